Source: an optimization exercise on an open RTL-to-GDS flow (aim: small area). Production flows keep margins and buffers that such runs may drop. RTL that was checked went through simulation tests only; none was proved equivalent to the original. Runs are listed by start time; runs that overlapped did not see each other's results, and the first one shown may already differ from the original design. The series may have gaps, and a smaller design here may also do less where the tests do not look. For runs 5 to 7, only the layout was checked, not whether the RTL still works. In runs 17 to 29 the design's own scripts or RTL, not TritonCTS, make the clock network. The clock port is modelled as an ideal driver, which makes a skipped or thinned clock tree look cheaper than it is; a real chip needs a root buffer or a tree.

[flow/run.sh]
#!/bin/bash
# synth_recipe.tcl (not shown) runs the flow's synth.tcl, then flattens the netlist and writes it again
# the make line also repeats each setting of config.mk as NAME=value (left out here)
make -C /OpenROAD-flow-scripts/flow DESIGN_CONFIG=/design/flow/config.mk WORK_HOME=/design/flow/orfs CLKGATE_MAP_FILE= SYNTH_SCRIPT=/design/flow/synth_recipe.tcl finish
[flow/config.mk]
export PLATFORM = sky130hd
export DESIGN_NAME = axis_jtag_v1_0
export DESIGN_NICKNAME = axis_jtag_v1_0
export VERILOG_FILES = /design/flow/design.v
export SDC_FILE = /design/flow/constraint.sdc
export NUM_CORES = 4
export LEC_CHECK = 0
export CAP_MARGIN = 20
export CORE_MARGIN = 2
export CORE_UTILIZATION = 35
export SLEW_MARGIN = 20
[flow/constraint.sdc]
create_clock -name core_clock -period 10.0 [get_ports {s_axis_aclk}]
set_input_delay 2.0000 -clock core_clock [delete_from_list [all_inputs] [get_ports {s_axis_aclk}]]
set_output_delay 2.0000 -clock core_clock [all_outputs]
set_load 0.01 [all_outputs]
[flow/design.v]
`timescale 1ns / 1ps
module jtag_fifo # (
   parameter integer C_S_AXIS_DATA_WIDTH = 64
)
(
   input  wire           CLK        ,
   input  wire           ARESETN    ,
   output reg            RESET      ,
   output reg            ENABLE     ,
   input  wire           DONE       ,
   output wire [31 : 0 ] TMS_VECTOR ,
   output wire [31 : 0 ] TDI_VECTOR ,
   input  wire [31 : 0 ] TDO_VECTOR ,
   input  wire           S_AXIS_TVALID ,
   output reg            S_AXIS_TREADY ,
   input  wire [C_S_AXIS_DATA_WIDTH-1 : 0 ] S_AXIS_TDATA 
);
   localparam  IDLE = 2'b01 ,
               PULL = 2'b10 ;          
   reg [ 1:0]  state;
   reg [31:0]  tms_output;
   reg [31:0]  tdi_output;
   reg         first;
   always @(posedge CLK) begin 
      if (ARESETN == 1'b0) begin
         state         <= IDLE;
         first         <= 1'b1;
         RESET         <= 1'b1;
         ENABLE        <= 1'b0;
         S_AXIS_TREADY <= 1'b0;
      end else
      case (state)
         IDLE : begin
            if (DONE == 1'b1 || first == 1'b1) begin
               state      <= PULL;
               first      <= 1'b0;
               RESET      <= 1'b1;
               ENABLE     <= 1'b0;
               S_AXIS_TREADY <= 1'b0;
            end else begin
               S_AXIS_TREADY <= 1'b0;
            end
         end
         PULL : begin
            if (S_AXIS_TVALID == 1'b1) begin
               state <= IDLE;
               RESET      <= 1'b0;
               ENABLE     <= 1'b1;
               S_AXIS_TREADY <= 1'b1;
               tms_output    <= S_AXIS_TDATA[31:0];
	           tdi_output	 <= S_AXIS_TDATA[63:32];
            end else begin
               state <= PULL;
            end 
         end
         default : begin
            state <= IDLE;
         end
      endcase
   end
   assign TMS_VECTOR = tms_output;
   assign TDI_VECTOR = tdi_output;
endmodule
`timescale 1 ns / 1 ps
module jtag_fifo_proc # (
   parameter integer C_TCK_CLOCK_RATIO    = 4,
   parameter integer C_S_AXIS_DATA_LENGTH = 32
)
(
   input  wire           CLK        ,
   input  wire           RESET      ,
   input  wire           ENABLE     ,
   output reg            DONE       ,
   input  wire [31 : 0 ] TMS_VECTOR ,
   input  wire [31 : 0 ] TDI_VECTOR ,
   output wire [31 : 0 ] TDO_VECTOR ,
   output wire           TCK        ,
   output wire           TMS        ,
   output wire           TDI        ,
   input  wire           TDO       
);
   localparam  IDLE = 3'b001 ,
               TCKL = 3'b010 ,
               TCKH = 3'b100 ;           
   reg [ 2:0]   state, next_state;
   reg          enable_d;
   wire         enable_red;
   reg          tck_en;
   reg          tck_i;
   reg          done_i;
   reg [ 7:0]   tck_count;
   reg [31:0]   bit_count;
   reg [31:0]   tms_output;
   reg [31:0]   tdi_output;
   reg [31:0]   tdo_capture;
   reg [0:0]    tdo_buffer [31:0];
   reg [4:0]    index;
   wire         tck_pulse;
   wire [31:0]  tdo_capture2;
   always @(posedge CLK) begin
      if (RESET == 1'b1) begin
         state    <= IDLE;
         enable_d <= 1'b0;
      end else begin
         state    <= next_state;
         enable_d <= ENABLE;
      end
   end
   assign enable_red = ENABLE && !enable_d;
   always @(state or enable_red or bit_count or tck_pulse) begin 
      next_state = state;
      tck_en     = 1'b0;
      done_i     = 1'b0;
      case (state)
         IDLE : begin
            if (enable_red == 1'b1) begin
               next_state = TCKL;
               tck_en      = 1'b1;
            end
         end
         TCKL : begin
            tck_en     = 1'b1;
            if (tck_pulse == 1'b1) begin
               next_state = TCKH;
            end else begin
               next_state = TCKL;
            end 
         end
         TCKH : begin
            tck_en     = 1'b1;
            if (tck_pulse == 1'b1) begin
               if (bit_count == 0) begin
                  next_state = IDLE;
                  done_i     = 1'b1;
               end else begin
                  next_state = TCKL;
               end
            end else begin
               next_state = TCKH;
            end 
         end
         default : begin
            next_state = IDLE;
         end
      endcase
   end
   always @(posedge CLK) begin
      if (RESET == 1'b1) begin
         tck_count <= 0;
         bit_count <= 0;
         index     <= 0;
      end else begin
         if (enable_red == 1'b1) begin
            tck_count <= 0;
            bit_count <= C_S_AXIS_DATA_LENGTH-1;
            index     <= 0;
         end else if (tck_en == 1'b1) begin
            if (tck_count == (C_TCK_CLOCK_RATIO/2)-1) begin
               tck_count <= 0;
            end else begin
               tck_count <= tck_count + 1;
            end
            if (state == TCKH && tck_pulse) begin
               bit_count <= bit_count - 1;
               index     <= index + 1;
            end
         end
      end
   end
   assign tck_pulse = (tck_count == (C_TCK_CLOCK_RATIO/2)-1) ? 1'b1 : 1'b0;
   always @(posedge CLK) begin
      if (RESET == 1'b1) begin
         tck_i       <= 1'b0;
         tms_output  <= 0;
         tdi_output  <= 0;
         tdo_capture <= 0;
         DONE        <= 1'b0;
      end else begin
         DONE <= done_i;
         if (enable_red == 1'b1) begin
            tck_i       <= 1'b0;
            tms_output  <= TMS_VECTOR;
            tdi_output  <= TDI_VECTOR;
            tdo_capture <= 0;
         end else if (tck_en == 1'b1) begin
            if (tck_pulse == 1'b1) begin
               tck_i <= ~tck_i;
               if (state == TCKH) begin
                  tms_output  <= {1'b0, tms_output[31:1]};
                  tdi_output  <= {1'b0, tdi_output[31:1]};
                  tdo_capture <= {tdo_capture[30:0], TDO};
               end else begin
                  tdo_buffer[index] <= TDO;
               end
            end
         end else begin
            tms_output <= 0;
            tdi_output <= 0;
         end
      end
   end
genvar i;
generate 
    for (i=0; i < 32; i = i + 1) begin : array
        assign tdo_capture2[i] = tdo_buffer[i];
    end
endgenerate
assign TMS = tms_output[0];
assign TDI = tdi_output[0];
assign TCK = tck_i;
assign TDO_VECTOR = tdo_capture2;   
endmodule
`timescale 1 ns / 1 ps
   module axis_jtag_v1_0 #
   (
      parameter integer C_S_AXIS_DATA_WIDTH   = 64,
      parameter integer C_S_AXIS_DATA_LENGTH  = 32,
      parameter integer C_TCK_CLOCK_RATIO     = 4
   )
   (
      input  wire                                  channel,
      input  wire                                  s_axis_aclk,
      input  wire                                  s_axis_aresetn,
      input  wire [C_S_AXIS_DATA_WIDTH-1 : 0]      s_axis_tdata,
      input  wire                                  s_axis_tvalid,
      output wire                                  s_axis_tready,
      input  wire [7 : 0]                          s_axis_tkeep,
      input  wire                                  s_axis_tlast,
      (* X_INTERFACE_INFO = "xilinx.com:interface:jtag:2.0 jtag_0 TCK" *)
      output wire                                  TCK_0,
      (* X_INTERFACE_INFO = "xilinx.com:interface:jtag:2.0 jtag_0 TMS" *)
      output wire                                  TMS_0,
      (* X_INTERFACE_INFO = "xilinx.com:interface:jtag:2.0 jtag_0 TDI" *)
      output wire                                  TDI_0,
      (* X_INTERFACE_INFO = "xilinx.com:interface:jtag:2.0 jtag_0 TDO" *)
      input  wire                                  TDO_0,
      (* X_INTERFACE_INFO = "xilinx.com:interface:jtag:2.0 jtag_1 TCK" *)
      output wire                                  TCK_1,
      (* X_INTERFACE_INFO = "xilinx.com:interface:jtag:2.0 jtag_1 TMS" *)
      output wire                                  TMS_1,
      (* X_INTERFACE_INFO = "xilinx.com:interface:jtag:2.0 jtag_1 TDI" *)
      output wire                                  TDI_1,
      (* X_INTERFACE_INFO = "xilinx.com:interface:jtag:2.0 jtag_1 TDO" *)
      input  wire                                  TDO_1
   );
   wire [31:0] tdo_vector;
   wire [31:0] tdi_vector;
   wire [31:0] tms_vector;
   wire        enable;
   wire        reset;
   wire        done;
   wire        TCK;
   wire        TMS;
   wire        TDI;
   wire        TDO;
   reg         x1;
   reg         x2;
   reg         x3;
   reg         x4;
   reg         x5;
   reg         x6;
   wire        proc_reset;
   assign proc_reset = reset | ~s_axis_aresetn;
   always @(*) begin
      if (channel == 1'b0) begin
         x1 <= TCK;
         x2 <= TMS;
         x3 <= TDI;
         x4 <= 1'b0;
         x5 <= 1'b0;
         x6 <= 1'b0;
      end else begin
         x1 <= 1'b0;
         x2 <= 1'b0;
         x3 <= 1'b0;
         x4 <= TCK;
         x5 <= TMS;
         x6 <= TDI;
      end
   end
   assign TCK_0 = x1;
   assign TMS_0 = x2;
   assign TDI_0 = x3;
   assign TCK_1 = x4;
   assign TMS_1 = x5;
   assign TDI_1 = x6;
   jtag_fifo # (
      .C_S_AXIS_DATA_WIDTH (C_S_AXIS_DATA_WIDTH)
   ) u_jtag_fifo (
      .CLK        (s_axis_aclk),
      .ARESETN    (s_axis_aresetn),
      .RESET      (reset),
      .ENABLE     (enable),
      .DONE       (done),
      .TMS_VECTOR (tms_vector),
      .TDI_VECTOR (tdi_vector),
      .TDO_VECTOR (tdo_vector),
      .S_AXIS_TDATA (s_axis_tdata),
      .S_AXIS_TVALID (s_axis_tvalid),
      .S_AXIS_TREADY (s_axis_tready)
   );
   jtag_fifo_proc # (
      .C_TCK_CLOCK_RATIO (C_TCK_CLOCK_RATIO),
      .C_S_AXIS_DATA_LENGTH (C_S_AXIS_DATA_LENGTH)
   ) u_jtag_fifo_proc (
      .CLK        (s_axis_aclk),
      .RESET      (proc_reset),
      .ENABLE     (enable),
      .DONE       (done),
      .TMS_VECTOR (tms_vector),
      .TDI_VECTOR (tdi_vector),
      .TDO_VECTOR (tdo_vector),
      .TCK        (TCK),
      .TMS        (TMS),
      .TDI        (TDI),
      .TDO        (TDO)
   );
   endmodule
==> results of run 1 <==
## metal layers
layer  vias up  global-route usage [%]  wire length (µm)
li1       2538                       -                 -
met3        12                    3.72               567
met1      2449                    18.5              6990
met5         -                       0                 0
met2       116                    22.7              6970
met4         0                    4.17               131
## cells by family (layout without fill, tap and decap cells)
logic type / Yosys count / in the layout / synth area share, %
and+or+nand+nor: 219 / 219 / 18.6
DFF: 180 / 180 / 59.6
AOI/OAI and AO/OA: 143 / 143 / 15.6
buffers and inverters: 51 / 124 / 2.85
muxes: 12 / 12 / 1.69
adders and majority gates: 6 / 6 / 1.05
xor gates and xnor gates: 5 / 5 / 0.615
## worst register-to-register path, cell delays in order (launching register included)
cell	delay, ns
dfxtp_1	0.40
ha_1	0.18
nor4b_4	0.46
nand3_1	0.86
nor2_4	0.28
buf_4	0.53
a221o_1	0.27
## worst paths after layout
path	endpoint	cells after the start
max	TMS_1	3
min	u_jtag_fifo_proc.bit_count[29]$_SDFFE_PP0P_	2
max reg2reg	u_jtag_fifo_proc.tms_output[13]$_SDFFE_PP0P_	6
min reg2reg	u_jtag_fifo_proc.bit_count[29]$_SDFFE_PP0P_	2
## through the flow
stage / hold WS, ns / instances / setup slack [ns] / util, %
after floorplan: 0.439 / 616 / 5.82 / -
after global placement: 0.454 / 927 / 4.67 / 40.4
after detailed placement: 0.458 / 927 / 4.63 / 40.4
after CTS: 0.474 / 959 / 4.63 / 43.4
after global routing: 0.486 / 959 / 4.59 / 43.4
final: 0.471 / 959 / 4.70 / 43.4
## flip-flops by register name, indices dropped and copies added (netlist names), 2 cells and up
| register | cells |
|---|---|
| u_jtag_fifo.state | 2 |
| u_jtag_fifo.tdi_output | 32 |
| u_jtag_fifo.tms_output | 32 |
| u_jtag_fifo_proc.bit_count | 32 |
| u_jtag_fifo_proc.state | 3 |
| u_jtag_fifo_proc.tck_count | 8 |
| u_jtag_fifo_proc.tdi_output | 32 |
| u_jtag_fifo_proc.tms_output | 32 |
## area by class of cell
cell class / count / area [µm²] / area share (%)
inverters: 11 / 41.3 / 0.473
multi-input cells: 385 / 2700 / 30.9
well taps: 270 / 338 / 3.87
repair buffers: 81 / 793 / 9.08
clock inverters: 11 / 110 / 1.26
flip-flops and latches: 180 / 4240 / 48.6
clock buffers: 21 / 504 / 5.77
## cell usage in the layout (no fill, tap or decap), drive strengths merged, types with 6 or more instances in the layout
cell type | synthesis | routed
or4 | 14 | 14
nand4 | 9 | 9
inv | 11 | 16
nor2b | 6 | 6
nor3 | 10 | 10
o21ai | 17 | 17
nor4 | 18 | 18
nor2 | 13 | 13
and3 | 61 | 61
mux2i | 12 | 12
a221o | 58 | 58
nand2b | 8 | 8
and2 | 8 | 8
a21oi | 30 | 30
buf | 5 | 7
o31ai | 14 | 14
ha | 6 | 6
clkbuf | 35 | 21
dfxtp | 116 | 116
clkdlybuf4s50 | 0 | 74
or3 | 27 | 27
edfxtp | 64 | 64
nand2 | 27 | 27
==> summary.md, run 1 <==
| Metric | Value |
|---|---|
| 1st-pass router iterations | `5` |
| CTS Buf Count | `17` |
| Ys Warns | `3` |
| Worst flop-to-flop path startpoint | `u_jtag_fifo_proc.tck_count[0]$_SDFFE_PP0P_` |
| Fmax | `189 MHz` |
| Crit path cell chain | `clkdlybuf4s50_1, and2_1, clkdlybuf4s50_1` |
| Post-synth top flop | `dfxtp_1` |
| # setup viols final | `0` |
| # diodes | `0` |
| Largest net degree at the start of global routing | `81` |
| Setup CP Type | `in -> out` |
| Initial core utilization | `35.4%` |
| Area growth, synth to finish | `22.6%` |
| Routability congestion estimate | `0.753` |
| Asr flop ratio synth | `0%` |
| Die Y | `~150 µm` |
| Worst setup EP type | `output port` |
| Clk sinks | `180` |
| CTS max path bufs | `2` |
| Share of cells above drive strength 1 | `about 7.5%` |
| Yosys cell types | `49` |
| Unrepaired setup endpoints after global routing | `false` |
| Via count | `5115` |
| Slowest CP cell | `clkdlybuf4s50_1` |
| Fillcell total | `approximately 1900` |
| Hold_buf cts | `0` |
| Wirelength, routed | `approximately 15000 µm` |
| Vias per cell | `between 5 and 6` |
| Initial antenna violation count | `0` |
| CP delay by family, top | `buffers and inverters` |
| Setup TNS | `0 ns` |
| Num ports | `86` |
| Reg-to-reg slack, setup | `6.97 ns` |
| Hold Startpoint | `u_jtag_fifo_proc.bit_count[29]$_SDFFE_PP0P_` |
| CP Launch Type | `input pin` |
| CTS tree | `yes` |
| Total GRT Usage | `~14%` |
| Slew @ Worst Pin | `just over 1 ns` |
| Design area | `about 8700 µm²` |
| Leading area contributor after synthesis | `dfxtp_1` |
| # port buffers | `74` |
| Arrival @ worst endpoint | `3.30 ns` |
| Synth top area cells | `dfxtp_1 (33%), edfxtp_1 (27%), a221o_1 (8.2%)` |
| Largest stage delay on the critical path | `around 0.6 ns` |
| Final Hold Fails | `0` |
| Syn_nets | `about 700` |
| Final Critical Period | `5.30 ns` |
| H-tree Lvls | `4` |
| Setup Skew | `0.00832 ns` |
| Die extent in x | `147 µm` |
| Post-cts repair resize count | `0` |
| Die area | `21500 µm²` |
| Clock transition at the registers of the reported paths | `0.07 ns` |
| Cells after synthesis | `616` |
| Seq cells post-synth | `180` |
| First-pass GRT wire length | `24700 µm` |
| Vias in the first global route | `4991` |
| Critical path required time | `8.00 ns` |
| CP Launch Point | `channel` |
| Cell with the most instances after synthesis | `dfxtp_1` |
| Avg Cell Area, Syn | `11.6 µm²` |
| Max Slew Vio Count | `0` |
| Most used cell, CP | `clkdlybuf4s50_1` |
| Max-Cap Viols | `0` |
| WL/cell | `15.3 µm` |
| Rows | `52` |
| Placed Area | `8120 µm²` |
| Status | `no timing/DRC/antenna violations` |
| Post-synth top cells | `dfxtp_1 (116), edfxtp_1 (64), and3_1 (61)` |
| Post-synthesis sequential area ratio | `59.6%` |
| Share of the cycle needed by the critical path after routing | `53.0%` |
| Max FO, Critical Path | `6` |
| Worst hold path class | `reg -> reg` |
| Number of flops mapped to enable cells by yosys | `64` |
| Clock latency at the later pin of the worst-skew pair | `0.43 ns` |
| Core area | `approximately 20000 µm²` |
| ANT nets after route | `0` |
| Overflow after GRT | `0` |
| Final nets | `761` |
| Crit path buf inv count | `2` |
| Synth Cell Area | `7120 µm²` |
| Post-synth top area share | `approximately 33%` |
| Remaining DRCs | `0` |
| Slew headroom | `between 30% and 40%` |
| Setup bufs post-CTS | `0` |
| Detailed-placement wirelength estimate | `a little over 9000 µm` |
| Root buffer cell | `clkbuf_16` |
| Starting DRT DRC Count | `362` |
Power of run 1 is not shown: the default activity estimate is doubtful for this run.
==> run 2, diff against run 1 <==
==> flow/design.v (replaced) <==
`timescale 1 ns / 1 ps
module axis_jtag_v1_0 #
(
   parameter integer C_S_AXIS_DATA_WIDTH   = 64,
   parameter integer C_S_AXIS_DATA_LENGTH  = 32,
   parameter integer C_TCK_CLOCK_RATIO     = 4
)
(
   input  wire                                  channel,
   input  wire                                  s_axis_aclk,
   input  wire                                  s_axis_aresetn,
   input  wire [C_S_AXIS_DATA_WIDTH-1 : 0]      s_axis_tdata,
   input  wire                                  s_axis_tvalid,
   output wire                                  s_axis_tready,
   input  wire [7 : 0]                          s_axis_tkeep,
   input  wire                                  s_axis_tlast,
   output wire                                  TCK_0,
   output wire                                  TMS_0,
   output wire                                  TDI_0,
   input  wire                                  TDO_0,
   output wire                                  TCK_1,
   output wire                                  TMS_1,
   output wire                                  TDI_1,
   input  wire                                  TDO_1
);
   reg         pull;      
   reg         ready;     
   reg         active;    
   reg  [6:0]  k;         
   reg  [31:0] tms_q;
   reg  [31:0] tdi_q;
   wire        last = &k;
   always @(posedge s_axis_aclk) begin
      if (!s_axis_aresetn) begin
         pull   <= 1'b0;
         ready  <= 1'b0;
         active <= 1'b0;
         k      <= 7'd0;
      end else begin
         pull   <= (pull & ~s_axis_tvalid) | (~pull & ~ready & ~active);
         ready  <= pull & s_axis_tvalid;
         active <= ready | (active & ~last);
         k      <= active ? k + 7'd1 : 7'd0;
      end
   end
   always @(posedge s_axis_aclk) begin
      if (pull) begin
         tms_q <= s_axis_tdata[31:0];
         tdi_q <= s_axis_tdata[63:32];
      end
   end
   wire tck = k[1];
   wire tms = active & tms_q[k[6:2]];
   wire tdi = active & tdi_q[k[6:2]];
   assign s_axis_tready = ready;
   assign TCK_0 = ~channel & tck;
   assign TMS_0 = ~channel & tms;
   assign TDI_0 = ~channel & tdi;
   assign TCK_1 =  channel & tck;
   assign TMS_1 =  channel & tms;
   assign TDI_1 =  channel & tdi;
endmodule
==> summary.md, run 2 <==
| Metric | Value |
|---|---|
| Via count | `1704 (-67%)` |
| Ys Warns | `1 (-2)` |
| Max FO, Critical Path | `4 (-2)` |
| Cell with the most instances after synthesis | `edfxtp_1` |
| Unrepaired setup endpoints after global routing | `false` |
| Commonest non-fill, non-tap cells in the layout | `clkdlybuf4s50_1 (74), edfxtp_1 (64), mux2i_1 (16), nor2_1 (9), clkbuf_8 (9)` |
| Share of the cycle needed by the critical path after routing | `54.9% (+1.8 points)` |
| Detailed-placement wirelength estimate | `3850 µm (-58%)` |
| CTS max path bufs | `2 (unchanged)` |
| Final Hold Fails | `0 (unchanged)` |
| Seq cells post-synth | `74 (-59%)` |
| Avg Cell Area, Syn | `17.5 µm² (+51%)` |
| Post-synth top flop | `edfxtp_1` |
| Remaining DRCs | `0 (unchanged)` |
| Max Slew Vio Count | `0 (unchanged)` |
| Slowest CP cell | `clkdlybuf4s50_1` |
| Total GRT Usage | `13.0% (-0.99 points)` |
| Critical path required time | `8.00 ns (about the same)` |
| Die Y | `95.3 µm (-35%)` |
| Setup Skew | `0.00546 ns (-0.00286 ns)` |
| Share of cells above drive strength 1 | `10.4% (+2.8 points)` |
| Worst hold path class | `reg -> reg` |
| Setup CP Type | `in -> out` |
| Hold_buf cts | `0 (unchanged)` |
| Cells after synthesis | `167 (-73%)` |
| Post-synth top area share | `65.8% (+33 points)` |
| Area growth, synth to finish | `34.8%` |
| Yosys cell types | `29 (-41%)` |
| Max-Cap Viols | `0 (unchanged)` |
| Post-cts repair resize count | `0 (unchanged)` |
| Hold Startpoint | `k[0]$_SDFF_PN0_` |
| Fillcell total | `703 (-62%)` |
| Die area | `9090 µm² (-58%)` |
| Clock transition at the registers of the reported paths | `0.07 ns (about the same)` |
| Starting DRT DRC Count | `72 (-80%)` |
| Util after Layout | `48.4% (+5.0 points)` |
| Die extent in x | `95.3 µm (-35%)` |
| First-pass GRT wire length | `8530 µm (-65%)` |
| Final Critical Period | `5.49 ns (+0.185 ns)` |
| H-tree Lvls | `3 (-1)` |
| Synth top area cells | `edfxtp_1 (66%), dfxtp_1 (6.9%), mux2i_1 (5.5%)` |
| Vias in the first global route | `1720 (-66%)` |
| Clock latency at the later pin of the worst-skew pair | `0.34 ns (-0.09 ns)` |
| # diodes | `0 (unchanged)` |
| Commonest non-fill, non-tap cell in the layout | `clkdlybuf4s50_1` |
| ANT nets after route | `0 (unchanged)` |
| Worst flop-to-flop path startpoint | `pull$_SDFF_PN0_` |
| Largest net degree at the start of global routing | `36 (-56%)` |
| 1st-pass router iterations | `4 (-1)` |
| # port buffers | `74 (unchanged)` |
| Status | `no timing/DRC/antenna violations` |
| Clk sinks | `74 (-59%)` |
| Slew @ Worst Pin | `0.925 ns (-0.115 ns)` |
| CTS tree | `yes` |
| Post-synth top cells | `edfxtp_1 (64), mux2i_1 (16), dfxtp_1 (10)` |
| Core area | `8130 µm² (-60%)` |
| CTS Buf Count | `9 (-8)` |
| # setup viols final | `0 (unchanged)` |
| Post-synthesis sequential area ratio | `72.7% (+13 points)` |
| Worst setup EP type | `output port` |
| Rows | `33 (-37%)` |
| CP Launch Type | `input pin` |
| Setup bufs post-CTS | `0 (unchanged)` |
| Top Registers | `tdi_q x32, tms_q x32, k x7` |
| Initial antenna violation count | `0 (unchanged)` |
| Leading area contributor after synthesis | `edfxtp_1` |
| Initial core utilization | `35.9% (+0.47 points)` |
| Num ports | `86 (unchanged)` |
| Slew headroom | `38.4% (+7.9 points)` |
| Arrival @ worst endpoint | `3.49 ns (+0.19 ns)` |
| WL/cell | `15.5 µm (+1.3%)` |
| Syn_nets | `247 (-65%)` |
| Routability congestion estimate | `0.758 (+0.77%)` |
| Final nets | `326 (-57%)` |
| Overflow after GRT | `0 (unchanged)` |
| Hold WS | `0.452 ns (-0.0189 ns)` |
| Number of flops mapped to enable cells by yosys | `64 (unchanged)` |
| Wirelength, routed | `5510 µm (-62%)` |
| Setup TNS | `0 ns (unchanged)` |
| Area of the multi-input gates | `746 µm² (-72%)` |
| Asr flop ratio synth | `0% (unchanged)` |
| Root buffer cell | `clkbuf_8` |
| Most used cell, CP | `clkdlybuf4s50_1` |
| Vias per cell | `4.79 (-10%)` |
| Synth Cell Area | `2920 µm² (-59%)` |
| Fmax | `182 MHz (-3.4%)` |
| Largest stage delay on the critical path | `0.60 ns (about the same)` |
| Crit path cell chain | `clkdlybuf4s50_1, nand2b_1, nor3_1, clkdlybuf4s50_1` |
| Reg area | `2120 µm² (-50%)` |
| CP Launch Point | `channel` |
[run 2: cell count changes in the layout (fill, tap and decap cells not counted), sizes merged, moves of 17 or more]
cell,delta
a21oi,-30
a221o,-58
and3,-58
dfxtp,-106
nand2,-23
nor4,-18
o21ai,-17
or3,-27
[run 2: worst paths after layout]
| kind | end | slack [ns] | depth (start not counted) |
|---|---|---|---|
| setup reg to reg | pull$_SDFF_PN0_ | 8.26 | 3 |
| hold reg to reg | k[0]$_SDFF_PN0_ | 0.45 | 1 |
| hold / removal | k[0]$_SDFF_PN0_ | 0.45 | 1 |
| setup / recovery | TDI_0 | 4.51 | 4 |
[run 2: cell type report]
type	instances	area share (%)
tap	105	3.34
timing repair buffer	75	19.0
sequential	74	54.0
clock buffer	9	3.15
multi-input combinational	85	18.9
inverter	1	0.0953
clock inverter	7	1.53
[run 2: per-layer routing]
layer  wire (µm)  vias up  track usage [%]
met1        2420      817             17.0
met3         451       11             4.82
met4         115        0             5.80
met5           0        -                0
met2        2530       62             19.5
li1            -      814                -
[run 2: kinds of logic after synthesis]
| kind of cell | after synthesis | synth area share, % |
|---|---|---|
| flip-flops | 74 | 72.7 |
| adder cells (fa/ha/maj) | 1 | 0.428 |
| multiplexers | 24 | 11.8 |
| buffers and inverters | 8 | 1.80 |
| AO/OA/AOI/OAI | 15 | 4.54 |
| AND/OR/NAND/NOR | 40 | 7.28 |
| XOR/XNOR | 5 | 1.50 |
[run 2: worst max-delay path: cells and delay by family]
family,cells,cell delay [ns]
buffers and inverters,2,1.07
AND/OR/NAND/NOR,2,0.42
[run 2: metrics by stage]
step / setup WS [ns] / instance area [µm²] / instances
2_1_floorplan: 5.55 / 2920 / 167
3_3_place_gp: 4.57 / 3750 / 340
3_5_place_dp: 4.54 / 3750 / 340
4_1_cts: 4.53 / 3940 / 356
5_1_grt: 4.41 / 3940 / 356
6_report: 4.51 / 3940 / 356
Power of run 2 is not shown: the default activity estimate is doubtful for this run.
==> run 3, diff against run 2 <==
==> flow/flow/run.sh (new file) <==
#!/bin/bash
# Standard layout, with the smallest buffer on the ports and a lighter clock tree.
export BUFFER_PORTS_ARGS="-buffer_cell sky130_fd_sc_hd__buf_1"
export CTS_ARGS="-sink_clustering_enable -repair_clock_nets -dont_use_dummy_load -buf_list {sky130_fd_sc_hd__clkbuf_2 sky130_fd_sc_hd__clkbuf_4}"
bash standard.sh > standard.log 2>&1
==> flow/standard.sh (new file) <==
#!/bin/bash
# synth_recipe.tcl (not shown) runs the flow's synth.tcl, then flattens the netlist and writes it again
# the make line also repeats each setting of config.mk as NAME=value (left out here)
make -C /OpenROAD-flow-scripts/flow DESIGN_CONFIG=/design/flow/config.mk WORK_HOME=/design/flow/orfs CLKGATE_MAP_FILE= SYNTH_SCRIPT=/design/flow/synth_recipe.tcl "${@:-finish}"
--- a/flow/config.mk
+++ b/flow/config.mk
@@ -5,6 +5,7 @@
 export SDC_FILE = /design/flow/constraint.sdc
 export NUM_CORES = 4
 export LEC_CHECK = 0
+export ABC_AREA = 1
 export CAP_MARGIN = 20
 export CORE_MARGIN = 2
 export CORE_UTILIZATION = 35
removed: flow/run.sh
==> summary.md, run 3 <==
| Metric | Value |
|---|---|
| CTS tree | `yes` |
| Routed metal-1 wirelength | `2890 µm (+20%)` |
| Top Metal Used | `met4` |
| Avg Cell Area, Syn | `10.3 µm² (-41%)` |
| Post-synth top cells | `nand2_1 (95), edfxtp_1 (64), inv_1 (38), nand3_1 (38), nor2_1 (27)` |
| Crit path buf inv count | `3 (+1)` |
| H-tree Lvls | `3 (unchanged)` |
| Largest stage delay on the critical path | `0.17 ns (-0.43 ns)` |
| Share of the cycle needed by the critical path after routing | `45.0% (-9.8 points)` |
| Vias in the first global route | `2026 (+18%)` |
| # diodes | `0 (unchanged)` |
| Num ports | `86 (unchanged)` |
| Hold_buf cts | `0 (unchanged)` |
| Setup CP Type | `in -> out` |
| Starting DRT DRC Count | `146 (+100%)` |
| Slew @ Worst Pin | `0.987 ns (+0.0619 ns)` |
| Commonest non-fill, non-tap cells in the layout | `nand2_1 (95), buf_1 (74), edfxtp_1 (64), inv_1 (38), nand3_1 (38)` |
| Worst hold path class | `reg -> reg` |
| Fmax | `222 MHz (+22%)` |
| Top Registers | `tdi_q x32, tms_q x32, k x7` |
| Detailed-placement wirelength estimate | `4370 µm (+14%)` |
| Commonest non-fill, non-tap cell in the layout | `nand2_1` |
| Seq cells post-synth | `74 (unchanged)` |
| Die area | `9690 µm² (+6.6%)` |
| Worst setup EP type | `output port` |
| CTS max path bufs | `2 (unchanged)` |
| Most used cell, CP | `buf_1` |
| Remaining DRCs | `0 (unchanged)` |
| Crit path cell chain | `buf_1, inv_1, nor2_1, buf_1` |
| Share of cells above drive strength 1 | `3.73% (-6.6 points)` |
| Routed length on met2 | `2900 µm (+15%)` |
| Initial core utilization | `36.0% (+0.070 points)` |
| Synth top area cells | `edfxtp_1 (62%), nand2_1 (11%), dfxtp_1 (6.4%)` |
| Via count | `2198 (+29%)` |
| Initial antenna violation count | `0 (unchanged)` |
| Status | `no timing/DRC/antenna violations` |
| Post-synthesis sequential area ratio | `68.0% (-4.7 points)` |
| Setup bufs post-CTS | `0 (unchanged)` |
| WL/cell | `12.9 µm (-16%)` |
| Unrepaired setup endpoints after global routing | `false` |
| ANT nets after route | `0 (unchanged)` |
| Critical path required time | `8.00 ns (about the same)` |
| Number of flops mapped to enable cells by yosys | `64 (unchanged)` |
| # port buffers | `74 (unchanged)` |
| Max FO, Critical Path | `5 (+1)` |
| Cells after synthesis | `302 (+81%)` |
| Leading area contributor after synthesis | `edfxtp_1` |
| Routability congestion estimate | `0.749 (-1.3%)` |
| CTS Buf Count | `9 (unchanged)` |
| Wirelength, routed | `6250 µm (+13%)` |
| Slew headroom | `34.2% (-4.2 points)` |
| Core area | `8680 µm² (+6.7%)` |
| Root buffer cell | `clkbuf_4` |
| Setup TNS | `0 ns (unchanged)` |
| Die extent in x | `98.4 µm (+3.2%)` |
| Max Slew Vio Count | `0 (unchanged)` |
| Final Critical Period | `4.50 ns (-0.985 ns)` |
| Ys Warns | `1 (unchanged)` |
| Overflow after GRT | `0 (unchanged)` |
| Syn_nets | `382 (+55%)` |
| Max-Cap Viols | `0 (unchanged)` |
| First-pass GRT wire length | `9920 µm (+16%)` |
| Final nets | `457 (+40%)` |
| Clock transition at the registers of the reported paths | `0.09 ns (+0.02 ns)` |
| Clock latency at the later pin of the worst-skew pair | `0.41 ns (+0.07 ns)` |
| Asr flop ratio synth | `0% (unchanged)` |
| Synth Cell Area | `3120 µm² (+6.9%)` |
| Cell with the most instances after synthesis | `nand2_1` |
| Arrival @ worst endpoint | `2.50 ns (-0.99 ns)` |
| Vias per cell | `4.55 (-4.9%)` |
| Area growth, synth to finish | `12.5%` |
| Die Y | `98.4 µm (+3.2%)` |
| Post-cts repair resize count | `0 (unchanged)` |
| Yosys cell types | `17 (-41%)` |
| # setup viols final | `0 (unchanged)` |
| Clk sinks | `74 (unchanged)` |
| CP delay by family, top | `buffers and inverters` |
| Routed wire length on met3 | `401 µm (-11%)` |
| Post-synth top area share | `61.6% (-4.2 points)` |
| Post-synth top flop | `edfxtp_1` |
| CP Launch Type | `input pin` |
| Largest net degree at the start of global routing | `38 (+5.6%)` |
| 1st-pass router iterations | `4 (unchanged)` |
| Final Hold Fails | `0 (unchanged)` |
| Total GRT Usage | `13.4% (+0.35 points)` |
| Rows | `34 (+3.0%)` |
| Setup Skew | `0.0240 ns (+0.0185 ns)` |
| Slowest CP cell | `buf_1` |
-- run 3: layer usage --
metal,global-route usage [%],vias up
met1,18.2,992
met2,20.4,74
met3,4.82,5
met4,3.90,0
li1,-,1127
met5,0,-
-- run 3: path summary, 6_finish.rpt --
path / from / end / slack, ns / depth (start not counted)
setup / recovery: channel / TDI_1 / 5.50 / 4
hold / removal: k[0]$_SDFF_PN0_ / k[0]$_SDFF_PN0_ / 0.47 / 1
setup reg to reg: k[3]$_SDFF_PN0_ / active$_SDFF_PN0_ / 8.15 / 7
hold reg to reg: k[0]$_SDFF_PN0_ / k[0]$_SDFF_PN0_ / 0.47 / 1
-- run 3: area by class of cell --
cell class	instances	area, µm²
Tap cell	108	135
Timing Repair Buffer	76	293
Clock buffer	9	67.6
Inverter	39	146
Sequential cell	74	2120
Multi-Input combinational cell	177	748
Fill cell	888	5160
-- run 3: cell families (layout without fill, tap and decap cells) --
kind of cell	count (synthesis)	after routing	synth area share, %
buffers and inverters	51	124	8.06
AO/OA/AOI/OAI	15	15	2.48
flip-flops	74	74	68.0
AND/OR/NAND/NOR	161	161	21.1
adder cells (fa/ha/maj)	1	1	0.401
-- run 3: metrics by stage --
step	area (µm²)	hold slack, ns	setup WS [ns]	std cells	utilization [%]
2_1_floorplan	3120	0.429	5.80	302	-
3_3_place_gp	3450	0.437	5.52	474	39.7
3_5_place_dp	3450	0.448	5.50	474	39.7
4_1_cts	3510	0.471	5.49	483	40.5
5_1_grt	3510	0.474	5.33	483	40.5
6_report	3510	0.470	5.50	483	40.5
Power of run 3 is not shown: the default activity estimate is doubtful for this run.
==> run 4, diff against run 3 <==
==> flow/flow/run.sh (replaced) <==
#!/bin/bash
# Standard layout, with the smallest buffer on the ports and a lighter clock tree.
export BUFFER_PORTS_ARGS="-buffer_cell sky130_fd_sc_hd__buf_1"
export CTS_ARGS="-sink_clustering_enable -repair_clock_nets -dont_use_dummy_load"
bash standard.sh > standard.log 2>&1
--- a/flow/config.mk
+++ b/flow/config.mk
@@ -5,7 +5,6 @@
 export SDC_FILE = /design/flow/constraint.sdc
 export NUM_CORES = 4
 export LEC_CHECK = 0
-export ABC_AREA = 1
 export CAP_MARGIN = 20
 export CORE_MARGIN = 2
 export CORE_UTILIZATION = 35
==> summary.md, run 4 <==
| Metric | Value |
|---|---|
| Routed metal-1 wirelength | `2280 µm (-21%)` |
| Clock transition at the registers of the reported paths | `0.07 ns (-0.02 ns)` |
| Num ports | `86 (unchanged)` |
| Post-synth top area share | `65.8% (+4.2 points)` |
| Area growth, synth to finish | `16.9%` |
| WL/cell | `15.2 µm (+18%)` |
| Via count | `1648 (-25%)` |
| Worst flop-to-flop path startpoint | `pull$_SDFF_PN0_` |
| Setup bufs post-CTS | `0 (unchanged)` |
| Overflow after GRT | `0 (unchanged)` |
| Initial core utilization | `35.9% (-0.070 points)` |
| Fmax | `212 MHz (-4.6%)` |
| Share of the cycle needed by the critical path after routing | `47.2% (+2.2 points)` |
| Root buffer cell | `clkbuf_8` |
| ANT nets after route | `0 (unchanged)` |
| Synth Cell Area | `2920 µm² (-6.5%)` |
| Post-synth top cells | `edfxtp_1 (64), mux2i_1 (16), dfxtp_1 (10)` |
| # setup viols final | `0 (unchanged)` |
| 1st-pass router iterations | `4 (unchanged)` |
| Post-cts repair resize count | `0 (unchanged)` |
| Seq cells post-synth | `74 (unchanged)` |
| Total GRT Usage | `12.5% (-0.91 points)` |
| Max-Cap Viols | `0 (unchanged)` |
| Post-synthesis sequential area ratio | `72.7% (+4.7 points)` |
| Rows | `33 (-2.9%)` |
| Slew @ Worst Pin | `0.908 ns (-0.0789 ns)` |
| Asr flop ratio synth | `0% (unchanged)` |
| Setup TNS | `0 ns (unchanged)` |
| Final Hold Fails | `0 (unchanged)` |
| Most used cell, CP | `buf_1` |
| Reg area | `2120 µm² (about the same)` |
| Syn_nets | `247 (-35%)` |
| Fillcell total | `769 (-13%)` |
| Worst hold path class | `reg -> reg` |
| Critical path required time | `8.00 ns (about the same)` |
| Initial antenna violation count | `0 (unchanged)` |
| Avg Cell Area, Syn | `17.5 µm² (+69%)` |
| Largest net degree at the start of global routing | `36 (-5.3%)` |
| Post-synth top flop | `edfxtp_1` |
| CP Launch Point | `channel` |
| Non-filler cells, final | `349 (-28%)` |
| Top Registers | `tdi_q x32, tms_q x32, k x7` |
| Setup Skew | `0.00917 ns (-0.0148 ns)` |
| CTS tree | `yes` |
| Arrival @ worst endpoint | `2.72 ns (+0.22 ns)` |
| CTS Buf Count | `9 (unchanged)` |
| Commonest non-fill, non-tap cells in the layout | `buf_1 (74), edfxtp_1 (64), mux2i_1 (16), nor2_1 (9), clkbuf_8 (9)` |
| Leading area contributor after synthesis | `edfxtp_1` |
| Starting DRT DRC Count | `69 (-53%)` |
| CP delay by family, top | `simple AND/OR/NAND/NOR gates` |
| Final nets | `326 (-29%)` |
| Worst setup EP type | `output port` |
| Ys Warns | `1 (unchanged)` |
| Number of flops mapped to enable cells by yosys | `64 (unchanged)` |
| Die extent in x | `95.3 µm (-3.1%)` |
| Status | `no timing/DRC/antenna violations` |
| Final Critical Period | `4.72 ns (+0.219 ns)` |
| Synth top area cells | `edfxtp_1 (66%), dfxtp_1 (6.9%), mux2i_1 (5.5%)` |
| Max FO, Critical Path | `4 (-1)` |
| Routability congestion estimate | `0.730 (-2.5%)` |
| Wirelength, routed | `5320 µm (-15%)` |
| Vias in the first global route | `1646 (-19%)` |
| Crit path buf inv count | `2 (-1)` |
| Area of the multi-input gates | `746 µm² (-0.33%)` |
| Commonest non-fill, non-tap cell in the layout | `buf_1` |
| Cells after synthesis | `167 (-45%)` |
| Max Slew Vio Count | `0 (unchanged)` |
| CTS max path bufs | `2 (unchanged)` |
| Die Y | `95.3 µm (-3.1%)` |
| Share of cells above drive strength 1 | `8.61% (+4.9 points)` |
| Die area | `9090 µm² (-6.2%)` |
| Clk sinks | `74 (unchanged)` |
| First-pass GRT wire length | `8150 µm (-18%)` |
| Crit path cell chain | `buf_1, nand2b_1, nor3_1, buf_1` |
| Vias per cell | `4.72 (+3.8%)` |
| Largest stage delay on the critical path | `0.22 ns (+0.05 ns)` |
| Routed wire length on met3 | `425 µm (+6.0%)` |
| Hold Startpoint | `k[0]$_SDFF_PN0_` |
| Remaining DRCs | `0 (unchanged)` |
| CP Launch Type | `input pin` |
| Hold_buf cts | `0 (unchanged)` |
| Core area | `8130 µm² (-6.3%)` |
| Top Metal Used | `met4` |
| Clock latency at the later pin of the worst-skew pair | `0.33 ns (-0.08 ns)` |
| Slowest CP cell | `buf_1` |
| H-tree Lvls | `3 (unchanged)` |
| Yosys cell types | `29 (+12)` |
| Setup CP Type | `in -> out` |
| Routed length on met2 | `2560 µm (-12%)` |
| Post-placement cell count | `340 (-28%)` |
| Unrepaired setup endpoints after global routing | `false` |
| Cell with the most instances after synthesis | `edfxtp_1` |
| Slew headroom | `39.5% (+5.3 points)` |
| # diodes | `0 (unchanged)` |
| Detailed-placement wirelength estimate | `3790 µm (-13%)` |
| # port buffers | `74 (unchanged)` |
run 4: changes by cell type after synthesis, moves of 7 or more:
cell     change
a21oi_1      -8
inv_1       -37
mux2i_1     +16
mux4_2       +7
nand2_1     -91
nand3_1     -35
nor2_1      -18
run 4: metal layers:
metal	global-route usage [%]	vias to the layer above
met1	15.7	777
li1	-	805
met5	0	-
met2	19.7	59
met3	3.87	7
met4	5.80	0
run 4: path summary, 6_finish.rpt:
| kind | endpoint | slack, ns | depth (start not counted) |
|---|---|---|---|
| setup / recovery | TDI_0 | 5.28 | 4 |
| hold / removal | k[0]$_SDFF_PN0_ | 0.46 | 1 |
| setup reg to reg | pull$_SDFF_PN0_ | 8.27 | 3 |
| hold reg to reg | k[0]$_SDFF_PN0_ | 0.46 | 1 |
run 4: final cells by class:
type	count	share of cell area [%]
sequential	74	62.2
inverter	1	0.110
tap	105	3.85
multi-input combinational	85	21.8
clock buffer	9	3.63
timing repair buffer	75	8.35
run 4: logic make-up after synthesis:
| family | count (synthesis) | synth area share (%) |
|---|---|---|
| XOR/XNOR | 5 | 1.50 |
| buffers and inverters | 8 | 1.80 |
| multiplexers | 24 | 11.8 |
| AND/OR/NAND/NOR | 40 | 7.28 |
| adder cells (fa/ha/maj) | 1 | 0.428 |
| AO/OA/AOI/OAI | 15 | 4.54 |
| flip-flops | 74 | 72.7 |
run 4: worst register-to-register path, cell delays in order, from the launching register on:
cell and delay, ns:
dfxtp_2 0.84, buf_4 0.50, nor3_1 0.11, o21a_1 0.18
run 4: stage by stage:
step / hold slack [ns] / area, µm² / util (%) / setup slack, ns
2_1_floorplan: 0.418 / 2920 / - / 5.55
3_3_place_gp: 0.430 / 3290 / 40.5 / 5.32
3_5_place_dp: 0.455 / 3290 / 40.5 / 5.29
4_1_cts: 0.466 / 3410 / 42.0 / 5.29
5_1_grt: 0.476 / 3410 / 42.0 / 5.18
6_report: 0.460 / 3410 / 42.0 / 5.28
Power of run 4 is not shown: the default activity estimate is doubtful for this run.
==> run 5, diff against run 4 <==
--- a/flow/design.v
+++ b/flow/design.v
@@ -49,9 +49,19 @@
          tdi_q <= s_axis_tdata[63:32];
       end
    end
+   wire [3:0]  s1n = ~(4'b0001 << k[3:2]);
+   wire [7:0]  s2n = ~(8'b00000001 << k[6:4]);
+   wire [7:0]  gms, gdi;
+   genvar g, j;
+   generate
+      for (g = 0; g < 8; g = g + 1) begin : grp
+         assign gms[g] = &(tms_q[4*g+3:4*g] | s1n);
+         assign gdi[g] = &(tdi_q[4*g+3:4*g] | s1n);
+      end
+   endgenerate
    wire tck = k[1];
-   wire tms = active & tms_q[k[6:2]];
-   wire tdi = active & tdi_q[k[6:2]];
+   wire tms = active & (&(gms | s2n));
+   wire tdi = active & (&(gdi | s2n));
    assign s_axis_tready = ready;
    assign TCK_0 = ~channel & tck;
    assign TMS_0 = ~channel & tms;
==> flow/flow/run.sh (replaced) <==
#!/bin/bash
# Layout flow: the standard ORFS flow (standard.sh) with three changes:
#  - synthesis maps the logic with an area-oriented ABC script (abc.script);
#    the registers are the standard synthesis's (ABC does not touch them);
#  - port buffers are the smallest buffer, sky130_fd_sc_hd__buf_1;
#  - clock tree synthesis without dummy loads.
# Each tool's output goes to the ORFS logs; make's output to standard.log.
set -euo pipefail
here=$(pwd)
cp flow/abc.script "$here/abc_area_opt.script"
cat > "$here/synth_opt.tcl" <<TCL
proc abc {args} {
  set i [lsearch -exact \$args -script]
  if { \$i >= 0 } { lset args [expr { \$i + 1 }] $here/abc_area_opt.script }
  yosys abc {*}\$args
}
source $here/synth_recipe.tcl
TCL
sed "s#SYNTH_SCRIPT=[^ ]*#SYNTH_SCRIPT=$here/synth_opt.tcl#" standard.sh > standard_opt.sh
export BUFFER_PORTS_ARGS="-buffer_cell sky130_fd_sc_hd__buf_1"
export CTS_ARGS="${CTS_ARGS_OPT:--sink_clustering_enable -repair_clock_nets -dont_use_dummy_load}"
bash standard_opt.sh > standard.log 2>&1
==> flow/flow/abc.script (new file) <==
&get -n
&st
&dch
&nf -R 1000 -p -F 8 -A 8 -a
&put
==> summary.md, run 5 <==
| Metric | Value |
|---|---|
| Status | `no timing/DRC/antenna violations` |
| Setup bufs post-CTS | `0 (unchanged)` |
| Area growth, synth to finish | `20.1%` |
| Worst setup EP type | `output port` |
| Top Registers | `tdi_q x32, tms_q x32, k x7` |
| Post-synth top area share | `71.3% (+5.5 points)` |
| Max-Cap Viols | `0 (unchanged)` |
| Leading area contributor after synthesis | `edfxtp_1` |
| Final nets | `343 (+5.2%)` |
| Cells after synthesis | `176 (+5.4%)` |
| WL/cell | `15.5 µm (+2.0%)` |
| Critical path required time | `8.00 ns (about the same)` |
| Crit path cell chain | `or2_0, buf_4, o22ai_1, o21ai_0, nand3_1, nor3_1, nand3_1, nor2b_1, buf_1` |
| Post-synthesis sequential area ratio | `78.7% (+6.1 points)` |
| H-tree Lvls | `3 (unchanged)` |
| Commonest non-fill, non-tap cell in the layout | `buf_1` |
| Slew headroom | `48.1% (+8.7 points)` |
| Cell with the most instances after synthesis | `edfxtp_1` |
| Remaining DRCs | `0 (unchanged)` |
| Max FO, Critical Path | `10 (+6)` |
| # setup viols final | `0 (unchanged)` |
| CP Launch Type | `flop` |
| CTS Buf Count | `9 (unchanged)` |
| Yosys cell types | `23 (-21%)` |
| Vias in the first global route | `1742 (+5.8%)` |
| Total GRT Usage | `13.8% (+1.3 points)` |
| Area of the multi-input gates | `573 µm² (-23%)` |
| Largest net degree at the start of global routing | `35 (-2.8%)` |
| Setup CP Type | `reg -> out` |
| Reg area | `2120 µm² (about the same)` |
| Fmax | `215 MHz (+1.4%)` |
| Share of the cycle needed by the critical path after routing | `46.6% (-0.67 points)` |
| Most used cell, CP | `nand3_1` |
| Final Hold Fails | `0 (unchanged)` |
| Via count | `1763 (+7.0%)` |
| Final Critical Period | `4.66 ns (-0.0675 ns)` |
| Arrival @ worst endpoint | `2.66 ns (-0.06 ns)` |
| Overflow after GRT | `0 (unchanged)` |
| # port buffers | `74 (unchanged)` |
| Unrepaired setup endpoints after global routing | `false` |
| Initial core utilization | `36.6% (+0.67 points)` |
| Core area | `7370 µm² (-9.4%)` |
| Setup TNS | `0 ns (unchanged)` |
| Post-synth top cells | `edfxtp_1 (64), o22ai_1 (32), nor2_1 (16), o21ai_0 (16), dfxtp_1 (10)` |
| Max Slew Vio Count | `0 (unchanged)` |
| Die Y | `91.8 µm (-3.8%)` |
| CTS max path bufs | `2 (unchanged)` |
| # diodes | `0 (unchanged)` |
| Number of flops mapped to enable cells by yosys | `64 (unchanged)` |
| Vias per cell | `4.90 (+3.7%)` |
| Synth Cell Area | `2700 µm² (-7.7%)` |
| Largest stage delay on the critical path | `0.48 ns (+0.26 ns)` |
| Routability congestion estimate | `0.737 (+1.0%)` |
| First-pass GRT wire length | `8650 µm (+6.2%)` |
| Initial antenna violation count | `0 (unchanged)` |
| Avg Cell Area, Syn | `15.3 µm² (-12%)` |
| CTS tree | `yes` |
| Detailed-placement wirelength estimate | `3800 µm (+0.11%)` |
| Post-cts repair resize count | `0 (unchanged)` |
| ANT nets after route | `0 (unchanged)` |
| Ys Warns | `1 (unchanged)` |
| Starting DRT DRC Count | `72 (+4.3%)` |
| Clk sinks | `74 (unchanged)` |
| Slowest CP cell | `or2_0` |
| Post-synth top flop | `edfxtp_1` |
| Synth top area cells | `edfxtp_1 (71%), dfxtp_1 (7.4%), o22ai_1 (7.4%)` |
| Wirelength, routed | `5590 µm (+5.2%)` |
| Setup Skew | `0.00915 ns (-0.0000185 ns)` |
| Num ports | `86 (unchanged)` |
| Root buffer cell | `clkbuf_8` |
| Rows | `31 (-6.1%)` |
| Fillcell total | `707 (-8.1%)` |
| Die area | `8420 µm² (-7.4%)` |
| Asr flop ratio synth | `0% (unchanged)` |
| Clock latency at the later pin of the worst-skew pair | `0.33 ns (about the same)` |
| Syn_nets | `256 (+3.6%)` |
| Seq cells post-synth | `74 (unchanged)` |
| Slew @ Worst Pin | `0.778 ns (-0.130 ns)` |
| Reg-to-reg slack, setup | `8.31 ns (+0.04 ns)` |
| Hold_buf cts | `0 (unchanged)` |
| 1st-pass router iterations | `4 (unchanged)` |
| Commonest non-fill, non-tap cells in the layout | `buf_1 (74), edfxtp_1 (64), o22ai_1 (32), o21ai_0 (16), nor2_1 (16)` |
| Share of cells above drive strength 1 | `4.60% (-4.0 points)` |
| Die extent in x | `91.8 µm (-3.8%)` |
| Worst hold path class | `reg -> reg` |
| Clock transition at the registers of the reported paths | `0.07 ns (about the same)` |
[run 5: cell count changes in the layout (fill, tap and decap cells not counted), moves of 3 or more]
cell	delta
a221oi_1	-4
and2_1	-4
mux2i_1	-15
mux4_2	-7
nand2b_1	-3
nand3_1	+3
nor2_1	+7
o21ai_0	+16
o221ai_1	-4
o22ai_1	+32
[run 5: through the flow]
stage | setup WS, ns | utilization (%) | area [µm²] | cells | hold WS (ns)
3_3_place_gp | 5.53 | 42.2 | 3110 | 351 | 0.445
4_1_cts | 5.31 | 43.9 | 3240 | 360 | 0.462
3_5_place_dp | 5.51 | 42.2 | 3110 | 351 | 0.446
6_report | 5.34 | 43.9 | 3240 | 360 | 0.459
5_1_grt | 5.04 | 43.9 | 3240 | 360 | 0.478
2_1_floorplan | 5.80 | - | 2700 | 176 | 0.430
[run 5: path summary, 6_finish.rpt]
check | start | end | depth (start not counted)
max | k[2]$_SDFF_PN0_ | TDI_1 | 9
min | k[0]$_SDFF_PN0_ | k[0]$_SDFF_PN0_ | 1
max reg2reg | pull$_SDFF_PN0_ | tms_q[0]$_DFFE_PP_ | 1
min reg2reg | k[0]$_SDFF_PN0_ | k[0]$_SDFF_PN0_ | 1
[run 5: final cells by class]
class                      instances  area share [%]
multi-input combinational        102            17.7
tap                               99            3.83
sequential                        74            65.6
clock buffer                       9            3.83
timing repair buffer              76            9.05
[run 5: critical path: cells and delay by family, from the launching register on]
family | cells | cell delay, ns
and+or+nand+nor | 5 | 1.12
AOI/OAI and AO/OA | 2 | 0.32
buffers and inverters | 2 | 0.45
DFF | 1 | 0.43
[run 5: routing by layer]
metal  global-route usage (%)  up-vias  wire length (µm)  part of all wire [%]
li1                         -      875                 -                     -
met1                     17.5      830              2520                    45
met2                     22.5       53              2690                    48
met3                     4.35        5               315                   5.6
met4                     4.48        0                63                   1.1
met5                        0        -                 0                     0
[run 5: cell families after synthesis]
logic type               share of synthesized area, %
AO/OA/AOI/OAI                                    11.4
flip-flops                                       78.7
multiplexers                                    0.371
AND/OR/NAND/NOR                                  8.40
XOR/XNOR                                        0.650
adder cells (fa/ha/maj)                         0.464
Power of run 5 is not shown: the default activity estimate is doubtful for this run.
==> run 6, diff against run 5 <==
--- a/flow/design.v
+++ b/flow/design.v
@@ -23,25 +23,21 @@
    output wire                                  TDI_1,
    input  wire                                  TDO_1
 );
-   reg         pull;      
-   reg         ready;     
-   reg         active;    
-   reg  [6:0]  k;         
+   reg  [7:0]  c;
    reg  [31:0] tms_q;
    reg  [31:0] tdi_q;
-   wire        last = &k;
+   wire [6:0]  k      = c[6:0];
+   wire        active = ~c[7];
+   wire        pull   = c[7] & c[0];
+   wire        ready  = c[7] & c[1];
+   wire        inc    = ~(pull & ~s_axis_tvalid);
    always @(posedge s_axis_aclk) begin
-      if (!s_axis_aresetn) begin
-         pull   <= 1'b0;
-         ready  <= 1'b0;
-         active <= 1'b0;
-         k      <= 7'd0;
-      end else begin
-         pull   <= (pull & ~s_axis_tvalid) | (~pull & ~ready & ~active);
-         ready  <= pull & s_axis_tvalid;
-         active <= ready | (active & ~last);
-         k      <= active ? k + 7'd1 : 7'd0;
-      end
+      if (!s_axis_aresetn)
+         c <= 8'd128;
+      else if (ready)
+         c <= 8'd0;
+      else
+         c <= c + {7'd0, inc};
    end
    always @(posedge s_axis_aclk) begin
       if (pull) begin
@@ -49,19 +45,19 @@
          tdi_q <= s_axis_tdata[63:32];
       end
    end
-   wire [3:0]  s1n = ~(4'b0001 << k[3:2]);
-   wire [7:0]  s2n = ~(8'b00000001 << k[6:4]);
-   wire [7:0]  gms, gdi;
-   genvar g, j;
+   wire [7:0]  s1n = ~(8'b00000001 << k[4:2]);
+   wire [3:0]  s2  = {4{active}} & (4'b0001 << k[6:5]);
+   wire [3:0]  gms, gdi;
+   genvar g;
    generate
-      for (g = 0; g < 8; g = g + 1) begin : grp
-         assign gms[g] = &(tms_q[4*g+3:4*g] | s1n);
-         assign gdi[g] = &(tdi_q[4*g+3:4*g] | s1n);
+      for (g = 0; g < 4; g = g + 1) begin : grp
+         assign gms[g] = &(tms_q[8*g+7:8*g] | s1n);
+         assign gdi[g] = &(tdi_q[8*g+7:8*g] | s1n);
       end
    endgenerate
-   wire tck = k[1];
-   wire tms = active & (&(gms | s2n));
-   wire tdi = active & (&(gdi | s2n));
+   wire tck = active & k[1];
+   wire tms = |(gms & s2);
+   wire tdi = |(gdi & s2);
    assign s_axis_tready = ready;
    assign TCK_0 = ~channel & tck;
    assign TMS_0 = ~channel & tms;
--- a/flow/flow/run.sh
+++ b/flow/flow/run.sh
@@ -18,5 +18,5 @@
 TCL
 sed "s#SYNTH_SCRIPT=[^ ]*#SYNTH_SCRIPT=$here/synth_opt.tcl#" standard.sh > standard_opt.sh
 export BUFFER_PORTS_ARGS="-buffer_cell sky130_fd_sc_hd__buf_1"
-export CTS_ARGS="${CTS_ARGS_OPT:--sink_clustering_enable -repair_clock_nets -dont_use_dummy_load}"
+export CTS_ARGS="-sink_clustering_enable -repair_clock_nets -dont_use_dummy_load -buf_list sky130_fd_sc_hd__clkbuf_4"
 bash standard_opt.sh > standard.log 2>&1
==> summary.md, run 6 <==
| Metric | Value |
|---|---|
| Commonest non-fill, non-tap cells in the layout | `buf_1 (74), edfxtp_1 (64), o22ai_1 (24), nor2_1 (14), clkbuf_4 (9)` |
| Post-synthesis compound-gate area fraction | `9.18% (-2.2 points)` |
| Crit path cell chain | `or2_0, o22ai_1, nor4_1, a21oi_1, o211ai_1, and2_0, buf_1` |
| Cell with the most instances after synthesis | `edfxtp_1` |
| Rows | `31 (unchanged)` |
| Asr flop ratio synth | `0% (unchanged)` |
| Overflow after GRT | `0 (unchanged)` |
| # diodes | `0 (unchanged)` |
| Commonest non-fill, non-tap cell in the layout | `buf_1` |
| Clock latency at the later pin of the worst-skew pair | `0.41 ns (+0.08 ns)` |
| Area growth, synth to finish | `17.8%` |
| Largest family of logic cells by synthesized area | `simple AND/OR/NAND/NOR gates` |
| Clk sinks | `72 (-2.7%)` |
| Critical path required time | `8.00 ns (about the same)` |
| Die Y | `91.6 µm (-0.20%)` |
| CP Launch Point | `c[2]$_SDFF_PP0_` |
| CTS tree | `yes` |
| Unrepaired setup endpoints after global routing | `false` |
| Routability congestion estimate | `0.753 (+2.1%)` |
| Seq cells post-synth | `72 (-2.7%)` |
| Post-synth top area share | `71.6% (+0.30 points)` |
| Avg Cell Area, Syn | `15.6 µm² (+1.9%)` |
| Slew @ Worst Pin | `0.826 ns (+0.0484 ns)` |
| Hold Path Cell Cnt | `2 (+1)` |
| Largest net degree at the start of global routing | `66 (+89%)` |
| Via count | `1776 (+0.74%)` |
| Mux cell area share after synthesis | `0% (-0.37 points)` |
| Final Hold Fails | `0 (unchanged)` |
| Syn_nets | `253 (-1.2%)` |
| Hold Startpoint | `c[6]$_SDFF_PP0_` |
| Root buffer cell | `clkbuf_4` |
| Gr busiest metal | `met2` |
| Largest stage delay on the critical path | `0.55 ns (+0.07 ns)` |
| Number of flops mapped to enable cells by yosys | `64 (unchanged)` |
| Post-Synth XOR/XNOR Area | `0.979% (+0.33 points)` |
| Yosys cell types | `30 (+30%)` |
| CP Launch Type | `flop` |
| Wirelength, routed | `5820 µm (+4.1%)` |
| ANT nets after route | `0 (unchanged)` |
| Fin worst setup slack | `5.36 ns (+0.0164 ns)` |
| Max FO, Critical Path | `12 (+2)` |
| Share of the cycle needed by the critical path after routing | `46.4% (-0.16 points)` |
| GRT met1 Usage | `20.1% (+2.6 points)` |
| Setup CP Type | `reg -> out` |
| Synth Cell Area | `2680 µm² (-0.42%)` |
| Worst flop-to-flop path startpoint | `c[7]$_SDFF_PN1_` |
| H-tree Lvls | `3 (unchanged)` |
| Detailed-placement wirelength estimate | `3940 µm (+3.9%)` |
| Post-cts repair resize count | `0 (unchanged)` |
| Initial core utilization | `36.6% (+0.040 points)` |
| CP delay by family, top | `simple AND/OR/NAND/NOR gates` |
| M2 GR Usage | `21.6% (-0.92 points)` |
| Share of cells above drive strength 1 | `4.30% (-0.30 points)` |
| Status | `no timing/DRC/antenna violations` |
| Final Critical Period | `4.64 ns (-0.0164 ns)` |
| Ys Warns | `1 (unchanged)` |
| M3 GR Usage | `4.56% (+0.21 points)` |
| Setup Skew | `0.0188 ns (+0.00969 ns)` |
| WL/cell | `16.4 µm (+5.5%)` |
| Top Registers | `tdi_q x32, tms_q x32, c x8` |
| Cells after synthesis | `172 (-2.3%)` |
| 1st-pass router iterations | `4 (unchanged)` |
| Initial antenna violation count | `0 (unchanged)` |
| Hold_buf cts | `0 (unchanged)` |
| Max Slew Vio Count | `0 (unchanged)` |
| Post-synthesis sequential area ratio | `77.6% (-1.2 points)` |
| Slew headroom | `44.9% (-3.2 points)` |
| Die area | `8380 µm² (-0.40%)` |
| Num ports | `86 (unchanged)` |
| Leading area contributor after synthesis | `edfxtp_1` |
| Starting DRT DRC Count | `196 (+170%)` |
| # setup viols final | `0 (unchanged)` |
| Post-synth top flop | `edfxtp_1` |
| Worst slack, placed | `5.41 ns (-0.0975 ns)` |
| Hold worst-path end | `c[6]$_SDFF_PP0_` |
| Clock transition at the registers of the reported paths | `0.08 ns (about the same)` |
| Core area | `7330 µm² (-0.53%)` |
| Synth top area cells | `edfxtp_1 (72%), dfxtp_1 (6.0%), o22ai_1 (5.6%)` |
| Vias per cell | `5.00 (+2.2%)` |
| Setup TNS | `0 ns (unchanged)` |
| Reg-to-reg slack, setup | `7.68 ns (-0.63 ns)` |
| CTS max path bufs | `2 (unchanged)` |
| Worst setup EP type | `output port` |
| Final nets | `339 (-1.2%)` |
| Crit path buf inv count | `1 (-1)` |
| Post-Synth Adder-Cell Area | `0.932% (+0.47 points)` |
| Vias in the first global route | `1737 (-0.29%)` |
| Max-Cap Viols | `0 (unchanged)` |
| Arrival @ worst endpoint | `2.64 ns (-0.02 ns)` |
| Fillcell total | `698 (-1.3%)` |
| Worst reg-to-reg path cell count | `8 (+7)` |
| Post-Synth Simple-Gate Area | `11.2% (+2.8 points)` |
| Slowest CP cell | `or2_0` |
| First-pass GRT wire length | `9100 µm (+5.2%)` |
| # port buffers | `74 (unchanged)` |
| Setup bufs post-CTS | `0 (unchanged)` |
| Die extent in x | `91.6 µm (-0.20%)` |
| CTS Buf Count | `9 (unchanged)` |
| Remaining DRCs | `0 (unchanged)` |
| Post-synth top cells | `edfxtp_1 (64), o22ai_1 (24), nor2_1 (14)` |
| Total GRT Usage | `15.0% (+1.2 points)` |
| RR Endpoint | `c[4]$_SDFF_PP0_` |
| Fmax | `216 MHz (+0.35%)` |
| Worst hold path class | `reg -> reg` |
==> run 6: changes by cell type after synthesis, moves of 2 or more <==
| cell | before | now |
|---|---|---|
| or3b_1 | 0 | 2 |
| and2_0 | 1 | 3 |
| nor3_1 | 6 | 2 |
| o22ai_1 | 32 | 24 |
| nor4_1 | 0 | 5 |
| dfxtp_1 | 10 | 8 |
| nand4_1 | 0 | 2 |
| or3_1 | 0 | 3 |
| o21ai_0 | 16 | 6 |
| nor2_1 | 16 | 14 |
| a21oi_1 | 1 | 3 |
| o221ai_1 | 0 | 3 |
==> run 6: worst reg2reg max path, delay by kind of cell, from the launching register on <==
kind | cells | cell delay (ns)
and+or+nand+nor | 4 | 0.49
xor gates and xnor gates | 1 | 0.14
adders and majority gates | 2 | 0.47
buffers and inverters | 1 | 0.60
DFF | 1 | 0.51
==> run 6: worst max path at each step <==
stage / endpoint / cells after the start
after detailed placement: TCK_1 / 3
after floorplan: TCK_0 / 1
after CTS: TDI_1 / 7
after global routing: TDI_1 / 8
final: TDI_1 / 7
after global placement: TCK_1 / 3
==> run 6: logic make-up after synthesis <==
family / count (synthesis)
flops: 72
fa+ha+maj: 2
buf+inv: 1
simple gates: 55
xor+xnor: 3
compound gates: 39
==> run 6: through the flow <==
step	instance area [µm²]	hold WS, ns	utilization, %	std cells
after global placement	3090	0.550	42.2	346
after global routing	3160	0.611	43.1	355
after detailed placement	3090	0.548	42.2	346
final	3160	0.567	43.1	355
after floorplan	2680	0.509	-	172
after CTS	3160	0.561	43.1	355
==> run 6: final cells by class <==
| cell class | instances | area [µm²] | share of cell area [%] |
|---|---|---|---|
| sequential | 72 | 2080 | 65.8 |
| multi-input combinational | 99 | 599 | 19.0 |
| timing repair buffer | 75 | 285 | 9.02 |
| tap | 99 | 124 | 3.92 |
| clock buffer | 9 | 67.6 | 2.14 |
| inverter | 1 | 3.75 | 0.119 |
==> run 6: metal layers <==
metal / share of wire, % / wire length, µm
met4: 2.2 / 129
met5: 0 / 0
met3: 5.9 / 344
met1: 47 / 2720
met2: 45 / 2620
Power of run 6 is not shown: the default activity estimate is doubtful for this run.
==> run 7, diff against run 6 <==
--- a/flow/flow/run.sh
+++ b/flow/flow/run.sh
@@ -18,5 +18,5 @@
 TCL
 sed "s#SYNTH_SCRIPT=[^ ]*#SYNTH_SCRIPT=$here/synth_opt.tcl#" standard.sh > standard_opt.sh
 export BUFFER_PORTS_ARGS="-buffer_cell sky130_fd_sc_hd__buf_1"
-export CTS_ARGS="-sink_clustering_enable -repair_clock_nets -dont_use_dummy_load -buf_list sky130_fd_sc_hd__clkbuf_4"
+export CTS_ARGS="-sink_clustering_enable -repair_clock_nets -dont_use_dummy_load -buf_list sky130_fd_sc_hd__clkbuf_16 -sink_clustering_size 80 -sink_clustering_max_diameter 500"
 bash standard_opt.sh > standard.log 2>&1
==> summary.md, run 7 <==
| Metric | Value |
|---|---|
| Status | `no timing/DRC/antenna violations` |
| Post-synth top cells | `edfxtp_1 (64), o22ai_1 (24), nor2_1 (14)` |
| Core area | `7330 µm² (unchanged)` |
| # port buffers | `74 (unchanged)` |
| Max-Cap Viols | `0 (unchanged)` |
| Max FO, Critical Path | `12 (unchanged)` |
| Setup Skew | `0.00788 ns (-0.0110 ns)` |
| Clk sinks | `72 (unchanged)` |
| Vias in the first global route | `1776 (+2.2%)` |
| Total GRT Usage | `14.8% (-0.14 points)` |
| CTS Buf Count | `9 (unchanged)` |
| Vias per cell | `4.98 (-0.51%)` |
| Slowest CP cell | `or2_0` |
| CP Launch Type | `flop` |
| Post-synth top flop | `edfxtp_1` |
| First-pass GRT wire length | `9220 µm (+1.3%)` |
| Max Slew Vio Count | `0 (unchanged)` |
| Area growth, synth to finish | `23.7%` |
| Detailed-placement wirelength estimate | `3940 µm (unchanged)` |
| 1st-pass router iterations | `4 (unchanged)` |
| Die Y | `91.6 µm (unchanged)` |
| Seq cells post-synth | `72 (unchanged)` |
| Post-cts repair resize count | `0 (unchanged)` |
| Routability congestion estimate | `0.753 (unchanged)` |
| Leading area contributor after synthesis | `edfxtp_1` |
| Hold_buf cts | `0 (unchanged)` |
| # setup viols final | `0 (unchanged)` |
| Final nets | `339 (unchanged)` |
| Worst hold path class | `reg -> reg` |
| Avg Cell Area, Syn | `15.6 µm² (unchanged)` |
| Root buffer cell | `clkbuf_16` |
| Unrepaired setup endpoints after global routing | `false` |
| Initial core utilization | `36.6% (unchanged)` |
| Cells after synthesis | `172 (unchanged)` |
| Share of the cycle needed by the critical path after routing | `45.9% (-0.51 points)` |
| Cell with the most instances after synthesis | `edfxtp_1` |
| Slew headroom | `45.2% (+0.23 points)` |
| Placed Area | `3090 µm² (unchanged)` |
| Initial antenna violation count | `0 (unchanged)` |
| Final Hold Fails | `0 (unchanged)` |
| Post-placement cell count | `346 (unchanged)` |
| Ys Warns | `1 (unchanged)` |
| Syn_nets | `253 (unchanged)` |
| Final Critical Period | `4.59 ns (-0.0505 ns)` |
| Setup CP Type | `reg -> out` |
| Post-synthesis sequential area ratio | `77.6% (unchanged)` |
| Via count | `1767 (-0.51%)` |
| H-tree Lvls | `3 (unchanged)` |
| Synth Cell Area | `2680 µm² (unchanged)` |
| Rows | `31 (unchanged)` |
| Die area | `8380 µm² (unchanged)` |
| Design area | `3320 µm² (+5.0%)` |
| Wirelength, routed | `5830 µm (+0.17%)` |
| Remaining DRCs | `0 (unchanged)` |
| Post-Synth Simple-Gate Area | `11.2% (unchanged)` |
| CTS max path bufs | `2 (unchanged)` |
| Synth top area cells | `edfxtp_1 (72%), dfxtp_1 (6.0%), o22ai_1 (5.6%)` |
| CTS tree | `yes` |
| Setup bufs post-CTS | `0 (unchanged)` |
| Post-synthesis compound-gate area fraction | `9.18% (unchanged)` |
| Worst setup EP type | `output port` |
| Crit path cell chain | `or2_0, o22ai_1, nor4_1, a21oi_1, o211ai_1, and2_0, buf_1` |
| Clock latency at the later pin of the worst-skew pair | `0.32 ns (-0.09 ns)` |
| Starting DRT DRC Count | `200 (+2.0%)` |
| Post-Synth XOR/XNOR Area | `0.979% (unchanged)` |
| Asr flop ratio synth | `0% (unchanged)` |
| Overflow after GRT | `0 (unchanged)` |
| Commonest non-fill, non-tap cells in the layout | `buf_1 (74), edfxtp_1 (64), o22ai_1 (24), nor2_1 (14), clkbuf_16 (9)` |
| Top Registers | `tdi_q x32, tms_q x32, c x8` |
| Share of cells above drive strength 1 | `4.30% (unchanged)` |
| Mux cell area share after synthesis | `0% (unchanged)` |
| WL/cell | `16.4 µm (+0.17%)` |
| Post-synth top area share | `71.6% (unchanged)` |
| Largest family of logic cells by synthesized area | `simple AND/OR/NAND/NOR gates` |
| Arrival @ worst endpoint | `2.59 ns (-0.05 ns)` |
| Setup TNS | `0 ns (unchanged)` |
| Largest net degree at the start of global routing | `66 (unchanged)` |
| Clock transition at the registers of the reported paths | `0.04 ns (-0.04 ns)` |
| Num ports | `86 (unchanged)` |
| ANT nets after route | `0 (unchanged)` |
| Commonest non-fill, non-tap cell in the layout | `buf_1` |
| Non-filler cells, final | `355 (unchanged)` |
| Critical path required time | `8.00 ns (about the same)` |
| Post-Synth Adder-Cell Area | `0.932% (unchanged)` |
| Yosys cell types | `30 (unchanged)` |
| Slew @ Worst Pin | `0.823 ns (-0.00348 ns)` |
| Number of flops mapped to enable cells by yosys | `64 (unchanged)` |
| # diodes | `0 (unchanged)` |
| Largest stage delay on the critical path | `0.56 ns (about the same)` |
| Util after Layout | `45.3% (+2.2 points)` |
| Die extent in x | `91.6 µm (unchanged)` |
| Fmax | `218 MHz (+1.1%)` |
==> run 7: changes by cell type in the layout (fill, tap and decap cells not counted) <==
cell | previous run | this run
clkbuf_16 | 0 | 9
clkbuf_4 | 9 | 0
==> run 7: worst paths after layout <==
kind,start,to,slack [ns],cells after the start
max,c[2]$_SDFF_PP0_,TDI_1,5.41,7
min,c[6]$_SDFF_PP0_,c[6]$_SDFF_PP0_,0.57,2
max reg2reg,c[7]$_SDFF_PN1_,c[4]$_SDFF_PP0_,7.67,8
min reg2reg,c[6]$_SDFF_PP0_,c[6]$_SDFF_PP0_,0.57,2
==> run 7: worst max-delay path: cells and delay by family, from the launching register on <==
family | cells | cell delay [ns]
AO/OA/AOI/OAI | 3 | 0.44
buffers and inverters | 1 | 0.15
flip-flops | 1 | 0.53
AND/OR/NAND/NOR | 3 | 1.16
==> run 7: final cells by class <==
class,count,area (µm²)
Tap cell,99,124
Clock buffer,9,225
Sequential cell,72,2080
Inverter,1,3.75
Multi-Input combinational cell,99,599
Timing Repair Buffer,75,285
Fill cell,679,4010
==> run 7: logic make-up after synthesis <==
| group | Yosys count |
|---|---|
| buffers and inverters | 1 |
| adders and majority gates | 2 |
| and+or+nand+nor | 55 |
| DFF | 72 |
| xor gates and xnor gates | 3 |
| AOI/OAI and AO/OA | 39 |
==> run 7: metal layers <==
metal / global-route usage, % / share of wire [%] / vias up
met5: 0 / 0 / -
met4: 6.19 / 1.0 / 0
met3: 4.32 / 5.2 / 9
met2: 22.2 / 47 / 54
met1: 20.1 / 47 / 838
li1: - / - / 866
==> run 7: stage by stage <==
step	hold slack [ns]	setup WS (ns)
floorplan	0.509	5.69
global placement	0.550	5.42
detailed placement	0.548	5.41
CTS	0.561	5.41
global route	0.611	5.19
finish	0.569	5.41
Power of run 7 is not shown: the default activity estimate is doubtful for this run.
==> run 8, diff against run 7 <==
--- a/flow/design.v
+++ b/flow/design.v
@@ -40,10 +40,8 @@
          c <= c + {7'd0, inc};
    end
    always @(posedge s_axis_aclk) begin
-      if (pull) begin
-         tms_q <= s_axis_tdata[31:0];
-         tdi_q <= s_axis_tdata[63:32];
-      end
+      tms_q <= ~((s_axis_tdata[31:0]  | {32{~pull}}) & (tms_q | {32{pull}}));
+      tdi_q <= ~((s_axis_tdata[63:32] | {32{~pull}}) & (tdi_q | {32{pull}}));
    end
    wire [7:0]  s1n = ~(8'b00000001 << k[4:2]);
    wire [3:0]  s2  = {4{active}} & (4'b0001 << k[6:5]);
@@ -56,8 +54,8 @@
       end
    endgenerate
    wire tck = active & k[1];
-   wire tms = |(gms & s2);
-   wire tdi = |(gdi & s2);
+   wire tms = |(gms & s2) ^ (active & c[0]);
+   wire tdi = |(gdi & s2) ^ (active & c[0]);
    assign s_axis_tready = ready;
    assign TCK_0 = ~channel & tck;
    assign TMS_0 = ~channel & tms;
--- a/flow/flow/run.sh
+++ b/flow/flow/run.sh
@@ -18,5 +18,5 @@
 TCL
 sed "s#SYNTH_SCRIPT=[^ ]*#SYNTH_SCRIPT=$here/synth_opt.tcl#" standard.sh > standard_opt.sh
 export BUFFER_PORTS_ARGS="-buffer_cell sky130_fd_sc_hd__buf_1"
-export CTS_ARGS="-sink_clustering_enable -repair_clock_nets -dont_use_dummy_load -buf_list sky130_fd_sc_hd__clkbuf_16 -sink_clustering_size 80 -sink_clustering_max_diameter 500"
+export CTS_ARGS="-sink_clustering_enable -repair_clock_nets -dont_use_dummy_load -buf_list sky130_fd_sc_hd__clkbuf_4"
 bash standard_opt.sh > standard.log 2>&1
==> flow/flow/abc.script (replaced) <==
strash
dch
amap
topo
==> summary.md, run 8 <==
| Metric | Value |
|---|---|
| Arrival @ worst endpoint | `2.77 ns (+0.18 ns)` |
| Critical path required time | `8.00 ns (about the same)` |
| Util after Layout | `43.1% (-2.2 points)` |
| Clock transition at the registers of the reported paths | `0.10 ns (+0.06 ns)` |
| Detailed-placement wirelength estimate | `4470 µm (+13%)` |
| Clock latency at the later pin of the worst-skew pair | `0.41 ns (+0.09 ns)` |
| Synth Cell Area | `2440 µm² (-9.0%)` |
| Setup bufs post-CTS | `0 (unchanged)` |
| Status | `no timing/DRC/antenna violations` |
| Commonest non-fill, non-tap cell in the layout | `o22ai_1` |
| Final nets | `415 (+22%)` |
| CTS tree | `yes` |
| Vias per cell | `5.56 (+12%)` |
| Reg-to-reg slack, setup | `7.94 ns (+0.27 ns)` |
| Setup TNS | `0 ns (unchanged)` |
| Starting DRT DRC Count | `104 (-48%)` |
| Worst hold path class | `reg -> reg` |
| Num ports | `86 (unchanged)` |
| Overflow after GRT | `0 (unchanged)` |
| Cell with the most instances after synthesis | `o22ai_1` |
| Wirelength, routed | `6580 µm (+13%)` |
| Placed Area | `2840 µm² (-8.1%)` |
| Hold Startpoint | `tdi_q[30]$_DFF_P_` |
| Unrepaired setup endpoints after global routing | `false` |
| Rows | `30 (-3.2%)` |
| Die Y | `87.6 µm (-4.4%)` |
| # port buffers | `74 (unchanged)` |
| Setup CP Type | `reg -> out` |
| # setup viols final | `0 (unchanged)` |
| Synth top area cells | `dfxtp_1 (59%), o22ai_1 (22%), nor2_1 (3.7%)` |
| Seq cells post-synth | `72 (unchanged)` |
| Area growth, synth to finish | `19.1%` |
| Via count | `2291 (+30%)` |
| CTS max path bufs | `2 (unchanged)` |
| Die extent in x | `87.6 µm (-4.4%)` |
| Commonest non-fill, non-tap cells in the layout | `o22ai_1 (87), buf_1 (74), dfxtp_1 (72), nor2_1 (23)` |
| Max Slew Vio Count | `0 (unchanged)` |
| H-tree Lvls | `3 (unchanged)` |
| Share of cells above drive strength 1 | `3.61% (-0.68 points)` |
| Root buffer cell | `clkbuf_4` |
| Hold_buf cts | `0 (unchanged)` |
| Hold Path Cell Cnt | `1 (-1)` |
| Number of flops mapped to enable cells by yosys | `0 (-100%)` |
| Post-synth top cells | `o22ai_1 (87), dfxtp_1 (72), nor2_1 (24)` |
| Initial antenna violation count | `0 (unchanged)` |
| Syn_nets | `328 (+30%)` |
| Post-cts repair resize count | `0 (unchanged)` |
| Clk sinks | `72 (unchanged)` |
| Largest net degree at the start of global routing | `65 (-1.5%)` |
| Setup Skew | `0.0264 ns (+0.0185 ns)` |
| Asr flop ratio synth | `0% (unchanged)` |
| Routability congestion estimate | `0.753 (unchanged)` |
| Final Critical Period | `4.77 ns (+0.182 ns)` |
| Slew headroom | `50.5% (+5.3 points)` |
| Share of the cycle needed by the critical path after routing | `47.7% (+1.8 points)` |
| Remaining DRCs | `0 (unchanged)` |
| Hold worst-path end | `tdi_q[30]$_DFF_P_` |
| Post-synthesis sequential area ratio | `59.0% (-19 points)` |
| # diodes | `0 (unchanged)` |
| CTS Buf Count | `9 (unchanged)` |
| Cells after synthesis | `247 (+44%)` |
| Post-synth top flop | `dfxtp_1` |
| Slew @ Worst Pin | `0.735 ns (-0.0876 ns)` |
| Total GRT Usage | `17.8% (+3.0 points)` |
| Worst setup EP type | `output port` |
| Max FO, Critical Path | `8 (-4)` |
| Ys Warns | `1 (unchanged)` |
| Worst flop-to-flop path startpoint | `c[7]$_SDFF_PN1_` |
| Fmax | `210 MHz (-3.8%)` |
| RR Endpoint | `c[6]$_SDFF_PP0_` |
| Post-synth top area share | `59.0% (-13 points)` |
| WL/cell | `16.0 µm (-2.7%)` |
| Top Registers | `tdi_q x32, tms_q x32, c x8` |
| Max-Cap Viols | `0 (unchanged)` |
| Fillcell total | `711 (+4.7%)` |
| Final Hold Fails | `0 (unchanged)` |
| Yosys cell types | `20 (-33%)` |
| Vias in the first global route | `2138 (+20%)` |
| ANT nets after route | `0 (unchanged)` |
| Leading area contributor after synthesis | `dfxtp_1` |
| CP Launch Type | `flop` |
| Initial core utilization | `36.2% (-0.44 points)` |
| Core area | `6760 µm² (-7.8%)` |
| Design area | `2910 µm² (-12%)` |
| Die area | `7670 µm² (-8.6%)` |
| Worst reg-to-reg path cell count | `11 (+3)` |
| Avg Cell Area, Syn | `9.89 µm² (-37%)` |
| 1st-pass router iterations | `4 (unchanged)` |
| First-pass GRT wire length | `10300 µm (+12%)` |
## run 8: changes by cell type after synthesis, moves of 3 or more
cell,change
nor3_1,+4
edfxtp_1,-64
dfxtp_1,+64
or3_1,-3
and2_0,-3
clkinv_1,+11
nor2_1,+10
nand3_1,+6
o22ai_1,+63
## run 8: metal layers
metal  track usage, %  vias up  wire length, µm
li1                 -     1161                -
met1             24.5     1054             3030
met2             26.6       65             3020
met3             5.47       11              414
met4             6.43        0              118
met5                0        -                0
## run 8: area by class of cell
type / count / area (µm²) / share of cell area [%]
clock buffer: 9 / 67.6 / 2.32
inverter: 12 / 45.0 / 1.55
multi-input combinational: 163 / 965 / 33.1
sequential: 72 / 1440 / 49.5
tap: 80 / 100 / 3.44
timing repair buffer: 76 / 293 / 10.1
## run 8: worst max-delay path by stage
stage | start | end | cells after the start
global placement | channel | TCK_1 | 4
global route | c[2]$_SDFF_PP0_ | TDI_0 | 9
finish | c[2]$_SDFF_PP0_ | TDI_1 | 10
CTS | c[2]$_SDFF_PP0_ | TDI_0 | 9
detailed placement | channel | TCK_1 | 4
floorplan | c[7]$_SDFF_PN1_ | c[6]$_SDFF_PP0_ | 11
## run 8: worst max-delay path, cell delays in order, from the launching register on
cell	delay, ns
dfxtp_1	0.46
clkinv_1	0.18
nand3_1	0.37
o22ai_1	0.17
nor4_1	0.47
a22o_1	0.24
a221oi_1	0.06
nor2_1	0.11
a21oi_1	0.07
nor2_1	0.10
buf_1	0.16
## run 8: cells by family after synthesis
family / after synthesis / synth area share (%)
compound gates: 106 / 27.8
simple gates: 55 / 10.4
flops: 72 / 59.0
fa+ha+maj: 2 / 1.02
buf+inv: 12 / 1.84
## run 8: stage by stage
step | hold WS [ns] | instances | setup WS (ns)
2_1_floorplan | 0.434 | 247 | 4.12
3_3_place_gp | 0.442 | 403 | 5.29
3_5_place_dp | 0.449 | 403 | 5.30
4_1_cts | 0.463 | 412 | 5.25
5_1_grt | 0.477 | 412 | 4.92
6_report | 0.461 | 412 | 5.23
Power of run 8 is not shown: the default activity estimate is doubtful for this run.
==> run 9, diff against run 8 <==
--- a/flow/config.mk
+++ b/flow/config.mk
@@ -7,5 +7,5 @@
 export LEC_CHECK = 0
 export CAP_MARGIN = 20
 export CORE_MARGIN = 2
-export CORE_UTILIZATION = 35
+export CORE_UTILIZATION = 60
 export SLEW_MARGIN = 20
==> summary.md, run 9 <==
| Metric | Value |
|---|---|
| Num ports | `86 (unchanged)` |
| Area growth, synth to finish | `17.6%` |
| Root buffer cell | `clkbuf_4` |
| H-tree Lvls | `3 (unchanged)` |
| Syn_nets | `328 (unchanged)` |
| Wirelength, routed | `5940 µm (-9.7%)` |
| Yosys cell types | `20 (unchanged)` |
| Worst slack, placed | `5.33 ns (+0.0354 ns)` |
| First-pass GRT wire length | `8850 µm (-14%)` |
| Initial antenna violation count | `0 (unchanged)` |
| Ys Warns | `1 (unchanged)` |
| Die extent in x | `67.8 µm (-23%)` |
| Post-synth top cells | `o22ai_1 (87), dfxtp_1 (72), nor2_1 (24)` |
| Post-synth top flop | `dfxtp_1` |
| Share of cells above drive strength 1 | `3.61% (unchanged)` |
| Setup bufs post-CTS | `0 (unchanged)` |
| Worst reg-to-reg path cell count | `11 (unchanged)` |
| Final nets | `415 (unchanged)` |
| Worst setup EP type | `output port` |
| Seq cells post-synth | `72 (unchanged)` |
| Post-synth top area share | `59.0% (unchanged)` |
| Hold Startpoint | `tdi_q[21]$_DFF_P_` |
| # port buffers | `74 (unchanged)` |
| Unrepaired setup endpoints after global routing | `false` |
| CTS Buf Count | `9 (unchanged)` |
| RR Endpoint | `c[6]$_SDFF_PP0_` |
| Setup CP Type | `in -> out` |
| CTS max path bufs | `2 (unchanged)` |
| Hold Path Cell Cnt | `1 (unchanged)` |
| Worst flop-to-flop path startpoint | `c[7]$_SDFF_PN1_` |
| CP Launch Type | `input pin` |
| Routability congestion estimate | `0.836 (+11%)` |
| Status | `no timing/DRC/antenna violations` |
| Rows | `23 (-23%)` |
| Top Registers | `tdi_q x32, tms_q x32, c x8` |
| Leading area contributor after synthesis | `dfxtp_1` |
| Fmax | `215 MHz (+2.4%)` |
| Hold_buf cts | `0 (unchanged)` |
| Total GRT Usage | `26.8% (+8.9 points)` |
| Clock latency at the later pin of the worst-skew pair | `0.40 ns (about the same)` |
| Vias per cell | `5.99 (+7.7%)` |
| Reg-to-reg slack, setup | `8.03 ns (+0.09 ns)` |
| Worst hold path class | `reg -> reg` |
| Final Critical Period | `4.66 ns (-0.110 ns)` |
| Cell with the most instances after synthesis | `o22ai_1` |
| Critical path required time | `8.00 ns (about the same)` |
| Clock transition at the registers of the reported paths | `0.08 ns (-0.02 ns)` |
| Die area | `4600 µm² (-40%)` |
| Max FO, Critical Path | `4 (-4)` |
| Die Y | `67.8 µm (-23%)` |
| Via count | `2287 (-0.17%)` |
| Slew headroom | `50.8% (+0.36 points)` |
| Max-Cap Viols | `0 (unchanged)` |
| Asr flop ratio synth | `0% (unchanged)` |
| Setup TNS | `0 ns (unchanged)` |
| Core area | `3970 µm² (-41%)` |
| Slew @ Worst Pin | `0.730 ns (-0.00541 ns)` |
| Arrival @ worst endpoint | `2.66 ns (-0.11 ns)` |
| Number of flops mapped to enable cells by yosys | `0 (unchanged)` |
| Synth top area cells | `dfxtp_1 (59%), o22ai_1 (22%), nor2_1 (3.7%)` |
| Initial core utilization | `61.5% (+25 points)` |
| Overflow after GRT | `0 (unchanged)` |
| # diodes | `0 (unchanged)` |
| Remaining DRCs | `0 (unchanged)` |
| Commonest non-fill, non-tap cells in the layout | `o22ai_1 (87), buf_1 (74), dfxtp_1 (72), nor2_1 (23)` |
| Setup Skew | `0.0273 ns (+0.000887 ns)` |
| # setup viols final | `0 (unchanged)` |
| ANT nets after route | `0 (unchanged)` |
| Avg Cell Area, Syn | `9.89 µm² (unchanged)` |
| Cells after synthesis | `247 (unchanged)` |
| Fin worst setup slack | `5.34 ns (+0.110 ns)` |
| Hold worst-path end | `tdi_q[21]$_DFF_P_` |
| Final Hold Fails | `0 (unchanged)` |
| Starting DRT DRC Count | `141 (+36%)` |
| Synth Cell Area | `2440 µm² (unchanged)` |
| Post-synthesis sequential area ratio | `59.0% (unchanged)` |
| 1st-pass router iterations | `4 (unchanged)` |
| Vias in the first global route | `1904 (-11%)` |
| Post-cts repair resize count | `0 (unchanged)` |
| WL/cell | `15.5 µm (-2.6%)` |
| Largest net degree at the start of global routing | `65 (unchanged)` |
| Max Slew Vio Count | `0 (unchanged)` |
| Share of the cycle needed by the critical path after routing | `46.6% (-1.1 points)` |
| CTS tree | `yes` |
| Clk sinks | `72 (unchanged)` |
| Commonest non-fill, non-tap cell in the layout | `o22ai_1` |
| Detailed-placement wirelength estimate | `4110 µm (-8.1%)` |
[run 9: cell counts after synthesis]
No cell type changed its count.
[run 9: worst max-delay path by stage]
stage | start | to | slack (ns) | depth (start not counted)
2_1_floorplan | c[7]$_SDFF_PN1_ | c[6]$_SDFF_PP0_ | 4.12 | 11
3_3_place_gp | channel | TCK_1 | 5.31 | 4
3_5_place_dp | channel | TCK_1 | 5.33 | 4
4_1_cts | c[3]$_SDFF_PP0_ | TMS_1 | 5.33 | 9
5_1_grt | c[2]$_SDFF_PP0_ | TMS_0 | 5.07 | 9
6_report | channel | TCK_1 | 5.34 | 4
[run 9: layout make-up]
class	instances	area, µm²
Sequential cell	72	1440
Fill cell	325	1100
Multi-Input combinational cell	163	965
Timing Repair Buffer	76	293
Clock buffer	9	67.6
Tap cell	50	62.6
Inverter	12	45.0
[run 9: stage by stage]
stage	utilization [%]	cells	cell area, µm²	hold WS [ns]
final	72.4	382	2870	0.461
after global routing	72.4	382	2870	0.476
after CTS	72.4	382	2870	0.461
after detailed placement	70.7	373	2810	0.449
after global placement	70.7	373	2810	0.442
after floorplan	-	247	2440	0.434
[run 9: worst max-delay path, stage by stage]
cell	delay (ns)
buf_1	0.16
clkinv_1	0.14
nor3_1	0.17
buf_1	0.19
[run 9: metal layers]
metal / GRT usage [%] / up-vias / share of wire, %
li1: - / 1167 / -
met1: 36.8 / 1047 / 46
met2: 40.4 / 64 / 47
met3: 5.26 / 9 / 4.7
met4: 13.3 / 0 / 1.6
met5: 0 / - / 0
[run 9: cells by family (layout without fill, tap and decap cells)]
logic type / after synthesis / in the layout / synth area share [%]
adders and majority gates: 2 / 2 / 1.02
DFF: 72 / 72 / 59.0
AOI/OAI and AO/OA: 106 / 106 / 27.8
and+or+nand+nor: 55 / 55 / 10.4
buffers and inverters: 12 / 97 / 1.84
Power of run 9 is not shown: the default activity estimate is doubtful for this run.
==> run 10, diff against run 9 <==
--- a/flow/flow/run.sh
+++ b/flow/flow/run.sh
@@ -18,5 +18,5 @@
 TCL
 sed "s#SYNTH_SCRIPT=[^ ]*#SYNTH_SCRIPT=$here/synth_opt.tcl#" standard.sh > standard_opt.sh
 export BUFFER_PORTS_ARGS="-buffer_cell sky130_fd_sc_hd__buf_1"
-export CTS_ARGS="-sink_clustering_enable -repair_clock_nets -dont_use_dummy_load -buf_list sky130_fd_sc_hd__clkbuf_4"
+export CTS_ARGS="-sink_clustering_enable -repair_clock_nets -dont_use_dummy_load -buf_list {sky130_fd_sc_hd__clkbuf_2 sky130_fd_sc_hd__clkbuf_4}"
 bash standard_opt.sh > standard.log 2>&1
==> summary.md, run 10 <==
| Metric | Value |
|---|---|
| Commonest non-fill, non-tap cell in the layout | `o22ai_1` |
| Yosys cell types | `20 (unchanged)` |
| Post-synth top cells | `o22ai_1 (87), dfxtp_1 (72), nor2_1 (24)` |
| Num ports | `86 (unchanged)` |
| Die Y | `67.8 µm (unchanged)` |
| Synth Cell Area | `2440 µm² (unchanged)` |
| Crit path buf inv count | `3 (unchanged)` |
| Area growth, synth to finish | `17.6% (unchanged)` |
| Vias in the first global route | `1904 (unchanged)` |
| Die extent in x | `67.8 µm (unchanged)` |
| CTS max path bufs | `2 (unchanged)` |
| Worst flop-to-flop path startpoint | `c[7]$_SDFF_PN1_` |
| Vias per cell | `5.99 (unchanged)` |
| Max Slew Vio Count | `0 (unchanged)` |
| Worst hold path class | `reg -> reg` |
| Cell with the most instances after synthesis | `o22ai_1` |
| WL/cell | `15.5 µm (unchanged)` |
| Total GRT Usage | `26.8% (unchanged)` |
| Arrival @ worst endpoint | `2.66 ns (about the same)` |
| Slew headroom | `50.8% (unchanged)` |
| Wirelength, routed | `5940 µm (unchanged)` |
| Core area | `3970 µm² (unchanged)` |
| Max FO, Critical Path | `4 (unchanged)` |
| Syn_nets | `328 (unchanged)` |
| Root buffer cell | `clkbuf_4` |
| Avg Cell Area, Syn | `9.89 µm² (unchanged)` |
| Via count | `2287 (unchanged)` |
| Critical path required time | `8.00 ns (about the same)` |
| Worst setup EP type | `output port` |
| Asr flop ratio synth | `0% (unchanged)` |
| Status | `no timing/DRC/antenna violations` |
| Reg-to-reg slack, setup | `8.03 ns (about the same)` |
| Initial core utilization | `61.5% (unchanged)` |
| Most used cell, CP | `buf_1` |
| Post-synthesis sequential area ratio | `59.0% (unchanged)` |
| Slowest CP cell | `buf_1` |
| Share of cells above drive strength 1 | `3.61% (unchanged)` |
| Hold Path Cell Cnt | `1 (unchanged)` |
| Rows | `23 (unchanged)` |
| Overflow after GRT | `0 (unchanged)` |
| RR Endpoint | `c[6]$_SDFF_PP0_` |
| H-tree Lvls | `3 (unchanged)` |
| Final Hold Fails | `0 (unchanged)` |
| # port buffers | `74 (unchanged)` |
| Detailed-placement wirelength estimate | `4110 µm (unchanged)` |
| Util after Layout | `72.4% (unchanged)` |
| CP delay by family, top | `buffers and inverters` |
| ANT nets after route | `0 (unchanged)` |
| Top Registers | `tdi_q x32, tms_q x32, c x8` |
| Synth top area cells | `dfxtp_1 (59%), o22ai_1 (22%), nor2_1 (3.7%)` |
| Clock latency at the later pin of the worst-skew pair | `0.40 ns (about the same)` |
| CTS tree | `yes` |
| Cells after synthesis | `247 (unchanged)` |
| Routability congestion estimate | `0.836 (unchanged)` |
| First-pass GRT wire length | `8850 µm (unchanged)` |
| Hold_buf cts | `0 (unchanged)` |
| Post-cts repair resize count | `0 (unchanged)` |
| Initial antenna violation count | `0 (unchanged)` |
| Post-synth top flop | `dfxtp_1` |
| CP Launch Type | `input pin` |
| CTS Buf Count | `9 (unchanged)` |
| Clock transition at the registers of the reported paths | `0.08 ns (about the same)` |
| Setup TNS | `0 ns (unchanged)` |
| # setup viols final | `0 (unchanged)` |
| Clk sinks | `72 (unchanged)` |
| Setup bufs post-CTS | `0 (unchanged)` |
| Setup Skew | `0.0273 ns (unchanged)` |
| 1st-pass router iterations | `4 (unchanged)` |
| Remaining DRCs | `0 (unchanged)` |
| Seq cells post-synth | `72 (unchanged)` |
| Hold worst-path end | `tdi_q[21]$_DFF_P_` |
| Die area | `4600 µm² (unchanged)` |
| Commonest non-fill, non-tap cells in the layout | `o22ai_1 (87), buf_1 (74), dfxtp_1 (72), nor2_1 (23)` |
| Final nets | `415 (unchanged)` |
| Max-Cap Viols | `0 (unchanged)` |
| Fmax | `215 MHz (unchanged)` |
| Hold Startpoint | `tdi_q[21]$_DFF_P_` |
| Crit path cell chain | `buf_1, clkinv_1, nor3_1, buf_1` |
| Starting DRT DRC Count | `141 (unchanged)` |
| Leading area contributor after synthesis | `dfxtp_1` |
| Final Critical Period | `4.66 ns (unchanged)` |
| Worst reg-to-reg path cell count | `11 (unchanged)` |
| Largest stage delay on the critical path | `0.19 ns (about the same)` |
| Ys Warns | `1 (unchanged)` |
| Number of flops mapped to enable cells by yosys | `0 (unchanged)` |
| Post-synth top area share | `59.0% (unchanged)` |
| Share of the cycle needed by the critical path after routing | `46.6% (unchanged)` |
| # diodes | `0 (unchanged)` |
| Slew @ Worst Pin | `0.730 ns (unchanged)` |
| Unrepaired setup endpoints after global routing | `false` |
| Setup CP Type | `in -> out` |
| Largest net degree at the start of global routing | `65 (unchanged)` |
## run 10: worst max-delay path by stage
stage                          from              end  slack (ns)  cells past startpoint
finish                      channel            TCK_1        5.34                      4
global placement            channel            TCK_1        5.31                      4
floorplan           c[7]$_SDFF_PN1_  c[6]$_SDFF_PP0_        4.12                     11
CTS                 c[3]$_SDFF_PP0_            TMS_1        5.33                      9
global route        c[2]$_SDFF_PP0_            TMS_0        5.07                      9
detailed placement          channel            TCK_1        5.33                      4
## run 10: cell families after synthesis
logic type	Yosys count	share of synthesized area, %
AND/OR/NAND/NOR	55	10.4
adder cells (fa/ha/maj)	2	1.02
AO/OA/AOI/OAI	106	27.8
flip-flops	72	59.0
buffers and inverters	12	1.84
## run 10: area by class of cell
cell class                      instances  area (µm²)
Multi-Input combinational cell        163         965
Tap cell                               50        62.6
Inverter                               12        45.0
Fill cell                             325        1100
Clock buffer                            9        67.6
Timing Repair Buffer                   76         293
Sequential cell                        72        1440
## run 10: through the flow
step	cells	setup slack, ns	hold slack [ns]	cell area, µm²
floorplan	247	4.12	0.434	2440
global placement	373	5.31	0.442	2810
detailed placement	373	5.33	0.449	2810
CTS	382	5.33	0.461	2870
global route	382	5.07	0.476	2870
finish	382	5.34	0.461	2870
## run 10: worst reg2reg max path, cell delays in order, from the launching register on
cell and delay, ns:
dfxtp_1 0.43, clkinv_1 0.23, nor2_4 0.14, clkinv_1 0.08
or2_0 0.20, ha_1 0.20, ha_1 0.20, nand2_1 0.08
nor2_1 0.07, nand3_1 0.10, o21ai_0 0.08, a21oi_1 0.12
## run 10: layer usage
layer,wire (µm),vias to the layer above,track usage [%]
met4,95,0,13.3
met5,0,-,0
met2,2820,64,40.4
li1,-,1167,-
met3,282,9,5.26
met1,2750,1047,36.8
Power of run 10 is not shown: the default activity estimate is doubtful for this run.
==> run 11, diff against run 10 <==
--- a/flow/design.v
+++ b/flow/design.v
@@ -24,12 +24,13 @@
    input  wire                                  TDO_1
 );
    reg  [7:0]  c;
-   reg  [31:0] tms_q;
-   reg  [31:0] tdi_q;
+   reg  [31:0] a;
+   reg  [31:0] b;
    wire [6:0]  k      = c[6:0];
    wire        active = ~c[7];
    wire        pull   = c[7] & c[0];
    wire        ready  = c[7] & c[1];
+   wire        turn   = ~(pull | ready);
    wire        inc    = ~(pull & ~s_axis_tvalid);
    always @(posedge s_axis_aclk) begin
       if (!s_axis_aresetn)
@@ -40,22 +41,26 @@
          c <= c + {7'd0, inc};
    end
    always @(posedge s_axis_aclk) begin
-      tms_q <= ~((s_axis_tdata[31:0]  | {32{~pull}}) & (tms_q | {32{pull}}));
-      tdi_q <= ~((s_axis_tdata[63:32] | {32{~pull}}) & (tdi_q | {32{pull}}));
+      a <= ~((s_axis_tdata[31:0]  & {32{pull}})  |
+             (s_axis_tdata[63:32] & {32{ready}}) |
+             (b                   & {32{turn}}));
+      b <= a;
    end
    wire [7:0]  s1n = ~(8'b00000001 << k[4:2]);
-   wire [3:0]  s2  = {4{active}} & (4'b0001 << k[6:5]);
-   wire [3:0]  gms, gdi;
+   wire [3:0]  s2  = 4'b0001 << k[6:5];
+   wire [3:0]  ga, gb;
    genvar g;
    generate
       for (g = 0; g < 4; g = g + 1) begin : grp
-         assign gms[g] = &(tms_q[8*g+7:8*g] | s1n);
-         assign gdi[g] = &(tdi_q[8*g+7:8*g] | s1n);
+         assign ga[g] = &(a[8*g+7:8*g] | s1n);
+         assign gb[g] = &(b[8*g+7:8*g] | s1n);
       end
    endgenerate
+   wire ma = |(ga & s2);
+   wire mb = |(gb & s2);
    wire tck = active & k[1];
-   wire tms = |(gms & s2) ^ (active & c[0]);
-   wire tdi = |(gdi & s2) ^ (active & c[0]);
+   wire tms = active & ((k[0] ? ma : mb) ^ ~(k[0] ^ k[1]));
+   wire tdi = active & ((k[0] ? mb : ma) ^ ~k[1]);
    assign s_axis_tready = ready;
    assign TCK_0 = ~channel & tck;
    assign TMS_0 = ~channel & tms;
--- a/flow/flow/run.sh
+++ b/flow/flow/run.sh
@@ -18,5 +18,5 @@
 TCL
 sed "s#SYNTH_SCRIPT=[^ ]*#SYNTH_SCRIPT=$here/synth_opt.tcl#" standard.sh > standard_opt.sh
 export BUFFER_PORTS_ARGS="-buffer_cell sky130_fd_sc_hd__buf_1"
-export CTS_ARGS="-sink_clustering_enable -repair_clock_nets -dont_use_dummy_load -buf_list {sky130_fd_sc_hd__clkbuf_2 sky130_fd_sc_hd__clkbuf_4}"
+export CTS_ARGS="-sink_clustering_enable -repair_clock_nets -dont_use_dummy_load -buf_list sky130_fd_sc_hd__clkbuf_4"
 bash standard_opt.sh > standard.log 2>&1
--- a/flow/config.mk
+++ b/flow/config.mk
@@ -7,5 +7,5 @@
 export LEC_CHECK = 0
 export CAP_MARGIN = 20
 export CORE_MARGIN = 2
-export CORE_UTILIZATION = 60
+export CORE_UTILIZATION = 35
 export SLEW_MARGIN = 20
==> summary.md, run 11 <==
| Metric | Value |
|---|---|
| Status | `no timing/DRC/antenna violations` |
| Overflow after GRT | `0 (unchanged)` |
| Clock latency at the later pin of the worst-skew pair | `0.40 ns (about the same)` |
| Number of flops mapped to enable cells by yosys | `0 (unchanged)` |
| Slowest CP cell | `or4_1` |
| Rows | `30 (+30%)` |
| Syn_nets | `297 (-9.5%)` |
| # diodes | `0 (unchanged)` |
| Via count | `2128 (-7.0%)` |
| Vias in the first global route | `1967 (+3.3%)` |
| Post-synth top cells | `dfxtp_1 (72), a222oi_1 (32), o22ai_1 (26)` |
| CTS Buf Count | `9 (unchanged)` |
| Hold_buf cts | `0 (unchanged)` |
| Share of the cycle needed by the critical path after routing | `50.4% (+3.8 points)` |
| Detailed-placement wirelength estimate | `4390 µm (+7.0%)` |
| Num ports | `86 (unchanged)` |
| Seq cells post-synth | `72 (unchanged)` |
| Setup CP Type | `reg -> out` |
| Leading area contributor after synthesis | `dfxtp_1` |
| Post-cts repair resize count | `0 (unchanged)` |
| Core area | `6680 µm² (+68%)` |
| Top Registers | `a x32, b x32, c x8` |
| Routability congestion estimate | `0.807 (-3.5%)` |
| Max Slew Vio Count | `0 (unchanged)` |
| CP Launch Type | `flop` |
| Cell with the most instances after synthesis | `dfxtp_1` |
| Synth top area cells | `dfxtp_1 (61%), a222oi_1 (13%), o22ai_1 (6.8%)` |
| Largest net degree at the start of global routing | `36 (-45%)` |
| Area growth, synth to finish | `20.0%` |
| # port buffers | `74 (unchanged)` |
| Util after Layout | `42.7% (-30 points)` |
| Post-synth top area share | `60.6% (+1.6 points)` |
| Die Y | `86.4 µm (+27%)` |
| Max FO, Critical Path | `8 (+4)` |
| WL/cell | `16.0 µm (+3.0%)` |
| Design area | `2850 µm² (-0.70%)` |
| Commonest non-fill, non-tap cells in the layout | `buf_1 (74), dfxtp_1 (72), a222oi_1 (32), o22ai_1 (26), nor2_1 (19)` |
| Commonest non-fill, non-tap cell in the layout | `buf_1` |
| Remaining DRCs | `0 (unchanged)` |
| Vias per cell | `5.57 (-7.0%)` |
| Arrival @ worst endpoint | `3.04 ns (+0.38 ns)` |
| Setup Skew | `0.0328 ns (+0.00548 ns)` |
| CP delay by family, top | `simple AND/OR/NAND/NOR gates` |
| Synth Cell Area | `2380 µm² (-2.7%)` |
| Clock transition at the registers of the reported paths | `0.09 ns (about the same)` |
| Max-Cap Viols | `0 (unchanged)` |
| Worst setup EP type | `output port` |
| Fillcell total | `706 (+120%)` |
| Largest stage delay on the critical path | `0.56 ns (+0.37 ns)` |
| Slew @ Worst Pin | `0.877 ns (+0.147 ns)` |
| Ys Warns | `1 (unchanged)` |
| H-tree Lvls | `3 (unchanged)` |
| Fmax | `198 MHz (-7.5%)` |
| # setup viols final | `0 (unchanged)` |
| Avg Cell Area, Syn | `11.0 µm² (+11%)` |
| Critical path required time | `8.00 ns (about the same)` |
| First-pass GRT wire length | `9680 µm (+9.4%)` |
| Final Critical Period | `5.04 ns (+0.380 ns)` |
| Final Hold Fails | `0 (unchanged)` |
| Initial core utilization | `35.6% (-26 points)` |
| Unrepaired setup endpoints after global routing | `false` |
| Wirelength, routed | `6120 µm (+3.0%)` |
| Die area | `7470 µm² (+62%)` |
| CTS max path bufs | `2 (unchanged)` |
| Total GRT Usage | `17.1% (-9.7 points)` |
| Hold WS | `0.339 ns (-0.122 ns)` |
| Clk sinks | `72 (unchanged)` |
| Share of cells above drive strength 1 | `4.97% (+1.4 points)` |
| Setup TNS | `0 ns (unchanged)` |
| Most used cell, CP | `a21oi_1` |
| Starting DRT DRC Count | `196 (+39%)` |
| Placed Area | `2790 µm² (-0.71%)` |
| Final nets | `385 (-7.2%)` |
| Die extent in x | `86.4 µm (+27%)` |
| Post-synthesis sequential area ratio | `60.6% (+1.6 points)` |
| Crit path buf inv count | `2 (-1)` |
| 1st-pass router iterations | `6 (+2)` |
| Initial antenna violation count | `0 (unchanged)` |
| Worst hold path class | `reg -> reg` |
| Yosys cell types | `22 (+10%)` |
| CTS tree | `yes` |
| ANT nets after route | `0 (unchanged)` |
| Asr flop ratio synth | `0% (unchanged)` |
| Slew headroom | `40.9% (-9.9 points)` |
| Root buffer cell | `clkbuf_4` |
| Setup bufs post-CTS | `0 (unchanged)` |
| Cells after synthesis | `216 (-13%)` |
| Crit path cell chain | `clkinv_1, nand3_1, o22ai_1, or4_1, o221ai_1, a21oi_1, a21oi_1, o21ai_0, nor2_1, buf_1` |
| Post-synth top flop | `dfxtp_1` |
-- run 11: area by class of cell --
| cell class | instances | area [µm²] | area share [%] |
|---|---|---|---|
| Sequential cell | 72 | 1440 | 50.5 |
| Multi-Input combinational cell | 133 | 903 | 31.7 |
| Timing Repair Buffer | 77 | 300 | 10.5 |
| Tap cell | 80 | 100 | 3.51 |
| Clock buffer | 9 | 67.6 | 2.37 |
| Inverter | 11 | 41.3 | 1.45 |
-- run 11: per-stage QoR --
stage                     worst slack [ns]  instances
final                                 4.96        382
after detailed placement              5.36        373
after floorplan                       5.67        216
after CTS                             4.93        382
after global placement                5.42        373
after global routing                  4.73        382
-- run 11: logic make-up (layout without fill, tap and decap cells) --
logic type,count (synthesis),after routing,share of synthesized area [%]
DFF,72,72,60.6
buffers and inverters,11,97,1.74
adders and majority gates,2,2,1.05
and+or+nand+nor,53,53,10.4
AOI/OAI and AO/OA,78,78,26.2
-- run 11: path summary, 6_finish.rpt --
check,endpoint,startpoint,cells past startpoint,slack (ns)
max,TMS_1,c[2]$_SDFF_PP0_,10,4.96
min,b[14]$_DFF_P_,a[14]$_DFF_P_,0,0.34
max reg2reg,c[7]$_SDFF_PN1_,c[7]$_SDFF_PN1_,12,7.58
min reg2reg,b[14]$_DFF_P_,a[14]$_DFF_P_,0,0.34
-- run 11: routing by layer --
layer,track usage [%],wire length (µm),vias to the layer above
li1,-,-,1074
met1,23.8,3010,978
met2,25.0,2710,67
met3,4.00,319,9
met4,7.95,77,0
met5,0,0,-
Power of run 11 is not shown: the default activity estimate is doubtful for this run.
==> run 12, diff against run 11 <==
==> flow/flow/abc.script (replaced) <==
strash
dch
amap -F 20 -A 40 -C 5000 -E 0.5
topo
--- a/flow/config.mk
+++ b/flow/config.mk
@@ -5,7 +5,7 @@
 export SDC_FILE = /design/flow/constraint.sdc
 export NUM_CORES = 4
 export LEC_CHECK = 0
-export CAP_MARGIN = 20
+export CAP_MARGIN = 0
 export CORE_MARGIN = 2
 export CORE_UTILIZATION = 35
-export SLEW_MARGIN = 20
+export SLEW_MARGIN = 0
==> summary.md, run 12 <==
| Metric | Value |
|---|---|
| Die area | `7400 µm² (-1.0%)` |
| Hold Path Cell Cnt | `0 (unchanged)` |
| Root buffer cell | `clkbuf_4` |
| Post-synth top area share | `61.2% (+0.64 points)` |
| Rows | `29 (-3.3%)` |
| Setup bufs post-CTS | `0 (unchanged)` |
| Fillcell total | `636 (-9.9%)` |
| RR Endpoint | `c[7]$_SDFF_PN1_` |
| Critical path required time | `8.00 ns (about the same)` |
| CTS Buf Count | `9 (unchanged)` |
| Slew @ Worst Pin | `0.799 ns (-0.0776 ns)` |
| CTS tree | `yes` |
| Wirelength, routed | `5870 µm (-4.1%)` |
| Post-synth top flop | `dfxtp_1` |
| Initial antenna violation count | `0 (unchanged)` |
| Vias in the first global route | `2012 (+2.3%)` |
| Area of the multi-input gates | `878 µm² (-2.8%)` |
| Post-synth top cells | `dfxtp_1 (72), o22ai_1 (35), a222oi_1 (32)` |
| Reg-to-reg slack, setup | `7.34 ns (-0.24 ns)` |
| WL/cell | `15.9 µm (-1.0%)` |
| Detailed-placement wirelength estimate | `4360 µm (-0.84%)` |
| Clock transition at the registers of the reported paths | `0.10 ns (about the same)` |
| Total GRT Usage | `16.5% (-0.55 points)` |
| Setup TNS | `0 ns (unchanged)` |
| Area growth, synth to finish | `20.0% (about the same)` |
| Max Slew Vio Count | `0 (unchanged)` |
| # setup viols final | `0 (unchanged)` |
| Syn_nets | `288 (-3.0%)` |
| Die Y | `86 µm (-0.50%)` |
| Worst setup EP type | `output port` |
| Commonest non-fill, non-tap cell in the layout | `buf_1` |
| Cell with the most instances after synthesis | `dfxtp_1` |
| Final Critical Period | `5.09 ns (+0.0450 ns)` |
| Num ports | `86 (unchanged)` |
| Synth Cell Area | `2350 µm² (-1.1%)` |
| Fmax | `197 MHz (-0.88%)` |
| GRT met1 Usage | `21.0% (-2.8 points)` |
| Worst reg-to-reg path cell count | `12 (unchanged)` |
| Top Registers | `a x32, b x32, c x8` |
| Setup Skew | `0.0243 ns (-0.00848 ns)` |
| Slew headroom | `46.2% (+5.2 points)` |
| Synth top area cells | `dfxtp_1 (61%), a222oi_1 (14%), o22ai_1 (9.3%)` |
| Crit path cell chain | `clkinv_1, nand3_1, o22ai_1, or4_1, o22ai_1, a221o_1, o22ai_1, a21oi_1, o21ai_0, nor2_1, buf_1` |
| Clock latency at the later pin of the worst-skew pair | `0.40 ns (about the same)` |
| Asr flop ratio synth | `0% (unchanged)` |
| CTS max path bufs | `2 (unchanged)` |
| Leading area contributor after synthesis | `dfxtp_1` |
| Hold WS | `0.351 ns (+0.0122 ns)` |
| Max-Cap Viols | `0 (unchanged)` |
| Initial core utilization | `36.6% (+1.0 points)` |
| Worst flop-to-flop path startpoint | `c[7]$_SDFF_PN1_` |
| Final nets | `376 (-2.3%)` |
| M3 GR Usage | `4.23% (+0.23 points)` |
| # diodes | `0 (unchanged)` |
| Slowest CP cell | `or4_1` |
| Vias per cell | `5.70 (+2.3%)` |
| Number of flops mapped to enable cells by yosys | `0 (unchanged)` |
| # port buffers | `74 (unchanged)` |
| Arrival @ worst endpoint | `3.09 ns (+0.05 ns)` |
| Post-synthesis sequential area ratio | `61.2% (+0.64 points)` |
| Worst hold path class | `reg -> reg` |
| Avg Cell Area, Syn | `11.4 µm² (+3.3%)` |
| Final Hold Fails | `0 (unchanged)` |
| First-pass GRT wire length | `9370 µm (-3.2%)` |
| Yosys cell types | `19 (-14%)` |
| Routability congestion estimate | `0.855 (+5.9%)` |
| Via count | `2109 (-0.89%)` |
| 1st-pass router iterations | `7 (+1)` |
| Hold Startpoint | `a[22]$_DFF_P_` |
| H-tree Lvls | `3 (unchanged)` |
| Reg area | `1440 µm² (unchanged)` |
| Clk sinks | `72 (unchanged)` |
| Largest net degree at the start of global routing | `36 (unchanged)` |
| Share of the cycle needed by the critical path after routing | `50.9% (+0.45 points)` |
| Die extent in x | `86 µm (-0.50%)` |
| Starting DRT DRC Count | `193 (-1.5%)` |
| Setup CP Type | `reg -> out` |
| Unrepaired setup endpoints after global routing | `false` |
| Most used cell, CP | `o22ai_1` |
| Share of cells above drive strength 1 | `5.12% (+0.15 points)` |
| Status | `no timing/DRC/antenna violations` |
| CP Launch Type | `flop` |
| Overflow after GRT | `0 (unchanged)` |
| Hold_buf cts | `0 (unchanged)` |
| Hold worst-path end | `b[22]$_DFF_P_` |
| Seq cells post-synth | `72 (unchanged)` |
| Core area | `6420 µm² (-3.9%)` |
| Largest stage delay on the critical path | `0.55 ns (about the same)` |
| Gr busiest metal | `met2` |
| Remaining DRCs | `0 (unchanged)` |
| Max FO, Critical Path | `8 (unchanged)` |
| ANT nets after route | `0 (unchanged)` |
| M2 GR Usage | `27.1% (+2.0 points)` |
| Post-cts repair resize count | `0 (unchanged)` |
| Cells after synthesis | `207 (-4.2%)` |
| Commonest non-fill, non-tap cells in the layout | `buf_1 (74), dfxtp_1 (72), o22ai_1 (35), a222oi_1 (32), clkinv_1 (11)` |
| Ys Warns | `1 (unchanged)` |
-- run 12: cell count changes after synthesis, moves of 2 or more --
cell / previous run / this run
a221o_1: 0 / 2
a2bb2oi_1: 0 / 2
nand2_1: 6 / 4
nor2_1: 22 / 12
nor3_1: 5 / 3
o221ai_1: 5 / 0
o22a_1: 2 / 0
o22ai_1: 26 / 35
-- run 12: worst max path at each step --
stage | startpoint | endpoint | slack (ns) | depth (start not counted)
global route | c[2]$_SDFF_PP0_ | TMS_0 | 4.60 | 11
global placement | channel | TCK_1 | 5.43 | 4
finish | c[2]$_SDFF_PP0_ | TDI_1 | 4.91 | 11
CTS | c[2]$_SDFF_PP0_ | TDI_1 | 4.89 | 11
detailed placement | c[2]$_SDFF_PP0_ | TDI_1 | 5.38 | 11
floorplan | channel | TCK_1 | 5.67 | 2
-- run 12: layout make-up --
class	count	share of cell area, %
Clock buffer	9	2.39
Inverter	11	1.46
Multi-Input combinational cell	124	31.1
Sequential cell	72	51.0
Tap cell	77	3.41
Timing Repair Buffer	77	10.6
-- run 12: routing by layer --
metal / up-vias / part of all wire (%)
met5: - / 0
met4: 0 / 1.3
met3: 10 / 6.9
met2: 79 / 47
met1: 964 / 45
li1: 1056 / -
-- run 12: metrics by stage --
stage	cells	util (%)	setup WS, ns	area (µm²)
6_report	370	44.0	4.91	2830
3_3_place_gp	361	42.9	5.43	2760
3_5_place_dp	361	42.9	5.38	2760
4_1_cts	370	44.0	4.89	2830
2_1_floorplan	207	-	5.67	2350
5_1_grt	370	44.0	4.60	2830
-- run 12: cells by family after synthesis --
| kind of cell | Yosys count | synth area share (%) |
|---|---|---|
| buf+inv | 11 | 1.75 |
| flops | 72 | 61.2 |
| simple gates | 40 | 8.45 |
| fa+ha+maj | 2 | 1.06 |
| compound gates | 82 | 27.5 |
-- run 12: critical path, delay by kind of cell, from the launching register on --
kind,cells,cell delay (ns)
and+or+nand+nor,3,1.00
AOI/OAI and AO/OA,6,0.86
DFF,1,0.47
buffers and inverters,2,0.37
Power of run 12 is not shown: the default activity estimate is doubtful for this run.
==> run 13, diff against run 12 <==
--- a/flow/config.mk
+++ b/flow/config.mk
@@ -5,7 +5,7 @@
 export SDC_FILE = /design/flow/constraint.sdc
 export NUM_CORES = 4
 export LEC_CHECK = 0
-export CAP_MARGIN = 0
+export CAP_MARGIN = 20
 export CORE_MARGIN = 2
 export CORE_UTILIZATION = 35
-export SLEW_MARGIN = 0
+export SLEW_MARGIN = 20
==> summary.md, run 13 <==
| Metric | Value |
|---|---|
| Setup bufs post-CTS | `0 (unchanged)` |
| Clk sinks | `72 (unchanged)` |
| # port buffers | `74 (unchanged)` |
| Via count | `2109 (unchanged)` |
| Share of cells above drive strength 1 | `5.12% (unchanged)` |
| Synth top area cells | `dfxtp_1 (61%), a222oi_1 (14%), o22ai_1 (9.3%)` |
| Worst hold path class | `reg -> reg` |
| Setup Skew | `0.0243 ns (unchanged)` |
| Top Registers | `a x32, b x32, c x8` |
| Syn_nets | `288 (unchanged)` |
| Ys Warns | `1 (unchanged)` |
| Die area | `7400 µm² (unchanged)` |
| Leading area contributor after synthesis | `dfxtp_1` |
| Worst setup EP type | `output port` |
| Area growth, synth to finish | `20.0% (unchanged)` |
| Starting DRT DRC Count | `193 (unchanged)` |
| Overflow after GRT | `0 (unchanged)` |
| # setup viols final | `0 (unchanged)` |
| Status | `no timing/DRC/antenna violations` |
| Slew headroom | `46.2% (unchanged)` |
| Final Hold Fails | `0 (unchanged)` |
| Fmax | `197 MHz (unchanged)` |
| Post-synth top area share | `61.2% (unchanged)` |
| CTS tree | `yes` |
| Share of the cycle needed by the critical path after routing | `50.9% (unchanged)` |
| Initial antenna violation count | `0 (unchanged)` |
| # diodes | `0 (unchanged)` |
| Fillcell total | `636 (unchanged)` |
| Cell with the most instances after synthesis | `dfxtp_1` |
| Hold WS | `0.351 ns (unchanged)` |
| Critical path required time | `8.00 ns (about the same)` |
| Reg-to-reg slack, setup | `7.34 ns (about the same)` |
| Final nets | `376 (unchanged)` |
| Avg Cell Area, Syn | `11.4 µm² (unchanged)` |
| WL/cell | `15.9 µm (unchanged)` |
| Die Y | `86 µm (unchanged)` |
| Routability congestion estimate | `0.855 (unchanged)` |
| Wirelength, routed | `5870 µm (unchanged)` |
| Total GRT Usage | `16.5% (unchanged)` |
| Setup CP Type | `reg -> out` |
| Largest net degree at the start of global routing | `36 (unchanged)` |
| Cells after synthesis | `207 (unchanged)` |
| Root buffer cell | `clkbuf_4` |
| Commonest non-fill, non-tap cell in the layout | `buf_1` |
| Rows | `29 (unchanged)` |
| CTS Buf Count | `9 (unchanged)` |
| CP Launch Type | `flop` |
| Setup TNS | `0 ns (unchanged)` |
| Design area | `2830 µm² (unchanged)` |
| Max Slew Vio Count | `0 (unchanged)` |
| CTS max path bufs | `2 (unchanged)` |
| Post-cts repair resize count | `0 (unchanged)` |
| Detailed-placement wirelength estimate | `4360 µm (unchanged)` |
| Num ports | `86 (unchanged)` |
| Core area | `6420 µm² (unchanged)` |
| Vias per cell | `5.70 (unchanged)` |
| H-tree Lvls | `3 (unchanged)` |
| Final Critical Period | `5.09 ns (unchanged)` |
| 1st-pass router iterations | `7 (unchanged)` |
| Post-synth top cells | `dfxtp_1 (72), o22ai_1 (35), a222oi_1 (32)` |
| Yosys cell types | `19 (unchanged)` |
| Synth Cell Area | `2350 µm² (unchanged)` |
| Hold_buf cts | `0 (unchanged)` |
| Post-synth top flop | `dfxtp_1` |
| Max FO, Critical Path | `8 (unchanged)` |
| Commonest non-fill, non-tap cells in the layout | `buf_1 (74), dfxtp_1 (72), o22ai_1 (35), a222oi_1 (32), clkinv_1 (11)` |
| Max-Cap Viols | `0 (unchanged)` |
| Reg area | `1440 µm² (unchanged)` |
| Hold Startpoint | `a[22]$_DFF_P_` |
| First-pass GRT wire length | `9370 µm (unchanged)` |
| ANT nets after route | `0 (unchanged)` |
| Post-synthesis sequential area ratio | `61.2% (unchanged)` |
| Remaining DRCs | `0 (unchanged)` |
| Clock transition at the registers of the reported paths | `0.10 ns (about the same)` |
| Clock latency at the later pin of the worst-skew pair | `0.40 ns (about the same)` |
| Asr flop ratio synth | `0% (unchanged)` |
| Seq cells post-synth | `72 (unchanged)` |
| Worst flop-to-flop path startpoint | `c[7]$_SDFF_PN1_` |
| Vias in the first global route | `2012 (unchanged)` |
| Arrival @ worst endpoint | `3.09 ns (about the same)` |
| CP Launch Point | `c[2]$_SDFF_PP0_` |
| Die extent in x | `86 µm (unchanged)` |
| Placed Area | `2760 µm² (unchanged)` |
| Area of the multi-input gates | `878 µm² (unchanged)` |
| Unrepaired setup endpoints after global routing | `false` |
| Slew @ Worst Pin | `0.799 ns (unchanged)` |
| Initial core utilization | `36.6% (unchanged)` |
| Number of flops mapped to enable cells by yosys | `0 (unchanged)` |
run 13: area by class of cell:
class	instances	area share, %
inverters	11	1.46
repair buffers	77	10.6
multi-input cells	124	31.1
well taps	77	3.41
flip-flops and latches	72	51.0
clock buffers	9	2.39
run 13: layer usage:
metal,global-route usage (%),wire (µm),vias to the layer above
met5,0,0,-
met4,6.06,77,0
met1,21.0,2620,964
met2,27.1,2770,79
li1,-,-,1056
met3,4.23,405,10
run 13: through the flow:
stage               util [%]  setup WS [ns]  std cells
finish                  44.0           4.91        370
global route            44.0           4.60        370
CTS                     44.0           4.89        370
detailed placement      42.9           5.38        361
global placement        42.9           5.43        361
floorplan                  -           5.67        207
run 13: logic make-up after synthesis:
group,Yosys count,synth area share (%)
adders and majority gates,2,1.06
DFF,72,61.2
and+or+nand+nor,40,8.45
AOI/OAI and AO/OA,82,27.5
buffers and inverters,11,1.75
run 13: worst max-delay path: stages (launching register included):
cell	delay, ns
dfxtp_1	0.47
clkinv_1	0.21
nand3_1	0.35
o22ai_1	0.16
or4_1	0.55
o22ai_1	0.17
a221o_1	0.18
o22ai_1	0.09
a21oi_1	0.14
o21ai_0	0.12
nor2_1	0.10
buf_1	0.16
run 13: final timing paths:
check	end	cells past startpoint
setup reg to reg	c[7]$_SDFF_PN1_	12
hold / removal	b[22]$_DFF_P_	0
hold reg to reg	b[22]$_DFF_P_	0
setup / recovery	TDI_1	11
Power of run 13 is not shown: the default activity estimate is doubtful for this run.
==> run 14, diff against run 13 <==
--- a/flow/design.v
+++ b/flow/design.v
@@ -26,17 +26,18 @@
    reg  [7:0]  c;
    reg  [31:0] a;
    reg  [31:0] b;
-   wire [6:0]  k      = c[6:0];
-   wire        active = ~c[7];
-   wire        pull   = c[7] & c[0];
-   wire        ready  = c[7] & c[1];
+   reg         tms_r;
+   reg         tdi_r;
+   wire        active = ~c[7] | (~c[1] & ~c[0]);
+   wire        pull   = c[7] & c[1] & ~c[0];
+   wire        ready  = c[7] & c[1] & c[0];
    wire        turn   = ~(pull | ready);
    wire        inc    = ~(pull & ~s_axis_tvalid);
    always @(posedge s_axis_aclk) begin
       if (!s_axis_aresetn)
-         c <= 8'd128;
+         c <= 8'd129;
       else if (ready)
-         c <= 8'd0;
+         c <= 8'd1;
       else
          c <= c + {7'd0, inc};
    end
@@ -46,21 +47,27 @@
              (b                   & {32{turn}}));
       b <= a;
    end
-   wire [7:0]  s1n = ~(8'b00000001 << k[4:2]);
-   wire [3:0]  s2  = 4'b0001 << k[6:5];
-   wire [3:0]  ga, gb;
+   wire [4:0]  sel = c[6:2];
+   wire [7:0]  s1n = ~(8'b00000001 << sel[2:0]);
+   wire [3:0]  s2  = 4'b0001 << sel[4:3];
+   wire [3:0]  ga;
    genvar g;
    generate
       for (g = 0; g < 4; g = g + 1) begin : grp
          assign ga[g] = &(a[8*g+7:8*g] | s1n);
-         assign gb[g] = &(b[8*g+7:8*g] | s1n);
       end
    endgenerate
-   wire ma = |(ga & s2);
-   wire mb = |(gb & s2);
-   wire tck = active & k[1];
-   wire tms = active & ((k[0] ? ma : mb) ^ ~(k[0] ^ k[1]));
-   wire tdi = active & ((k[0] ? mb : ma) ^ ~k[1]);
+   wire m = |(ga & s2);
+   wire phase0 = ~c[1] & c[0];
+   always @(posedge s_axis_aclk) begin
+      if ((~c[1] & ~c[0]) | ready)
+         tms_r <= ~m;
+      if (phase0)
+         tdi_r <= ~m;
+   end
+   wire tck = active & ~(c[1] ^ c[0]);
+   wire tms = active & tms_r;
+   wire tdi = active & (phase0 ? ~m : tdi_r);
    assign s_axis_tready = ready;
    assign TCK_0 = ~channel & tck;
    assign TMS_0 = ~channel & tms;
==> summary.md, run 14 <==
| Metric | Value |
|---|---|
| Crit path cell chain | `clkinv_1, nand3_1, o22ai_1, or4_1, o311ai_0, a21oi_1, o21ai_0, nor2_1, buf_1` |
| Post-placement cell count | `344 (-4.7%)` |
| Via count | `1925 (-8.7%)` |
| Final Critical Period | `5.17 ns (+0.0810 ns)` |
| Slew headroom | `47.0% (+0.83 points)` |
| Cells after synthesis | `190 (-8.2%)` |
| # setup viols final | `0 (unchanged)` |
| Number of flops mapped to enable cells by yosys | `1 (+1)` |
| Largest family of logic cells by synthesized area | `compound AO/OA/AOI/OAI gates` |
| Non-filler cells, final | `353 (-4.6%)` |
| Fillcell total | `647 (+1.7%)` |
| # port buffers | `74 (unchanged)` |
| Yosys cell types | `23 (+4)` |
| Synth top area cells | `dfxtp_1 (64%), a222oi_1 (14%), o22ai_1 (4.4%)` |
| Crit path buf inv count | `2 (unchanged)` |
| Hold WS | `0.345 ns (-0.00612 ns)` |
| Die extent in x | `84.8 µm (-1.4%)` |
| WL/cell | `15.3 µm (-3.3%)` |
| 1st-pass router iterations | `7 (unchanged)` |
| Mux cell area share after synthesis | `0% (unchanged)` |
| # diodes | `0 (unchanged)` |
| Setup TNS | `0 ns (unchanged)` |
| Total GRT Usage | `16.0% (-0.53 points)` |
| Initial core utilization | `36.2% (-0.46 points)` |
| Die area | `7190 µm² (-2.8%)` |
| Largest net degree at the start of global routing | `35 (-2.8%)` |
| Top Registers | `a x32, b x32, c x8` |
| Core area | `6310 µm² (-1.7%)` |
| Max Slew Vio Count | `0 (unchanged)` |
| Seq cells post-synth | `74 (+2.8%)` |
| Worst hold path class | `reg -> reg` |
| Root buffer cell | `clkbuf_4` |
| Setup CP Type | `reg -> out` |
| CTS max path bufs | `2 (unchanged)` |
| Cell with the most instances after synthesis | `dfxtp_1` |
| Share of the cycle needed by the critical path after routing | `51.7% (+0.81 points)` |
| Vias in the first global route | `1841 (-8.5%)` |
| Leading area contributor after synthesis | `dfxtp_1` |
| Worst setup EP type | `output port` |
| CP Launch Type | `flop` |
| Slew @ Worst Pin | `0.787 ns (-0.0123 ns)` |
| Overflow after GRT | `0 (unchanged)` |
| ANT nets after route | `0 (unchanged)` |
| Post-synthesis compound-gate area fraction | `22.1% (-5.4 points)` |
| Post-cts repair resize count | `0 (unchanged)` |
| Initial antenna violation count | `0 (unchanged)` |
| Wirelength, routed | `5410 µm (-7.8%)` |
| Commonest non-fill, non-tap cells in the layout | `buf_1 (74), dfxtp_1 (73), a222oi_1 (32), o22ai_1 (16), nor2_1 (13)` |
| Detailed-placement wirelength estimate | `3690 µm (-15%)` |
| Post-synthesis sequential area ratio | `65.3% (+4.0 points)` |
| Remaining DRCs | `0 (unchanged)` |
| Starting DRT DRC Count | `190 (-1.6%)` |
| Slowest CP cell | `o311ai_0` |
| Asr flop ratio synth | `0% (unchanged)` |
| Avg Cell Area, Syn | `12.0 µm² (+5.8%)` |
| H-tree Lvls | `3 (unchanged)` |
| Vias per cell | `5.45 (-4.3%)` |
| Commonest non-fill, non-tap cell in the layout | `buf_1` |
| Clk sinks | `74 (+2.8%)` |
| Post-synth top flop | `dfxtp_1` |
| Clock latency at the later pin of the worst-skew pair | `0.41 ns (about the same)` |
| Fmax | `194 MHz (-1.6%)` |
| Num ports | `86 (unchanged)` |
| CP delay by family, top | `compound AO/OA/AOI/OAI gates` |
| Hold_buf cts | `0 (unchanged)` |
| Post-Synth Adder-Cell Area | `2.19% (+1.1 points)` |
| CTS tree | `yes` |
| Setup Skew | `0.0298 ns (+0.00549 ns)` |
| Ys Warns | `1 (unchanged)` |
| Max FO, Critical Path | `7 (-1)` |
| Setup bufs post-CTS | `0 (unchanged)` |
| Routability congestion estimate | `0.828 (-3.2%)` |
| Post-Synth XOR/XNOR Area | `0.383% (+0.38 points)` |
| Critical path required time | `8.00 ns (about the same)` |
| Syn_nets | `273 (-5.2%)` |
| Area of the multi-input gates | `753 µm² (-14%)` |
| Final Hold Fails | `0 (unchanged)` |
| Die Y | `84.8 µm (-1.4%)` |
| Area growth, synth to finish | `20.5%` |
| Rows | `29 (unchanged)` |
| Final nets | `361 (-4.0%)` |
| Largest stage delay on the critical path | `0.63 ns (+0.08 ns)` |
| Max-Cap Viols | `0 (unchanged)` |
| CTS Buf Count | `9 (unchanged)` |
| Post-Synth Simple-Gate Area | `8.05% (-0.40 points)` |
| Post-synth top area share | `64.0% (+2.7 points)` |
| Synth Cell Area | `2280 µm² (-2.9%)` |
| Post-synth top cells | `dfxtp_1 (73), a222oi_1 (32), o22ai_1 (16)` |
| Reg area | `1490 µm² (+3.5%)` |
| Status | `no timing/DRC/antenna violations` |
| Unrepaired setup endpoints after global routing | `false` |
| First-pass GRT wire length | `8800 µm (-6.1%)` |
| Clock transition at the registers of the reported paths | `0.12 ns (+0.02 ns)` |
| Arrival @ worst endpoint | `3.17 ns (+0.08 ns)` |
| Share of cells above drive strength 1 | `5.07% (-0.047 points)` |
==> run 14: cells by family after synthesis <==
family,Yosys count
AOI/OAI and AO/OA,61
xor gates and xnor gates,1
adders and majority gates,4
buffers and inverters,12
DFF,74
and+or+nand+nor,38
==> run 14: cell type report <==
cell class	instances	area share [%]
repair buffers	77	10.9
clock buffers	9	2.45
well taps	77	3.50
flip-flops and latches	74	54.2
multi-input cells	104	27.4
inverters	12	1.64
==> run 14: final timing paths <==
path | from | end | slack [ns] | depth (start not counted)
worst min register to register | a[23]$_DFF_P_ | b[23]$_DFF_P_ | 0.34 | 0
worst max register to register | c[2]$_SDFF_PP0_ | tms_r$_DFFE_PP_ | 7.30 | 6
worst max-delay path | c[2]$_SDFF_PP0_ | TDI_1 | 4.83 | 9
worst min-delay path | a[23]$_DFF_P_ | b[23]$_DFF_P_ | 0.34 | 0
==> run 14: routing by layer <==
layer  wire length (µm)  up-vias  global-route usage [%]
met2               2420       84                    22.6
met1               2520      887                    21.8
met5                  0        -                       0
met3                377        7                    6.78
li1                   -      947                       -
met4                 89        0                    5.92
==> run 14: metrics by stage <==
step,util [%],setup WS [ns],cell area [µm²]
6_report,43.6,4.83,2750
5_1_grt,43.6,4.58,2750
4_1_cts,43.6,4.83,2750
3_5_place_dp,42.5,5.29,2690
3_3_place_gp,42.5,5.32,2690
2_1_floorplan,-,5.75,2280
Power of run 14 is not shown: the default activity estimate is doubtful for this run.
==> run 15, diff against run 14 <==
--- a/flow/design.v
+++ b/flow/design.v
@@ -24,50 +24,39 @@
    input  wire                                  TDO_1
 );
    reg  [7:0]  c;
-   reg  [31:0] a;
-   reg  [31:0] b;
+   reg  [30:0] a;
+   reg  [30:0] b;
    reg         tms_r;
    reg         tdi_r;
-   wire        active = ~c[7] | (~c[1] & ~c[0]);
-   wire        pull   = c[7] & c[1] & ~c[0];
-   wire        ready  = c[7] & c[1] & c[0];
+   wire        active = ~c[7];
+   wire        pull   = c[7] & c[0];
+   wire        ready  = c[7] & c[1];
    wire        turn   = ~(pull | ready);
    wire        inc    = ~(pull & ~s_axis_tvalid);
    always @(posedge s_axis_aclk) begin
       if (!s_axis_aresetn)
-         c <= 8'd129;
+         c <= 8'd128;
       else if (ready)
-         c <= 8'd1;
+         c <= 8'd0;
       else
          c <= c + {7'd0, inc};
    end
+   wire [30:0] du = {s_axis_tdata[16], s_axis_tdata[1], s_axis_tdata[17], s_axis_tdata[2], s_axis_tdata[18], s_axis_tdata[3], s_axis_tdata[19], s_axis_tdata[4], s_axis_tdata[20], s_axis_tdata[5], s_axis_tdata[21], s_axis_tdata[6], s_axis_tdata[22], s_axis_tdata[7], s_axis_tdata[23], s_axis_tdata[8], s_axis_tdata[24], s_axis_tdata[9], s_axis_tdata[25], s_axis_tdata[10], s_axis_tdata[26], s_axis_tdata[11], s_axis_tdata[27], s_axis_tdata[12], s_axis_tdata[28], s_axis_tdata[13], s_axis_tdata[29], s_axis_tdata[14], s_axis_tdata[30], s_axis_tdata[15], s_axis_tdata[31]};
+   wire [30:0] dv = {s_axis_tdata[33], s_axis_tdata[49], s_axis_tdata[34], s_axis_tdata[50], s_axis_tdata[35], s_axis_tdata[51], s_axis_tdata[36], s_axis_tdata[52], s_axis_tdata[37], s_axis_tdata[53], s_axis_tdata[38], s_axis_tdata[54], s_axis_tdata[39], s_axis_tdata[55], s_axis_tdata[40], s_axis_tdata[56], s_axis_tdata[41], s_axis_tdata[57], s_axis_tdata[42], s_axis_tdata[58], s_axis_tdata[43], s_axis_tdata[59], s_axis_tdata[44], s_axis_tdata[60], s_axis_tdata[45], s_axis_tdata[61], s_axis_tdata[46], s_axis_tdata[62], s_axis_tdata[47], s_axis_tdata[63], s_axis_tdata[48]};
    always @(posedge s_axis_aclk) begin
-      a <= ~((s_axis_tdata[31:0]  & {32{pull}})  |
-             (s_axis_tdata[63:32] & {32{ready}}) |
-             (b                   & {32{turn}}));
+      a <= ~((du & {31{pull}}) | (dv & {31{ready}}) |
+             ({b[29:0], b[30]} & {31{turn}}));
       b <= a;
    end
-   wire [4:0]  sel = c[6:2];
-   wire [7:0]  s1n = ~(8'b00000001 << sel[2:0]);
-   wire [3:0]  s2  = 4'b0001 << sel[4:3];
-   wire [3:0]  ga;
-   genvar g;
-   generate
-      for (g = 0; g < 4; g = g + 1) begin : grp
-         assign ga[g] = &(a[8*g+7:8*g] | s1n);
+   always @(posedge s_axis_aclk) begin
+      if (c[1] & (c[0] | c[7])) begin
+         tms_r <= ready ? s_axis_tdata[0]  : ~a[0];
+         tdi_r <= ready ? s_axis_tdata[32] : b[0];
       end
-   endgenerate
-   wire m = |(ga & s2);
-   wire phase0 = ~c[1] & c[0];
-   always @(posedge s_axis_aclk) begin
-      if ((~c[1] & ~c[0]) | ready)
-         tms_r <= ~m;
-      if (phase0)
-         tdi_r <= ~m;
    end
-   wire tck = active & ~(c[1] ^ c[0]);
+   wire tck = active & c[1];
    wire tms = active & tms_r;
-   wire tdi = active & (phase0 ? ~m : tdi_r);
+   wire tdi = active & tdi_r;
    assign s_axis_tready = ready;
    assign TCK_0 = ~channel & tck;
    assign TMS_0 = ~channel & tms;
==> flow/flow/abc.script (replaced) <==
strash
dc2
dch -f
amap
==> summary.md, run 15 <==
| Metric | Value |
|---|---|
| CP delay by family, top | `buffers and inverters` |
| Setup TNS | `0 ns (unchanged)` |
| Max FO, Critical Path | `4 (-3)` |
| Arrival @ worst endpoint | `2.63 ns (-0.54 ns)` |
| Slew headroom | `36.5% (-10 points)` |
| Worst setup EP type | `output port` |
| Fillcell total | `569 (-12%)` |
| CTS Buf Count | `9 (unchanged)` |
| Share of cells above drive strength 1 | `5.51% (+0.44 points)` |
| Crit path cell chain | `buf_1, clkinv_1, nor3_1, buf_1` |
| Num ports | `86 (unchanged)` |
| Synth top area cells | `dfxtp_1 (70%), a222oi_1 (15%), edfxtp_1 (3.0%)` |
| Final nets | `319 (-12%)` |
| Syn_nets | `232 (-15%)` |
| Commonest non-fill, non-tap cell in the layout | `buf_1` |
| Cells after synthesis | `151 (-21%)` |
| ANT nets after route | `0 (unchanged)` |
| Die area | `6370 µm² (-11%)` |
| WL/cell | `13.0 µm (-15%)` |
| Area of the multi-input gates | `517 µm² (-31%)` |
| Die extent in x | `79.8 µm (-5.9%)` |
| Unrepaired setup endpoints after global routing | `false` |
| Setup Skew | `0.0197 ns (-0.0101 ns)` |
| Asr flop ratio synth | `0% (unchanged)` |
| Slowest CP cell | `nor3_1` |
| Root buffer cell | `clkbuf_4` |
| Max-Cap Viols | `0 (unchanged)` |
| CP Launch Type | `input pin` |
| Detailed-placement wirelength estimate | `2610 µm (-29%)` |
| Core area | `5540 µm² (-12%)` |
| 1st-pass router iterations | `5 (-2)` |
| Routability congestion estimate | `0.697 (-16%)` |
| # diodes | `0 (unchanged)` |
| Hold_buf cts | `0 (unchanged)` |
| Fmax | `216 MHz (+11%)` |
| Final Critical Period | `4.63 ns (-0.532 ns)` |
| Commonest non-fill, non-tap cells in the layout | `buf_1 (74), dfxtp_1 (70), a222oi_1 (31), clkinv_1 (10), clkbuf_4 (9)` |
| Area growth, synth to finish | `22.7%` |
| Synth Cell Area | `2010 µm² (-12%)` |
| Seq cells post-synth | `72 (-2.7%)` |
| Status | `no timing/DRC/antenna violations` |
| Largest stage delay on the critical path | `0.18 ns (-0.45 ns)` |
| Design area | `2470 µm² (-10%)` |
| Clk sinks | `72 (-2.7%)` |
| Via count | `1540 (-20%)` |
| Clock transition at the registers of the reported paths | `0.09 ns (-0.03 ns)` |
| Total GRT Usage | `13.4% (-2.6 points)` |
| Largest net degree at the start of global routing | `39 (+11%)` |
| Vias in the first global route | `1361 (-26%)` |
| Wirelength, routed | `4010 µm (-26%)` |
| Critical path required time | `8.00 ns (about the same)` |
| Overflow after GRT | `0 (unchanged)` |
| Yosys cell types | `16 (-30%)` |
| # port buffers | `74 (unchanged)` |
| Crit path buf inv count | `3 (+1)` |
| Post-cts repair resize count | `0 (unchanged)` |
| H-tree Lvls | `3 (unchanged)` |
| Post-synth top cells | `dfxtp_1 (70), a222oi_1 (31), clkinv_1 (10)` |
| CTS max path bufs | `2 (unchanged)` |
| Remaining DRCs | `0 (unchanged)` |
| Slew @ Worst Pin | `0.946 ns (+0.159 ns)` |
| First-pass GRT wire length | `6330 µm (-28%)` |
| Fin worst setup slack | `5.37 ns (+0.532 ns)` |
| Top Registers | `a x31, b x31, c x8` |
| Most used cell, CP | `buf_1` |
| Avg Cell Area, Syn | `13.3 µm² (+11%)` |
| Reg area | `1460 µm² (-2.0%)` |
| Reg-to-reg slack, setup | `7.65 ns (+0.35 ns)` |
| # setup viols final | `0 (unchanged)` |
| Clock latency at the later pin of the worst-skew pair | `0.39 ns (-0.02 ns)` |
| Share of the cycle needed by the critical path after routing | `46.3% (-5.3 points)` |
| Cell with the most instances after synthesis | `dfxtp_1` |
| Ys Warns | `1 (unchanged)` |
| Die Y | `79.8 µm (-5.9%)` |
| Worst slack, placed | `5.37 ns (+0.0715 ns)` |
| Vias per cell | `5.00 (-8.3%)` |
| CTS tree | `yes` |
| Number of flops mapped to enable cells by yosys | `2 (+1)` |
| Initial core utilization | `36.3% (+0.10 points)` |
| Setup CP Type | `in -> out` |
| Initial antenna violation count | `0 (unchanged)` |
| Post-synth top area share | `69.7% (+5.7 points)` |
| Final Hold Fails | `0 (unchanged)` |
| Rows | `27 (-6.9%)` |
| Starting DRT DRC Count | `128 (-33%)` |
| Post-synthesis sequential area ratio | `72.7% (+7.4 points)` |
| Leading area contributor after synthesis | `dfxtp_1` |
| Placed Area | `2400 µm² (-11%)` |
| Worst hold path class | `reg -> reg` |
| Setup bufs post-CTS | `0 (unchanged)` |
| Post-synth top flop | `dfxtp_1` |
| Max Slew Vio Count | `0 (unchanged)` |
[run 15: path summary, 6_finish.rpt]
path / from / to / cells after the start
max: channel / TCK_1 / 4
min: a[10]$_DFF_P_ / b[10]$_DFF_P_ / 0
max reg2reg: c[7]$_SDFF_PN1_ / a[17]$_DFF_P_ / 5
min reg2reg: a[10]$_DFF_P_ / b[10]$_DFF_P_ / 0
[run 15: routing by layer]
layer	part of all wire, %	GRT usage (%)
met4	2.8	8.64
met3	9.6	5.09
met1	48	17.5
met5	0	0
met2	40	18.5
[run 15: metrics by stage]
| stage | hold WS (ns) | utilization, % | instances |
|---|---|---|---|
| 2_1_floorplan | 0.310 | - | 151 |
| 3_3_place_gp | 0.310 | 43.3 | 299 |
| 3_5_place_dp | 0.313 | 43.3 | 299 |
| 4_1_cts | 0.332 | 44.5 | 308 |
| 5_1_grt | 0.335 | 44.5 | 308 |
| 6_report | 0.332 | 44.5 | 308 |
[run 15: area by class of cell]
class                   instances  share of cell area (%)
inverters                      10                    1.52
multi-input cells              69                    21.0
repair buffers                 76                    11.9
clock buffers                   9                    2.74
flip-flops and latches         72                    59.3
well taps                      72                    3.65
[run 15: cells by family (layout without fill, tap and decap cells)]
logic type	count (synthesis)	after routing	share of synthesized area, %
compound gates	41	41	18.3
flops	72	72	72.7
buf+inv	10	95	1.87
simple gates	26	26	5.91
fa+ha+maj	2	2	1.24
Power of run 15 is not shown: the default activity estimate is doubtful for this run.
==> run 16, diff against run 15 <==
--- a/flow/design.v
+++ b/flow/design.v
@@ -50,13 +50,13 @@
    end
    always @(posedge s_axis_aclk) begin
       if (c[1] & (c[0] | c[7])) begin
-         tms_r <= ready ? s_axis_tdata[0]  : ~a[0];
-         tdi_r <= ready ? s_axis_tdata[32] : b[0];
+         tms_r <= ready ? ~s_axis_tdata[0]  : a[0];
+         tdi_r <= ready ? ~s_axis_tdata[32] : ~b[0];
       end
    end
    wire tck = active & c[1];
-   wire tms = active & tms_r;
-   wire tdi = active & tdi_r;
+   wire tms = active & ~tms_r;
+   wire tdi = active & ~tdi_r;
    assign s_axis_tready = ready;
    assign TCK_0 = ~channel & tck;
    assign TMS_0 = ~channel & tms;
==> summary.md, run 16 <==
| Metric | Value |
|---|---|
| Root buffer cell | `clkbuf_4` |
| Max Slew Vio Count | `0 (unchanged)` |
| Largest net degree at the start of global routing | `36 (-7.7%)` |
| Unrepaired setup endpoints after global routing | `false` |
| # port buffers | `74 (unchanged)` |
| Setup CP Type | `in -> out` |
| Initial antenna violation count | `0 (unchanged)` |
| Fillcell total | `540 (-5.1%)` |
| # setup viols final | `0 (unchanged)` |
| Synth top area cells | `dfxtp_1 (70%), a222oi_1 (16%), edfxtp_1 (3.0%)` |
| Max FO, Critical Path | `4 (unchanged)` |
| Setup TNS | `0 ns (unchanged)` |
| Timing endpoint of the critical path | `TDI_1` |
| Slew @ Worst Pin | `0.470 ns (-0.477 ns)` |
| Number of flops mapped to enable cells by yosys | `2 (unchanged)` |
| Max-Cap Viols | `0 (unchanged)` |
| H-tree Lvls | `3 (unchanged)` |
| Area growth, synth to finish | `23.5%` |
| Cells after synthesis | `149 (-1.3%)` |
| Crit path cell chain | `buf_1, clkinv_1, nor3_1, buf_1` |
| Wirelength, routed | `3990 µm (-0.47%)` |
| Top Registers | `a x31, b x31, c x8` |
| Total GRT Usage | `13.9% (+0.48 points)` |
| Largest stage delay on the critical path | `0.17 ns (about the same)` |
| 1st-pass router iterations | `5 (unchanged)` |
| Vias per cell | `5.06 (+1.1%)` |
| Initial core utilization | `36.3% (+0.041 points)` |
| Asr flop ratio synth | `0% (unchanged)` |
| Slowest CP cell | `buf_1` |
| Clock latency at the later pin of the worst-skew pair | `0.39 ns (about the same)` |
| Synth Cell Area | `2000 µm² (-0.50%)` |
| CP Launch Point | `channel` |
| Syn_nets | `230 (-0.86%)` |
| Overflow after GRT | `0 (unchanged)` |
| Critical path required time | `8.00 ns (about the same)` |
| Die extent in x | `79.6 µm (-0.24%)` |
| CTS max path bufs | `2 (unchanged)` |
| Reg-to-reg slack, setup | `7.81 ns (+0.16 ns)` |
| Post-synth top area share | `70.0% (+0.35 points)` |
| CTS tree | `yes` |
| Cell with the most instances after synthesis | `dfxtp_1` |
| Core area | `5510 µm² (-0.61%)` |
| Leading area contributor after synthesis | `dfxtp_1` |
| Avg Cell Area, Syn | `13.4 µm² (+0.84%)` |
| Final Critical Period | `4.64 ns (+0.00124 ns)` |
| Die area | `6340 µm² (-0.48%)` |
| Share of the cycle needed by the critical path after routing | `46.4% (about the same)` |
| Worst hold path class | `reg -> reg` |
| Remaining DRCs | `0 (unchanged)` |
| Worst flop-to-flop path startpoint | `c[7]$_SDFF_PN1_` |
| Post-synth top flop | `dfxtp_1` |
| Most used cell, CP | `buf_1` |
| Final Hold Fails | `0 (unchanged)` |
| # diodes | `0 (unchanged)` |
| Rows | `27 (unchanged)` |
| Non-filler cells, final | `307 (-0.32%)` |
| Via count | `1552 (+0.78%)` |
| Post-synth top cells | `dfxtp_1 (70), a222oi_1 (31), clkinv_1 (8), nor2_1 (8), nor3_1 (7)` |
| Share of cells above drive strength 1 | `5.96% (+0.45 points)` |
| Clk sinks | `72 (unchanged)` |
| Post-placement cell count | `297 (-0.67%)` |
| Post-synthesis sequential area ratio | `73.0% (+0.36 points)` |
| Commonest non-fill, non-tap cells in the layout | `buf_1 (74), dfxtp_1 (70), a222oi_1 (31), clkbuf_4 (9), clkinv_1 (8)` |
| Vias in the first global route | `1440 (+5.8%)` |
| ANT nets after route | `0 (unchanged)` |
| Hold_buf cts | `0 (unchanged)` |
| CTS Buf Count | `9 (unchanged)` |
| Seq cells post-synth | `72 (unchanged)` |
| Worst reg-to-reg path cell count | `6 (+1)` |
| Routability congestion estimate | `0.705 (+1.2%)` |
| Yosys cell types | `16 (unchanged)` |
| Status | `no timing/DRC/antenna violations` |
| Setup Skew | `0.0304 ns (+0.0107 ns)` |
| Arrival @ worst endpoint | `2.64 ns (about the same)` |
| Num ports | `86 (unchanged)` |
| Fin worst setup slack | `5.36 ns (-0.00124 ns)` |
| Slew headroom | `68.5% (+32 points)` |
| First-pass GRT wire length | `6510 µm (+2.8%)` |
| Ys Warns | `1 (unchanged)` |
| Worst setup EP type | `output port` |
| Final nets | `318 (-0.31%)` |
| Die Y | `79.6 µm (-0.24%)` |
| Starting DRT DRC Count | `139 (+8.6%)` |
| Detailed-placement wirelength estimate | `2650 µm (+1.2%)` |
| Commonest non-fill, non-tap cell in the layout | `buf_1` |
| RR Endpoint | `a[5]$_DFF_P_` |
| Setup bufs post-CTS | `0 (unchanged)` |
| Post-cts repair resize count | `0 (unchanged)` |
| CP Launch Type | `input pin` |
| Worst slack, placed | `5.39 ns (+0.0286 ns)` |
| WL/cell | `13.0 µm (-0.15%)` |
| Fmax | `216 MHz (about the same)` |
| Clock transition at the registers of the reported paths | `0.08 ns (about the same)` |
==> run 16: critical path: cells and delay by family <==
| kind | cells | cell delay [ns] |
|---|---|---|
| buffers and inverters | 3 | 0.47 |
| and+or+nand+nor | 1 | 0.16 |
==> run 16: final cells by class <==
class | count | area, µm² | area share [%]
Sequential cell | 72 | 1460 | 59.1
Tap cell | 72 | 90.1 | 3.65
Timing Repair Buffer | 77 | 308 | 12.5
Multi-Input combinational cell | 69 | 514 | 20.8
Inverter | 8 | 30.0 | 1.22
Clock buffer | 9 | 67.6 | 2.73
==> run 16: worst min-delay path by stage <==
stage	start	to	slack [ns]	cells after the start
2_1_floorplan	a[10]$_DFF_P_	b[10]$_DFF_P_	0.31	0
3_3_place_gp	a[27]$_DFF_P_	b[27]$_DFF_P_	0.31	0
3_5_place_dp	a[29]$_DFF_P_	b[29]$_DFF_P_	0.31	0
4_1_cts	a[2]$_DFF_P_	b[2]$_DFF_P_	0.33	0
5_1_grt	a[2]$_DFF_P_	b[2]$_DFF_P_	0.33	0
6_report	a[2]$_DFF_P_	b[2]$_DFF_P_	0.32	0
==> run 16: logic make-up (layout without fill, tap and decap cells) <==
| logic type | count (synthesis) | after routing | share of synthesized area, % |
|---|---|---|---|
| fa+ha+maj | 2 | 2 | 1.25 |
| compound gates | 41 | 41 | 18.3 |
| flops | 72 | 72 | 73.0 |
| buf+inv | 8 | 94 | 1.50 |
| simple gates | 26 | 26 | 5.94 |
==> run 16: metrics by stage <==
step	hold WS (ns)	utilization, %	cell area, µm²
5_1_grt	0.334	44.9	2470
2_1_floorplan	0.310	-	2000
3_3_place_gp	0.310	43.4	2390
3_5_place_dp	0.312	43.4	2390
6_report	0.325	44.9	2470
4_1_cts	0.331	44.6	2460
==> run 16: per-layer routing <==
metal / global-route usage [%] / wire (µm)
met1: 18.1 / 1890
met2: 19.1 / 1630
met3: 5.43 / 387
met4: 8.79 / 89
met5: 0 / 0
Power of run 16 is not shown: the default activity estimate is doubtful for this run.
==> run 17, diff against run 16 <==
--- a/flow/flow/run.sh
+++ b/flow/flow/run.sh
@@ -3,7 +3,8 @@
 #  - synthesis maps the logic with an area-oriented ABC script (abc.script);
 #    the registers are the standard synthesis's (ABC does not touch them);
 #  - port buffers are the smallest buffer, sky130_fd_sc_hd__buf_1;
-#  - clock tree synthesis without dummy loads.
+#  - a one-level clock tree of 4 buffers (flow/manual_cts.tcl) in place of
+#    clock_tree_synthesis.
 # Each tool's output goes to the ORFS logs; make's output to standard.log.
 set -euo pipefail
 here=$(pwd)
@@ -18,5 +19,6 @@
 TCL
 sed "s#SYNTH_SCRIPT=[^ ]*#SYNTH_SCRIPT=$here/synth_opt.tcl#" standard.sh > standard_opt.sh
 export BUFFER_PORTS_ARGS="-buffer_cell sky130_fd_sc_hd__buf_1"
+export PRE_CTS_TCL="$here/flow/manual_cts.tcl"
 export CTS_ARGS="-sink_clustering_enable -repair_clock_nets -dont_use_dummy_load -buf_list sky130_fd_sc_hd__clkbuf_4"
 bash standard_opt.sh > standard.log 2>&1
==> flow/flow/manual_cts.tcl (new file) <==
# Sourced by ORFS's cts.tcl before clock tree synthesis (PRE_CTS_TCL).
# Replaces clock_tree_synthesis with a one-level tree: the flip-flops are
# split into 4 clusters by their placement (k-means) and each cluster gets one
# clock buffer, placed at its centre and driven by the clock port. The rest of
# cts.tcl (legalisation, timing repair) runs as usual.
proc clock_tree_synthesis { args } {
  set K 4
  set buf sky130_fd_sc_hd__clkbuf_8
  set block [ord::get_db_block]
  set net [$block findNet s_axis_aclk]
  set pts {}
  foreach it [$net getITerms] {
    set i [$it getInst]
    set bb [$i getBBox]
    lappend pts [list [expr { ([$bb xMin] + [$bb xMax]) / 2000.0 }] \
      [expr { ([$bb yMin] + [$bb yMax]) / 2000.0 }] \
      [$i getName] [[$it getMTerm] getName]]
  }
  set n [llength $pts]
  puts "manual_cts: $n clock sinks, $K clusters of $buf"
  set srt [lsort -real -index 0 $pts]
  set cs {}
  for { set k 0 } { $k < $K } { incr k } {
    set p [lindex $srt [expr { int(($k + 0.5) * $n / $K) }]]
    lappend cs [list [lindex $p 0] [lindex $p 1]]
  }
  for { set it 0 } { $it < 50 } { incr it } {
    set asg {}
    foreach p $pts {
      set best 0
      set bd 1e18
      for { set k 0 } { $k < $K } { incr k } {
        set c [lindex $cs $k]
        set d [expr { pow([lindex $p 0] - [lindex $c 0], 2) + pow([lindex $p 1] - [lindex $c 1], 2) }]
        if { $d < $bd } {
          set bd $d
          set best $k
        }
      }
      lappend asg $best
    }
    set ncs {}
    for { set k 0 } { $k < $K } { incr k } {
      set sx 0
      set sy 0
      set m 0
      foreach p $pts a $asg {
        if { $a == $k } {
          set sx [expr { $sx + [lindex $p 0] }]
          set sy [expr { $sy + [lindex $p 1] }]
          incr m
        }
      }
      if { $m > 0 } {
        lappend ncs [list [expr { $sx / $m }] [expr { $sy / $m }]]
      } else {
        lappend ncs [lindex $cs $k]
      }
    }
    set cs $ncs
  }
  for { set k 0 } { $k < $K } { incr k } {
    set pins {}
    foreach p $pts a $asg {
      if { $a == $k } {
        lappend pins [get_pins "[lindex $p 2]/[lindex $p 3]"]
      }
    }
    if { [llength $pins] == 0 } {
      continue
    }
    puts "manual_cts: cluster $k, [llength $pins] sinks at [lindex $cs $k]"
    insert_buffer -buffer_cell $buf -net s_axis_aclk -load_pins $pins \
      -location [lindex $cs $k] -buffer_name clkbuf_leaf_$k \
      -net_name clknet_leaf_$k
  }
  set_propagated_clock [all_clocks]
}
==> summary.md, run 17 <==
| Metric | Value |
|---|---|
| # port buffers | `74 (unchanged)` |
| Final Hold Fails | `0 (unchanged)` |
| Post-synth top flop | `dfxtp_1` |
| Vias in the first global route | `1384 (-3.9%)` |
| Final Critical Period | `4.64 ns (+0.00205 ns)` |
| Asr flop ratio synth | `0% (unchanged)` |
| Slew headroom | `68.6% (+0.094 points)` |
| Final nets | `313 (-1.6%)` |
| Share of cells above drive strength 1 | `3.91% (-2.0 points)` |
| Fmax | `216 MHz (about the same)` |
| CP Launch Point | `channel` |
| Worst reg-to-reg path cell count | `6 (unchanged)` |
| Cell with the most instances after synthesis | `dfxtp_1` |
| Avg Cell Area, Syn | `13.4 µm² (unchanged)` |
| Initial core utilization | `36.3% (unchanged)` |
| Clock latency at the later pin of the worst-skew pair | `0.17 ns (-0.22 ns)` |
| WL/cell | `13.0 µm (+0.23%)` |
| Clock transition at the registers of the reported paths | `0.08 ns (about the same)` |
| Commonest non-fill, non-tap cell in the layout | `buf_1` |
| Number of flops mapped to enable cells by yosys | `2 (unchanged)` |
| 1st-pass router iterations | `5 (unchanged)` |
| First-pass GRT wire length | `6350 µm (-2.3%)` |
| Rows | `27 (unchanged)` |
| Post-synth top cells | `dfxtp_1 (70), a222oi_1 (31), clkinv_1 (8), nor2_1 (8), nor3_1 (7)` |
| Hold_buf cts | `0 (unchanged)` |
| Crit path buf inv count | `3 (unchanged)` |
| Fin worst setup slack | `5.36 ns (-0.00205 ns)` |
| Timing endpoint of the critical path | `TDI_1` |
| CP delay by family, top | `buffers and inverters` |
| Initial antenna violation count | `0 (unchanged)` |
| Max Slew Vio Count | `0 (unchanged)` |
| Yosys cell types | `16 (unchanged)` |
| Unrepaired setup endpoints after global routing | `false` |
| Ys Warns | `1 (unchanged)` |
| Largest net degree at the start of global routing | `36 (unchanged)` |
| Die extent in x | `79.6 µm (unchanged)` |
| Largest stage delay on the critical path | `0.17 ns (about the same)` |
| Reg-to-reg slack, setup | `7.81 ns (about the same)` |
| Seq cells post-synth | `72 (unchanged)` |
| Total GRT Usage | `12.2% (-1.7 points)` |
| Top Registers | `a x31, b x31, c x8` |
| Core area | `5510 µm² (unchanged)` |
| Worst flop-to-flop path startpoint | `c[7]$_SDFF_PN1_` |
| Worst setup EP type | `output port` |
| CP Launch Type | `input pin` |
| Max FO, Critical Path | `4 (unchanged)` |
| Synth top area cells | `dfxtp_1 (70%), a222oi_1 (16%), edfxtp_1 (3.0%)` |
| Worst slack, placed | `5.39 ns (unchanged)` |
| Cells after synthesis | `149 (unchanged)` |
| Arrival @ worst endpoint | `2.64 ns (about the same)` |
| Slew @ Worst Pin | `0.468 ns (-0.00141 ns)` |
| # setup viols final | `0 (unchanged)` |
| Leading area contributor after synthesis | `dfxtp_1` |
| Die area | `6340 µm² (unchanged)` |
| Via count | `1507 (-2.9%)` |
| Post-cts repair resize count | `0 (unchanged)` |
| Starting DRT DRC Count | `130 (-6.5%)` |
| Max-Cap Viols | `0 (unchanged)` |
| Vias per cell | `4.99 (-1.3%)` |
| Setup bufs post-CTS | `0 (unchanged)` |
| Slowest CP cell | `buf_1` |
| CP Depth | `4 (unchanged)` |
| Post-synth top area share | `70.0% (unchanged)` |
| Wirelength, routed | `3930 µm (-1.4%)` |
| Setup CP Type | `in -> out` |
| Fillcell total | `536 (-0.74%)` |
| Share of the cycle needed by the critical path after routing | `46.4% (about the same)` |
| Detailed-placement wirelength estimate | `2650 µm (unchanged)` |
| Critical path required time | `8.00 ns (about the same)` |
| Setup TNS | `0 ns (unchanged)` |
| # diodes | `0 (unchanged)` |
| Synth Cell Area | `2000 µm² (unchanged)` |
| Area growth, synth to finish | `22.9%` |
| Num ports | `86 (unchanged)` |
| Setup Skew | `0.0353 ns (+0.00483 ns)` |
| Die Y | `79.6 µm (unchanged)` |
| Commonest non-fill, non-tap cells in the layout | `buf_1 (74), dfxtp_1 (70), a222oi_1 (31), clkinv_1 (8), nor3_1 (7)` |
| Syn_nets | `230 (unchanged)` |
| Remaining DRCs | `0 (unchanged)` |
| ANT nets after route | `0 (unchanged)` |
| Status | `no timing/DRC/antenna violations` |
| Routability congestion estimate | `0.705 (unchanged)` |
| Post-synthesis sequential area ratio | `73.0% (unchanged)` |
| Worst hold path class | `reg -> reg` |
| RR Endpoint | `a[5]$_DFF_P_` |
| Most used cell, CP | `buf_1` |
| Crit path cell chain | `buf_1, clkinv_1, nor3_1, buf_1` |
| Overflow after GRT | `0 (unchanged)` |
==> run 17: cell counts after synthesis <==
No cell type changed its count.
==> run 17: kinds of logic after synthesis <==
logic type	after synthesis	synth area share, %
buf+inv	8	1.50
flops	72	73.0
compound gates	41	18.3
fa+ha+maj	2	1.25
simple gates	26	5.94
==> run 17: worst min-delay path by stage <==
stage                              from            end  cells past startpoint
after floorplan           a[10]$_DFF_P_  b[10]$_DFF_P_                      0
after global placement    a[27]$_DFF_P_  b[27]$_DFF_P_                      0
after detailed placement  a[29]$_DFF_P_  b[29]$_DFF_P_                      0
after CTS                 a[29]$_DFF_P_  b[29]$_DFF_P_                      0
after global routing      a[30]$_DFF_P_  b[30]$_DFF_P_                      0
final                     a[29]$_DFF_P_  b[29]$_DFF_P_                      0
==> run 17: per-stage QoR <==
step	cells	hold slack [ns]	utilization, %	instance area (µm²)
floorplan	149	0.310	-	2000
global placement	297	0.310	43.4	2390
detailed placement	297	0.312	43.4	2390
CTS	301	0.332	44.4	2440
global route	302	0.342	44.6	2460
finish	302	0.331	44.6	2460
==> run 17: layer usage <==
metal / part of all wire (%) / vias up / GRT usage, % / wire length (µm)
li1: - / 759 / - / -
met1: 48 / 687 / 17.8 / 1890
met2: 41 / 59 / 19.0 / 1610
met3: 10 / 2 / 2.94 / 394
met4: 0.79 / 0 / 1.03 / 31
met5: 0 / - / 0 / 0
==> run 17: layout make-up, without the clock buffers <==
| class | instances | area [µm²] | area share [%] |
|---|---|---|---|
| flip-flops and latches | 72 | 1460 | 59.4 |
| inverters | 8 | 30.0 | 1.22 |
| multi-input cells | 69 | 514 | 20.9 |
| repair buffers | 77 | 308 | 12.5 |
| well taps | 72 | 90.1 | 3.66 |
Power of run 17 is not shown: the default activity estimate is doubtful for this run.
==> run 18, diff against run 17 <==
--- a/flow/config.mk
+++ b/flow/config.mk
@@ -7,5 +7,5 @@
 export LEC_CHECK = 0
 export CAP_MARGIN = 20
 export CORE_MARGIN = 2
-export CORE_UTILIZATION = 35
+export CORE_UTILIZATION = 60
 export SLEW_MARGIN = 20
==> summary.md, run 18 <==
| Metric | Value |
|---|---|
| Setup Skew | `0.0249 ns (-0.0104 ns)` |
| Max Slew Vio Count | `0 (unchanged)` |
| Die extent in x | `61.7 µm (-22%)` |
| # port buffers | `74 (unchanged)` |
| Max-Cap Viols | `0 (unchanged)` |
| Post-synth top area share | `70.0% (unchanged)` |
| Post-synth top cells | `dfxtp_1 (70), a222oi_1 (31), clkinv_1 (8), nor2_1 (8), nor3_1 (7)` |
| Largest net degree at the start of global routing | `37 (+2.8%)` |
| Crit path cell chain | `buf_1, clkinv_1, nor3_1, buf_1` |
| Number of flops mapped to enable cells by yosys | `2 (unchanged)` |
| Detailed-placement wirelength estimate | `2740 µm (+3.5%)` |
| Leading area contributor after synthesis | `dfxtp_1` |
| Num ports | `86 (unchanged)` |
| First-pass GRT wire length | `5910 µm (-7.1%)` |
| Non-filler cells, final | `272 (-9.9%)` |
| Initial core utilization | `64.5% (+28 points)` |
| Share of cells above drive strength 1 | `3.07% (-0.84 points)` |
| Rows | `20 (-26%)` |
| Asr flop ratio synth | `0% (unchanged)` |
| Hold_buf cts | `0 (unchanged)` |
| CP Depth | `4 (unchanged)` |
| Max FO, Critical Path | `4 (unchanged)` |
| Clock transition at the registers of the reported paths | `0.09 ns (about the same)` |
| Post-placement cell count | `268 (-9.8%)` |
| Ys Warns | `1 (unchanged)` |
| Status | `no timing/DRC/antenna violations` |
| Overflow after GRT | `0 (unchanged)` |
| Worst setup EP type | `output port` |
| Remaining DRCs | `0 (unchanged)` |
| # setup viols final | `0 (unchanged)` |
| WL/cell | `14.7 µm (+13%)` |
| Vias in the first global route | `1406 (+1.6%)` |
| Cell with the most instances after synthesis | `dfxtp_1` |
| Post-synthesis compound-gate area fraction | `18.3% (unchanged)` |
| Initial antenna violation count | `0 (unchanged)` |
| CP delay by family, top | `buffers and inverters` |
| Die area | `3810 µm² (-40%)` |
| Crit path buf inv count | `3 (unchanged)` |
| Yosys cell types | `16 (unchanged)` |
| Fmax | `217 MHz (+0.47%)` |
| Unrepaired setup endpoints after global routing | `false` |
| Commonest non-fill, non-tap cell in the layout | `buf_1` |
| Mux cell area share after synthesis | `0% (unchanged)` |
| Seq cells post-synth | `72 (unchanged)` |
| Worst reg-to-reg path cell count | `4 (-2)` |
| Worst hold path class | `reg -> reg` |
| Largest stage delay on the critical path | `0.17 ns (about the same)` |
| Post-Synth Adder-Cell Area | `1.25% (unchanged)` |
| Setup TNS | `0 ns (unchanged)` |
| Slew headroom | `39.8% (-29 points)` |
| Fillcell total | `206 (-62%)` |
| # diodes | `0 (unchanged)` |
| Fin worst setup slack | `5.38 ns (+0.0218 ns)` |
| Setup bufs post-CTS | `0 (unchanged)` |
| Routability congestion estimate | `0.747 (+6.0%)` |
| CP Launch Type | `input pin` |
| Wirelength, routed | `4000 µm (+1.7%)` |
| Setup CP Type | `in -> out` |
| ANT nets after route | `0 (unchanged)` |
| Critical path required time | `8.00 ns (about the same)` |
| Total GRT Usage | `20.0% (+7.8 points)` |
| Slew @ Worst Pin | `0.898 ns (+0.430 ns)` |
| Post-synthesis sequential area ratio | `73.0% (unchanged)` |
| Syn_nets | `230 (unchanged)` |
| Post-synth top flop | `dfxtp_1` |
| 1st-pass router iterations | `5 (unchanged)` |
| Cells after synthesis | `149 (unchanged)` |
| Clock latency at the later pin of the worst-skew pair | `0.17 ns (about the same)` |
| Post-Synth Simple-Gate Area | `5.94% (unchanged)` |
| Synth top area cells | `dfxtp_1 (70%), a222oi_1 (16%), edfxtp_1 (3.0%)` |
| Starting DRT DRC Count | `278 (+110%)` |
| Largest family of logic cells by synthesized area | `compound AO/OA/AOI/OAI gates` |
| Via count | `1585 (+5.2%)` |
| Final Critical Period | `4.62 ns (-0.0218 ns)` |
| Final Hold Fails | `0 (unchanged)` |
| Share of the cycle needed by the critical path after routing | `46.2% (-0.22 points)` |
| Worst slack, placed | `5.38 ns (-0.0115 ns)` |
| Arrival @ worst endpoint | `2.62 ns (-0.02 ns)` |
| Avg Cell Area, Syn | `13.4 µm² (unchanged)` |
| Post-cts repair resize count | `0 (unchanged)` |
| Commonest non-fill, non-tap cells in the layout | `buf_1 (74), dfxtp_1 (70), a222oi_1 (31), clkinv_1 (8), nor3_1 (7)` |
| Slowest CP cell | `buf_1` |
| Post-Synth XOR/XNOR Area | `0% (unchanged)` |
| Vias per cell | `5.83 (+17%)` |
| Area growth, synth to finish | `20.3%` |
| Core area | `3100 µm² (-44%)` |
| Hold Path Cell Cnt | `0 (unchanged)` |
| Die Y | `61.7 µm (-22%)` |
| Final nets | `311 (-0.64%)` |
| Most used cell, CP | `buf_1` |
| Synth Cell Area | `2000 µm² (unchanged)` |
| Top Registers | `a x31, b x31, c x8` |
[run 18: changes by cell type in the layout (fill, tap and decap cells not counted), sizes merged]
cell / previous run / this run
buf: 77 / 75
[run 18: logic make-up after synthesis]
group	Yosys count
simple gates	26
compound gates	41
fa+ha+maj	2
flops	72
buf+inv	8
[run 18: layout make-up, without the clock buffers]
type	count	area, µm²	area share [%]
sequential	72	1460	60.7
inverter	8	30.0	1.25
timing repair buffer	75	285	11.9
tap	44	55.1	2.29
multi-input combinational	69	519	21.6
[run 18: metal layers]
layer	routed length, µm	global-route usage (%)	vias to the layer above	share of wire [%]
li1	-	-	756	-
met1	1650	26.6	737	41
met2	2000	35.6	90	50
met3	324	2.48	2	8.1
met4	17	3.34	0	0.43
met5	0	0	-	0
[run 18: path summary, 6_finish.rpt]
path                                 startpoint            end  slack (ns)
worst min register to register     a[2]$_DFF_P_   b[2]$_DFF_P_        0.33
worst min-delay path               a[2]$_DFF_P_   b[2]$_DFF_P_        0.33
worst max register to register  c[7]$_SDFF_PN1_  a[26]$_DFF_P_        7.49
worst max-delay path                    channel          TDI_1        5.38
[run 18: through the flow]
step	utilization (%)	area, µm²	hold WS [ns]
detailed placement	75.6	2350	0.313
floorplan	-	2000	0.310
global placement	75.6	2350	0.311
finish	77.5	2410	0.328
global route	77.5	2410	0.333
CTS	77.4	2400	0.331
Power of run 18 is not shown: the default activity estimate is doubtful for this run.
==> run 19, diff against run 18 <==
--- a/flow/config.mk
+++ b/flow/config.mk
@@ -5,7 +5,7 @@
 export SDC_FILE = /design/flow/constraint.sdc
 export NUM_CORES = 4
 export LEC_CHECK = 0
-export CAP_MARGIN = 20
+export CAP_MARGIN = 0
 export CORE_MARGIN = 2
-export CORE_UTILIZATION = 60
-export SLEW_MARGIN = 20
+export CORE_UTILIZATION = 35
+export SLEW_MARGIN = 0
==> summary.md, run 19 <==
| Metric | Value |
|---|---|
| Post-synth top flop | `dfxtp_1` |
| Final nets | `312 (+0.32%)` |
| ANT nets after route | `0 (unchanged)` |
| Largest net degree at the start of global routing | `36 (-2.7%)` |
| Total GRT Usage | `12.2% (-7.8 points)` |
| CP Launch Type | `input pin` |
| Setup bufs post-CTS | `0 (unchanged)` |
| Cells after synthesis | `149 (unchanged)` |
| Critical path required time | `8.00 ns (about the same)` |
| Final Critical Period | `4.62 ns (-0.000940 ns)` |
| Post-cts repair resize count | `0 (unchanged)` |
| 1st-pass router iterations | `6 (+1)` |
| Vias in the first global route | `1384 (-1.6%)` |
| Yosys cell types | `16 (unchanged)` |
| Post-Synth Simple-Gate Area | `5.94% (unchanged)` |
| WL/cell | `13.0 µm (-12%)` |
| Rows | `27 (+35%)` |
| Fmax | `217 MHz (about the same)` |
| Routed metal-1 wirelength | `1870 µm (+13%)` |
| Most used cell, CP | `buf_1` |
| Routed length on met2 | `1600 µm (-20%)` |
| Area growth, synth to finish | `22.1%` |
| Avg Cell Area, Syn | `13.4 µm² (unchanged)` |
| Top Metal Used | `met4` |
| Post-synthesis compound-gate area fraction | `18.3% (unchanged)` |
| Cell with the most instances after synthesis | `dfxtp_1` |
| Vias per cell | `4.98 (-15%)` |
| Starting DRT DRC Count | `141 (-49%)` |
| Status | `no timing/DRC/antenna violations` |
| # port buffers | `74 (unchanged)` |
| Synth Cell Area | `2000 µm² (unchanged)` |
| Top Registers | `a x31, b x31, c x8` |
| Post-synth top area share | `70.0% (unchanged)` |
| Syn_nets | `230 (unchanged)` |
| Initial antenna violation count | `0 (unchanged)` |
| Clock latency at the later pin of the worst-skew pair | `0.18 ns (about the same)` |
| Slew headroom | `35.3% (-4.5 points)` |
| Share of the cycle needed by the critical path after routing | `46.2% (about the same)` |
| Hold Path Cell Cnt | `0 (unchanged)` |
| Largest family of logic cells by synthesized area | `compound AO/OA/AOI/OAI gates` |
| Die Y | `79.6 µm (+29%)` |
| Seq cells post-synth | `72 (unchanged)` |
| Routed wire length on met3 | `399 µm (+23%)` |
| Number of flops mapped to enable cells by yosys | `2 (unchanged)` |
| Post-synth top cells | `dfxtp_1 (70), a222oi_1 (31), clkinv_1 (8), nor2_1 (8), nor3_1 (7)` |
| Max-Cap Viols | `0 (unchanged)` |
| Hold_buf cts | `0 (unchanged)` |
| # setup viols final | `0 (unchanged)` |
| Initial core utilization | `36.3% (-28 points)` |
| Mux cell area share after synthesis | `0% (unchanged)` |
| Share of cells above drive strength 1 | `3.49% (+0.42 points)` |
| Remaining DRCs | `0 (unchanged)` |
| Max FO, Critical Path | `4 (unchanged)` |
| Setup Skew | `0.0371 ns (+0.0123 ns)` |
| Commonest non-fill, non-tap cells in the layout | `buf_1 (74), dfxtp_1 (70), a222oi_1 (31), clkinv_1 (8), nor3_1 (7)` |
| Num ports | `86 (unchanged)` |
| Crit path cell chain | `buf_1, clkinv_1, nor3_1, buf_1` |
| Commonest non-fill, non-tap cell in the layout | `buf_1` |
| Slew @ Worst Pin | `0.964 ns (+0.0666 ns)` |
| Unrepaired setup endpoints after global routing | `false` |
| Leading area contributor after synthesis | `dfxtp_1` |
| Worst hold path class | `reg -> reg` |
| First-pass GRT wire length | `6350 µm (+7.6%)` |
| Overflow after GRT | `0 (unchanged)` |
| Setup TNS | `0 ns (unchanged)` |
| # diodes | `0 (unchanged)` |
| Arrival @ worst endpoint | `2.62 ns (about the same)` |
| Max Slew Vio Count | `0 (unchanged)` |
| Worst reg-to-reg path cell count | `5 (+1)` |
| Asr flop ratio synth | `0% (unchanged)` |
| Worst slack, placed | `5.39 ns (+0.0115 ns)` |
| Routability congestion estimate | `0.705 (-5.6%)` |
| Worst setup EP type | `output port` |
| Wirelength, routed | `3910 µm (-2.3%)` |
| Die area | `6340 µm² (+66%)` |
| Final Hold Fails | `0 (unchanged)` |
| Fin worst setup slack | `5.38 ns (+0.000940 ns)` |
| Core area | `5510 µm² (+77%)` |
| Detailed-placement wirelength estimate | `2650 µm (-3.4%)` |
| Post-Synth Adder-Cell Area | `1.25% (unchanged)` |
| Synth top area cells | `dfxtp_1 (70%), a222oi_1 (16%), edfxtp_1 (3.0%)` |
| Post-synthesis sequential area ratio | `73.0% (unchanged)` |
| Clock transition at the registers of the reported paths | `0.12 ns (+0.03 ns)` |
| Via count | `1498 (-5.5%)` |
| Largest stage delay on the critical path | `0.17 ns (about the same)` |
| Die extent in x | `79.6 µm (+29%)` |
| Slowest CP cell | `buf_1` |
| Ys Warns | `1 (unchanged)` |
| Setup CP Type | `in -> out` |
| Post-Synth XOR/XNOR Area | `0% (unchanged)` |
[run 19: cell counts after synthesis]
Identical to the previous run, type by type.
[run 19: kinds of logic after synthesis]
| logic type | Yosys count |
|---|---|
| AND/OR/NAND/NOR | 26 |
| buffers and inverters | 8 |
| flip-flops | 72 |
| AO/OA/AOI/OAI | 41 |
| adder cells (fa/ha/maj) | 2 |
[run 19: final timing paths]
| kind | end | slack [ns] | startpoint |
|---|---|---|---|
| min reg2reg | b[23]$_DFF_P_ | 0.33 | a[23]$_DFF_P_ |
| max reg2reg | a[5]$_DFF_P_ | 7.40 | c[7]$_SDFF_PN1_ |
| max | TDI_1 | 5.38 | channel |
| min | b[23]$_DFF_P_ | 0.33 | a[23]$_DFF_P_ |
[run 19: area by class of cell, without the clock buffers]
cell class / instances / area, µm²
inverters: 8 / 30.0
well taps: 72 / 90.1
flip-flops and latches: 72 / 1460
fillers: 537 / 3060
repair buffers: 76 / 293
multi-input cells: 69 / 514
[run 19: routing by layer]
layer  vias up  GRT usage, %
met1       677          17.8
met2        62          19.0
li1        757             -
met5         -             0
met3         2          2.94
met4         0          1.03
[run 19: metrics by stage]
stage	cells	hold WS (ns)	utilization, %	instance area [µm²]
after floorplan	149	0.310	-	2000
after global placement	297	0.310	43.4	2390
after detailed placement	297	0.312	43.4	2390
after CTS	301	0.332	44.4	2440
after global routing	301	0.342	44.4	2440
final	301	0.328	44.4	2440
[run 19: worst max-delay path, delay by kind of cell]
family | cells | cell delay [ns]
and+or+nand+nor | 1 | 0.16
buffers and inverters | 3 | 0.45
Power of run 19 is not shown: the default activity estimate is doubtful for this run.
==> run 20, diff against run 19 <==
--- a/flow/config.mk
+++ b/flow/config.mk
@@ -5,7 +5,7 @@
 export SDC_FILE = /design/flow/constraint.sdc
 export NUM_CORES = 4
 export LEC_CHECK = 0
-export CAP_MARGIN = 0
+export CAP_MARGIN = 20
 export CORE_MARGIN = 2
-export CORE_UTILIZATION = 35
-export SLEW_MARGIN = 0
+export CORE_UTILIZATION = 75
+export SLEW_MARGIN = 20
==> summary.md, run 20 <==
| Metric | Value |
|---|---|
| Via count | `1807 (+21%)` |
| Post-cts repair resize count | `0 (unchanged)` |
| Seq cells post-synth | `72 (unchanged)` |
| Initial core utilization | `80.0% (+44 points)` |
| Commonest non-fill, non-tap cell in the layout | `buf_1` |
| Remaining DRCs | `0 (unchanged)` |
| Post-synthesis sequential area ratio | `73.0% (unchanged)` |
| Die Y | `55.7 µm (-30%)` |
| Leading area contributor after synthesis | `dfxtp_1` |
| Final Hold Fails | `0 (unchanged)` |
| Final Critical Period | `4.64 ns (+0.0268 ns)` |
| Worst hold path class | `reg -> reg` |
| Num ports | `86 (unchanged)` |
| Hold_buf cts | `0 (unchanged)` |
| Worst setup EP type | `output port` |
| Synth Cell Area | `2000 µm² (unchanged)` |
| Post-Synth Simple-Gate Area | `5.94% (unchanged)` |
| Unrepaired setup endpoints after global routing | `false` |
| Setup CP Type | `in -> out` |
| Vias in the first global route | `1762 (+27%)` |
| Detailed-placement wirelength estimate | `3530 µm (+33%)` |
| RR Endpoint | `a[0]$_DFF_P_` |
| Mux cell area share after synthesis | `0% (unchanged)` |
| Status | `no timing/DRC/antenna violations` |
| Routability congestion estimate | `0.737 (+4.6%)` |
| Synth top area cells | `dfxtp_1 (70%), a222oi_1 (16%), edfxtp_1 (3.0%)` |
| Slew headroom | `36.2% (+0.93 points)` |
| Util after Layout | `95.5% (+51 points)` |
| Max Slew Vio Count | `0 (unchanged)` |
| Yosys cell types | `16 (unchanged)` |
| Avg Cell Area, Syn | `13.4 µm² (unchanged)` |
| Slew @ Worst Pin | `0.950 ns (-0.0139 ns)` |
| Share of cells above drive strength 1 | `3.07% (-0.42 points)` |
| Cell with the most instances after synthesis | `dfxtp_1` |
| Worst flop-to-flop path startpoint | `c[7]$_SDFF_PN1_` |
| # setup viols final | `0 (unchanged)` |
| Largest family of logic cells by synthesized area | `compound AO/OA/AOI/OAI gates` |
| WL/cell | `24.8 µm (+91%)` |
| Hold Path Cell Cnt | `0 (unchanged)` |
| First-pass GRT wire length | `8850 µm (+39%)` |
| Final nets | `311 (-0.32%)` |
| Starting DRT DRC Count | `289 (+100%)` |
| Rows | `18 (-33%)` |
| 1st-pass router iterations | `6 (unchanged)` |
| Overflow after GRT | `0 (unchanged)` |
| Largest net degree at the start of global routing | `36 (unchanged)` |
| Reg-to-reg slack, setup | `7.24 ns (-0.16 ns)` |
| Die area | `3100 µm² (-51%)` |
| Post-Synth XOR/XNOR Area | `0% (unchanged)` |
| # diodes | `0 (unchanged)` |
| Arrival @ worst endpoint | `2.64 ns (+0.02 ns)` |
| Area growth, synth to finish | `19.4%` |
| CP Launch Type | `input pin` |
| Number of flops mapped to enable cells by yosys | `2 (unchanged)` |
| Post-synth top area share | `70.0% (unchanged)` |
| Top Registers | `a x31, b x31, c x8` |
| Max-Cap Viols | `0 (unchanged)` |
| Worst reg-to-reg path cell count | `4 (-1)` |
| Hold worst-path end | `b[26]$_DFF_P_` |
| Post-Synth Adder-Cell Area | `1.25% (unchanged)` |
| Initial antenna violation count | `0 (unchanged)` |
| Fin worst setup slack | `5.36 ns (-0.0268 ns)` |
| Hold Startpoint | `a[26]$_DFF_P_` |
| ANT nets after route | `0 (unchanged)` |
| Die extent in x | `55.7 µm (-30%)` |
| Core area | `2500 µm² (-55%)` |
| Fmax | `215 MHz (-0.58%)` |
| Cells after synthesis | `149 (unchanged)` |
| Setup TNS | `0 ns (unchanged)` |
| Syn_nets | `230 (unchanged)` |
| Wirelength, routed | `6410 µm (+64%)` |
| Setup bufs post-CTS | `0 (unchanged)` |
| # port buffers | `74 (unchanged)` |
| Clock latency at the later pin of the worst-skew pair | `0.17 ns (about the same)` |
| Post-synth top cells | `dfxtp_1 (70), a222oi_1 (31), clkinv_1 (8), nor2_1 (8), nor3_1 (7)` |
| Clock transition at the registers of the reported paths | `0.11 ns (about the same)` |
| Total GRT Usage | `37.6% (+25 points)` |
| Worst slack, placed | `5.36 ns (-0.0379 ns)` |
| Post-synthesis compound-gate area fraction | `18.3% (unchanged)` |
| Max FO, Critical Path | `4 (unchanged)` |
| Setup Skew | `0.0345 ns (-0.00269 ns)` |
| Critical path required time | `8.00 ns (about the same)` |
| Ys Warns | `1 (unchanged)` |
| Commonest non-fill, non-tap cells in the layout | `buf_1 (74), dfxtp_1 (70), a222oi_1 (31), clkinv_1 (8), nor3_1 (7)` |
| Vias per cell | `7.00 (+41%)` |
| Share of the cycle needed by the critical path after routing | `46.4% (+0.27 points)` |
| Post-synth top flop | `dfxtp_1` |
| Asr flop ratio synth | `0% (unchanged)` |
[run 20: cell counts after synthesis]
Identical to the previous run, type by type.
[run 20: metal layers]
metal  share of wire, %  routed length, µm  global-route usage (%)
met5                  0                  0                       0
met3                 10                660                    8.14
met4                6.7                431                    17.4
met1                 32               2060                    43.1
met2                 51               3260                    66.5
[run 20: critical path: stages]
cell,delay (ns)
buf_1,0.16
clkinv_1,0.13
nor3_1,0.17
buf_1,0.17
[run 20: final cells by class, without the clock buffers]
cell class / instances / area [µm²]
timing repair buffer: 75 / 285
multi-input combinational: 69 / 519
fill: 58 / 111
sequential: 72 / 1460
tap: 30 / 37.5
inverter: 8 / 30.0
[run 20: logic make-up after synthesis]
logic type                 after synthesis
AOI/OAI and AO/OA                       41
adders and majority gates                2
buffers and inverters                    8
DFF                                     72
and+or+nand+nor                         26
[run 20: worst max path at each step]
stage | start | end | slack [ns]
2_1_floorplan | channel | TCK_1 | 5.67
3_3_place_gp | channel | TDI_1 | 5.46
3_5_place_dp | channel | TDI_1 | 5.36
4_1_cts | channel | TCK_1 | 5.38
5_1_grt | channel | TCK_1 | 5.28
6_report | channel | TDI_1 | 5.36
[run 20: through the flow]
| step | cells | hold WS [ns] | area (µm²) |
|---|---|---|---|
| 3_3_place_gp | 254 | 0.311 | 2330 |
| 2_1_floorplan | 149 | 0.310 | 2000 |
| 4_1_cts | 258 | 0.334 | 2380 |
| 6_report | 258 | 0.332 | 2390 |
| 5_1_grt | 258 | 0.326 | 2390 |
| 3_5_place_dp | 254 | 0.314 | 2330 |
Power of run 20 is not shown: the default activity estimate is doubtful for this run.
==> run 21, diff against run 20 <==
--- a/flow/config.mk
+++ b/flow/config.mk
@@ -5,7 +5,7 @@
 export SDC_FILE = /design/flow/constraint.sdc
 export NUM_CORES = 4
 export LEC_CHECK = 0
-export CAP_MARGIN = 20
+export CAP_MARGIN = 0
 export CORE_MARGIN = 2
-export CORE_UTILIZATION = 75
-export SLEW_MARGIN = 20
+export CORE_UTILIZATION = 60
+export SLEW_MARGIN = 0
==> summary.md, run 21 <==
| Metric | Value |
|---|---|
| Crit path cell chain | `buf_1, clkinv_1, nor3_1, buf_1` |
| Commonest non-fill, non-tap cell in the layout | `buf_1` |
| Most used cell, CP | `buf_1` |
| CP delay by family, top | `buffers and inverters` |
| Asr flop ratio synth | `0% (unchanged)` |
| Post-synth top area share | `70.0% (unchanged)` |
| Synth top area cells | `dfxtp_1 (70%), a222oi_1 (16%), edfxtp_1 (3.0%)` |
| Total GRT Usage | `20.0% (-18 points)` |
| Seq cells post-synth | `72 (unchanged)` |
| Remaining DRCs | `0 (unchanged)` |
| Cell with the most instances after synthesis | `dfxtp_1` |
| Critical path required time | `8.00 ns (about the same)` |
| Syn_nets | `230 (unchanged)` |
| Leading area contributor after synthesis | `dfxtp_1` |
| Largest stage delay on the critical path | `0.17 ns (about the same)` |
| Starting DRT DRC Count | `275 (-4.8%)` |
| Via count | `1562 (-14%)` |
| Yosys cell types | `16 (unchanged)` |
| Post-cts repair resize count | `0 (unchanged)` |
| Setup CP Type | `in -> out` |
| Area of the multi-input gates | `514 µm² (-0.96%)` |
| 1st-pass router iterations | `6 (unchanged)` |
| Setup TNS | `0 ns (unchanged)` |
| Post-synth top flop | `dfxtp_1` |
| Wirelength, routed | `4040 µm (-37%)` |
| Vias per cell | `5.74 (-18%)` |
| Avg Cell Area, Syn | `13.4 µm² (unchanged)` |
| Ys Warns | `1 (unchanged)` |
| Worst slack, placed | `5.38 ns (+0.0264 ns)` |
| Top Registers | `a x31, b x31, c x8` |
| Clock transition at the registers of the reported paths | `0.11 ns (about the same)` |
| Fillcell total | `208 (+260%)` |
| Max FO, Critical Path | `4 (unchanged)` |
| Largest net degree at the start of global routing | `37 (+2.8%)` |
| Vias in the first global route | `1406 (-20%)` |
| ANT nets after route | `0 (unchanged)` |
| Worst setup EP type | `output port` |
| Die extent in x | `61.7 µm (+11%)` |
| Synth Cell Area | `2000 µm² (unchanged)` |
| Share of cells above drive strength 1 | `3.07% (unchanged)` |
| # port buffers | `74 (unchanged)` |
| Max Slew Vio Count | `0 (unchanged)` |
| Commonest non-fill, non-tap cells in the layout | `buf_1 (74), dfxtp_1 (70), a222oi_1 (31), clkinv_1 (8), nor3_1 (7)` |
| Detailed-placement wirelength estimate | `2740 µm (-22%)` |
| Share of the cycle needed by the critical path after routing | `46.1% (-0.27 points)` |
| Core area | `3100 µm² (+24%)` |
| Routability congestion estimate | `0.747 (+1.3%)` |
| Placed Area | `2350 µm² (+0.75%)` |
| Final nets | `311 (unchanged)` |
| Area growth, synth to finish | `20.0%` |
| Hold WS | `0.327 ns (-0.00471 ns)` |
| Post-synth top cells | `dfxtp_1 (70), a222oi_1 (31), clkinv_1 (8), nor2_1 (8), nor3_1 (7)` |
| Die area | `3810 µm² (+23%)` |
| Post-synthesis sequential area ratio | `73.0% (unchanged)` |
| Die Y | `61.7 µm (+11%)` |
| CP Launch Type | `input pin` |
| Slew @ Worst Pin | `1.23 ns (+0.282 ns)` |
| Slowest CP cell | `buf_1` |
| Unrepaired setup endpoints after global routing | `false` |
| Initial antenna violation count | `0 (unchanged)` |
| Setup bufs post-CTS | `0 (unchanged)` |
| Cells after synthesis | `149 (unchanged)` |
| Worst hold path class | `reg -> reg` |
| Num ports | `86 (unchanged)` |
| Rows | `20 (+2)` |
| Fin worst setup slack | `5.39 ns (+0.0271 ns)` |
| # diodes | `0 (unchanged)` |
| Final Critical Period | `4.61 ns (-0.0271 ns)` |
| WL/cell | `14.8 µm (-40%)` |
| First-pass GRT wire length | `5910 µm (-33%)` |
| Setup Skew | `0.0243 ns (-0.0101 ns)` |
| # setup viols final | `0 (unchanged)` |
| Crit path buf inv count | `3 (unchanged)` |
| Status | `no timing/DRC/antenna violations` |
| Final Hold Fails | `0 (unchanged)` |
| Reg area | `1460 µm² (unchanged)` |
| Hold_buf cts | `0 (unchanged)` |
| Clock latency at the later pin of the worst-skew pair | `0.17 ns (about the same)` |
| Max-Cap Viols | `0 (unchanged)` |
| Number of flops mapped to enable cells by yosys | `2 (unchanged)` |
| Design area | `2400 µm² (+0.52%)` |
| Slew headroom | `17.7% (-19 points)` |
| Overflow after GRT | `0 (unchanged)` |
| Initial core utilization | `64.5% (-16 points)` |
| Fmax | `217 MHz (+0.59%)` |
| Arrival @ worst endpoint | `2.61 ns (-0.03 ns)` |
-- run 21: cell counts after synthesis --
Identical to the previous run, type by type.
-- run 21: cell families after synthesis --
logic type / synth area share, %
buf+inv: 1.50
flops: 73.0
fa+ha+maj: 1.25
compound gates: 18.3
simple gates: 5.94
-- run 21: stage by stage --
stage | std cells | utilization, %
after floorplan | 149 | -
after global placement | 268 | 75.6
after detailed placement | 268 | 75.6
after CTS | 272 | 77.4
after global routing | 272 | 77.4
final | 272 | 77.4
-- run 21: area by class of cell, without the clock buffers --
type                            instances  area share [%]
Inverter                                8            1.25
Tap cell                               44            2.29
Multi-Input combinational cell         69            21.4
Sequential cell                        72            60.9
Timing Repair Buffer                   75            11.9
-- run 21: layer usage --
| layer | routed length, µm | global-route usage [%] | up-vias |
|---|---|---|---|
| met5 | 0 | 0 | - |
| met3 | 300 | 2.48 | 2 |
| met4 | 17 | 3.34 | 0 |
| met2 | 2000 | 35.6 | 76 |
| met1 | 1720 | 26.6 | 728 |
| li1 | - | - | 756 |
-- run 21: worst paths after layout --
check,from,endpoint,slack [ns],cells after the start
setup / recovery,channel,TDI_1,5.39,4
hold reg to reg,a[10]$_DFF_P_,b[10]$_DFF_P_,0.33,0
setup reg to reg,c[7]$_SDFF_PN1_,a[26]$_DFF_P_,7.05,4
hold / removal,a[10]$_DFF_P_,b[10]$_DFF_P_,0.33,0
Power of run 21 is not shown: the default activity estimate is doubtful for this run.
==> run 22, diff against run 21 <==
--- a/flow/design.v
+++ b/flow/design.v
@@ -31,7 +31,7 @@
    wire        active = ~c[7];
    wire        pull   = c[7] & c[0];
    wire        ready  = c[7] & c[1];
-   wire        turn   = ~(pull | ready);
+   wire        turn   = active;
    wire        inc    = ~(pull & ~s_axis_tvalid);
    always @(posedge s_axis_aclk) begin
       if (!s_axis_aresetn)
==> flow/flow/abc.script (replaced) <==
strash
dc2
dc2
dch -f
amap
topo
==> summary.md, run 22 <==
| Metric | Value |
|---|---|
| # port buffers | `74 (unchanged)` |
| Status | `no timing/DRC/antenna violations` |
| Top Registers | `a x31, b x31, c x8` |
| Routability congestion estimate | `0.792 (+6.0%)` |
| Post-synth top area share | `70.2% (+0.18 points)` |
| Max Slew Vio Count | `0 (unchanged)` |
| Worst setup EP type | `output port` |
| Overflow after GRT | `0 (unchanged)` |
| # setup viols final | `0 (unchanged)` |
| Syn_nets | `228 (-0.87%)` |
| WL/cell | `16.0 µm (+7.8%)` |
| Commonest non-fill, non-tap cells in the layout | `buf_1 (74), dfxtp_1 (70), a222oi_1 (31), clkinv_1 (7)` |
| Ys Warns | `1 (unchanged)` |
| Hold WS | `0.334 ns (+0.00725 ns)` |
| Final Critical Period | `4.60 ns (-0.0171 ns)` |
| Yosys cell types | `17 (+1)` |
| Seq cells post-synth | `72 (unchanged)` |
| Largest net degree at the start of global routing | `36 (-2.7%)` |
| Unrepaired setup endpoints after global routing | `false` |
| Non-filler cells, final | `270 (-0.74%)` |
| Critical path required time | `8.00 ns (about the same)` |
| Wirelength, routed | `4320 µm (+7.0%)` |
| Initial core utilization | `64.3% (-0.16 points)` |
| Avg Cell Area, Syn | `13.6 µm² (+1.1%)` |
| Share of the cycle needed by the critical path after routing | `46.0% (-0.17 points)` |
| Worst hold path class | `reg -> reg` |
| Die extent in x | `61.7 µm (-0.12%)` |
| Post-synthesis sequential area ratio | `73.2% (+0.18 points)` |
| Fmax | `217 MHz (+0.37%)` |
| Post-synth top flop | `dfxtp_1` |
| Vias in the first global route | `1452 (+3.3%)` |
| 1st-pass router iterations | `8 (+2)` |
| Final nets | `309 (-0.64%)` |
| Arrival @ worst endpoint | `2.60 ns (about the same)` |
| Cell with the most instances after synthesis | `dfxtp_1` |
| # diodes | `0 (unchanged)` |
| First-pass GRT wire length | `6490 µm (+9.8%)` |
| Core area | `3100 µm² (unchanged)` |
| Detailed-placement wirelength estimate | `3000 µm (+9.4%)` |
| Slew headroom | `39.3% (+22 points)` |
| Fillcell total | `217 (+4.3%)` |
| Area growth, synth to finish | `19.9% (about the same)` |
| Number of flops mapped to enable cells by yosys | `2 (unchanged)` |
| Remaining DRCs | `0 (unchanged)` |
| Setup Skew | `0.0117 ns (-0.0127 ns)` |
| Leading area contributor after synthesis | `dfxtp_1` |
| Share of cells above drive strength 1 | `2.65% (-0.42 points)` |
| Hold_buf cts | `0 (unchanged)` |
| Total GRT Usage | `22.9% (+2.9 points)` |
| Max-Cap Viols | `0 (unchanged)` |
| Via count | `1599 (+2.4%)` |
| Cells after synthesis | `147 (-1.3%)` |
| CP Launch Type | `input pin` |
| Die Y | `61.7 µm (-0.12%)` |
| Setup CP Type | `in -> out` |
| Setup TNS | `0 ns (unchanged)` |
| Rows | `20 (unchanged)` |
| ANT nets after route | `0 (unchanged)` |
| Die area | `3800 µm² (-0.24%)` |
| Post-synth top cells | `dfxtp_1 (70), a222oi_1 (31), clkinv_1 (7), nor2_1 (7), nor3_1 (6)` |
| Num ports | `86 (unchanged)` |
| Commonest non-fill, non-tap cell in the layout | `buf_1` |
| Post-cts repair resize count | `0 (unchanged)` |
| Setup bufs post-CTS | `0 (unchanged)` |
| Clock latency at the later pin of the worst-skew pair | `0.16 ns (about the same)` |
| Synth Cell Area | `2000 µm² (-0.25%)` |
| Starting DRT DRC Count | `161 (-41%)` |
| Initial antenna violation count | `0 (unchanged)` |
| Vias per cell | `5.92 (+3.1%)` |
| Synth top area cells | `dfxtp_1 (70%), a222oi_1 (16%), edfxtp_1 (3.0%)` |
| Final Hold Fails | `0 (unchanged)` |
| Asr flop ratio synth | `0% (unchanged)` |
| Max FO, Critical Path | `4 (unchanged)` |
| Post-placement cell count | `266 (-0.75%)` |
| Clock transition at the registers of the reported paths | `0.10 ns (about the same)` |
| Slew @ Worst Pin | `0.905 ns (-0.327 ns)` |
## run 22: path summary, 6_finish.rpt
| check | startpoint | end | slack [ns] | depth (start not counted) |
|---|---|---|---|---|
| setup / recovery | channel | TCK_1 | 5.40 | 4 |
| hold / removal | a[13]$_DFF_P_ | b[13]$_DFF_P_ | 0.33 | 0 |
| setup reg to reg | c[7]$_SDFF_PN1_ | c[5]$_SDFF_PP0_ | 7.14 | 8 |
| hold reg to reg | a[13]$_DFF_P_ | b[13]$_DFF_P_ | 0.33 | 0 |
## run 22: layer usage
metal  part of all wire [%]  track usage [%]
met1                     41             30.9
met3                    8.4             3.15
met2                     49             39.4
met4                    2.1             4.86
met5                      0                0
## run 22: cell families (layout without fill, tap and decap cells)
kind of cell	after synthesis	count (layout)	share of synthesized area, %
DFF	72	72	73.2
adders and majority gates	2	2	1.25
AOI/OAI and AO/OA	41	41	18.4
buffers and inverters	7	86	1.32
and+or+nand+nor	25	25	5.77
## run 22: cell type report, without the clock buffers
cell class                      instances  area (µm²)  area share, %
Timing Repair Buffer                   75         285           11.9
Tap cell                               44        55.1           2.30
Inverter                                7        26.3           1.10
Sequential cell                        72        1460           61.1
Multi-Input combinational cell         68         510           21.3
## run 22: metrics by stage
step                      util (%)  area [µm²]  setup slack, ns
after floorplan                  -        2000             5.65
after global placement        75.4        2340             5.45
after detailed placement      75.4        2340             5.41
after CTS                     77.1        2390             5.40
after global routing          77.1        2390             5.30
final                         77.1        2390             5.40
## run 22: critical path: stages
cell      delay [ns]
buf_1           0.15
clkinv_1        0.13
nor3_1          0.15
buf_1           0.18
Power of run 22 is not shown: the default activity estimate is doubtful for this run.
==> run 23, diff against run 22 <==
--- a/flow/flow/manual_cts.tcl
+++ b/flow/flow/manual_cts.tcl
@@ -5,7 +5,7 @@
 # cts.tcl (legalisation, timing repair) runs as usual.
 proc clock_tree_synthesis { args } {
   set K 4
-  set buf sky130_fd_sc_hd__clkbuf_8
+  set buf sky130_fd_sc_hd__buf_6
   set block [ord::get_db_block]
   set net [$block findNet s_axis_aclk]
   set pts {}
==> summary.md, run 23 <==
| Metric | Value |
|---|---|
| Status | `no timing/DRC/antenna violations` |
| Max-Cap Viols | `0 (unchanged)` |
| Top Registers | `a x31, b x31, c x8` |
| Setup TNS | `0 ns (unchanged)` |
| Worst flop-to-flop path startpoint | `c[7]$_SDFF_PN1_` |
| Max FO, Critical Path | `4 (unchanged)` |
| First-pass GRT wire length | `6450 µm (-0.54%)` |
| Worst setup EP type | `output port` |
| Cell with the most instances after synthesis | `dfxtp_1` |
| M2 GR Usage | `39.1% (-0.30 points)` |
| RR Endpoint | `c[5]$_SDFF_PP0_` |
| Hold Startpoint | `a[21]$_DFF_P_` |
| Clock latency at the later pin of the worst-skew pair | `0.14 ns (-0.02 ns)` |
| Core area | `3100 µm² (unchanged)` |
| Vias per cell | `5.90 (-0.44%)` |
| Worst reg-to-reg path cell count | `8 (unchanged)` |
| Share of cells above drive strength 1 | `2.65% (unchanged)` |
| Unrepaired setup endpoints after global routing | `false` |
| Most used cell, CP | `buf_1` |
| Rows | `20 (unchanged)` |
| Remaining DRCs | `0 (unchanged)` |
| Commonest non-fill, non-tap cell in the layout | `buf_1` |
| Final Hold Fails | `0 (unchanged)` |
| Seq cells post-synth | `72 (unchanged)` |
| WL/cell | `15.9 µm (-0.72%)` |
| Overflow after GRT | `0 (unchanged)` |
| Cells after synthesis | `147 (unchanged)` |
| Setup CP Type | `in -> out` |
| Syn_nets | `228 (unchanged)` |
| Reg-to-reg slack, setup | `7.14 ns (about the same)` |
| ANT nets after route | `0 (unchanged)` |
| Slew headroom | `39.4% (+0.10 points)` |
| Share of the cycle needed by the critical path after routing | `46.0% (about the same)` |
| Slowest CP cell | `buf_1` |
| Area growth, synth to finish | `19.4%` |
| Vias in the first global route | `1450 (-0.14%)` |
| Wirelength, routed | `4290 µm (-0.72%)` |
| # port buffers | `74 (unchanged)` |
| Post-synthesis sequential area ratio | `73.2% (unchanged)` |
| Yosys cell types | `17 (unchanged)` |
| Max Slew Vio Count | `0 (unchanged)` |
| Die extent in x | `61.7 µm (unchanged)` |
| Die Y | `61.7 µm (unchanged)` |
| Crit path cell chain | `buf_1, clkinv_1, nor3_1, buf_1` |
| Post-synth top flop | `dfxtp_1` |
| Number of flops mapped to enable cells by yosys | `2 (unchanged)` |
| Gr busiest metal | `met2` |
| Initial core utilization | `64.3% (unchanged)` |
| Largest stage delay on the critical path | `0.18 ns (about the same)` |
| Post-synth top cells | `dfxtp_1 (70), a222oi_1 (31), clkinv_1 (7), nor2_1 (7), nor3_1 (6)` |
| Num ports | `86 (unchanged)` |
| Die area | `3800 µm² (unchanged)` |
| Detailed-placement wirelength estimate | `3000 µm (unchanged)` |
| Starting DRT DRC Count | `159 (-1.2%)` |
| Setup bufs post-CTS | `0 (unchanged)` |
| Clock transition at the registers of the reported paths | `0.11 ns (about the same)` |
| Critical path required time | `8.00 ns (about the same)` |
| M3 GR Usage | `2.73% (-0.42 points)` |
| Commonest non-fill, non-tap cells in the layout | `buf_1 (74), dfxtp_1 (70), a222oi_1 (31), clkinv_1 (7)` |
| Post-synth top area share | `70.2% (unchanged)` |
| Avg Cell Area, Syn | `13.6 µm² (unchanged)` |
| Synth top area cells | `dfxtp_1 (70%), a222oi_1 (16%), edfxtp_1 (3.0%)` |
| Slew @ Worst Pin | `0.904 ns (-0.00155 ns)` |
| 1st-pass router iterations | `7 (-1)` |
| Final nets | `309 (unchanged)` |
| Largest net degree at the start of global routing | `36 (unchanged)` |
| Post-cts repair resize count | `0 (unchanged)` |
| Via count | `1592 (-0.44%)` |
| Hold_buf cts | `0 (unchanged)` |
| GRT met1 Usage | `30.8% (-0.14 points)` |
| Ys Warns | `1 (unchanged)` |
| Initial antenna violation count | `0 (unchanged)` |
| Final Critical Period | `4.60 ns (+0.000230 ns)` |
| Asr flop ratio synth | `0% (unchanged)` |
| # setup viols final | `0 (unchanged)` |
| Total GRT Usage | `22.6% (-0.22 points)` |
| Fmax | `217 MHz (about the same)` |
| Arrival @ worst endpoint | `2.60 ns (about the same)` |
| Hold worst-path end | `b[21]$_DFF_P_` |
| # diodes | `0 (unchanged)` |
| Synth Cell Area | `2000 µm² (unchanged)` |
| Routability congestion estimate | `0.792 (unchanged)` |
| Hold Path Cell Cnt | `0 (unchanged)` |
| Leading area contributor after synthesis | `dfxtp_1` |
| CP Launch Type | `input pin` |
| Setup Skew | `0.0108 ns (-0.000860 ns)` |
| Worst hold path class | `reg -> reg` |
-- run 23: cell types whose count changed in the layout (fill, tap and decap cells not counted) --
| cell | previous run | this run |
|---|---|---|
| buf_6 | 0 | 4 |
| clkbuf_8 | 4 | 0 |
-- run 23: how the worst max path moves through the flow --
stage	from	slack [ns]	depth (start not counted)	to
after floorplan	c[7]$_SDFF_PN1_	5.65	2	s_axis_tready
after global placement	channel	5.45	4	TMS_1
after detailed placement	channel	5.41	4	TCK_1
after CTS	channel	5.40	4	TCK_1
after global routing	channel	5.30	4	TCK_1
final	channel	5.40	4	TCK_1
-- run 23: final cells by class, without the clock buffers --
class                           instances  area, µm²
Sequential cell                        72       1460
Fill cell                             220        719
Multi-Input combinational cell         68        510
Timing Repair Buffer                   75        285
Tap cell                               44       55.1
Inverter                                7       26.3
-- run 23: stage by stage --
stage          hold slack [ns]  worst slack, ns  area [µm²]  cells  utilization [%]
6_report                 0.339             5.40        2380    270             76.8
5_1_grt                  0.341             5.30        2380    270             76.8
4_1_cts                  0.339             5.40        2380    270             76.8
3_5_place_dp             0.313             5.41        2340    266             75.4
3_3_place_gp             0.311             5.45        2340    266             75.4
2_1_floorplan            0.310             5.65        2000    147                -
-- run 23: critical path, delay by kind of cell --
family | cells | cell delay (ns)
buffers and inverters | 3 | 0.46
AND/OR/NAND/NOR | 1 | 0.15
-- run 23: metal layers --
metal  part of all wire [%]  routed length [µm]
met5                      0                   0
met4                    2.6                 110
met3                    6.8                 293
met2                     48                2080
met1                     42                1810
-- run 23: logic make-up (layout without fill, tap and decap cells) --
| logic type | Yosys count | in the layout | share of synthesized area [%] |
|---|---|---|---|
| AO/OA/AOI/OAI | 41 | 41 | 18.4 |
| adder cells (fa/ha/maj) | 2 | 2 | 1.25 |
| AND/OR/NAND/NOR | 25 | 25 | 5.77 |
| buffers and inverters | 7 | 86 | 1.32 |
| flip-flops | 72 | 72 | 73.2 |
Power of run 23 is not shown: the default activity estimate is doubtful for this run.
==> run 24, diff against run 23 <==
--- a/flow/flow/run.sh
+++ b/flow/flow/run.sh
@@ -3,7 +3,7 @@
 #  - synthesis maps the logic with an area-oriented ABC script (abc.script);
 #    the registers are the standard synthesis's (ABC does not touch them);
 #  - port buffers are the smallest buffer, sky130_fd_sc_hd__buf_1;
-#  - a one-level clock tree of 4 buffers (flow/manual_cts.tcl) in place of
+#  - a one-level clock tree of 4 buffers (buf_6, flow/manual_cts.tcl) in place of
 #    clock_tree_synthesis.
 # Each tool's output goes to the ORFS logs; make's output to standard.log.
 set -euo pipefail
==> summary.md, run 24 <==
| Metric | Value |
|---|---|
| # setup viols final | `0 (unchanged)` |
| Setup CP Type | `in -> out` |
| Crit path cell chain | `buf_1, clkinv_1, nor3_1, buf_1` |
| Die Y | `61.7 µm (unchanged)` |
| Critical path required time | `8.00 ns (about the same)` |
| Syn_nets | `228 (unchanged)` |
| CP Launch Type | `input pin` |
| Initial core utilization | `64.3% (unchanged)` |
| Commonest non-fill, non-tap cell in the layout | `buf_1` |
| Yosys cell types | `17 (unchanged)` |
| Synth top area cells | `dfxtp_1 (70%), a222oi_1 (16%), edfxtp_1 (3.0%)` |
| ANT nets after route | `0 (unchanged)` |
| Fillcell total | `220 (unchanged)` |
| Die area | `3800 µm² (unchanged)` |
| Asr flop ratio synth | `0% (unchanged)` |
| Vias per cell | `5.90 (unchanged)` |
| Fmax | `217 MHz (unchanged)` |
| Avg Cell Area, Syn | `13.6 µm² (unchanged)` |
| Leading area contributor after synthesis | `dfxtp_1` |
| # diodes | `0 (unchanged)` |
| Seq cells post-synth | `72 (unchanged)` |
| Cell with the most instances after synthesis | `dfxtp_1` |
| Max-Cap Viols | `0 (unchanged)` |
| Non-filler cells, final | `270 (unchanged)` |
| Overflow after GRT | `0 (unchanged)` |
| Vias in the first global route | `1450 (unchanged)` |
| Starting DRT DRC Count | `159 (unchanged)` |
| Wirelength, routed | `4290 µm (unchanged)` |
| Most used cell, CP | `buf_1` |
| Setup bufs post-CTS | `0 (unchanged)` |
| Hold_buf cts | `0 (unchanged)` |
| Post-placement cell count | `266 (unchanged)` |
| Slew @ Worst Pin | `0.904 ns (unchanged)` |
| Slowest CP cell | `buf_1` |
| Share of the cycle needed by the critical path after routing | `46.0% (unchanged)` |
| Final nets | `309 (unchanged)` |
| Cells after synthesis | `147 (unchanged)` |
| Commonest non-fill, non-tap cells in the layout | `buf_1 (74), dfxtp_1 (70), a222oi_1 (31), clkinv_1 (7)` |
| Post-synthesis sequential area ratio | `73.2% (unchanged)` |
| WL/cell | `15.9 µm (unchanged)` |
| Rows | `20 (unchanged)` |
| Core area | `3100 µm² (unchanged)` |
| Area growth, synth to finish | `19.4% (unchanged)` |
| Via count | `1592 (unchanged)` |
| Max Slew Vio Count | `0 (unchanged)` |
| Slew headroom | `39.4% (unchanged)` |
| Num ports | `86 (unchanged)` |
| Die extent in x | `61.7 µm (unchanged)` |
| Ys Warns | `1 (unchanged)` |
| Final Critical Period | `4.60 ns (unchanged)` |
| Post-cts repair resize count | `0 (unchanged)` |
| Clock latency at the later pin of the worst-skew pair | `0.14 ns (about the same)` |
| Unrepaired setup endpoints after global routing | `false` |
| Post-synth top cells | `dfxtp_1 (70), a222oi_1 (31), clkinv_1 (7), nor2_1 (7), nor3_1 (6)` |
| Status | `no timing/DRC/antenna violations` |
| Detailed-placement wirelength estimate | `3000 µm (unchanged)` |
| Max FO, Critical Path | `4 (unchanged)` |
| Arrival @ worst endpoint | `2.60 ns (about the same)` |
| Clock transition at the registers of the reported paths | `0.11 ns (about the same)` |
| Number of flops mapped to enable cells by yosys | `2 (unchanged)` |
| Synth Cell Area | `2000 µm² (unchanged)` |
| Total GRT Usage | `22.6% (unchanged)` |
| Initial antenna violation count | `0 (unchanged)` |
| 1st-pass router iterations | `7 (unchanged)` |
| Worst hold path class | `reg -> reg` |
| Post-synth top flop | `dfxtp_1` |
| Setup TNS | `0 ns (unchanged)` |
| Largest stage delay on the critical path | `0.18 ns (about the same)` |
| Post-synth top area share | `70.2% (unchanged)` |
| Routability congestion estimate | `0.792 (unchanged)` |
| Remaining DRCs | `0 (unchanged)` |
| Largest net degree at the start of global routing | `36 (unchanged)` |
| First-pass GRT wire length | `6450 µm (unchanged)` |
| Worst setup EP type | `output port` |
| Share of cells above drive strength 1 | `2.65% (unchanged)` |
| Top Registers | `a x31, b x31, c x8` |
| # port buffers | `74 (unchanged)` |
| Setup Skew | `0.0108 ns (unchanged)` |
| Final Hold Fails | `0 (unchanged)` |
-- run 24: layer usage --
layer  wire length (µm)  GRT usage [%]  vias to the layer above
met1               1810           30.8                      750
li1                   -              -                      755
met2               2080           39.1                       78
met4                110           4.86                        0
met3                293           2.73                        9
met5                  0              0                        -
-- run 24: cell type report, without the clock buffers --
type	instances	area (µm²)	area share, %
inverter	7	26.3	1.10
sequential	72	1460	61.3
timing repair buffer	75	285	12.0
tap	44	55.1	2.31
multi-input combinational	68	510	21.4
-- run 24: through the flow --
stage	setup WS (ns)	util [%]	hold slack (ns)	area [µm²]
after floorplan	5.65	-	0.310	2000
after global placement	5.45	75.4	0.311	2340
after detailed placement	5.41	75.4	0.313	2340
after CTS	5.40	76.8	0.339	2380
after global routing	5.30	76.8	0.341	2380
final	5.40	76.8	0.339	2380
-- run 24: cell families after synthesis --
kind of cell	count (synthesis)	synth area share [%]
flip-flops	72	73.2
AO/OA/AOI/OAI	41	18.4
AND/OR/NAND/NOR	25	5.77
buffers and inverters	7	1.32
adder cells (fa/ha/maj)	2	1.25
-- run 24: worst paths after layout --
| path | start | to | slack, ns | cells after the start |
|---|---|---|---|---|
| worst min register to register | a[21]$_DFF_P_ | b[21]$_DFF_P_ | 0.34 | 0 |
| worst max register to register | c[7]$_SDFF_PN1_ | c[5]$_SDFF_PP0_ | 7.14 | 8 |
| worst max-delay path | channel | TCK_1 | 5.40 | 4 |
| worst min-delay path | a[21]$_DFF_P_ | b[21]$_DFF_P_ | 0.34 | 0 |
-- run 24: worst max-delay path: cells and delay by family --
| kind | cells | cell delay [ns] |
|---|---|---|
| buffers and inverters | 3 | 0.46 |
| AND/OR/NAND/NOR | 1 | 0.15 |
Power of run 24 is not shown: the default activity estimate is doubtful for this run.
==> run 25, diff against run 24 <==
--- a/flow/design.v
+++ b/flow/design.v
@@ -23,23 +23,29 @@
    output wire                                  TDI_1,
    input  wire                                  TDO_1
 );
-   reg  [7:0]  c;
+   reg         f;         
+   reg  [1:0]  q;         
+   reg  [4:0]  p;         
    reg  [30:0] a;
    reg  [30:0] b;
    reg         tms_r;
    reg         tdi_r;
-   wire        active = ~c[7];
-   wire        pull   = c[7] & c[0];
-   wire        ready  = c[7] & c[1];
+   wire        active = ~f;
+   wire        pull   = f & ~q[1] & q[0];
+   wire        ready  = f & q[1] & q[0];
    wire        turn   = active;
-   wire        inc    = ~(pull & ~s_axis_tvalid);
+   wire        last   = active & q[1] & ~q[0];    
+   wire [5:0]  pn     = {1'b0, p} + {5'd0, last};
    always @(posedge s_axis_aclk) begin
-      if (!s_axis_aresetn)
-         c <= 8'd128;
-      else if (ready)
-         c <= 8'd0;
-      else
-         c <= c + {7'd0, inc};
+      if (!s_axis_aresetn) begin
+         f <= 1'b1;
+         q <= 2'b00;
+      end else begin
+         f    <= f ? ~ready : pn[5];
+         q[0] <= ~q[1];
+         q[1] <= q[0] & (active | (~q[1] & s_axis_tvalid));
+      end
+      p <= f ? 5'd0 : pn[4:0];
    end
    wire [30:0] du = {s_axis_tdata[16], s_axis_tdata[1], s_axis_tdata[17], s_axis_tdata[2], s_axis_tdata[18], s_axis_tdata[3], s_axis_tdata[19], s_axis_tdata[4], s_axis_tdata[20], s_axis_tdata[5], s_axis_tdata[21], s_axis_tdata[6], s_axis_tdata[22], s_axis_tdata[7], s_axis_tdata[23], s_axis_tdata[8], s_axis_tdata[24], s_axis_tdata[9], s_axis_tdata[25], s_axis_tdata[10], s_axis_tdata[26], s_axis_tdata[11], s_axis_tdata[27], s_axis_tdata[12], s_axis_tdata[28], s_axis_tdata[13], s_axis_tdata[29], s_axis_tdata[14], s_axis_tdata[30], s_axis_tdata[15], s_axis_tdata[31]};
    wire [30:0] dv = {s_axis_tdata[33], s_axis_tdata[49], s_axis_tdata[34], s_axis_tdata[50], s_axis_tdata[35], s_axis_tdata[51], s_axis_tdata[36], s_axis_tdata[52], s_axis_tdata[37], s_axis_tdata[53], s_axis_tdata[38], s_axis_tdata[54], s_axis_tdata[39], s_axis_tdata[55], s_axis_tdata[40], s_axis_tdata[56], s_axis_tdata[41], s_axis_tdata[57], s_axis_tdata[42], s_axis_tdata[58], s_axis_tdata[43], s_axis_tdata[59], s_axis_tdata[44], s_axis_tdata[60], s_axis_tdata[45], s_axis_tdata[61], s_axis_tdata[46], s_axis_tdata[62], s_axis_tdata[47], s_axis_tdata[63], s_axis_tdata[48]};
@@ -49,12 +55,12 @@
       b <= a;
    end
    always @(posedge s_axis_aclk) begin
-      if (c[1] & (c[0] | c[7])) begin
+      if (last | ready) begin
          tms_r <= ready ? ~s_axis_tdata[0]  : a[0];
          tdi_r <= ready ? ~s_axis_tdata[32] : ~b[0];
       end
    end
-   wire tck = active & c[1];
+   wire tck = active & q[1];
    wire tms = active & ~tms_r;
    wire tdi = active & ~tdi_r;
    assign s_axis_tready = ready;
==> summary.md, run 25 <==
| Metric | Value |
|---|---|
| Detailed-placement wirelength estimate | `2670 µm (-11%)` |
| Syn_nets | `222 (-2.6%)` |
| Starting DRT DRC Count | `208 (+31%)` |
| Clock transition at the registers of the reported paths | `0.11 ns (about the same)` |
| Fmax | `218 MHz (+0.22%)` |
| Setup bufs post-CTS | `0 (unchanged)` |
| Top Registers | `a x31, b x31, p x5` |
| Worst setup EP type | `output port` |
| Final Hold Fails | `0 (unchanged)` |
| Hold Path Cell Cnt | `0 (unchanged)` |
| Post-synthesis sequential area ratio | `74.1% (+0.88 points)` |
| Setup CP Type | `in -> out` |
| Max FO, Critical Path | `4 (unchanged)` |
| Post-synthesis compound-gate area fraction | `19.0% (+0.60 points)` |
| Hold worst-path end | `b[11]$_DFF_P_` |
| Max-Cap Viols | `0 (unchanged)` |
| Seq cells post-synth | `72 (unchanged)` |
| Vias per cell | `5.76 (-2.3%)` |
| Yosys cell types | `16 (-1)` |
| Largest family of logic cells by synthesized area | `compound AO/OA/AOI/OAI gates` |
| Num ports | `86 (unchanged)` |
| Post-Synth Adder-Cell Area | `1.27% (+0.015 points)` |
| Leading area contributor after synthesis | `dfxtp_1` |
| Overflow after GRT | `0 (unchanged)` |
| Area growth, synth to finish | `20.4%` |
| Remaining DRCs | `0 (unchanged)` |
| Crit path cell chain | `buf_1, clkinv_1, nor3_1, buf_1` |
| RR Endpoint | `a[6]$_DFF_P_` |
| Number of flops mapped to enable cells by yosys | `2 (unchanged)` |
| Hold Startpoint | `a[11]$_DFF_P_` |
| Share of the cycle needed by the critical path after routing | `45.9% (-0.10 points)` |
| Hold WS | `0.337 ns (-0.00234 ns)` |
| Critical path required time | `8.00 ns (about the same)` |
| Slowest CP cell | `buf_1` |
| Initial antenna violation count | `0 (unchanged)` |
| Setup Skew | `0.0219 ns (+0.0111 ns)` |
| Arrival @ worst endpoint | `2.59 ns (about the same)` |
| CP delay by family, top | `buffers and inverters` |
| Total GRT Usage | `21.1% (-1.6 points)` |
| Routability congestion estimate | `0.765 (-3.4%)` |
| Post-synth top cells | `dfxtp_1 (70), a222oi_1 (31), clkinv_1 (8)` |
| Ys Warns | `1 (unchanged)` |
| Rows | `20 (unchanged)` |
| Avg Cell Area, Syn | `14.0 µm² (+3.0%)` |
| Post-cts repair resize count | `0 (unchanged)` |
| Final nets | `304 (-1.6%)` |
| Synth Cell Area | `1970 µm² (-1.2%)` |
| Final Critical Period | `4.59 ns (-0.0101 ns)` |
| Worst hold path class | `reg -> reg` |
| Crit path buf inv count | `3 (unchanged)` |
| Clock latency at the later pin of the worst-skew pair | `0.14 ns (about the same)` |
| Setup TNS | `0 ns (unchanged)` |
| Max Slew Vio Count | `0 (unchanged)` |
| Commonest non-fill, non-tap cell in the layout | `buf_1` |
| Share of cells above drive strength 1 | `3.62% (+0.97 points)` |
| Most used cell, CP | `buf_1` |
| Via count | `1527 (-4.1%)` |
| Largest stage delay on the critical path | `0.17 ns (about the same)` |
| # setup viols final | `0 (unchanged)` |
| Worst reg-to-reg path cell count | `4 (-4)` |
| Die Y | `61.3 µm (-0.56%)` |
| Post-synth top area share | `71.1% (+0.85 points)` |
| First-pass GRT wire length | `6060 µm (-6.1%)` |
| Hold_buf cts | `0 (unchanged)` |
| Unrepaired setup endpoints after global routing | `false` |
| Commonest non-fill, non-tap cells in the layout | `buf_1 (74), dfxtp_1 (70), a222oi_1 (31), clkinv_1 (8), nor2_1 (6)` |
| # diodes | `0 (unchanged)` |
| Reg-to-reg slack, setup | `6.90 ns (-0.24 ns)` |
| # port buffers | `74 (unchanged)` |
| Core area | `3080 µm² (-0.81%)` |
| Die area | `3760 µm² (-1.1%)` |
| Cells after synthesis | `141 (-4.1%)` |
| Largest net degree at the start of global routing | `36 (unchanged)` |
| Vias in the first global route | `1372 (-5.4%)` |
| Asr flop ratio synth | `0% (unchanged)` |
| Mux cell area share after synthesis | `0% (unchanged)` |
| Post-Synth XOR/XNOR Area | `0% (unchanged)` |
| Post-Synth Simple-Gate Area | `4.06% (-1.7 points)` |
| Slew headroom | `35.3% (-4.1 points)` |
| Die extent in x | `61.3 µm (-0.56%)` |
| Status | `no timing/DRC/antenna violations` |
| CP Launch Type | `input pin` |
| Worst flop-to-flop path startpoint | `f$_SDFF_PN1_` |
| Cell with the most instances after synthesis | `dfxtp_1` |
| Post-synth top flop | `dfxtp_1` |
| WL/cell | `14.6 µm (-8.2%)` |
| Synth top area cells | `dfxtp_1 (71%), a222oi_1 (16%), edfxtp_1 (3.0%)` |
| Wirelength, routed | `3870 µm (-9.9%)` |
| ANT nets after route | `0 (unchanged)` |
| Initial core utilization | `64.1% (-0.25 points)` |
| 1st-pass router iterations | `6 (-1)` |
| Slew @ Worst Pin | `0.964 ns (+0.0604 ns)` |
run 25: changes by cell type after synthesis, sizes merged:
| cell | before | now |
|---|---|---|
| o221ai | 1 | 0 |
| and3 | 2 | 1 |
| nor2b | 0 | 2 |
| or2 | 1 | 0 |
| clkinv | 7 | 8 |
| nor3 | 6 | 7 |
| nor2 | 7 | 6 |
| and2 | 1 | 0 |
| o21a | 0 | 1 |
| nand2 | 5 | 1 |
| a311oi | 0 | 1 |
| nand3 | 3 | 0 |
run 25: how the worst max path moves through the flow:
stage                  from  depth (start not counted)            end
5_1_grt             channel                          4          TDI_1
2_1_floorplan  f$_SDFF_PN1_                          2  s_axis_tready
3_3_place_gp        channel                          4          TMS_1
4_1_cts             channel                          4          TMS_1
3_5_place_dp        channel                          4          TMS_1
6_report            channel                          4          TMS_1
run 25: per-layer routing:
metal	global-route usage [%]	wire (µm)
met5	0	0
met4	2.48	16
met3	2.94	327
met2	37.2	1950
met1	28.6	1570
run 25: kinds of logic (layout without fill, tap and decap cells):
family | Yosys count | in the layout
DFF | 72 | 72
AOI/OAI and AO/OA | 42 | 42
and+or+nand+nor | 17 | 17
buffers and inverters | 8 | 88
adders and majority gates | 2 | 2
run 25: layout make-up, without the clock buffers:
| type | count | area, µm² |
|---|---|---|
| fill | 224 | 703 |
| inverter | 8 | 30.0 |
| timing repair buffer | 76 | 293 |
| sequential | 72 | 1460 |
| tap | 44 | 55.1 |
| multi-input combinational | 61 | 490 |
run 25: per-stage QoR:
| step | area [µm²] | cells | setup WS (ns) | utilization, % |
|---|---|---|---|---|
| after floorplan | 1970 | 141 | 4.81 | - |
| after global placement | 2330 | 261 | 5.45 | 75.7 |
| after detailed placement | 2330 | 261 | 5.41 | 75.7 |
| after CTS | 2370 | 265 | 5.41 | 77.2 |
| after global routing | 2370 | 265 | 5.30 | 77.2 |
| final | 2370 | 265 | 5.41 | 77.2 |
Power of run 25 is not shown: the default activity estimate is doubtful for this run.
==> run 26, diff against run 25 <==
==> flow/flow/abc.script (replaced) <==
strash
dch
amap
topo
==> summary.md, run 26 <==
| Metric | Value |
|---|---|
| Worst setup EP type | `output port` |
| Design area | `2370 µm² (about the same)` |
| Number of flops mapped to enable cells by yosys | `2 (unchanged)` |
| # port buffers | `74 (unchanged)` |
| First-pass GRT wire length | `6100 µm (+0.68%)` |
| Cell with the most instances after synthesis | `dfxtp_1` |
| Leading area contributor after synthesis | `dfxtp_1` |
| CP Depth | `4 (unchanged)` |
| M2 GR Usage | `37.4% (+0.15 points)` |
| Core area | `3080 µm² (unchanged)` |
| Unrepaired setup endpoints after global routing | `false` |
| Die Y | `61.3 µm (about the same)` |
| Max FO, Critical Path | `4 (unchanged)` |
| Arrival @ worst endpoint | `2.61 ns (+0.02 ns)` |
| Setup Skew | `0.0189 ns (-0.00302 ns)` |
| GRT met1 Usage | `29.0% (+0.43 points)` |
| Asr flop ratio synth | `0% (unchanged)` |
| Hold WS | `0.334 ns (-0.00262 ns)` |
| WL/cell | `13.8 µm (-5.5%)` |
| Critical path required time | `8.00 ns (about the same)` |
| Final nets | `305 (+0.33%)` |
| Fmax | `217 MHz (-0.44%)` |
| Vias in the first global route | `1397 (+1.8%)` |
| Post-synth top area share | `71.1% (about the same)` |
| Post-synth top flop | `dfxtp_1` |
| Top Registers | `a x31, b x31, p x5` |
| Crit path cell chain | `buf_1, clkinv_1, nor3_1, buf_1` |
| Wirelength, routed | `3670 µm (-5.1%)` |
| Largest stage delay on the critical path | `0.17 ns (about the same)` |
| Detailed-placement wirelength estimate | `2560 µm (-4.3%)` |
| Initial core utilization | `64.0% (about the same)` |
| Slew headroom | `36.2% (+0.85 points)` |
| 1st-pass router iterations | `7 (+1)` |
| Setup TNS | `0 ns (unchanged)` |
| Clock transition at the registers of the reported paths | `0.09 ns (-0.02 ns)` |
| Placed Area | `2330 µm² (about the same)` |
| Die area | `3760 µm² (about the same)` |
| Share of cells above drive strength 1 | `3.60% (-0.016 points)` |
| ANT nets after route | `0 (unchanged)` |
| # diodes | `0 (unchanged)` |
| Commonest non-fill, non-tap cell in the layout | `buf_1` |
| Die extent in x | `61.3 µm (about the same)` |
| Slew @ Worst Pin | `0.952 ns (-0.0126 ns)` |
| Most used cell, CP | `buf_1` |
| Cells after synthesis | `142 (+0.71%)` |
| # setup viols final | `0 (unchanged)` |
| Final Hold Fails | `0 (unchanged)` |
| Yosys cell types | `16 (unchanged)` |
| Rows | `20 (unchanged)` |
| M3 GR Usage | `2.10% (-0.84 points)` |
| Clock latency at the later pin of the worst-skew pair | `0.14 ns (about the same)` |
| Setup bufs post-CTS | `0 (unchanged)` |
| Slowest CP cell | `buf_1` |
| Status | `no timing/DRC/antenna violations` |
| Worst hold path class | `reg -> reg` |
| Ys Warns | `1 (unchanged)` |
| Vias per cell | `5.56 (-3.6%)` |
| Starting DRT DRC Count | `135 (-35%)` |
| Total GRT Usage | `21.0% (-0.096 points)` |
| Hold_buf cts | `0 (unchanged)` |
| Final Critical Period | `4.61 ns (+0.0203 ns)` |
| Gr busiest metal | `met2` |
| Avg Cell Area, Syn | `13.9 µm² (-0.77%)` |
| Post-cts repair resize count | `0 (unchanged)` |
| Worst reg-to-reg path cell count | `4 (unchanged)` |
| Setup CP Type | `in -> out` |
| Initial antenna violation count | `0 (unchanged)` |
| Syn_nets | `223 (+0.45%)` |
| Area growth, synth to finish | `20.4% (about the same)` |
| Synth top area cells | `dfxtp_1 (71%), a222oi_1 (16%), edfxtp_1 (3.0%)` |
| Remaining DRCs | `0 (unchanged)` |
| Crit path buf inv count | `3 (unchanged)` |
| Max-Cap Viols | `0 (unchanged)` |
| Max Slew Vio Count | `0 (unchanged)` |
| Post-synth top cells | `dfxtp_1 (70), a222oi_1 (31), clkinv_1 (8)` |
| Hold Path Cell Cnt | `0 (unchanged)` |
| Seq cells post-synth | `72 (unchanged)` |
| Synth Cell Area | `1970 µm² (about the same)` |
| CP Launch Type | `input pin` |
| Routability congestion estimate | `0.734 (-4.0%)` |
| Post-synthesis sequential area ratio | `74.2% (about the same)` |
| Overflow after GRT | `0 (unchanged)` |
| Via count | `1478 (-3.2%)` |
| Largest net degree at the start of global routing | `36 (unchanged)` |
| CP delay by family, top | `buffers and inverters` |
| Num ports | `86 (unchanged)` |
| Commonest non-fill, non-tap cells in the layout | `buf_1 (74), dfxtp_1 (70), a222oi_1 (31), clkinv_1 (8), nor2_1 (7)` |
| Share of the cycle needed by the critical path after routing | `46.1% (+0.20 points)` |
[run 26: final timing paths]
path	startpoint	to	slack, ns
worst max register to register	f$_SDFF_PN1_	a[4]$_DFF_P_	6.89
worst max-delay path	channel	TDI_1	5.39
worst min register to register	a[2]$_DFF_P_	b[2]$_DFF_P_	0.33
worst min-delay path	a[2]$_DFF_P_	b[2]$_DFF_P_	0.33
[run 26: cell type report, without the clock buffers]
| type | count | area (µm²) |
|---|---|---|
| Sequential cell | 72 | 1460 |
| Fill cell | 227 | 704 |
| Timing Repair Buffer | 76 | 293 |
| Multi-Input combinational cell | 62 | 489 |
| Tap cell | 44 | 55.1 |
| Inverter | 8 | 30.0 |
[run 26: metrics by stage]
stage               cells  utilization, %  setup slack (ns)
floorplan             142               -              4.89
global placement      262            75.7              5.45
detailed placement    262            75.7              5.40
CTS                   266            77.1              5.41
global route          266            77.1              5.27
finish                266            77.1              5.39
[run 26: layer usage]
metal | wire length, µm | part of all wire, % | vias to the layer above
met5 | 0 | 0 | -
met4 | 32 | 0.87 | 0
met3 | 280 | 7.6 | 4
met2 | 1770 | 48 | 63
met1 | 1590 | 43 | 676
li1 | - | - | 735
[run 26: cells by family after synthesis]
kind of cell               synth area share [%]
AOI/OAI and AO/OA                          18.5
adders and majority gates                  1.27
buffers and inverters                      1.52
DFF                                        74.2
and+or+nand+nor                            4.57
Power of run 26 is not shown: the default activity estimate is doubtful for this run.
==> run 27, diff against run 26 <==
--- a/flow/flow/run.sh
+++ b/flow/flow/run.sh
@@ -3,7 +3,7 @@
 #  - synthesis maps the logic with an area-oriented ABC script (abc.script);
 #    the registers are the standard synthesis's (ABC does not touch them);
 #  - port buffers are the smallest buffer, sky130_fd_sc_hd__buf_1;
-#  - a one-level clock tree of 4 buffers (buf_6, flow/manual_cts.tcl) in place of
+#  - a one-level clock tree of 4 buffers (clkbuf_8, flow/manual_cts.tcl) in place of
 #    clock_tree_synthesis.
 # Each tool's output goes to the ORFS logs; make's output to standard.log.
 set -euo pipefail
--- a/flow/flow/manual_cts.tcl
+++ b/flow/flow/manual_cts.tcl
@@ -5,7 +5,7 @@
 # cts.tcl (legalisation, timing repair) runs as usual.
 proc clock_tree_synthesis { args } {
   set K 4
-  set buf sky130_fd_sc_hd__buf_6
+  set buf sky130_fd_sc_hd__clkbuf_8
   set block [ord::get_db_block]
   set net [$block findNet s_axis_aclk]
   set pts {}
==> summary.md, run 27 <==
| Metric | Value |
|---|---|
| Status | `no timing/DRC/antenna violations` |
| Clock transition at the registers of the reported paths | `0.08 ns (about the same)` |
| CP Launch Type | `input pin` |
| Share of cells above drive strength 1 | `3.60% (unchanged)` |
| Vias per cell | `5.64 (+1.4%)` |
| Clock latency at the later pin of the worst-skew pair | `0.17 ns (+0.03 ns)` |
| Share of the cycle needed by the critical path after routing | `46.1% (about the same)` |
| Initial antenna violation count | `0 (unchanged)` |
| Synth Cell Area | `1970 µm² (unchanged)` |
| Seq cells post-synth | `72 (unchanged)` |
| Post-synth top flop | `dfxtp_1` |
| Asr flop ratio synth | `0% (unchanged)` |
| Worst hold path class | `reg -> reg` |
| Fin worst setup slack | `5.39 ns (-0.00295 ns)` |
| Worst slack, placed | `5.40 ns (unchanged)` |
| Setup TNS | `0 ns (unchanged)` |
| Cells after synthesis | `142 (unchanged)` |
| Ys Warns | `1 (unchanged)` |
| Synth top area cells | `dfxtp_1 (71%), a222oi_1 (16%), edfxtp_1 (3.0%)` |
| 1st-pass router iterations | `7 (unchanged)` |
| Hold_buf cts | `0 (unchanged)` |
| Num ports | `86 (unchanged)` |
| Remaining DRCs | `0 (unchanged)` |
| Slew headroom | `35.6% (-0.58 points)` |
| Fillcell total | `223 (-1.8%)` |
| Rows | `20 (unchanged)` |
| Starting DRT DRC Count | `117 (-13%)` |
| Avg Cell Area, Syn | `13.9 µm² (unchanged)` |
| Leading area contributor after synthesis | `dfxtp_1` |
| Syn_nets | `223 (unchanged)` |
| Unrepaired setup endpoints after global routing | `false` |
| Detailed-placement wirelength estimate | `2560 µm (unchanged)` |
| Max-Cap Viols | `0 (unchanged)` |
| Commonest non-fill, non-tap cells in the layout | `buf_1 (74), dfxtp_1 (70), a222oi_1 (31), clkinv_1 (8), nor2_1 (7)` |
| Critical path required time | `8.00 ns (about the same)` |
| Post-synth top area share | `71.1% (unchanged)` |
| Total GRT Usage | `21.6% (+0.58 points)` |
| Cell with the most instances after synthesis | `dfxtp_1` |
| Commonest non-fill, non-tap cell in the layout | `buf_1` |
| Top Registers | `a x31, b x31, p x5` |
| Largest net degree at the start of global routing | `36 (unchanged)` |
| ANT nets after route | `0 (unchanged)` |
| Setup Skew | `0.0232 ns (+0.00425 ns)` |
| WL/cell | `14.3 µm (+3.8%)` |
| Post-synthesis sequential area ratio | `74.2% (unchanged)` |
| Die area | `3760 µm² (unchanged)` |
| Initial core utilization | `64.0% (unchanged)` |
| Yosys cell types | `16 (unchanged)` |
| Fmax | `217 MHz (about the same)` |
| # port buffers | `74 (unchanged)` |
| Hold WS | `0.332 ns (-0.00193 ns)` |
| # diodes | `0 (unchanged)` |
| Slew @ Worst Pin | `0.960 ns (+0.00866 ns)` |
| Arrival @ worst endpoint | `2.61 ns (about the same)` |
| Setup bufs post-CTS | `0 (unchanged)` |
| Post-synth top cells | `dfxtp_1 (70), a222oi_1 (31), clkinv_1 (8)` |
| Number of flops mapped to enable cells by yosys | `2 (unchanged)` |
| Overflow after GRT | `0 (unchanged)` |
| Routability congestion estimate | `0.734 (unchanged)` |
| Vias in the first global route | `1372 (-1.8%)` |
| Final Hold Fails | `0 (unchanged)` |
| Area growth, synth to finish | `21.0%` |
| Max Slew Vio Count | `0 (unchanged)` |
| Max FO, Critical Path | `4 (unchanged)` |
| Die Y | `61.3 µm (unchanged)` |
| Setup CP Type | `in -> out` |
| Final nets | `305 (unchanged)` |
| Via count | `1499 (+1.4%)` |
| Final Critical Period | `4.61 ns (+0.00295 ns)` |
| # setup viols final | `0 (unchanged)` |
| Die extent in x | `61.3 µm (unchanged)` |
| First-pass GRT wire length | `6220 µm (+2.0%)` |
| Post-cts repair resize count | `0 (unchanged)` |
| Worst setup EP type | `output port` |
| Wirelength, routed | `3810 µm (+3.8%)` |
| Core area | `3080 µm² (unchanged)` |
run 27: cell counts after synthesis:
Identical to the previous run, type by type.
run 27: cells by family (layout without fill, tap and decap cells):
group	after synthesis	in the layout	synth area share (%)
compound gates	40	40	18.5
simple gates	20	20	4.57
buf+inv	8	88	1.52
flops	72	72	74.2
fa+ha+maj	2	2	1.27
run 27: layout make-up, without the clock buffers:
class                   instances  area [µm²]  area share, %
inverters                       8        30.0           1.26
multi-input cells              62         489           20.5
flip-flops and latches         72        1460           61.3
well taps                      44        55.1           2.31
repair buffers                 76         293           12.3
run 27: stage by stage:
stage	utilization (%)	std cells	cell area [µm²]
6_report	77.4	266	2380
5_1_grt	77.4	266	2380
4_1_cts	77.4	266	2380
3_5_place_dp	75.7	262	2330
3_3_place_gp	75.7	262	2330
2_1_floorplan	-	142	1970
run 27: path summary, 6_finish.rpt:
| kind | cells after the start | slack (ns) | from | to |
|---|---|---|---|---|
| setup / recovery | 4 | 5.39 | channel | TDI_1 |
| hold / removal | 0 | 0.33 | a[2]$_DFF_P_ | b[2]$_DFF_P_ |
| setup reg to reg | 4 | 6.88 | f$_SDFF_PN1_ | a[4]$_DFF_P_ |
| hold reg to reg | 0 | 0.33 | a[2]$_DFF_P_ | b[2]$_DFF_P_ |
run 27: per-layer routing:
layer / GRT usage [%] / wire length [µm] / vias up
li1: - / - / 734
met1: 31.1 / 1670 / 700
met2: 37.2 / 1870 / 62
met3: 2.10 / 248 / 3
met4: 1.55 / 21 / 0
met5: 0 / 0 / -
run 27: worst max-delay path, cell delays in order:
cell	delay (ns)
buf_1	0.16
clkinv_1	0.12
nor3_1	0.16
buf_1	0.17
Power of run 27 is not shown: the default activity estimate is doubtful for this run.
==> run 28, diff against run 27 <==
--- a/flow/design.v
+++ b/flow/design.v
@@ -31,8 +31,8 @@
    reg         tms_r;
    reg         tdi_r;
    wire        active = ~f;
-   wire        pull   = f & ~q[1] & q[0];
-   wire        ready  = f & q[1] & q[0];
+   wire        pull   = f & ~q[1];           
+   wire        ready  = f & q[1];            
    wire        turn   = active;
    wire        last   = active & q[1] & ~q[0];    
    wire [5:0]  pn     = {1'b0, p} + {5'd0, last};
--- a/flow/flow/run.sh
+++ b/flow/flow/run.sh
@@ -3,7 +3,7 @@
 #  - synthesis maps the logic with an area-oriented ABC script (abc.script);
 #    the registers are the standard synthesis's (ABC does not touch them);
 #  - port buffers are the smallest buffer, sky130_fd_sc_hd__buf_1;
-#  - a one-level clock tree of 4 buffers (clkbuf_8, flow/manual_cts.tcl) in place of
+#  - a one-level clock tree of 4 buffers (buf_6, flow/manual_cts.tcl) in place of
 #    clock_tree_synthesis.
 # Each tool's output goes to the ORFS logs; make's output to standard.log.
 set -euo pipefail
--- a/flow/flow/manual_cts.tcl
+++ b/flow/flow/manual_cts.tcl
@@ -5,7 +5,7 @@
 # cts.tcl (legalisation, timing repair) runs as usual.
 proc clock_tree_synthesis { args } {
   set K 4
-  set buf sky130_fd_sc_hd__clkbuf_8
+  set buf sky130_fd_sc_hd__buf_6
   set block [ord::get_db_block]
   set net [$block findNet s_axis_aclk]
   set pts {}
==> summary.md, run 28 <==
| Metric | Value |
|---|---|
| Status | `no timing/DRC/antenna violations` |
| Commonest non-fill, non-tap cells in the layout | `buf_1 (74), dfxtp_1 (70), a222oi_1 (31), nor2_1 (9), clkinv_1 (5)` |
| Via count | `1490 (-0.60%)` |
| WL/cell | `14.7 µm (+3.0%)` |
| Setup bufs post-CTS | `0 (unchanged)` |
| First-pass GRT wire length | `5890 µm (-5.4%)` |
| Critical path required time | `8.00 ns (about the same)` |
| Worst hold path class | `reg -> reg` |
| Share of cells above drive strength 1 | `2.30% (-1.3 points)` |
| Setup TNS | `0 ns (unchanged)` |
| Post-synthesis sequential area ratio | `74.6% (+0.43 points)` |
| Top Registers | `a x31, b x31, p x5` |
| Vias in the first global route | `1342 (-2.2%)` |
| Placed Area | `2290 µm² (-1.5%)` |
| Initial antenna violation count | `0 (unchanged)` |
| Top Metal Used | `met4` |
| Fmax | `216 MHz (-0.44%)` |
| 1st-pass router iterations | `7 (unchanged)` |
| Detailed-placement wirelength estimate | `2600 µm (+1.6%)` |
| Cells after synthesis | `139 (-2.1%)` |
| Slew headroom | `12.8% (-23 points)` |
| Hold_buf cts | `0 (unchanged)` |
| Post-cts repair resize count | `0 (unchanged)` |
| Final Hold Fails | `0 (unchanged)` |
| Reg area | `1460 µm² (unchanged)` |
| Overflow after GRT | `0 (unchanged)` |
| Starting DRT DRC Count | `200 (+71%)` |
| Final nets | `300 (-1.6%)` |
| Synth top area cells | `dfxtp_1 (72%), a222oi_1 (16%), edfxtp_1 (3.1%)` |
| Wirelength, routed | `3850 µm (+1.0%)` |
| Max FO, Critical Path | `4 (unchanged)` |
| Ys Warns | `1 (unchanged)` |
| Num ports | `86 (unchanged)` |
| Core area | `3080 µm² (unchanged)` |
| Synth Cell Area | `1960 µm² (-0.57%)` |
| Design area | `2340 µm² (-1.8%)` |
| Share of the cycle needed by the critical path after routing | `46.3% (+0.20 points)` |
| Arrival @ worst endpoint | `2.63 ns (+0.02 ns)` |
| Post-synth top cells | `dfxtp_1 (70), a222oi_1 (31), nor2_1 (10)` |
| CP Launch Type | `input pin` |
| Leading area contributor after synthesis | `dfxtp_1` |
| Routed wire length on met3 | `324 µm (+31%)` |
| Rows | `20 (unchanged)` |
| Asr flop ratio synth | `0% (unchanged)` |
| Die Y | `61.1 µm (-0.27%)` |
| ANT nets after route | `0 (unchanged)` |
| Syn_nets | `220 (-1.3%)` |
| Routed length on met2 | `1790 µm (-3.9%)` |
| Die area | `3740 µm² (-0.54%)` |
| Slew @ Worst Pin | `1.31 ns (+0.347 ns)` |
| Routability congestion estimate | `0.687 (-6.5%)` |
| Commonest non-fill, non-tap cell in the layout | `buf_1` |
| Max-Cap Viols | `0 (unchanged)` |
| Avg Cell Area, Syn | `14.1 µm² (+1.6%)` |
| Seq cells post-synth | `72 (unchanged)` |
| Worst reg-to-reg path cell count | `3 (-1)` |
| Non-filler cells, final | `261 (-1.9%)` |
| Number of flops mapped to enable cells by yosys | `2 (unchanged)` |
| Area growth, synth to finish | `19.4%` |
| Yosys cell types | `15 (-1)` |
| Remaining DRCs | `0 (unchanged)` |
| Final Critical Period | `4.63 ns (+0.0202 ns)` |
| Setup Skew | `0.0310 ns (+0.00782 ns)` |
| # setup viols final | `0 (unchanged)` |
| Area of the multi-input gates | `482 µm² (-1.5%)` |
| Die extent in x | `61.1 µm (-0.27%)` |
| Unrepaired setup endpoints after global routing | `false` |
| Worst setup EP type | `output port` |
| Post-synth top area share | `71.5% (+0.41 points)` |
| Initial core utilization | `63.7% (-0.37 points)` |
| Max Slew Vio Count | `0 (unchanged)` |
| Cell with the most instances after synthesis | `dfxtp_1` |
| Fillcell total | `226 (+1.3%)` |
| Post-synth top flop | `dfxtp_1` |
| Largest net degree at the start of global routing | `36 (unchanged)` |
| Clock transition at the registers of the reported paths | `0.12 ns (+0.04 ns)` |
| Routed metal-1 wirelength | `1700 µm (+2.1%)` |
| # port buffers | `74 (unchanged)` |
| Setup CP Type | `in -> out` |
| Total GRT Usage | `20.5% (-1.1 points)` |
| Hold WS | `0.329 ns (-0.00328 ns)` |
| Vias per cell | `5.71 (+1.3%)` |
| Hold Path Cell Cnt | `0 (unchanged)` |
| Clock latency at the later pin of the worst-skew pair | `0.14 ns (-0.03 ns)` |
| # diodes | `0 (unchanged)` |
| Post-placement cell count | `257 (-1.9%)` |
==> run 28: layout make-up, without the clock buffers <==
cell class                      instances  area share [%]
Tap cell                               44            2.35
Multi-Input combinational cell         62            20.6
Sequential cell                        72            62.5
Timing Repair Buffer                   74            11.9
Inverter                                5           0.802
==> run 28: cell families (layout without fill, tap and decap cells) <==
kind of cell / Yosys count / in the layout / synth area share, %
AO/OA/AOI/OAI: 39 / 39 / 18.6
AND/OR/NAND/NOR: 21 / 21 / 4.60
buffers and inverters: 5 / 83 / 0.958
flip-flops: 72 / 72 / 74.6
adder cells (fa/ha/maj): 2 / 2 / 1.28
==> run 28: worst max-delay path, stage by stage <==
cell and delay (ns):
buf_1 0.17, clkinv_1 0.14, nor3_1 0.15, buf_1 0.17
==> run 28: path summary, 6_finish.rpt <==
check                start  slack [ns]            end
max                channel        5.37          TDI_1
min          a[18]$_DFF_P_        0.33  b[18]$_DFF_P_
max reg2reg   f$_SDFF_PN1_        6.68  a[24]$_DFF_P_
min reg2reg  a[18]$_DFF_P_        0.33  b[18]$_DFF_P_
==> run 28: per-layer routing <==
layer  vias to the layer above  GRT usage (%)
met1                       696           27.8
li1                        721              -
met2                        71           36.0
met4                         0           3.11
met3                         2           2.73
met5                         -              0
==> run 28: stage by stage <==
step           setup WS (ns)  utilization (%)
3_3_place_gp            5.45             74.6
4_1_cts                 5.38             76.0
6_report                5.37             76.0
2_1_floorplan           5.67                -
3_5_place_dp            5.38             74.6
5_1_grt                 5.28             76.0
Power of run 28 is not shown: the default activity estimate is doubtful for this run.
==> run 29, diff against run 28 <==
--- a/flow/flow/run.sh
+++ b/flow/flow/run.sh
@@ -3,7 +3,8 @@
 #  - synthesis maps the logic with an area-oriented ABC script (abc.script);
 #    the registers are the standard synthesis's (ABC does not touch them);
 #  - port buffers are the smallest buffer, sky130_fd_sc_hd__buf_1;
-#  - a one-level clock tree of 4 buffers (buf_6, flow/manual_cts.tcl) in place of
+#  - a one-level clock tree of 4 buffers (buf_6, 4 equal clusters,
+#    flow/manual_cts.tcl) in place of
 #    clock_tree_synthesis.
 # Each tool's output goes to the ORFS logs; make's output to standard.log.
 set -euo pipefail
--- a/flow/flow/manual_cts.tcl
+++ b/flow/flow/manual_cts.tcl
@@ -1,6 +1,6 @@
 # Sourced by ORFS's cts.tcl before clock tree synthesis (PRE_CTS_TCL).
 # Replaces clock_tree_synthesis with a one-level tree: the flip-flops are
-# split into 4 clusters by their placement (k-means) and each cluster gets one
+# split into 4 clusters of equal size by their placement (k-means) and each cluster gets one
 # clock buffer, placed at its centre and driven by the clock port. The rest of
 # cts.tcl (legalisation, timing repair) runs as usual.
 proc clock_tree_synthesis { args } {
@@ -24,20 +24,29 @@
     set p [lindex $srt [expr { int(($k + 0.5) * $n / $K) }]]
     lappend cs [list [lindex $p 0] [lindex $p 1]]
   }
+  # k-means with equal cluster sizes (at most ceil(n / K) sinks each):
+  # greedy assignment of the closest point-centre pairs first
+  set cap [expr { ($n + $K - 1) / $K }]
   for { set it 0 } { $it < 50 } { incr it } {
-    set asg {}
+    set pairs {}
+    set idx 0
     foreach p $pts {
-      set best 0
-      set bd 1e18
       for { set k 0 } { $k < $K } { incr k } {
         set c [lindex $cs $k]
-        set d [expr { pow([lindex $p 0] - [lindex $c 0], 2) + pow([lindex $p 1] - [lindex $c 1], 2) }]
-        if { $d < $bd } {
-          set bd $d
-          set best $k
-        }
+        lappend pairs [list [expr { pow([lindex $p 0] - [lindex $c 0], 2) + pow([lindex $p 1] - [lindex $c 1], 2) }] $idx $k]
       }
-      lappend asg $best
+      incr idx
+    }
+    set pairs [lsort -real -index 0 $pairs]
+    set asg [lrepeat $n -1]
+    set cnt [lrepeat $K 0]
+    foreach pr $pairs {
+      set i [lindex $pr 1]
+      set k [lindex $pr 2]
+      if { [lindex $asg $i] < 0 && [lindex $cnt $k] < $cap } {
+        lset asg $i $k
+        lset cnt $k [expr { [lindex $cnt $k] + 1 }]
+      }
     }
     set ncs {}
     for { set k 0 } { $k < $K } { incr k } {
==> summary.md, run 29 <==
| Metric | Value |
|---|---|
| Unrepaired setup endpoints after global routing | `false` |
| Hold_buf cts | `0 (unchanged)` |
| Worst slack, placed | `5.38 ns (unchanged)` |
| Post-synth top area share | `71.5% (unchanged)` |
| ANT nets after route | `0 (unchanged)` |
| Max FO, Critical Path | `4 (unchanged)` |
| Via count | `1489 (-0.067%)` |
| Clock latency at the later pin of the worst-skew pair | `0.13 ns (about the same)` |
| Post-placement cell count | `257 (unchanged)` |
| Fillcell total | `225 (-0.44%)` |
| Detailed-placement wirelength estimate | `2600 µm (unchanged)` |
| Setup bufs post-CTS | `0 (unchanged)` |
| Die extent in x | `61.1 µm (unchanged)` |
| Initial antenna violation count | `0 (unchanged)` |
| Clock transition at the registers of the reported paths | `0.10 ns (-0.02 ns)` |
| Commonest non-fill, non-tap cells in the layout | `buf_1 (74), dfxtp_1 (70), a222oi_1 (31), nor2_1 (9), clkinv_1 (5)` |
| 1st-pass router iterations | `5 (-2)` |
| Fin worst setup slack | `5.37 ns (-0.00109 ns)` |
| Fmax | `216 MHz (about the same)` |
| Vias in the first global route | `1346 (+0.30%)` |
| Final Hold Fails | `0 (unchanged)` |
| Share of the cycle needed by the critical path after routing | `46.3% (about the same)` |
| Starting DRT DRC Count | `188 (-6.0%)` |
| Worst hold path class | `reg -> reg` |
| Synth top area cells | `dfxtp_1 (72%), a222oi_1 (16%), edfxtp_1 (3.1%)` |
| Largest stage delay on the critical path | `0.17 ns (about the same)` |
| Arrival @ worst endpoint | `2.63 ns (about the same)` |
| # diodes | `0 (unchanged)` |
| Yosys cell types | `15 (unchanged)` |
| Routability congestion estimate | `0.687 (unchanged)` |
| Seq cells post-synth | `72 (unchanged)` |
| Ys Warns | `1 (unchanged)` |
| Final Critical Period | `4.63 ns (+0.00109 ns)` |
| Post-synth top cells | `dfxtp_1 (70), a222oi_1 (31), nor2_1 (10)` |
| CP Launch Point | `channel` |
| Post-synth top flop | `dfxtp_1` |
| Num ports | `86 (unchanged)` |
| Hold Startpoint | `a[9]$_DFF_P_` |
| Slowest CP cell | `buf_1` |
| Rows | `20 (unchanged)` |
| Slew @ Worst Pin | `1.30 ns (-0.00767 ns)` |
| Top Registers | `a x31, b x31, p x5` |
| Vias per cell | `5.70 (about the same)` |
| First-pass GRT wire length | `5900 µm (+0.24%)` |
| Die area | `3740 µm² (unchanged)` |
| Number of flops mapped to enable cells by yosys | `2 (unchanged)` |
| Wirelength, routed | `3840 µm (about the same)` |
| Setup TNS | `0 ns (unchanged)` |
| Avg Cell Area, Syn | `14.1 µm² (unchanged)` |
| Core area | `3080 µm² (unchanged)` |
| Worst flop-to-flop path startpoint | `f$_SDFF_PN1_` |
| Die Y | `61.1 µm (unchanged)` |
| Util after Layout | `76.0% (unchanged)` |
| Share of cells above drive strength 1 | `2.30% (unchanged)` |
| Leading area contributor after synthesis | `dfxtp_1` |
| Most used cell, CP | `buf_1` |
| # setup viols final | `0 (unchanged)` |
| Max-Cap Viols | `0 (unchanged)` |
| Final nets | `300 (unchanged)` |
| Setup CP Type | `in -> out` |
| Asr flop ratio synth | `0% (unchanged)` |
| Overflow after GRT | `0 (unchanged)` |
| CP Launch Type | `input pin` |
| Synth Cell Area | `1960 µm² (unchanged)` |
| Setup Skew | `0.00528 ns (-0.0257 ns)` |
| Cell with the most instances after synthesis | `dfxtp_1` |
| Reg-to-reg slack, setup | `6.68 ns (about the same)` |
| Critical path required time | `8.00 ns (about the same)` |
| Max Slew Vio Count | `0 (unchanged)` |
| Post-synthesis sequential area ratio | `74.6% (unchanged)` |
| Slew headroom | `13.3% (+0.51 points)` |
| Total GRT Usage | `20.6% (+0.044 points)` |
| Remaining DRCs | `0 (unchanged)` |
| Largest net degree at the start of global routing | `36 (unchanged)` |
| Area growth, synth to finish | `19.4% (unchanged)` |
| Initial core utilization | `63.7% (unchanged)` |
| Status | `no timing/DRC/antenna violations` |
| Non-filler cells, final | `261 (unchanged)` |
| Commonest non-fill, non-tap cell in the layout | `buf_1` |
| Crit path cell chain | `buf_1, clkinv_1, nor3_1, buf_1` |
| Cells after synthesis | `139 (unchanged)` |
| Syn_nets | `220 (unchanged)` |
| Post-cts repair resize count | `0 (unchanged)` |
| Worst setup EP type | `output port` |
| WL/cell | `14.7 µm (about the same)` |
| # port buffers | `74 (unchanged)` |
run 29: cell counts after synthesis:
No cell type changed its count.
run 29: layout make-up, without the clock buffers:
class,count,area [µm²],share of cell area (%)
repair buffers,74,278,11.9
well taps,44,55.1,2.35
inverters,5,18.8,0.802
flip-flops and latches,72,1460,62.5
multi-input cells,62,482,20.6
run 29: critical path, delay by kind of cell:
family	cells	cell delay, ns
buffers and inverters	3	0.48
and+or+nand+nor	1	0.15
run 29: cells by family (layout without fill, tap and decap cells):
| family | count (synthesis) | after routing | synth area share, % |
|---|---|---|---|
| buffers and inverters | 5 | 83 | 0.958 |
| AOI/OAI and AO/OA | 39 | 39 | 18.6 |
| DFF | 72 | 72 | 74.6 |
| and+or+nand+nor | 21 | 21 | 4.60 |
| adders and majority gates | 2 | 2 | 1.28 |
run 29: path summary, 6_finish.rpt:
| kind | end | cells after the start |
|---|---|---|
| hold / removal | b[9]$_DFF_P_ | 0 |
| hold reg to reg | b[9]$_DFF_P_ | 0 |
| setup reg to reg | a[24]$_DFF_P_ | 3 |
| setup / recovery | TDI_1 | 4 |
run 29: routing by layer:
metal,share of wire (%),vias to the layer above,global-route usage [%]
met2,47,71,35.4
met1,44,689,28.2
met3,7.9,5,2.10
met5,0,-,0
li1,-,724,-
met4,1.2,0,4.66
run 29: per-stage QoR:
| step | hold WS [ns] | area (µm²) |
|---|---|---|
| global route | 0.346 | 2340 |
| floorplan | 0.310 | 1960 |
| finish | 0.337 | 2340 |
| global placement | 0.310 | 2290 |
| CTS | 0.337 | 2340 |
| detailed placement | 0.314 | 2290 |
Power of run 29 is not shown: the default activity estimate is doubtful for this run.

==> port drivers added, routing unchanged <==
The results above use ideal ports. As a check the final layouts listed here were re-extracted and re-timed, cells and wires unchanged.
Step 1, drivers: a clkbuf_16 drives s_axis_aclk and a buf_2 each remaining input, both assumed.
Step 2 times the ports against the registers' clock, not the clock port: input delays grow and output delays shrink by t, the midpoint of the rising clock arrivals with the driver on.
Three values: ideal ports, drivers, drivers and shift; two values: the first two.
run | shift t [ns] | setup WS [ns] | worst setup path at the end | worst slew at a driven data input, ns
run 1 | 0.461 | 4.696 / 4.672 / 4.672 | input to output | 0.04
run 2 | 0.364 | 4.511 / 4.488 / 4.488 | input to output | 0.04
run 3 | 0.417 | 5.496 / 5.474 / 5.474 | input to output | 0.04
run 4 | 0.352 | 5.277 / 5.256 / 5.256 | input to output | 0.04
run 5 | 0.351 | 5.345 / 5.317 / 5.489 | input to output | 0.04
run 6 | 0.431 | 5.361 / 5.333 / 5.405 | input to output | 0.05
run 7 | 0.348 | 5.411 / 5.379 / 5.393 | input to output | 0.04
run 8 | 0.420 | 5.230 / 5.204 / 5.243 | input to output | 0.04
run 9 | 0.408 | 5.340 / 5.318 / 5.318 | input to output | 0.04
run 10 | 0.408 | 5.340 / 5.318 / 5.318 | input to output | 0.04
run 11 | 0.411 | 4.960 / 4.933 / 5.345 | register to output | 0.03
run 12 | 0.417 | 4.915 / 4.889 / 5.306 | register to output | 0.03
run 13 | 0.417 | 4.915 / 4.889 / 5.306 | register to output | 0.03
run 14 | 0.415 | 4.834 / 4.810 / 5.225 | register to output | 0.04
run 15 | 0.407 | 5.365 / 5.341 / 5.341 | input to output | 0.04
run 16 | 0.400 | 5.364 / 5.342 / 5.342 | input to output | 0.04
run 17 | 0.208 | 5.362 / 5.340 / 5.340 | input to output | 0.04
run 18 | 0.202 | 5.384 / 5.362 / 5.362 | input to output | 0.04
run 19 | 0.209 | 5.385 / 5.363 / 5.363 | input to output | 0.04
run 20 | 0.209 | 5.358 / 5.331 / 5.331 | input to output | 0.06
run 21 | 0.201 | 5.385 / 5.363 / 5.363 | input to output | 0.04
run 22 | 0.211 | 5.402 / 5.377 / 5.377 | input to output | 0.06
run 23 | 0.188 | 5.402 / 5.377 / 5.377 | input to output | 0.06
run 24 | 0.188 | 5.402 / 5.377 / 5.377 | input to output | 0.06
run 25 | 0.182 | 5.412 / 5.389 / 5.389 | input to output | 0.04
run 26 | 0.183 | 5.392 / 5.370 / 5.370 | input to output | 0.04
run 27 | 0.202 | 5.389 / 5.367 / 5.367 | input to output | 0.04
run 28 | 0.182 | 5.369 / 5.347 / 5.347 | input to output | 0.04
run 29 | 0.186 | 5.368 / 5.346 / 5.346 | input to output | 0.04
After both steps setup and hold are still met in every run listed. For run 20, which loses most, drivers alone change the setup slack by -0.027 ns; drivers and shift together by -0.027 ns.
